Context: an optimization exercise on an open-source flow, tuned for small area and a short achievable clock period. The choices shown serve that exercise and are no tape-out recipe. Where RTL was checked, it was by simulation tests only, not by an equivalence proof against the original. Order is by start time. A run may have started before the one above it ended, and the first run may already hold edits. Some runs may be left out. An edit can pass the tests and still lose a function that they never use. The RTL of runs 2, 6, 7, 10, 11 and 16 was laid out without a check of its function. Power and IR drop assume default switching activity.

--- run.sh ---
#!/bin/bash
# synth_recipe.tcl (not shown) runs the flow's synth.tcl, then flattens the netlist and writes it again
# the make line also repeats each setting of config.mk as NAME=value (left out here)
make -C /OpenROAD-flow-scripts/flow DESIGN_CONFIG=/design/flow/config.mk WORK_HOME=/design/flow/orfs CLKGATE_MAP_FILE= SYNTH_SCRIPT=/design/flow/synth_recipe.tcl finish
--- config.mk ---
export PLATFORM = sky130hd
export DESIGN_NAME = convolution
export DESIGN_NICKNAME = convolution
export VERILOG_FILES = /design/flow/design.v
export SDC_FILE = /design/flow/constraint.sdc
export NUM_CORES = 4
export LEC_CHECK = 0
export CAP_MARGIN = 20
export CORE_MARGIN = 2
export CORE_UTILIZATION = 40
export SLEW_MARGIN = 20
--- constraint.sdc ---
create_clock -name core_clock -period 5.5 [get_ports {clk}]
set_input_delay 1.1000 -clock core_clock [delete_from_list [all_inputs] [get_ports {clk}]]
set_output_delay 1.1000 -clock core_clock [all_outputs]
set_load 0.01 [all_outputs]
--- design.v ---
module convolution(
input        clk,
input [71:0] pixel_data_in,
input        pixel_data_valid_in,
output reg [7:0] convolved_data_out,
output reg   convolved_data_valid_out
);
wire [7:0] kernel_horizontal [8:0];
wire [7:0] kernel_vertical [8:0];
reg [10:0] mult_result_horizontal[8:0];
reg [10:0] mult_result_vertical[8:0];
reg [10:0] sum_horizontal;
reg [10:0] sum_vertical;
reg [10:0] sum_horizontal_reg;
reg [10:0] sum_vertical_reg;
reg mult_result_valid;
reg sum_result_valid;
reg convolved_data_valid_reg;
reg [20:0] convolved_data_intermediate1;
reg [20:0] convolved_data_intermediate2;
wire [21:0] convolved_data_combined;
reg convolved_data_intermediate_valid;
assign kernel_horizontal[0] = 8'd1;
assign kernel_horizontal[1] = 8'd0;
assign kernel_horizontal[2] = -8'd1;
assign kernel_horizontal[3] = 8'd2;
assign kernel_horizontal[4] = 8'd0;
assign kernel_horizontal[5] = -8'd2;
assign kernel_horizontal[6] = 8'd1;
assign kernel_horizontal[7] = 8'd0;
assign kernel_horizontal[8] = -8'd1;
assign kernel_vertical[0] = 8'd1;
assign kernel_vertical[1] = 8'd2;
assign kernel_vertical[2] = 8'd1;
assign kernel_vertical[3] = 8'd0;
assign kernel_vertical[4] = 8'd0;
assign kernel_vertical[5] = 8'd0;
assign kernel_vertical[6] = -8'd1;
assign kernel_vertical[7] = -8'd2;
assign kernel_vertical[8] = -8'd1;
always @(posedge clk) begin
    mult_result_horizontal[0] <= $signed(kernel_horizontal[0]) * $signed({1'b0, pixel_data_in[7:0]});
    mult_result_horizontal[1] <= $signed(kernel_horizontal[1]) * $signed({1'b0, pixel_data_in[15:8]});
    mult_result_horizontal[2] <= $signed(kernel_horizontal[2]) * $signed({1'b0, pixel_data_in[23:16]});
    mult_result_horizontal[3] <= $signed(kernel_horizontal[3]) * $signed({1'b0, pixel_data_in[31:24]});
    mult_result_horizontal[4] <= $signed(kernel_horizontal[4]) * $signed({1'b0, pixel_data_in[39:32]});
    mult_result_horizontal[5] <= $signed(kernel_horizontal[5]) * $signed({1'b0, pixel_data_in[47:40]});
    mult_result_horizontal[6] <= $signed(kernel_horizontal[6]) * $signed({1'b0, pixel_data_in[55:48]});
    mult_result_horizontal[7] <= $signed(kernel_horizontal[7]) * $signed({1'b0, pixel_data_in[63:56]});
    mult_result_horizontal[8] <= $signed(kernel_horizontal[8]) * $signed({1'b0, pixel_data_in[71:64]});
    mult_result_vertical[0] <= $signed(kernel_vertical[0]) * $signed({1'b0, pixel_data_in[7:0]});
    mult_result_vertical[1] <= $signed(kernel_vertical[1]) * $signed({1'b0, pixel_data_in[15:8]});
    mult_result_vertical[2] <= $signed(kernel_vertical[2]) * $signed({1'b0, pixel_data_in[23:16]});
    mult_result_vertical[3] <= $signed(kernel_vertical[3]) * $signed({1'b0, pixel_data_in[31:24]});
    mult_result_vertical[4] <= $signed(kernel_vertical[4]) * $signed({1'b0, pixel_data_in[39:32]});
    mult_result_vertical[5] <= $signed(kernel_vertical[5]) * $signed({1'b0, pixel_data_in[47:40]});
    mult_result_vertical[6] <= $signed(kernel_vertical[6]) * $signed({1'b0, pixel_data_in[55:48]});
    mult_result_vertical[7] <= $signed(kernel_vertical[7]) * $signed({1'b0, pixel_data_in[63:56]});
    mult_result_vertical[8] <= $signed(kernel_vertical[8]) * $signed({1'b0, pixel_data_in[71:64]});
    mult_result_valid <= pixel_data_valid_in;
end
always @(*) begin
    sum_horizontal = $signed(mult_result_horizontal[0]) + $signed(mult_result_horizontal[1]) + $signed(mult_result_horizontal[2]) +
                      $signed(mult_result_horizontal[3]) + $signed(mult_result_horizontal[4]) + $signed(mult_result_horizontal[5]) +
                      $signed(mult_result_horizontal[6]) + $signed(mult_result_horizontal[7]) + $signed(mult_result_horizontal[8]);
    sum_vertical = $signed(mult_result_vertical[0]) + $signed(mult_result_vertical[1]) + $signed(mult_result_vertical[2]) +
                   $signed(mult_result_vertical[3]) + $signed(mult_result_vertical[4]) + $signed(mult_result_vertical[5]) +
                   $signed(mult_result_vertical[6]) + $signed(mult_result_vertical[7]) + $signed(mult_result_vertical[8]);
end
always @(posedge clk) begin
    sum_horizontal_reg <= sum_horizontal;
    sum_vertical_reg <= sum_vertical;
    sum_result_valid <= mult_result_valid;
end
always @(posedge clk) begin
    convolved_data_intermediate1 <= $signed(sum_horizontal_reg) * $signed(sum_horizontal_reg);
    convolved_data_intermediate2 <= $signed(sum_vertical_reg) * $signed(sum_vertical_reg);
    convolved_data_intermediate_valid <= sum_result_valid;
end
assign convolved_data_combined = convolved_data_intermediate1 + convolved_data_intermediate2;
always @(posedge clk) begin
    if (convolved_data_combined > 4000)
        convolved_data_out <= 8'hFF;
    else
        convolved_data_out <= 8'h00;
    convolved_data_valid_out <= convolved_data_intermediate_valid;
end
endmodule
==> impl_metrics.env, run 1 <==
export IMPL_htree_levels=4
export IMPL_cts_resized_gates=0
export IMPL_min_period_ps=5200
export IMPL_grt_pass1_vias=10700
export IMPL_grt_ovfl_total=0
export IMPL_maxSlewViolCount=0
export IMPL_finalSetupTns_ps=0
export IMPL_die_area_sq_um=39300
export IMPL_synth_area_sq_um=15100
export IMPL_synth_warnings=3
export IMPL_final_common_cell="inv_1"
export IMPL_gr_usage_met2=0.299
export IMPL_top_regs="mult_result_horizontal x55, mult_result_vertical x36"
export IMPL_io_buffers=74
export IMPL_synth_top_family_by_area="adder cells"
export IMPL_num_fill_cells=3553
export IMPL_drt_pass1_iter_count=4
export IMPL_ys_types=52
export IMPL_synth_nets=1996
export IMPL_r2r_end="convolved_data_intermediate2[20]"
export IMPL_yosys_area_share_simple=0.100
export IMPL_synth_top_flop_cell="dfxtp_1"
export IMPL_die_h_um=198
export IMPL_clockBufferDepth=2
export IMPL_ant_nets=0
export IMPL_area_growth_pct=13.4
export IMPL_syn_inst=1523
export IMPL_start_kind="register"
export IMPL_post_dp_hpwl_mm=24.6
export IMPL_maxCapViolCount=0
export IMPL_place_congestion=0.797
export IMPL_tightest_slew_ps=576
export IMPL_fmax_mhz=192
export IMPL_use_met1=0.199
export IMPL_slew_headroom=0.606
export IMPL_totalWireLength_mm=28.5
export IMPL_cts_buffers=17
export IMPL_grt_usage=0.162
export IMPL_setup_worst_path_end_class="register"
export IMPL_synth_edf_count=0
export IMPL_synth_avg_cell_area_sq_um=9.90
export IMPL_post_place_ws_ps=57.0
export IMPL_io_pins=83
export IMPL_fin_skew_ps=16.1
export IMPL_arrival_ps=5500
export IMPL_largest_register_ffs=55
export IMPL_clkLatencyLatePin_ps=440
export IMPL_clk_pin_slew_ps=70
export IMPL_rows=71
export IMPL_grt_first_pass_wirelength_mm=49.9
export IMPL_layout_drive_gt1_share=0.0514
export IMPL_synth_compound_area_frac=0.0541
export IMPL_r2r_start="sum_vertical_reg[6]"
export IMPL_synth_seq_area_share=0.210
export IMPL_synthMuxAreaShare=0.00265
export IMPL_nets=2077
export IMPL_drt_iter0_drc=389
export IMPL_ys_async_sr_fraction=0
export IMPL_period_share=0.945
export IMPL_viasPerCell=4.58
export IMPL_drc=0
export IMPL_core_sq_um=37400
export IMPL_diodes=0
export IMPL_fin_ws_ps=301
export IMPL_start_util=0.403
export IMPL_cts_tree="done"
export IMPL_top_register="mult_result_horizontal"
export IMPL_worstSetupPathType="reg -> reg"
export IMPL_status="finished clean"
export IMPL_hp_start="sum_result_valid"
export IMPL_finalHoldViolCount=0
export IMPL_synth_fa_ha_area_frac=0.464
export IMPL_reg2reg_slack_ps=300
export IMPL_min_path_cells=0
export IMPL_clock_sinks=158
export IMPL_rsz0062_at_grt="false"
export IMPL_cts_hold_buf=0
export IMPL_cp_required_ps=5800
export IMPL_min_to="convolved_data_intermediate_valid"
export IMPL_grtUsageMet3=0.0249
export IMPL_mostFrequentLayoutCells="387 x inv_1, 266 x fa_1, 141 x dfxtp_1"
export IMPL_grt_max_degree=21
export IMPL_cts_setup_buffers=0
export IMPL_path_max_fanout=6
export IMPL_busiest_layer="met2"
export IMPL_setup_viol_count_final=0
export IMPL_r2r_cells=17
export IMPL_num_vias=9743
export IMPL_hold_class="reg -> reg"
export IMPL_ys_ff_latch=158
export IMPL_root_buffer="clkbuf_16"
export IMPL_post_drt_wl_per_cell_um=13.4
export IMPL_die_w_um=198
export IMPL_antenna_found_initial=1
export IMPL_synth_xor_area_share=0.0627
per-layer routing:
layer / wire (um) / share of wire
met1: 12100 / 0.43
met2: 15000 / 0.53
met3: 1030 / 0.036
met4: 312 / 0.011
met5: 16 / 0.00056
synth_stat cells, types with 3 or more instances:
library cell,number,area share
inv_1,387,0.096
fa_1,266,0.35
dfxtp_1,158,0.21
ha_1,133,0.11
nand2_1,93,0.023
xnor2_1,86,0.050
nor2_1,79,0.020
and2_1,46,0.019
a21oi_1,35,0.012
clkbuf_1,24,0.0060
o21ai_0,22,0.0073
xor2_1,22,0.013
nor3_1,21,0.0070
nor2b_1,16,0.0066
nand3_1,13,0.0043
a21o_1,9,0.0045
and3_1,9,0.0037
nand2b_1,9,0.0037
nand3b_1,8,0.0040
o21a_1,8,0.0040
buf_4,7,0.0035
a211oi_1,6,0.0030
nor4_1,6,0.0025
a31oi_1,5,0.0021
o21bai_1,5,0.0025
mux2i_1,4,0.0027
o31a_1,4,0.0023
nand4_1,3,0.0012
o211ai_1,3,0.0015
or4_1,3,0.0015
through the flow:
step | cell area (sq um) | utilization | hold slack [ps] | std cells
6_report | 17100 | 0.457 | 330 | 2127
4_1_cts | 17100 | 0.456 | 333 | 2127
2_1_floorplan | 15100 | - | 310 | 1523
3_3_place_gp | 16500 | 0.440 | 313 | 2096
5_1_grt | 17100 | 0.457 | 338 | 2127
3_5_place_dp | 16500 | 0.440 | 316 | 2096
cells by family (layout without fill, tap and decap cells):
| kind of cell | Yosys count | in the layout |
|---|---|---|
| XOR/XNOR | 108 | 108 |
| AND/OR/NAND/NOR | 313 | 313 |
| AO/OA/AOI/OAI | 120 | 120 |
| multiplexers | 4 | 4 |
| flip-flops | 158 | 158 |
| adder cells (fa/ha/maj) | 400 | 400 |
| buffers and inverters | 420 | 513 |
worst max-delay path, stage by stage (launching register included):
cell and delay, ps:
dfxtp_2 420, buf_4 180, and2_1 180, inv_1 70
fa_1 610, inv_1 120, fa_1 520, fa_1 540
fa_1 550, inv_1 50, fa_1 530, inv_1 40
ha_1 360, and2_1 200, o21a_1 160, a311oi_1 270
o21bai_1 110, xnor2_1 140
area by class of cell:
class | instances | area, sq um | share of cell area
flip-flops and latches | 158 | 3190 | 0.186
inverters | 387 | 1450 | 0.0850
clock buffers | 17 | 425 | 0.0249
clock inverters | 14 | 176 | 0.0103
repair buffers | 95 | 898 | 0.0525
well taps | 511 | 639 | 0.0374
multi-input cells | 945 | 10300 | 0.604
worst max-delay path by stage:
| stage | startpoint | endpoint | cells after the start |
|---|---|---|---|
| floorplan | sum_horizontal_reg[10] | convolved_data_intermediate1[19] | 20 |
| global placement | sum_vertical_reg[10] | convolved_data_intermediate2[20] | 16 |
| detailed placement | sum_vertical_reg[10] | convolved_data_intermediate2[20] | 16 |
| CTS | sum_vertical_reg[10] | convolved_data_intermediate2[20] | 16 |
| global route | sum_horizontal_reg[8] | convolved_data_intermediate1[20] | 17 |
| finish | sum_vertical_reg[6] | convolved_data_intermediate2[20] | 17 |
Power of run 1 is not shown: default switching activity piles up to over one toggle a cycle in this logic, so the estimate is an artifact.
==> run 2: changes to the inputs <==
==> design.v (replaced) <==
module convolution(
input        clk,
input [71:0] pixel_data_in,
input        pixel_data_valid_in,
output reg [7:0] convolved_data_out,
output reg   convolved_data_valid_out
);
wire [7:0] p0 = pixel_data_in[7:0];
wire [7:0] p1 = pixel_data_in[15:8];
wire [7:0] p2 = pixel_data_in[23:16];
wire [7:0] p3 = pixel_data_in[31:24];
wire [7:0] p5 = pixel_data_in[47:40];
wire [7:0] p6 = pixel_data_in[55:48];
wire [7:0] p7 = pixel_data_in[63:56];
wire [7:0] p8 = pixel_data_in[71:64];
wire signed [10:0] a = $signed({3'b0, p0}) - $signed({3'b0, p8});
wire signed [10:0] b = $signed({3'b0, p6}) - $signed({3'b0, p2});
wire signed [10:0] c = $signed({3'b0, p3}) - $signed({3'b0, p5});
wire signed [10:0] d = $signed({3'b0, p1}) - $signed({3'b0, p7});
wire signed [10:0] gx = a + b + (c <<< 1);
wire signed [10:0] gy = a - b + (d <<< 1);
wire bigx = ~(&gx[10:6] | ~|gx[10:6]);
wire bigy = ~(&gy[10:6] | ~|gy[10:6]);
wire signed [6:0] sx = gx[6:0];
wire signed [6:0] sy = gy[6:0];
wire [12:0] qx = sx * sx;
wire [12:0] qy = sy * sy;
wire [13:0] q = qx + qy;
wire is_edge = bigx | bigy | (q > 14'd4000);
always @(posedge clk) begin
    convolved_data_out <= {8{is_edge}};
    convolved_data_valid_out <= pixel_data_valid_in;
end
endmodule
==> run 2 against run 1 <==
Net effect: cell area is 46% lower; maximum frequency is 40% lower; die area shrank 58%; now fails the layout checks on setup timing; non-clock buffer count up 179; critical path type is now in -> reg; sequential cell count shrank 156; largest cell class unchanged; critical endpoint is now convolved_data_out[0]; hold slack improved by 1000 ps.
==> impl_metrics.env, run 2 <==
export IMPL_status="failed layout checks"
export IMPL_so_faults="setup timing"
export IMPL_antenna_found_initial=0
export IMPL_core_sq_um=15100
export IMPL_ant_nets=0
export IMPL_hp_start="pixel_data_valid_in"
export IMPL_slew_headroom=0.781
export IMPL_setup_viol_count_final=1
export IMPL_synth_common_cells="204 x inv_1, 118 x ha_1, 77 x fa_1"
export IMPL_synth_edf_count=0
export IMPL_start_util=0.405
export IMPL_path_buf_inv=8
export IMPL_cts_tree="done"
export IMPL_worstSetupPathType="in -> reg"
export IMPL_root_buffer="clkbuf_16"
export IMPL_totalWireLength_mm=14.7
export IMPL_cp_slowest_cell="fa_1"
export IMPL_fmax_mhz=116
export IMPL_synth_most_common_cell="inv_1"
export IMPL_num_vias=5614
export IMPL_worst_hold_slack_ps=1350
export IMPL_grt_first_pass_wirelength_mm=24.9
export IMPL_placed_area_sq_um=8520
export IMPL_final_common_cell="buf_4"
export IMPL_cp_top_family="adder cells"
export IMPL_nets=1296
export IMPL_area_growth_pct=52.3
export IMPL_multi_input_area_sq_um=5930
export IMPL_cts_buffers=3
export IMPL_period_share=1.57
export IMPL_cts_hold_buf=0
export IMPL_synthTopCellsByArea="fa_1 25%, ha_1 24%, inv_1 13%"
export IMPL_ys_async_sr_fraction=0
export IMPL_tightest_slew_ps=326
export IMPL_stdcell_area_sq_um=9320
export IMPL_grtUsageMet3=0.0142
export IMPL_use_met1=0.228
export IMPL_cpPeakStageDelay_ps=510
export IMPL_post_drt_wl_per_cell_um=12.2
export IMPL_seqCellArea_sq_um=40.0
export IMPL_synth_top_flop_cell="dfxtp_1"
export IMPL_ys_types=47
export IMPL_synth_seq_area_share=0.00654
export IMPL_grt_ovfl_total=0
export IMPL_top_regs="convolved_data_out x1, convolved_data_valid_out x1"
export IMPL_drt_pass1_iter_count=4
export IMPL_htree_levels=1
export IMPL_layout_drive_gt1_share=0.338
export IMPL_grt_pass1_vias=5725
export IMPL_die_h_um=128
export IMPL_finalHoldViolCount=0
export IMPL_die_w_um=128
export IMPL_path_max_fanout=5
export IMPL_io_buffers=74
export IMPL_synth_area_sq_um=6120
export IMPL_syn_inst=761
export IMPL_yosysTopAreaCell="fa_1"
export IMPL_grt_max_degree=11
export IMPL_hold_class="in -> reg"
export IMPL_arrival_ps=8720
export IMPL_mostFrequentLayoutCells="191 x buf_4, 180 x inv_1, 86 x ha_1"
export IMPL_ys_ff_latch=2
export IMPL_clockBufferDepth=2
export IMPL_drt_iter0_drc=136
export IMPL_min_to="convolved_data_valid_out"
export IMPL_gr_usage_met2=0.362
export IMPL_viasPerCell=4.63
export IMPL_die_area_sq_um=16300
export IMPL_synth_warnings=1
export IMPL_synth_top_area_share=0.252
export IMPL_num_fill_cells=1333
export IMPL_io_pins=83
export IMPL_synth_nets=1030
export IMPL_rsz0062_at_grt="true"
export IMPL_setup_worst_path_end_class="register"
export IMPL_path_common_cell="fa_1"
export IMPL_drc=0
export IMPL_cp_required_ps=5580
export IMPL_post_dp_hpwl_mm=12.7
export IMPL_busiest_layer="met2"
export IMPL_min_period_ps=8640
export IMPL_grt_usage=0.185
export IMPL_place_congestion=0.861
export IMPL_fin_ws_ps=-3140
export IMPL_rows=45
export IMPL_synth_avg_cell_area_sq_um=8.04
export IMPL_min_path_cells=1
export IMPL_maxCapViolCount=0
export IMPL_diodes=0
export IMPL_clk_pin_slew_ps=30
export IMPL_clock_sinks=2
export IMPL_start_kind="input pin"
export IMPL_maxSlewViolCount=0
run 2: changes by cell type after synthesis, moves of 19 or more:
cell / previous run / this run
nand2_1: 93 / 37
clkbuf_1: 24 / 5
inv_1: 387 / 204
and2_1: 46 / 16
xnor2_1: 86 / 54
dfxtp_1: 158 / 2
fa_1: 266 / 77
nor2_1: 79 / 35
run 2: layout make-up:
cell class              count  share of cell area
multi-input cells         542               0.636
flip-flops and latches      2             0.00430
inverters                 204              0.0843
repair buffers            274               0.242
clock buffers               3             0.00806
well taps                 188              0.0252
run 2: layer usage:
| layer | vias to the layer above | wire (um) |
|---|---|---|
| met5 | - | 0 |
| met4 | 0 | 82 |
| met3 | 8 | 439 |
| met2 | 79 | 7920 |
| met1 | 2608 | 6290 |
| li1 | 2919 | - |
run 2: worst max-delay path by stage:
stage / slack [ps] / cells past startpoint / from / end
floorplan: -2950 / 39 / pixel_data_in[0] / convolved_data_out[0]
global placement: -3950 / 37 / pixel_data_in[0] / convolved_data_out[0]
finish: -3140 / 39 / pixel_data_in[0] / convolved_data_out[0]
CTS: -3260 / 38 / pixel_data_in[48] / convolved_data_out[0]
detailed placement: -4050 / 37 / pixel_data_in[0] / convolved_data_out[0]
global route: -3560 / 38 / pixel_data_in[0] / convolved_data_out[0]
run 2: what timing repair did:
item,in CTS,in global routing
gates resized for setup,70,64
setup endpoints to repair,1,1
pin swaps,48,71
buffers inserted,22,18
run 2: through the flow:
stage               std cells  worst slack (ps)  utilization  TNS, ps
CTS                      1196             -3260        0.594    -3260
global placement         1171             -3950        0.565    -3950
detailed placement       1171             -4050        0.565    -4050
floorplan                 761             -2950            -    -2950
global route             1213             -3560        0.617    -3560
finish                   1213             -3140        0.617    -3140
run 2: cells by family after synthesis:
family	Yosys count	share of synthesized area
mux	2	0.00327
flops	2	0.00654
fa+ha+maj	195	0.493
buf+inv	217	0.138
xor+xnor	72	0.103
simple gates	160	0.133
compound gates	113	0.123
Power of run 2 is left out for the same reason.
==> run 3: changes to the inputs <==
==> design.v (replaced) <==
module convolution(
input        clk,
input [71:0] pixel_data_in,
input        pixel_data_valid_in,
output reg [7:0] convolved_data_out,
output reg   convolved_data_valid_out
);
wire [7:0] p0 = pixel_data_in[7:0];
wire [7:0] p1 = pixel_data_in[15:8];
wire [7:0] p2 = pixel_data_in[23:16];
wire [7:0] p3 = pixel_data_in[31:24];
wire [7:0] p5 = pixel_data_in[47:40];
wire [7:0] p6 = pixel_data_in[55:48];
wire [7:0] p7 = pixel_data_in[63:56];
wire [7:0] p8 = pixel_data_in[71:64];
wire [10:0] sx = {3'b0,p0} + {3'b0,p6} + {2'b0,p3,1'b0} + {3'b0,~p2} + {3'b0,~p8} + {2'b0,~p5,1'b0} + 11'd4;
wire [10:0] sy = {3'b0,p0} + {3'b0,p2} + {2'b0,p1,1'b0} + {3'b0,~p6} + {3'b0,~p8} + {2'b0,~p7,1'b0} + 11'd4;
reg [10:0] gx, gy;
reg v1;
always @(posedge clk) begin
    gx <= {~sx[10], sx[9:0]};
    gy <= {~sy[10], sy[9:0]};
    v1 <= pixel_data_valid_in;
end
wire [10:0] ox_ = gx ^ {11{gx[10]}};
wire [10:0] oy_ = gy ^ {11{gy[10]}};
wire bigx = (|ox_[9:6]) | (gx[10] & &ox_[5:0]);
wire bigy = (|oy_[9:6]) | (gy[10] & &oy_[5:0]);
wire [5:0] ox = ox_[5:0];
wire [5:0] oy = oy_[5:0];
reg [6:0] tx;
always @(*) case ({gx[10], ox})
  7'd0: tx = 7'd64;
  7'd1: tx = 7'd64;
  7'd2: tx = 7'd64;
  7'd3: tx = 7'd64;
  7'd4: tx = 7'd64;
  7'd5: tx = 7'd64;
  7'd6: tx = 7'd63;
  7'd7: tx = 7'd63;
  7'd8: tx = 7'd63;
  7'd9: tx = 7'd63;
  7'd10: tx = 7'd63;
  7'd11: tx = 7'd63;
  7'd12: tx = 7'd63;
  7'd13: tx = 7'd62;
  7'd14: tx = 7'd62;
  7'd15: tx = 7'd62;
  7'd16: tx = 7'd62;
  7'd17: tx = 7'd61;
  7'd18: tx = 7'd61;
  7'd19: tx = 7'd61;
  7'd20: tx = 7'd61;
  7'd21: tx = 7'd60;
  7'd22: tx = 7'd60;
  7'd23: tx = 7'd59;
  7'd24: tx = 7'd59;
  7'd25: tx = 7'd59;
  7'd26: tx = 7'd58;
  7'd27: tx = 7'd58;
  7'd28: tx = 7'd57;
  7'd29: tx = 7'd57;
  7'd30: tx = 7'd56;
  7'd31: tx = 7'd56;
  7'd32: tx = 7'd55;
  7'd33: tx = 7'd54;
  7'd34: tx = 7'd54;
  7'd35: tx = 7'd53;
  7'd36: tx = 7'd53;
  7'd37: tx = 7'd52;
  7'd38: tx = 7'd51;
  7'd39: tx = 7'd50;
  7'd40: tx = 7'd49;
  7'd41: tx = 7'd49;
  7'd42: tx = 7'd48;
  7'd43: tx = 7'd47;
  7'd44: tx = 7'd46;
  7'd45: tx = 7'd45;
  7'd46: tx = 7'd44;
  7'd47: tx = 7'd43;
  7'd48: tx = 7'd42;
  7'd49: tx = 7'd40;
  7'd50: tx = 7'd39;
  7'd51: tx = 7'd38;
  7'd52: tx = 7'd37;
  7'd53: tx = 7'd35;
  7'd54: tx = 7'd33;
  7'd55: tx = 7'd32;
  7'd56: tx = 7'd30;
  7'd57: tx = 7'd28;
  7'd58: tx = 7'd26;
  7'd59: tx = 7'd23;
  7'd60: tx = 7'd21;
  7'd61: tx = 7'd17;
  7'd62: tx = 7'd13;
  7'd63: tx = 7'd6;
  7'd64: tx = 7'd64;
  7'd65: tx = 7'd64;
  7'd66: tx = 7'd64;
  7'd67: tx = 7'd64;
  7'd68: tx = 7'd64;
  7'd69: tx = 7'd63;
  7'd70: tx = 7'd63;
  7'd71: tx = 7'd63;
  7'd72: tx = 7'd63;
  7'd73: tx = 7'd63;
  7'd74: tx = 7'd63;
  7'd75: tx = 7'd63;
  7'd76: tx = 7'd62;
  7'd77: tx = 7'd62;
  7'd78: tx = 7'd62;
  7'd79: tx = 7'd62;
  7'd80: tx = 7'd61;
  7'd81: tx = 7'd61;
  7'd82: tx = 7'd61;
  7'd83: tx = 7'd61;
  7'd84: tx = 7'd60;
  7'd85: tx = 7'd60;
  7'd86: tx = 7'd59;
  7'd87: tx = 7'd59;
  7'd88: tx = 7'd59;
  7'd89: tx = 7'd58;
  7'd90: tx = 7'd58;
  7'd91: tx = 7'd57;
  7'd92: tx = 7'd57;
  7'd93: tx = 7'd56;
  7'd94: tx = 7'd56;
  7'd95: tx = 7'd55;
  7'd96: tx = 7'd54;
  7'd97: tx = 7'd54;
  7'd98: tx = 7'd53;
  7'd99: tx = 7'd53;
  7'd100: tx = 7'd52;
  7'd101: tx = 7'd51;
  7'd102: tx = 7'd50;
  7'd103: tx = 7'd49;
  7'd104: tx = 7'd49;
  7'd105: tx = 7'd48;
  7'd106: tx = 7'd47;
  7'd107: tx = 7'd46;
  7'd108: tx = 7'd45;
  7'd109: tx = 7'd44;
  7'd110: tx = 7'd43;
  7'd111: tx = 7'd42;
  7'd112: tx = 7'd40;
  7'd113: tx = 7'd39;
  7'd114: tx = 7'd38;
  7'd115: tx = 7'd37;
  7'd116: tx = 7'd35;
  7'd117: tx = 7'd33;
  7'd118: tx = 7'd32;
  7'd119: tx = 7'd30;
  7'd120: tx = 7'd28;
  7'd121: tx = 7'd26;
  7'd122: tx = 7'd23;
  7'd123: tx = 7'd21;
  7'd124: tx = 7'd17;
  7'd125: tx = 7'd13;
  7'd126: tx = 7'd6;
  7'd127: tx = 7'd127;
endcase
wire [6:0] ay = {1'b0, oy} + gy[10];
wire is_edge = bigx | bigy | (ay >= tx);
always @(posedge clk) begin
    convolved_data_out <= {8{is_edge}};
    convolved_data_valid_out <= v1;
end
endmodule
==> run 3 against run 2 <==
Net effect: maximum frequency increased by 83%; critical path type unchanged; final cell count decreased by 33%; sequential cell count increased by 23; the run now finishes clean.
==> impl_metrics.env, run 3 <==
export IMPL_drt_pass1_iter_count=5
export IMPL_synth_area_sq_um=4930
export IMPL_grt_first_pass_wirelength_mm=19.0
export IMPL_r2r_cells=14
export IMPL_post_drt_wl_per_cell_um=13.3
export IMPL_core_sq_um=12000
export IMPL_maxSlewViolCount=0
export IMPL_num_fill_cells=1187
export IMPL_r2r_end="convolved_data_out[0]"
export IMPL_diodes=0
export IMPL_grt_max_degree=44
export IMPL_start_kind="input pin"
export IMPL_synth_most_common_cell="inv_1"
export IMPL_die_h_um=115
export IMPL_ys_async_sr_fraction=0
export IMPL_ys_types=57
export IMPL_rows=40
export IMPL_num_vias=4140
export IMPL_arrival_ps=4910
export IMPL_synth_nets=797
export IMPL_synthTopCellsByArea="fa_1 25%, ha_1 12%, inv_1 11%"
export IMPL_powerDensity_nw_per_um2=537
export IMPL_io_buffers=74
export IMPL_post_dp_hpwl_mm=8.87
export IMPL_cp_required_ps=5690
export IMPL_rsz0062_at_grt="false"
export IMPL_reg2reg_slack_ps=1730
export IMPL_top_regs="gx x11, gy x11"
export IMPL_synth_common_cells="148 x inv_1, 62 x fa_1, 48 x ha_1"
export IMPL_nets=846
export IMPL_layout_drive_gt1_share=0.0197
export IMPL_viasPerCell=5.12
export IMPL_slew_headroom=0.510
export IMPL_htree_levels=1
export IMPL_ys_ff_latch=25
export IMPL_worstSetupPathType="in -> reg"
export IMPL_p_leak_nw=2.76
export IMPL_start_util=0.410
export IMPL_cp_endpoint="gx[9]"
export IMPL_cts_setup_buffers=0
export IMPL_status="finished clean"
export IMPL_drc=0
export IMPL_cts_buffers=3
export IMPL_syn_inst=613
export IMPL_synth_top_area_share=0.252
export IMPL_min_period_ps=4720
export IMPL_die_w_um=115
export IMPL_clkLatencyLatePin_ps=260
export IMPL_clockBufferDepth=2
export IMPL_area_growth_pct=16.9
export IMPL_drt_iter0_drc=227
export IMPL_synth_warnings=1
export IMPL_fin_skew_ps=4.63
export IMPL_stdcell_area_sq_um=5760
export IMPL_r2r_start="gx[1]"
export IMPL_clock_sinks=25
export IMPL_setup_viol_count_final=0
export IMPL_grt_pass1_vias=4192
export IMPL_finalSetupTns_ps=0
export IMPL_stdcell_count=808
export IMPL_totalWireLength_mm=10.7
export IMPL_synth_top_flop_cell="dfxtp_1"
export IMPL_finalHoldViolCount=0
export IMPL_root_buffer="clkbuf_16"
export IMPL_synth_avg_cell_area_sq_um=8.04
export IMPL_io_pins=83
export IMPL_cts_resized_gates=0
export IMPL_period_share=0.857
export IMPL_mostFrequentLayoutCells="148 x inv_1, 74 x clkdlybuf4s50_1, 62 x fa_1"
export IMPL_yosysTopAreaCell="fa_1"
export IMPL_clk_pin_slew_ps=70
export IMPL_grt_ovfl_total=0
export IMPL_cts_tree="done"
export IMPL_synth_edf_count=0
export IMPL_irDropWorstVdd_mv=0.280
export IMPL_antenna_found_initial=0
export IMPL_path_max_fanout=4
export IMPL_grt_usage=0.172
export IMPL_ant_nets=0
export IMPL_place_congestion=0.867
export IMPL_tightest_slew_ps=733
export IMPL_cts_hold_buf=0
export IMPL_setup_worst_path_end_class="register"
export IMPL_synth_seq_area_share=0.102
export IMPL_final_common_cell="inv_1"
export IMPL_hold_class="reg -> reg"
export IMPL_dpl_cell_count=804
export IMPL_startpoint="pixel_data_in[3]"
export IMPL_fmax_mhz=212
export IMPL_maxCapViolCount=0
export IMPL_die_area_sq_um=13200
export IMPL_placed_area_sq_um=5680
==> run 3: cell count changes after synthesis, sizes merged, moves of 11 or more <==
cell and change:
ha -70, and2 -13, fa -15, nand2 -11, o21ai +16, xnor2 -35
dfxtp +23, inv -54, buf +20, a21o -14
==> run 3: worst max-delay path, cell delays in order <==
cell and delay (ps):
clkdlybuf4s50_1 460, inv_1 80, fa_1 540, inv_1 60
fa_1 530, inv_1 50, fa_1 540, inv_1 50
ha_1 340, a21o_1 170, a21oi_1 280, o211ai_1 180
a221oi_1 380, xnor2_1 160
==> run 3: worst min-delay path by stage <==
| stage | startpoint | endpoint | slack [ps] | depth (start not counted) |
|---|---|---|---|---|
| after floorplan | v1 | convolved_data_valid_out | 310 | 0 |
| after global placement | v1 | convolved_data_valid_out | 310 | 0 |
| after detailed placement | v1 | convolved_data_valid_out | 310 | 0 |
| after CTS | v1 | convolved_data_valid_out | 330 | 0 |
| after global routing | v1 | convolved_data_valid_out | 350 | 0 |
| final | v1 | convolved_data_valid_out | 330 | 0 |
==> run 3: layout make-up <==
type / instances / area, sq um / share of cell area
multi-input cells: 403 / 3650 / 0.634
repair buffers: 79 / 778 / 0.135
inverters: 150 / 563 / 0.0978
flip-flops and latches: 25 / 500 / 0.0869
well taps: 147 / 184 / 0.0319
clock buffers: 3 / 75.1 / 0.0130
clock inverters: 1 / 7.51 / 0.00130
==> run 3: per-layer routing <==
layer / track usage / part of all wire
met4: 0.0161 / 0.0068
met5: 0 / 0
met3: 0.0179 / 0.059
met1: 0.241 / 0.45
met2: 0.300 / 0.48
==> run 3: per-stage QoR <==
stage,util,total power [mW],hold slack [ps],worst slack (ps)
detailed placement,0.473,2.90,314,582
CTS,0.479,3.09,330,854
finish,0.479,3.09,328,784
global route,0.479,3.46,346,592
floorplan,-,2.38,310,1390
global placement,0.473,2.86,311,615
==> run 3: cells by family (layout without fill, tap and decap cells) <==
| kind of cell | after synthesis | count (layout) | share of synthesized area |
|---|---|---|---|
| fa+ha+maj | 110 | 110 | 0.374 |
| simple gates | 121 | 121 | 0.126 |
| flops | 25 | 25 | 0.102 |
| xor+xnor | 31 | 31 | 0.0551 |
| compound gates | 140 | 140 | 0.184 |
| mux | 1 | 1 | 0.00203 |
| buf+inv | 185 | 233 | 0.158 |
==> run 3: where the power goes <==
group          internal (mW)  total (mW)  switching, mW
combinational           1.08        2.52           1.44
sequential             0.283       0.405          0.122
clock                 0.0987       0.164         0.0651
==> run 4: changes to the inputs <==
==> flow/run.sh (new file) <==
#!/bin/bash
# Standard ORFS layout, with plain buf_1 cells as the port buffers.
set -euo pipefail
bash standard.sh BUFFER_PORTS_ARGS="-buffer_cell sky130_fd_sc_hd__buf_1" finish > flow_std.log 2>&1
==> standard.sh (new file) <==
#!/bin/bash
# synth_recipe.tcl (not shown) runs the flow's synth.tcl, then flattens the netlist and writes it again
# the make line also repeats each setting of config.mk as NAME=value (left out here)
make -C /OpenROAD-flow-scripts/flow DESIGN_CONFIG=/design/flow/config.mk WORK_HOME=/design/flow/orfs CLKGATE_MAP_FILE= SYNTH_SCRIPT=/design/flow/synth_recipe.tcl "${@:-finish}"
removed: run.sh
==> run 4 against run 3 <==
Net effect: via count shrank 0.92%; synthesized cell count is the same; non-clock buffer count shrank 1; global-route usage shrank 0.86 points; largest power group unchanged; highest routed layer unchanged.
==> impl_metrics.env, run 4 <==
export IMPL_crit_chain="buf_1 > inv_1 > fa_1 > inv_1 > fa_1 > inv_1 > fa_1 > inv_1 > ha_1 > nor2b_1 > o21ai_0 > a21oi_1 > o41ai_1 > xnor2_1"
export IMPL_die_w_um=115
export IMPL_p_leak_nw=2.55
export IMPL_cp_top_family="adder cells"
export IMPL_path_common_cell="inv_1"
export IMPL_cts_resized_gates=0
export IMPL_slew_headroom=0.516
export IMPL_htree_levels=1
export IMPL_io_buffers=74
export IMPL_totalWireLength_mm=10.3
export IMPL_grt_first_pass_wirelength_mm=18.1
export IMPL_finalPower_mw=3.02
export IMPL_min_period_ps=4240
export IMPL_core_sq_um=12000
export IMPL_synth_top_flop_cell="dfxtp_1"
export IMPL_clk_pin_slew_ps=70
export IMPL_synth_common_cells="148 x inv_1, 62 x fa_1, 48 x ha_1"
export IMPL_ys_types=57
export IMPL_synth_most_common_cell="inv_1"
export IMPL_cts_setup_buffers=0
export IMPL_grt_usage=0.164
export IMPL_setup_worst_path_end_class="register"
export IMPL_post_dp_hpwl_mm=8.53
export IMPL_fin_ws_ps=1260
export IMPL_clockBufferDepth=2
export IMPL_stdcell_count=807
export IMPL_rsz0062_at_grt="false"
export IMPL_cts_hold_buf=0
export IMPL_finalHoldViolCount=0
export IMPL_mostFrequentLayoutCells="148 x inv_1, 74 x buf_1, 62 x fa_1"
export IMPL_powerDensity_nw_per_um2=572
export IMPL_area_growth_pct=7.34
export IMPL_final_common_cell="inv_1"
export IMPL_cts_tree="done"
export IMPL_synth_seq_area_share=0.102
export IMPL_viasPerCell=5.08
export IMPL_fin_skew_ps=9.29
export IMPL_root_buffer="clkbuf_16"
export IMPL_stdcell_area_sq_um=5290
export IMPL_io_pins=83
export IMPL_ys_async_sr_fraction=0
export IMPL_synth_warnings=1
export IMPL_start_util=0.410
export IMPL_syn_inst=613
export IMPL_drc=0
export IMPL_cp_slowest_cell="fa_1"
export IMPL_layout_drive_gt1_share=0.0182
export IMPL_synth_top_area_share=0.252
export IMPL_synthTopCellsByArea="fa_1 25%, ha_1 12%, inv_1 11%"
export IMPL_nets=845
export IMPL_synth_nets=797
export IMPL_synth_avg_cell_area_sq_um=8.04
export IMPL_ys_ff_latch=25
export IMPL_yosysTopAreaCell="fa_1"
export IMPL_clock_sinks=25
export IMPL_start_kind="input pin"
export IMPL_ant_nets=0
export IMPL_setup_viol_count_final=0
export IMPL_drt_iter0_drc=171
export IMPL_worst_hold_slack_ps=329
export IMPL_die_h_um=115
export IMPL_grt_max_degree=54
export IMPL_synth_edf_count=0
export IMPL_fin_util=0.440
export IMPL_top_regs="gx x11, gy x11"
export IMPL_tightest_slew_ps=725
export IMPL_status="finished clean"
export IMPL_irDropWorstVdd_mv=0.231
export IMPL_cpPeakStageDelay_ps=530
export IMPL_die_area_sq_um=13200
export IMPL_cp_required_ps=5690
export IMPL_maxSlewViolCount=0
export IMPL_fmax_mhz=236
export IMPL_antenna_found_initial=0
export IMPL_place_congestion=0.879
export IMPL_path_max_fanout=4
export IMPL_cts_buffers=3
export IMPL_worstSetupPathType="in -> reg"
export IMPL_clkLatencyLatePin_ps=260
export IMPL_placed_area_sq_um=5200
export IMPL_path_buf_inv=5
export IMPL_period_share=0.771
export IMPL_rows=40
export IMPL_grt_ovfl_total=0
export IMPL_maxCapViolCount=0
export IMPL_grt_pass1_vias=4072
export IMPL_hold_class="reg -> reg"
export IMPL_post_drt_wl_per_cell_um=12.7
export IMPL_post_place_ws_ps=963
export IMPL_diodes=0
export IMPL_finalSetupTns_ps=0
export IMPL_arrival_ps=4430
export IMPL_drt_pass1_iter_count=5
export IMPL_dpl_cell_count=803
export IMPL_synth_area_sq_um=4930
export IMPL_num_vias=4102
## run 4: cell families (layout without fill, tap and decap cells)
family                     Yosys count  count (layout)  synth area share
adders and majority gates          110             110             0.374
DFF                                 25              25             0.102
AOI/OAI and AO/OA                  140             140             0.184
buffers and inverters              185             232             0.158
xor gates and xnor gates            31              31            0.0551
and+or+nand+nor                    121             121             0.126
muxes                                1               1           0.00203
## run 4: worst register-to-register path, stage by stage (launching register included)
cell	delay, ps
dfxtp_1	600
xor2_1	430
inv_1	200
ha_1	400
nor3b_1	300
o21ai_0	130
nor2_1	200
a221oi_2	80
o22ai_1	260
ha_1	280
nand2b_1	140
a21o_1	170
a21oi_1	140
o21a_1	150
o2111ai_1	140
## run 4: worst paths after layout
kind / cells past startpoint / slack [ps] / to / start
worst max-delay path: 14 / 1260 / gx[8] / pixel_data_in[50]
worst min-delay path: 0 / 330 / convolved_data_valid_out / v1
worst max register to register: 14 / 1770 / convolved_data_out[0] / gx[1]
worst min register to register: 0 / 330 / convolved_data_valid_out / v1
## run 4: final cells by class
class,instances,area (sq um)
repair buffers,78,308
inverters,150,563
well taps,147,184
fillers,1249,6720
flip-flops and latches,25,500
clock buffers,3,75.1
multi-input cells,403,3650
clock inverters,1,8.76
## run 4: routing by layer
layer / up-vias / wire (um) / global-route usage
li1: 2067 / - / -
met1: 1922 / 4800 / 0.220
met2: 111 / 5010 / 0.296
met3: 2 / 458 / 0.0169
met4: 0 / 13 / 0.0129
met5: - / 0 / 0
## run 4: where the power goes
group	switching, mW	internal, mW	total [mW]
clock	0.0661	0.100	0.166
combinational	1.42	1.04	2.46
sequential	0.113	0.283	0.397
total	1.60	1.43	3.02
==> run 5: changes to the inputs <==
==> flow/run.sh (replaced) <==
#!/bin/bash
# Own flow: the standard synthesis, then its combinational logic re-mapped by ABC for area
# (registers, their names and cell types kept as the standard synthesis made them), then the
# standard ORFS layout of that netlist with buf_1 port buffers.
set -euo pipefail
W=$PWD
R=orfs/results/sky130hd/convolution/base
YOSYS=$FLOW_HOME/../tools/install/yosys/bin/yosys
[ -x "$YOSYS" ] || YOSYS=yosys
LIB=$FLOW_HOME/platforms/sky130hd/lib/sky130_fd_sc_hd__tt_025C_1v80.lib

bash standard.sh synth > std_synth.log 2>&1
cp $R/1_2_yosys.v std_netlist.v
DU=$(grep -o -- "-dont_use [^ ]*" orfs/logs/sky130hd/convolution/base/1_2_yosys.log | sort -u | tr '\n' ' ')
mv orfs orfs_std

cat > resynth.ys <<EOT
read_liberty -ignore_miss_func $LIB
blackbox sky130_fd_sc_hd__df* sky130_fd_sc_hd__conb_*
read_verilog std_netlist.v
hierarchy -top $FLOW_TOP
flatten
opt_clean -purge
opt -fast
abc -script $W/flow/resynth.abc -liberty $LIB $DU
opt_clean -purge
hilomap -singleton -hicell sky130_fd_sc_hd__conb_1 HI -locell sky130_fd_sc_hd__conb_1 LO
splitnets
opt_clean -purge
stat -liberty $LIB
write_verilog -noattr -noexpr -nohex -nodec resynth.v
EOT
$YOSYS -s resynth.ys > resynth.log 2>&1

bash standard.sh SYNTH_NETLIST_FILES=$W/resynth.v \
  BUFFER_PORTS_ARGS="-buffer_cell sky130_fd_sc_hd__buf_1" finish > flow_layout.log 2>&1
==> flow/resynth.abc (new file) <==
strash
ifraig
scorr
dc2
dch -f
map -a
topo
strash
dch -f
map -a
topo
==> run 5 against run 4 <==
Net effect: synthesized cell count increased by 24%; register-to-register slack improved by 310 ps; critical path depth increased by 8; utilization increased by 2.0 points; hold slack improved by 7.3 ps; via count increased by 18%; worst setup slack improved by 220 ps; largest cell class unchanged.
==> impl_metrics.env, run 5 <==
export IMPL_status="finished clean"
export IMPL_slew_headroom=0.519
export IMPL_synth_area_sq_um=4010
export IMPL_synth_warnings=0
export IMPL_syn_inst=761
export IMPL_die_w_um=104
export IMPL_finalSetupTns_ps=0
export IMPL_maxSlewViolCount=0
export IMPL_clock_sinks=25
export IMPL_drt_pass1_iter_count=5
export IMPL_grt_pass1_vias=4299
export IMPL_num_vias=4860
export IMPL_maxCapViolCount=0
export IMPL_powerDensity_nw_per_um2=428
export IMPL_min_period_ps=4020
export IMPL_drc=0
export IMPL_ant_nets=0
export IMPL_totalWireLength_mm=10.2
export IMPL_path_max_fanout=5
export IMPL_die_h_um=104
export IMPL_clk_pin_slew_ps=80
export IMPL_hold_class="reg -> reg"
export IMPL_setup_worst_path_end_class="register"
export IMPL_clockBufferDepth=2
export IMPL_arrival_ps=4170
export IMPL_root_buffer="clkbuf_8"
export IMPL_cts_setup_buffers=0
export IMPL_setup_viol_count_final=0
export IMPL_grt_usage=0.186
export IMPL_area_growth_pct=12.3
export IMPL_grt_max_degree=25
export IMPL_cts_buffers=3
export IMPL_nets=914
export IMPL_worstSetupPathType="in -> reg"
export IMPL_drt_iter0_drc=197
export IMPL_irDropWorstVdd_mv=0.135
export IMPL_cts_resized_gates=0
export IMPL_viasPerCell=5.00
export IMPL_cp_required_ps=5640
export IMPL_io_buffers=74
export IMPL_post_drt_wl_per_cell_um=10.5
export IMPL_die_area_sq_um=10800
export IMPL_fmax_mhz=248
export IMPL_cts_hold_buf=0
export IMPL_grt_ovfl_total=0
export IMPL_layout_drive_gt1_share=0.0334
export IMPL_mostFrequentLayoutCells="185 x nand2_1, 167 x nor2_1, 104 x clkinv_1"
export IMPL_diodes=0
export IMPL_cts_tree="done"
export IMPL_htree_levels=1
export IMPL_fin_ws_ps=1480
export IMPL_period_share=0.732
export IMPL_rows=36
export IMPL_worst_hold_slack_ps=336
export IMPL_fin_skew_ps=0.955
export IMPL_rsz0062_at_grt="false"
export IMPL_tightest_slew_ps=712
export IMPL_final_common_cell="nand2_1"
export IMPL_place_congestion=0.926
export IMPL_start_util=0.410
export IMPL_grt_first_pass_wirelength_mm=17.5
export IMPL_synth_avg_cell_area_sq_um=5.27
export IMPL_start_kind="input pin"
export IMPL_core_sq_um=9770
export IMPL_finalHoldViolCount=0
export IMPL_post_dp_hpwl_mm=8.70
export IMPL_post_place_ws_ps=1180
export IMPL_synth_nets=835
export IMPL_p_leak_nw=1.86
export IMPL_finalPower_mw=1.93
export IMPL_clkLatencyLatePin_ps=260
export IMPL_top_regs="gx x11, gy x11"
export IMPL_io_pins=83
export IMPL_antenna_found_initial=0
-- run 5: cell types whose count changed in the layout (fill, tap and decap cells not counted), sizes merged, moves of 10 or more --
cell,previous run,this run
nand2,26,185
inv,151,0
nor2,37,167
clkinv,0,104
fa,62,0
ha,48,0
a21oi,33,66
or2,1,20
xor2,12,29
o21ai,35,48
xnor2,19,32
nand2b,12,0
nand3,5,15
nor3,3,13
-- run 5: per-layer routing --
layer / vias up / share of wire / wire [um] / GRT usage
met5: - / 0 / 0 / 0
met4: 0 / 0.018 / 182 / 0.0598
met3: 17 / 0.042 / 434 / 0.0100
met2: 130 / 0.49 / 4970 / 0.344
met1: 2080 / 0.45 / 4640 / 0.229
li1: 2633 / - / - / -
-- run 5: layout make-up --
| class | instances | area [sq um] |
|---|---|---|
| multi-input cells | 631 | 3120 |
| well taps | 133 | 166 |
| flip-flops and latches | 25 | 500 |
| inverters | 104 | 390 |
| repair buffers | 75 | 285 |
| clock buffers | 4 | 45.0 |
| fillers | 1110 | 5270 |
-- run 5: worst paths after layout --
| path | from | endpoint | slack, ps | depth (start not counted) |
|---|---|---|---|---|
| setup / recovery | pixel_data_in[49] | gx[10] | 1480 | 22 |
| hold / removal | v1 | convolved_data_valid_out | 340 | 0 |
| setup reg to reg | gx[2] | convolved_data_out[0] | 2080 | 13 |
| hold reg to reg | v1 | convolved_data_valid_out | 340 | 0 |
-- run 5: critical path: stages --
cell,delay [ps]
buf_1,160
maj3_1,240
a21oi_1,110
or2_2,300
nand2_1,60
nand2_1,60
or2_2,280
nand2_1,70
xnor2_1,70
or2_2,290
nand2_1,60
nand2_1,70
o21ai_0,310
nand2_1,90
nand2_1,110
nand2_1,60
nand2_1,110
nand2_1,60
nand2_1,100
nand2_1,80
a31oi_1,240
o21ai_0,130
-- run 5: through the flow --
step / cell area [sq um] / utilization / cells
6_report: 4500 / 0.461 / 972
5_1_grt: 4500 / 0.461 / 972
4_1_cts: 4500 / 0.461 / 972
3_5_place_dp: 4460 / 0.456 / 968
3_3_place_gp: 4460 / 0.456 / 968
2_1_floorplan: 4010 / - / 761
-- run 5: where the power goes --
part	internal [mW]	leakage (nW)	total, mW	switching (mW)
clock network	0.0517	0.0228	0.106	0.0542
registers	0.271	0.211	0.381	0.111
logic	0.518	1.63	1.44	0.923
total	0.841	1.86	1.93	1.09
==> run 6: changes to the inputs <==
==> design.v (replaced) <==
module convolution(
input        clk,
input [71:0] pixel_data_in,
input        pixel_data_valid_in,
output reg [7:0] convolved_data_out,
output reg   convolved_data_valid_out
);
wire [7:0] p0 = pixel_data_in[7:0];
wire [7:0] p1 = pixel_data_in[15:8];
wire [7:0] p2 = pixel_data_in[23:16];
wire [7:0] p3 = pixel_data_in[31:24];
wire [7:0] p5 = pixel_data_in[47:40];
wire [7:0] p6 = pixel_data_in[55:48];
wire [7:0] p7 = pixel_data_in[63:56];
wire [7:0] p8 = pixel_data_in[71:64];
wire [10:0] a = {3'b0, p0} - {3'b0, p8};
wire [10:0] b = {3'b0, p6} - {3'b0, p2};
wire [10:0] c = {3'b0, p3} - {3'b0, p5};
wire [10:0] d = {3'b0, p1} - {3'b0, p7};
reg [10:0] gx, gy;
reg        valid1;
always @(posedge clk) begin
    gx <= a + b + {c[9:0], 1'b0};
    gy <= a - b + {d[9:0], 1'b0};
    valid1 <= pixel_data_valid_in;
end
wire m64x = &gx[10:6] & ~|gx[5:0];
wire m64y = &gy[10:6] & ~|gy[5:0];
wire bigx = ~(&gx[10:6] | ~|gx[10:6]) | m64x;
wire bigy = ~(&gy[10:6] | ~|gy[10:6]) | m64y;
localparam [895:0] TX_TABLE = 896'h7efdfbf7ef9f3e7cf9f3e7af5ebd78f1e3c76edd3a74e5cb870ddbb66ad5a3466c98b060bd72d58ad5294e992a44480f9d3664b1420302800a308142c64d9d3e811244a993a954ad62d5cbd83062c99b468d5ab66eddc3872e5d3a74eddbc78f1e3d7af5ebe7cf9f3e7cf9fbf7efdfbf;
wire [6:0] tx = TX_TABLE[7*gx[6:0] +: 7];
wire [6:0] xy = gy[6:0] ^ {7{gy[10]}};
wire [7:0] cmp = {1'b0, xy} + {1'b0, ~tx} + {7'b0, gy[10]};
wire is_edge = bigx | bigy | cmp[7];
always @(posedge clk) begin
    convolved_data_out <= {8{is_edge}};
    convolved_data_valid_out <= valid1;
end
endmodule
==> flow/resynth.abc (replaced) <==
strash
ifraig
scorr
dc2
dch -f
map -a
topo
strash
dch -f
map -a
topo
strash
dch -f
map -a
topo
==> run 6 against run 5 <==
Net effect: still clean on timing, DRC and antenna; sequential share of layout area is 1.7 points higher; utilization grew 0.20 points; critical path depth increased by 4; cell area fell by 17%; non-clock buffer count shrank 1; combinational power decreased by 25%; first-iteration DRC count fell by 54%; sequential cell count is 1 lower; clock skew up 3.5 ps; largest cell class unchanged; largest power group unchanged; highest routed layer unchanged.
==> impl_metrics.env, run 6 <==
export IMPL_cp_top_family="simple AND/OR/NAND/NOR gates"
export IMPL_nets=744
export IMPL_clock_sinks=24
export IMPL_cts_setup_buffers=0
export IMPL_htree_levels=1
export IMPL_start_util=0.407
export IMPL_antenna_found_initial=0
export IMPL_stdcell_count=773
export IMPL_clockBufferDepth=2
export IMPL_topRoutingLayerUsed="met4"
export IMPL_powerDensity_nw_per_um2=413
export IMPL_grt_first_pass_wirelength_mm=13.8
export IMPL_top_register="gy"
export IMPL_root_buffer="clkbuf_8"
export IMPL_start_kind="input pin"
export IMPL_drt_pass1_iter_count=4
export IMPL_die_w_um=94.8
export IMPL_die_h_um=94.8
export IMPL_synth_area_sq_um=3290
export IMPL_drt_iter0_drc=90
export IMPL_fmax_mhz=222
export IMPL_post_drt_wl_per_cell_um=10.1
export IMPL_largest_register_ffs=11
export IMPL_num_fill_cells=942
export IMPL_clkLatencyLatePin_ps=260
export IMPL_dpl_cell_count=770
export IMPL_maxSlewViolCount=0
export IMPL_ant_nets=0
export IMPL_setup_worst_path_end_class="register"
export IMPL_min_period_ps=4510
export IMPL_switching_share=0.530
export IMPL_totalWireLength_mm=7.84
export IMPL_syn_inst=591
export IMPL_synth_nets=665
export IMPL_path_common_cell="nand2_1"
export IMPL_core_sq_um=8090
export IMPL_grt_ovfl_total=0
export IMPL_power_internal_mw=0.727
export IMPL_synth_avg_cell_area_sq_um=5.57
export IMPL_finalSetupTns_ps=0
export IMPL_finalHoldViolCount=0
export IMPL_dr_wl_met2_mm=3.81
export IMPL_clk_pin_slew_ps=80
export IMPL_grt_usage=0.188
export IMPL_area_growth_pct=13.7
export IMPL_hold_class="reg -> reg"
export IMPL_io_buffers=74
export IMPL_status="finished clean"
export IMPL_p_sw_mw=0.820
export IMPL_cpPeakStageDelay_ps=320
export IMPL_grt_pass1_vias=3292
export IMPL_io_pins=83
export IMPL_rows=33
export IMPL_grt_max_degree=17
export IMPL_combPwrFrac=0.699
export IMPL_cts_hold_buf=0
export IMPL_cp_slowest_cell="or2_2"
export IMPL_post_dp_hpwl_mm=6.97
export IMPL_tightest_slew_ps=559
export IMPL_wl_met1_mm=3.56
export IMPL_met3_length_um=258
export IMPL_path_buf_inv=5
export IMPL_path_max_fanout=3
export IMPL_final_common_cell="nand2_1"
export IMPL_setup_viol_count_final=0
export IMPL_layout_drive_gt1_share=0.0449
export IMPL_fin_skew_ps=4.50
export IMPL_period_share=0.820
export IMPL_reg2reg_slack_ps=2520
export IMPL_arrival_ps=4710
export IMPL_num_vias=3697
export IMPL_cts_resized_gates=0
export IMPL_cts_tree="done"
export IMPL_mostFrequentLayoutCells="124 x nand2_1, 119 x nor2_1, 102 x clkinv_1"
export IMPL_worstSetupPathType="in -> reg"
export IMPL_slew_headroom=0.627
export IMPL_viasPerCell=4.78
export IMPL_rsz0062_at_grt="false"
export IMPL_place_congestion=0.915
export IMPL_p_leak_nw=1.55
export IMPL_synth_warnings=0
export IMPL_top_regs="gy x11, gx x10"
export IMPL_irDropWorstVdd_mv=0.135
export IMPL_maxCapViolCount=0
export IMPL_power_share_clock=0.065
export IMPL_cts_buffers=3
export IMPL_drc=0
export IMPL_diodes=0
export IMPL_die_area_sq_um=8980
export IMPL_p_seq_frac=0.236
export IMPL_cp_required_ps=5690
## run 6: path summary, 6_finish.rpt
kind                     start                       end  cells after the start
max          pixel_data_in[64]                     gx[9]                     26
min                     valid1  convolved_data_valid_out                      0
max reg2reg              gx[3]     convolved_data_out[0]                     12
min reg2reg             valid1  convolved_data_valid_out                      0
## run 6: layout make-up
class                   count  area, sq um  area share
clock buffers               3         41.3      0.0110
inverters                 102          383       0.102
multi-input cells         465         2430       0.649
flip-flops and latches     24          480       0.128
well taps                 105          131      0.0351
repair buffers             74          278      0.0742
## run 6: per-stage QoR
stage	power (mW)	cell area, sq um	util	setup slack (ps)	hold slack, ps
2_1_floorplan	1.19	3290	-	1340	310
3_3_place_gp	1.45	3700	0.458	765	311
3_5_place_dp	1.45	3700	0.458	622	334
4_1_cts	1.55	3740	0.463	888	353
5_1_grt	1.75	3740	0.463	373	364
6_report	1.55	3740	0.463	988	343
## run 6: per-layer routing
metal | global-route usage | up-vias
li1 | - | 2033
met1 | 0.231 | 1569
met2 | 0.348 | 79
met3 | 0.0112 | 16
met4 | 0.0592 | 0
met5 | 0 | -
## run 6: power groups by stage
stage,Combinational (mW),Clock (mW),Sequential [mW]
4_1_cts,1.08,0.104,0.367
3_5_place_dp,1.08,0,0.371
5_1_grt,1.25,0.111,0.383
6_report,1.08,0.100,0.365
2_1_floorplan,0.841,0,0.347
3_3_place_gp,1.08,0,0.374
==> run 7: changes to the inputs <==
==> flow/resynth.abc (replaced) <==
strash
ifraig
scorr
dc2
dch -f
map -a
topo
strash
dch -f
map -D 2000
topo
strash
dch -f
map -D 2000
topo
==> run 7 against run 6 <==
Net effect: synthesized cell count is 8.6% higher; largest power group unchanged; via count up 12%; area after synthesis increased by 5.7%; sequential share of layout area down 0.71 points; combinational power about the same; final cell count is 7.1% higher; worst setup slack improved by 310 ps; non-clock buffer count did not move; critical endpoint is now gx[10]; global-route usage rose by 0.30 points; sequential power about the same; wire length up 14%; critical path type unchanged; die area rose by 5.4%.
==> impl_metrics.env, run 7 <==
export IMPL_synth_avg_cell_area_sq_um=5.42
export IMPL_setup_viol_count_final=0
export IMPL_cts_setup_buffers=0
export IMPL_synth_area_sq_um=3480
export IMPL_setup_worst_path_end_class="register"
export IMPL_path_max_fanout=4
export IMPL_nets=795
export IMPL_rsz0062_at_grt="false"
export IMPL_root_buffer="clkbuf_8"
export IMPL_power_internal_mw=0.758
export IMPL_switching_share=0.525
export IMPL_power_share_clock=0.097
export IMPL_cts_hold_buf=0
export IMPL_top_register="gy"
export IMPL_grt_first_pass_wirelength_mm=15.6
export IMPL_grt_max_degree=16
export IMPL_clock_sinks=24
export IMPL_cts_tree="done"
export IMPL_die_area_sq_um=9460
export IMPL_die_w_um=97.3
export IMPL_diodes=0
export IMPL_die_h_um=97.3
export IMPL_p_seq_frac=0.227
export IMPL_r2r_end="convolved_data_out[0]"
export IMPL_area_growth_pct=13.9
export IMPL_final_common_cell="nand2_1"
export IMPL_clkLatencyLatePin_ps=270
export IMPL_fin_util=0.461
export IMPL_io_pins=83
export IMPL_fmax_mhz=238
export IMPL_finalHoldViolCount=0
export IMPL_start_util=0.405
export IMPL_finalSetupTns_ps=0
export IMPL_top_regs="gy x11, gx x10"
export IMPL_cts_resized_gates=0
export IMPL_cts_buffers=3
export IMPL_irDropWorstVdd_mv=0.129
export IMPL_period_share=0.764
export IMPL_hp_start="valid1"
export IMPL_post_dp_hpwl_mm=7.69
export IMPL_post_drt_wl_per_cell_um=10.8
export IMPL_place_congestion=0.881
export IMPL_clockBufferDepth=2
export IMPL_rows=34
export IMPL_r2r_start="gx[3]"
export IMPL_io_buffers=74
export IMPL_drt_pass1_iter_count=5
export IMPL_maxSlewViolCount=0
export IMPL_powerDensity_nw_per_um2=402
export IMPL_min_to="convolved_data_valid_out"
export IMPL_htree_levels=1
export IMPL_viasPerCell=4.99
export IMPL_core_sq_um=8590
export IMPL_status="finished clean"
export IMPL_synth_warnings=0
export IMPL_cp_required_ps=5700
export IMPL_synth_nets=716
export IMPL_min_period_ps=4200
export IMPL_hold_class="reg -> reg"
export IMPL_grt_usage=0.191
export IMPL_layout_drive_gt1_share=0.0250
export IMPL_largest_register_ffs=11
export IMPL_drc=0
export IMPL_grt_ovfl_total=0
export IMPL_min_path_cells=0
export IMPL_num_fill_cells=976
export IMPL_ant_nets=0
export IMPL_grt_pass1_vias=3673
export IMPL_clk_pin_slew_ps=90
export IMPL_antenna_found_initial=0
export IMPL_tightest_slew_ps=567
export IMPL_num_vias=4130
export IMPL_syn_inst=642
export IMPL_start_kind="input pin"
export IMPL_reg2reg_slack_ps=2090
export IMPL_p_leak_nw=1.68
export IMPL_arrival_ps=4400
export IMPL_mostFrequentLayoutCells="160 x nand2_1, 100 x clkinv_1, 98 x nor2_1"
export IMPL_fin_skew_ps=2.78
export IMPL_totalWireLength_mm=8.92
export IMPL_slew_headroom=0.618
export IMPL_drt_iter0_drc=151
export IMPL_combPwrFrac=0.676
export IMPL_p_sw_mw=0.838
export IMPL_maxCapViolCount=0
export IMPL_worstSetupPathType="in -> reg"
export IMPL_r2r_cells=15
==> run 7: routing by layer <==
metal	wire length [um]	track usage
met4	87	0.0363
met3	342	0.0144
met5	0	0
met1	4470	0.267
met2	4030	0.326
==> run 7: power by group through the flow <==
stage	logic [mW]	clock network [mW]	registers, mW
2_1_floorplan	0.839	0	0.334
3_3_place_gp	1.07	0	0.368
3_5_place_dp	1.06	0	0.366
4_1_cts	1.07	0.158	0.363
5_1_grt	1.24	0.166	0.381
6_report	1.08	0.155	0.362
==> run 7: worst max path at each step <==
stage	end	cells past startpoint	slack (ps)	startpoint
floorplan	gx[8]	18	1910	pixel_data_in[1]
global placement	gx[10]	20	1100	pixel_data_in[1]
detailed placement	gx[10]	20	990	pixel_data_in[1]
CTS	gx[10]	20	1270	pixel_data_in[1]
global route	gy[9]	20	800	pixel_data_in[1]
finish	gx[10]	20	1300	pixel_data_in[1]
==> run 7: stage by stage <==
| step | setup slack (ps) | instances | power [mW] | hold slack, ps | cell area (sq um) |
|---|---|---|---|---|---|
| CTS | 1270 | 828 | 1.59 | 344 | 3970 |
| detailed placement | 985 | 824 | 1.43 | 317 | 3890 |
| global route | 805 | 828 | 1.79 | 353 | 3970 |
| global placement | 1100 | 824 | 1.44 | 319 | 3890 |
| floorplan | 1910 | 642 | 1.17 | 310 | 3480 |
| finish | 1300 | 828 | 1.60 | 339 | 3970 |
==> run 7: area by class of cell <==
class | instances | area, sq um | area share
Clock inverter | 1 | 30.0 | 0.00757
Sequential cell | 24 | 480 | 0.121
Tap cell | 108 | 135 | 0.0341
Inverter | 100 | 375 | 0.0947
Multi-Input combinational cell | 518 | 2630 | 0.662
Clock buffer | 3 | 41.3 | 0.0104
Timing Repair Buffer | 74 | 278 | 0.0701
==> run 7: critical path, stage by stage <==
cell	delay, ps
buf_1	100
clkinv_1	80
nand2_1	120
a21oi_1	100
nand2_1	100
nand3b_1	140
o21a_1	150
o21ai_0	290
nand2_1	150
a211oi_1	360
nor2_1	100
o21ai_0	470
clkinv_1	180
nand2_1	160
nand2_1	130
o21ai_0	130
nand2_1	120
a21boi_0	180
o22ai_1	90
a41oi_1	150
==> run 8: changes to the inputs <==
--- a/design.v
+++ b/design.v
@@ -15,12 +15,21 @@
 wire [7:0] p8 = pixel_data_in[71:64];
-wire [10:0] a = {3'b0, p0} - {3'b0, p8};
-wire [10:0] b = {3'b0, p6} - {3'b0, p2};
-wire [10:0] c = {3'b0, p3} - {3'b0, p5};
-wire [10:0] d = {3'b0, p1} - {3'b0, p7};
+reg [8:0] a, b, c, d;
+reg       valid1;
+always @(posedge clk) begin
+    a <= {1'b0, p0} - {1'b0, p8};
+    b <= {1'b0, p6} - {1'b0, p2};
+    c <= {1'b0, p3} - {1'b0, p5};
+    d <= {1'b0, p1} - {1'b0, p7};
+    valid1 <= pixel_data_valid_in;
+end
+wire [10:0] ae = {{2{a[8]}}, a};
+wire [10:0] be = {{2{b[8]}}, b};
+wire [10:0] ce = {{2{c[8]}}, c};
+wire [10:0] de = {{2{d[8]}}, d};
 reg [10:0] gx, gy;
-reg        valid1;
+reg        valid2;
 always @(posedge clk) begin
-    gx <= a + b + {c[9:0], 1'b0};
-    gy <= a - b + {d[9:0], 1'b0};
-    valid1 <= pixel_data_valid_in;
+    gx <= ae + be + {ce[9:0], 1'b0};
+    gy <= ae - be + {de[9:0], 1'b0};
+    valid2 <= valid1;
 end
@@ -37,3 +46,3 @@
     convolved_data_out <= {8{is_edge}};
-    convolved_data_valid_out <= valid1;
+    convolved_data_valid_out <= valid2;
 end
==> flow/resynth.abc (replaced) <==
strash
ifraig
scorr
dc2
dch -f
map -a
topo
strash
dch -f
map -D 1000
topo
strash
dch -f
map -D 1000
topo
==> run 8 against run 7 <==
Net effect: still clean on timing, DRC and antenna; sequential power up 97%; register-to-register slack better by 1000 ps; maximum frequency up 72%; combinational power about the same; synthesized cell count up 0.93%; sequential cell count up 37; global-route usage down 2.5 points; final cell count up 5.4%; critical path depth down 7; clock-buffer cell count up 8.
==> impl_metrics.env, run 8 <==
export IMPL_cts_tree="done"
export IMPL_clk_pin_slew_ps=70
export IMPL_cpPeakStageDelay_ps=280
export IMPL_top_register="gy"
export IMPL_period_share=0.444
export IMPL_syn_inst=648
export IMPL_clockBufferDepth=2
export IMPL_clkLatencyLatePin_ps=330
export IMPL_grt_first_pass_wirelength_mm=15.6
export IMPL_htree_levels=3
export IMPL_seqCellArea_sq_um=1220
export IMPL_finalHoldViolCount=0
export IMPL_placed_area_sq_um=4630
export IMPL_cp_slowest_cell="a21boi_0"
export IMPL_root_buffer="clkbuf_8"
export IMPL_post_drt_wl_per_cell_um=9.69
export IMPL_p_leak_nw=2.01
export IMPL_topRoutingLayerUsed="met4"
export IMPL_tightest_slew_ps=535
export IMPL_wl_met1_mm=4.00
export IMPL_path_max_fanout=2
export IMPL_startpoint="pixel_data_in[49]"
export IMPL_reg2reg_slack_ps=3120
export IMPL_synth_avg_cell_area_sq_um=6.46
export IMPL_io_buffers=74
export IMPL_slew_headroom=0.642
export IMPL_die_area_sq_um=11300
export IMPL_finalSetupTns_ps=0
export IMPL_totalWireLength_mm=8.46
export IMPL_stdcell_area_sq_um=4810
export IMPL_grt_pass1_vias=3979
export IMPL_core_sq_um=10200
export IMPL_drc=0
export IMPL_top_regs="gy x11, gx x10"
export IMPL_cts_buffers=9
export IMPL_hold_class="reg -> reg"
export IMPL_rows=37
export IMPL_setup_viol_count_final=0
export IMPL_maxCapViolCount=0
export IMPL_irDropWorstVdd_mv=0.131
export IMPL_r2r_cells=9
export IMPL_dr_wl_met2_mm=3.93
export IMPL_mostFrequentLayoutCells="137 x nand2_1, 105 x clkinv_1, 85 x nor2_1"
export IMPL_diodes=0
export IMPL_grt_ovfl_total=0
export IMPL_met3_length_um=356
export IMPL_nets=807
export IMPL_die_w_um=106
export IMPL_ant_nets=0
export IMPL_synth_nets=722
export IMPL_cp_endpoint="b[8]"
export IMPL_synth_warnings=0
export IMPL_drt_iter0_drc=153
export IMPL_r2r_end="convolved_data_out[0]"
export IMPL_grt_max_degree=14
export IMPL_grt_usage=0.166
export IMPL_viasPerCell=4.76
export IMPL_fmax_mhz=409
export IMPL_min_period_ps=2440
export IMPL_io_pins=83
export IMPL_start_util=0.409
export IMPL_cts_resized_gates=0
export IMPL_clock_sinks=61
export IMPL_path_common_cell="nand2_1"
export IMPL_cts_hold_buf=0
export IMPL_area_growth_pct=15.0
export IMPL_multi_input_area_sq_um=2570
export IMPL_r2r_start="gx[4]"
export IMPL_status="finished clean"
export IMPL_num_fill_cells=1060
export IMPL_powerDensity_nw_per_um2=448
export IMPL_cp_required_ps=5700
export IMPL_drt_pass1_iter_count=4
export IMPL_die_h_um=106
export IMPL_num_vias=4156
export IMPL_place_congestion=0.851
export IMPL_layout_drive_gt1_share=0.0475
export IMPL_crit_chain="buf_1 > clkinv_1 > nand2_1 > a21boi_0 > nand2_1 > nand2_1 > nand2_1 > o21ai_0 > nand2_1 > nand3_1 > nand3_1 > o21ai_0 > a21oi_1"
export IMPL_fin_skew_ps=9.52
export IMPL_cts_setup_buffers=0
export IMPL_post_dp_hpwl_mm=7.05
export IMPL_largest_register_ffs=11
export IMPL_antenna_found_initial=0
export IMPL_arrival_ps=2640
export IMPL_synth_area_sq_um=4190
export IMPL_maxSlewViolCount=0
export IMPL_final_common_cell="nand2_1"
export IMPL_rsz0062_at_grt="false"
export IMPL_worstSetupPathType="in -> reg"
export IMPL_start_kind="input pin"
export IMPL_setup_worst_path_end_class="register"
## run 8: cell count changes in the layout (fill, tap and decap cells not counted), moves of 7 or more
| cell | before | now |
|---|---|---|
| nor2_1 | 98 | 85 |
| nand2_1 | 160 | 137 |
| o21ai_0 | 46 | 39 |
| xor2_1 | 26 | 44 |
| dfxtp_1 | 24 | 61 |
## run 8: worst min-delay path by stage
| stage | cells after the start | start | to |
|---|---|---|---|
| 2_1_floorplan | 0 | valid2 | convolved_data_valid_out |
| 5_1_grt | 0 | valid2 | convolved_data_valid_out |
| 6_report | 0 | valid2 | convolved_data_valid_out |
| 3_5_place_dp | 0 | valid1 | valid2 |
| 4_1_cts | 0 | valid1 | valid2 |
| 3_3_place_gp | 0 | valid2 | convolved_data_valid_out |
## run 8: through the flow
step	worst slack (ps)	hold WS, ps	power [mW]	util	std cells
2_1_floorplan	3140	310	1.55	-	648
3_3_place_gp	2690	311	1.77	0.453	858
3_5_place_dp	2670	316	1.79	0.453	858
4_1_cts	3040	333	2.17	0.471	873
5_1_grt	2810	337	2.38	0.471	873
6_report	3060	329	2.16	0.471	873
## run 8: where the power goes
group	switching (mW)	internal (mW)
Clock	0.161	0.206
Sequential	0.138	0.574
Combinational	0.649	0.429
Total	0.948	1.21
## run 8: layout make-up
| class | instances | area share |
|---|---|---|
| Multi-Input combinational cell | 482 | 0.534 |
| Inverter | 105 | 0.0819 |
| Sequential cell | 61 | 0.254 |
| Clock buffer | 11 | 0.0273 |
| Timing Repair Buffer | 74 | 0.0577 |
| Tap cell | 136 | 0.0353 |
| Clock inverter | 4 | 0.0104 |
## run 8: worst max-delay path, delay by kind of cell
kind	cells	cell delay, ps
AOI/OAI and AO/OA	4	730
buffers and inverters	2	150
and+or+nand+nor	7	640
## run 8: layer usage
layer | up-vias | global-route usage
met4 | 0 | 0.0742
met5 | - | 0
met2 | 113 | 0.290
met3 | 15 | 0.0307
li1 | 2272 | -
met1 | 1756 | 0.198
==> run 9: changes to the inputs <==
--- a/config.mk
+++ b/config.mk
@@ -10,2 +10,3 @@
 export CORE_UTILIZATION = 40
+export SETUP_SLACK_MARGIN = 3.3
 export SLEW_MARGIN = 20
==> run 9 against run 8 <==
Net effect: largest cell class unchanged; critical path type unchanged; utilization grew 2.8 points; clock-buffer cell count shrank 1; sequential cell count is the same; clock power grew about 30%; maximum frequency grew 14%; register-to-register slack gained 380 ps; synthesized cell count is the same; still clean; non-clock buffer count grew 3; die area is the same; sequential share of layout area shrank 1.3 points; combinational power grew 6%.
==> impl_metrics.env, run 9 <==
export IMPL_path_buf_inv=2
export IMPL_area_growth_pct=21.9
export IMPL_synth_warnings=0
export IMPL_totalWireLength_mm=8.59
export IMPL_path_common_cell="nand2_2"
export IMPL_diodes=0
export IMPL_r2r_start="gx[3]"
export IMPL_arrival_ps=2350
export IMPL_synth_area_sq_um=4190
export IMPL_worstSetupPathType="in -> reg"
export IMPL_slew_headroom=0.716
export IMPL_finalSetupTns_ps=0
export IMPL_clkLatencyLatePin_ps=330
export IMPL_powerDensity_nw_per_um2=459
export IMPL_maxSlewViolCount=0
export IMPL_min_path_cells=0
export IMPL_grt_ovfl_total=0
export IMPL_fmax_mhz=467
export IMPL_status="finished clean"
export IMPL_io_pins=83
export IMPL_fin_util=0.499
export IMPL_crit_chain="clkbuf_2 > inv_2 > nor2_4 > nand2_2 > nand2_4 > o21ai_4 > nand2_2 > nand2_2 > nand2_2 > nand2_2 > nand2_1 > o211ai_1 > and3_4 > a21oi_1"
export IMPL_r2r_end="convolved_data_out[0]"
export IMPL_place_congestion=0.873
export IMPL_cp_depth=14
export IMPL_synth_nets=722
export IMPL_r2r_cells=9
export IMPL_num_fill_cells=1020
export IMPL_mostFrequentLayoutCells="120 x nand2_1, 99 x clkinv_1, 76 x nor2_1"
export IMPL_min_to="convolved_data_valid_out"
export IMPL_die_w_um=106
export IMPL_fin_skew_ps=10.7
export IMPL_post_drt_wl_per_cell_um=9.79
export IMPL_cts_tree="done"
export IMPL_grt_max_degree=14
export IMPL_cp_top_family="simple AND/OR/NAND/NOR gates"
export IMPL_largest_register_ffs=11
export IMPL_reg2reg_slack_ps=3500
export IMPL_finalPower_mw=2.34
export IMPL_grt_usage=0.158
export IMPL_drt_pass1_iter_count=7
export IMPL_min_period_ps=2140
export IMPL_io_buffers=74
export IMPL_cpPeakStageDelay_ps=220
export IMPL_grt_first_pass_wirelength_mm=14.8
export IMPL_antenna_found_initial=0
export IMPL_cp_slowest_cell="and3_4"
export IMPL_tightest_slew_ps=424
export IMPL_viasPerCell=4.77
export IMPL_die_h_um=106
export IMPL_clock_sinks=61
export IMPL_root_buffer="clkbuf_8"
export IMPL_hp_start="valid2"
export IMPL_start_kind="input pin"
export IMPL_maxCapViolCount=0
export IMPL_htree_levels=3
export IMPL_top_register="gy"
export IMPL_setup_viol_count_final=0
export IMPL_top_regs="gy x11, gx x10"
export IMPL_irDropWorstVdd_mv=0.165
export IMPL_clockBufferDepth=2
export IMPL_setup_worst_path_end_class="register"
export IMPL_clk_pin_slew_ps=70
export IMPL_rows=37
export IMPL_cts_buffers=9
export IMPL_rsz0062_at_grt="true"
export IMPL_final_common_cell="nand2_1"
export IMPL_ant_nets=0
export IMPL_die_area_sq_um=11300
export IMPL_drc=0
export IMPL_core_sq_um=10200
export IMPL_layout_drive_gt1_share=0.134
export IMPL_grt_pass1_vias=3680
export IMPL_nets=810
export IMPL_start_util=0.409
export IMPL_hold_class="reg -> reg"
export IMPL_p_leak_nw=2.12
export IMPL_synth_avg_cell_area_sq_um=6.46
export IMPL_syn_inst=648
export IMPL_drt_iter0_drc=150
export IMPL_finalHoldViolCount=0
export IMPL_cp_required_ps=5710
export IMPL_post_dp_hpwl_mm=7.10
export IMPL_period_share=0.389
export IMPL_path_max_fanout=2
export IMPL_num_vias=4187
==> run 9: changes by cell type in the layout (fill, tap and decap cells not counted), moves of 6 or more <==
cell	delta
nand2_1	-17
clkinv_1	-6
dfxtp_2	+7
o21ai_0	-11
nor2_1	-9
nor2_2	+8
dfxtp_1	-7
nand2_2	+16
==> run 9: worst max path at each step <==
stage / to / slack (ps) / startpoint
floorplan: a[8] / 3290 / pixel_data_in[65]
detailed placement: c[8] / 2900 / pixel_data_in[25]
global route: c[7] / 3290 / pixel_data_in[25]
global placement: d[8] / 2950 / pixel_data_in[56]
CTS: d[8] / 3300 / pixel_data_in[56]
finish: a[8] / 3360 / pixel_data_in[64]
==> run 9: timing repair <==
| action | CTS | global route |
|---|---|---|
| hold buffers | 0 | 0 |
| gates resized for setup | 9 | 49 |
| endpoints found under the setup margin | 6 | 17 |
| buffers inserted | 0 | 3 |
| pin swaps | 0 | 11 |
==> run 9: per-stage QoR <==
| stage | instance area [sq um] | setup WS, ps | cells | hold WS, ps |
|---|---|---|---|---|
| 3_3_place_gp | 4680 | 2950 | 858 | 311 |
| 3_5_place_dp | 4680 | 2900 | 858 | 315 |
| 5_1_grt | 5100 | 3290 | 877 | 347 |
| 6_report | 5100 | 3360 | 877 | 330 |
| 2_1_floorplan | 4230 | 3290 | 648 | 310 |
| 4_1_cts | 4950 | 3300 | 874 | 333 |
==> run 9: where the power goes <==
group,leakage [nW],switching [mW],total (mW),internal (mW)
Sequential,0.514,0.140,0.718,0.578
Clock,0.119,0.165,0.477,0.312
Combinational,1.48,0.688,1.14,0.457
Total,2.12,0.993,2.34,1.35
==> run 9: cell type report <==
type	instances	area (sq um)	area share
Multi-Input combinational cell	482	2750	0.538
Sequential cell	61	1230	0.241
Inverter	105	403	0.0789
Timing Repair Buffer	77	307	0.0601
Tap cell	136	170	0.0333
Clock buffer	10	138	0.0270
Clock inverter	6	110	0.0216
==> run 9: per-layer routing <==
layer,vias up,wire length [um],global-route usage
met5,-,0,0
met4,0,161,0.0686
met3,14,349,0.0294
met2,116,4020,0.263
met1,1780,4060,0.199
li1,2277,-,-
==> run 10: changes to the inputs <==
--- a/design.v
+++ b/design.v
@@ -28,18 +28,20 @@
 wire [10:0] de = {{2{d[8]}}, d};
-reg [10:0] gx, gy;
-reg        valid2;
+wire [10:0] gx = ae + be + {ce[9:0], 1'b0};
+wire [10:0] gy = ae - be + {de[9:0], 1'b0};
+wire bigx = ~(&gx[10:6] | ~|gx[10:6]) | (&gx[10:6] & ~|gx[5:0]);
+wire bigy = ~(&gy[10:6] | ~|gy[10:6]) | (&gy[10:6] & ~|gy[5:0]);
+reg [6:0] gx2, gy2;
+reg       big2;
+reg       valid2;
 always @(posedge clk) begin
-    gx <= ae + be + {ce[9:0], 1'b0};
-    gy <= ae - be + {de[9:0], 1'b0};
+    gx2 <= gx[6:0];
+    gy2 <= gy[6:0];
+    big2 <= bigx | bigy;
     valid2 <= valid1;
 end
-wire m64x = &gx[10:6] & ~|gx[5:0];
-wire m64y = &gy[10:6] & ~|gy[5:0];
-wire bigx = ~(&gx[10:6] | ~|gx[10:6]) | m64x;
-wire bigy = ~(&gy[10:6] | ~|gy[10:6]) | m64y;
 localparam [895:0] TX_TABLE = 896'h7efdfbf7ef9f3e7cf9f3e7af5ebd78f1e3c76edd3a74e5cb870ddbb66ad5a3466c98b060bd72d58ad5294e992a44480f9d3664b1420302800a308142c64d9d3e811244a993a954ad62d5cbd83062c99b468d5ab66eddc3872e5d3a74eddbc78f1e3d7af5ebe7cf9f3e7cf9fbf7efdfbf;
-wire [6:0] tx = TX_TABLE[7*gx[6:0] +: 7];
-wire [6:0] xy = gy[6:0] ^ {7{gy[10]}};
-wire [7:0] cmp = {1'b0, xy} + {1'b0, ~tx} + {7'b0, gy[10]};
-wire is_edge = bigx | bigy | cmp[7];
+wire [6:0] tx = TX_TABLE[7*gx2 +: 7];
+wire [6:0] xy = gy2 ^ {7{gy2[6]}};
+wire [7:0] cmp = {1'b0, xy} + {1'b0, ~tx} + {7'b0, gy2[6]};
+wire is_edge = big2 | cmp[7];
 always @(posedge clk) begin
==> flow/resynth.abc (replaced) <==
strash
ifraig
dc2
dch -f
map -a
topo
strash
dch -f
map -a
topo
strash
dch -f
map -a
topo
strash
dch -f
map -a
topo
--- a/config.mk
+++ b/config.mk
@@ -10,3 +10,3 @@
 export CORE_UTILIZATION = 40
-export SETUP_SLACK_MARGIN = 3.3
+export SETUP_SLACK_MARGIN = 3.4
 export SLEW_MARGIN = 20
==> run 10 against run 9 <==
Net effect: non-clock buffer count grew 103; maximum frequency shrank 23%; sequential share of layout area shrank 6.6 points; largest cell class unchanged; cell area grew 24%; largest power group unchanged; wire length grew 25%; sequential cell count shrank 7; first-iteration DRC count shrank 22%; worst setup slack lost 630 ps; clock skew shrank 6.2 ps; die area shrank 6.1%.
==> impl_metrics.env, run 10 <==
export IMPL_status="finished clean"
export IMPL_syn_inst=604
export IMPL_num_fill_cells=806
export IMPL_finalHoldViolCount=0
export IMPL_worstSetupPathType="reg -> reg"
export IMPL_totalWireLength_mm=10.7
export IMPL_die_w_um=103
export IMPL_setup_worst_path_end_class="register"
export IMPL_clkLatencyLatePin_ps=310
export IMPL_antenna_found_initial=0
export IMPL_cp_top_family="buffers and inverters"
export IMPL_grt_pass1_vias=3863
export IMPL_reg2reg_slack_ps=2730
export IMPL_io_buffers=74
export IMPL_cp_required_ps=5690
export IMPL_synth_area_sq_um=3920
export IMPL_powerDensity_nw_per_um2=450
export IMPL_clk_pin_slew_ps=100
export IMPL_post_place_ws_ps=2270
export IMPL_cts_buffers=5
export IMPL_layout_drive_gt1_share=0.372
export IMPL_nets=865
export IMPL_mostFrequentLayoutCells="100 x clkinv_1, 78 x nor2_1, 65 x nand2_1"
export IMPL_irDropWorstVdd_mv=0.209
export IMPL_maxSlewViolCount=0
export IMPL_core_sq_um=9640
export IMPL_drc=0
export IMPL_fin_skew_ps=4.43
export IMPL_path_max_fanout=3
export IMPL_clock_sinks=54
export IMPL_setup_viol_count_final=0
export IMPL_rows=36
export IMPL_post_drt_wl_per_cell_um=11.6
export IMPL_viasPerCell=4.71
export IMPL_cpPeakStageDelay_ps=370
export IMPL_finalSetupTns_ps=0
export IMPL_die_area_sq_um=10600
export IMPL_rsz0062_at_grt="true"
export IMPL_hp_start="valid2"
export IMPL_tightest_slew_ps=476
export IMPL_cts_tree="done"
export IMPL_grt_usage=0.186
export IMPL_period_share=0.504
export IMPL_io_pins=83
export IMPL_maxCapViolCount=0
export IMPL_fin_ws_ps=2730
export IMPL_hold_class="reg -> reg"
export IMPL_path_common_cell="buf_4"
export IMPL_place_congestion=0.894
export IMPL_clockBufferDepth=2
export IMPL_min_to="convolved_data_valid_out"
export IMPL_r2r_cells=18
export IMPL_synth_avg_cell_area_sq_um=6.49
export IMPL_r2r_end="big2"
export IMPL_num_vias=4355
export IMPL_diodes=0
export IMPL_final_common_cell="clkinv_1"
export IMPL_start_kind="register"
export IMPL_area_growth_pct=61.7
export IMPL_ant_nets=0
export IMPL_path_buf_inv=8
export IMPL_drt_iter0_drc=117
export IMPL_crit_chain="inv_4 > nor2_4 > or2_4 > xor2_4 > xnor2_2 > o21ai_2 > buf_4 > buf_4 > buf_4 > buf_4 > buf_4 > buf_4 > buf_6 > xor2_4 > a21oi_2 > nand3_1 > o22ai_2 > o211ai_1"
export IMPL_grt_first_pass_wirelength_mm=15.9
export IMPL_r2r_start="a[2]"
export IMPL_root_buffer="clkbuf_8"
export IMPL_grt_max_degree=18
export IMPL_htree_levels=2
export IMPL_synth_nets=678
export IMPL_min_period_ps=2770
export IMPL_cts_hold_buf=0
export IMPL_die_h_um=103
export IMPL_arrival_ps=2960
export IMPL_slew_headroom=0.680
export IMPL_cp_slowest_cell="dfxtp_4"
export IMPL_start_util=0.407
export IMPL_post_dp_hpwl_mm=6.61
export IMPL_fmax_mhz=361
export IMPL_min_path_cells=0
export IMPL_p_leak_nw=2.66
export IMPL_drt_pass1_iter_count=4
export IMPL_grt_ovfl_total=0
export IMPL_startpoint="a[2]"
export IMPL_synth_warnings=0
## run 10: stage by stage
stage                     hold WS [ps]  std cells   util  total power [mW]  cell area [sq um]
after floorplan                    310        604      -              1.71               4230
after global placement             312        811  0.485              1.97               4670
after detailed placement           324        811  0.485              1.98               4670
after CTS                          348        907  0.603              2.55               5810
after global routing               352        925  0.657              3.08               6340
final                              343        925  0.657              2.85               6340
## run 10: how the worst max path moves through the flow
stage	endpoint	depth (start not counted)	slack, ps
after floorplan	b[8]	15	2960
after global placement	b[8]	16	2290
after global routing	big2	19	2550
after detailed placement	a[8]	16	2270
after CTS	big2	20	2890
final	big2	18	2730
## run 10: area by class of cell
cell class	instances	area [sq um]	area share
clock inverter	3	43.8	0.00691
timing repair buffer	180	1390	0.220
multi-input combinational	426	2990	0.471
sequential	54	1110	0.175
clock buffer	5	68.8	0.0109
inverter	124	567	0.0894
tap	133	166	0.0263
## run 10: report_power, final
group          total [mW]  switching (mW)  internal, mW  leakage (nW)
sequential          0.647           0.136         0.510         0.456
clock               0.271           0.135         0.136        0.0547
combinational        1.93            1.02         0.915          2.15
total                2.85            1.29          1.56          2.66
## run 10: repair_timing
action | CTS | global route
setup buffers | 88 | 18
gates resized for setup | 111 | 102
pin swaps | 68 | 43
endpoints found under the setup margin | 19 | 35
## run 10: metal layers
metal	global-route usage	vias to the layer above	wire length, um
met5	0	-	0
met4	0.0688	0	334
met3	0.0271	34	385
met2	0.351	127	5710
met1	0.212	1953	4280
li1	-	2241	-
==> run 11: changes to the inputs <==
--- a/flow/run.sh
+++ b/flow/run.sh
@@ -1,5 +1,6 @@
 #!/bin/bash
-# Own flow: the standard synthesis, then its combinational logic re-mapped by ABC for area
-# (registers, their names and cell types kept as the standard synthesis made them), then the
-# standard ORFS layout of that netlist with buf_1 port buffers.
+# Own flow: the standard synthesis, then its combinational logic re-mapped by ABC (registers,
+# their names and cell types kept exactly as the standard synthesis made them), the logic fed
+# by the input ports mapped for a tighter delay than the rest, then the standard ORFS layout
+# of that netlist with buf_1 cells as the port buffers.
 set -euo pipefail
@@ -10,2 +11,3 @@
 LIB=$FLOW_HOME/platforms/sky130hd/lib/sky130_fd_sc_hd__tt_025C_1v80.lib
+source flow/params.sh
 
@@ -15,2 +17,8 @@
 mv orfs orfs_std
+
+abc_script() {
+  printf "strash\nifraig\nscorr\ndc2\ndch -f\nmap -a\ntopo\nstrash\ndch -f\nmap -D $1\ntopo\nstrash\ndch -f\nmap -D $1\ntopo\n"
+}
+abc_script $D_IN > resynth_in.abc
+abc_script $D_REST > resynth_rest.abc
 
@@ -23,4 +31,9 @@
 opt_clean -purge
+techmap
 opt -fast
-abc -script $W/flow/resynth.abc -liberty $LIB $DU
+select -set s1 w:pixel_data_in w:pixel_data_valid_in %u %co*:-sky130_fd_sc_hd__dfxtp_1[Q] t:sky130_fd_sc_hd__df* %d
+setattr -set stage1 1 @s1
+select -set s2 * a:stage1 %d t:sky130_fd_sc_hd__df* %d t:sky130_fd_sc_hd__conb* %d
+abc -script $W/resynth_rest.abc -liberty $LIB $DU @s2
+abc -script $W/resynth_in.abc -liberty $LIB $DU a:stage1
 opt_clean -purge
==> flow/params.sh (new file) <==
D_IN=900
D_REST=1500
--- a/config.mk
+++ b/config.mk
@@ -10,3 +10,3 @@
 export CORE_UTILIZATION = 40
-export SETUP_SLACK_MARGIN = 3.4
+export SETUP_SLACK_MARGIN = 3.3
 export SLEW_MARGIN = 20
removed: flow/resynth.abc
==> run 11 against run 10 <==
Net effect: still clean; clock power down 5%; sequential power down 9.1%; register-to-register slack better by 550 ps; via count up 8.6%; wire length down 1.6%; synthesized cell count up 16%; die area up 6.6%; non-clock buffer count down 62; largest power group unchanged.
==> impl_metrics.env, run 11 <==
export IMPL_cts_tree="done"
export IMPL_post_dp_hpwl_mm=8.11
export IMPL_slew_headroom=0.700
export IMPL_cp_required_ps=5750
export IMPL_ant_nets=0
export IMPL_cp_slowest_cell="or2b_4"
export IMPL_grt_usage=0.182
export IMPL_finalSetupTns_ps=0
export IMPL_placed_area_sq_um=4740
export IMPL_clock_sinks=54
export IMPL_fin_skew_ps=12.2
export IMPL_p_leak_nw=2.47
export IMPL_viasPerCell=4.93
export IMPL_syn_inst=698
export IMPL_fmax_mhz=449
export IMPL_core_sq_um=10200
export IMPL_setup_worst_path_end_class="register"
export IMPL_finalHoldViolCount=0
export IMPL_cp_top_family="compound AO/OA/AOI/OAI gates"
export IMPL_drt_pass1_iter_count=4
export IMPL_io_pins=83
export IMPL_grt_max_degree=16
export IMPL_die_h_um=106
export IMPL_synth_warnings=0
export IMPL_synth_avg_cell_area_sq_um=6.00
export IMPL_min_period_ps=2230
export IMPL_arrival_ps=2480
export IMPL_nets=897
export IMPL_rsz0062_at_grt="true"
export IMPL_num_fill_cells=1003
export IMPL_setup_viol_count_final=0
export IMPL_grt_ovfl_total=0
export IMPL_status="finished clean"
export IMPL_synth_area_sq_um=4190
export IMPL_start_util=0.409
export IMPL_final_common_cell="nand2_1"
export IMPL_die_w_um=106
export IMPL_synth_nets=772
export IMPL_antenna_found_initial=0
export IMPL_cts_buffers=5
export IMPL_area_growth_pct=36.0
export IMPL_start_kind="input pin"
export IMPL_totalWireLength_mm=10.5
export IMPL_tightest_slew_ps=445
export IMPL_seqCellArea_sq_um=1110
export IMPL_finalPower_mw=2.16
export IMPL_hold_class="reg -> reg"
export IMPL_clkLatencyLatePin_ps=300
export IMPL_powerDensity_nw_per_um2=380
export IMPL_io_buffers=74
export IMPL_root_buffer="clkbuf_8"
export IMPL_die_area_sq_um=11300
export IMPL_drc=0
export IMPL_htree_levels=2
export IMPL_period_share=0.405
export IMPL_irDropWorstVdd_mv=0.142
export IMPL_cpPeakStageDelay_ps=250
export IMPL_path_buf_inv=1
export IMPL_worstSetupPathType="in -> reg"
export IMPL_crit_chain="buf_6 > or2b_4 > nand2_2 > nand4_1 > a21oi_2 > o22ai_2 > a21oi_2 > o22ai_2 > o2bb2ai_1 > nand2_1"
export IMPL_multi_input_area_sq_um=3150
export IMPL_clockBufferDepth=2
export IMPL_diodes=0
export IMPL_place_congestion=0.797
export IMPL_clk_pin_slew_ps=90
export IMPL_path_max_fanout=4
export IMPL_layout_drive_gt1_share=0.278
export IMPL_post_drt_wl_per_cell_um=11.0
export IMPL_rows=37
export IMPL_num_vias=4729
export IMPL_drt_iter0_drc=144
export IMPL_grt_pass1_vias=4309
export IMPL_mostFrequentLayoutCells="143 x nand2_1, 108 x clkinv_1, 78 x nor2_1"
export IMPL_maxCapViolCount=0
export IMPL_stdcell_area_sq_um=5700
export IMPL_grt_first_pass_wirelength_mm=17.3
export IMPL_maxSlewViolCount=0
-- run 11: changes by cell type in the layout (fill, tap and decap cells not counted), sizes merged, moves of 6 or more --
cell / previous run / this run
inv: 16 / 8
clkinv: 108 / 114
and3: 0 / 10
o31a: 0 / 8
nand4: 2 / 11
nand3: 6 / 27
nor2: 112 / 102
xnor2: 39 / 5
o21ai: 24 / 56
buf: 178 / 118
a21oi: 46 / 31
or2: 15 / 9
nand2: 79 / 166
xor2: 56 / 30
-- run 11: per-stage QoR --
stage	hold slack, ps	utilization	instances	worst slack, ps
3_3_place_gp	311	0.463	908	2690
2_1_floorplan	310	-	698	3110
5_1_grt	338	0.557	960	3110
3_5_place_dp	314	0.463	908	2740
6_report	330	0.557	960	3270
4_1_cts	334	0.519	954	3250
-- run 11: area by class of cell --
| type | instances | area share |
|---|---|---|
| Sequential cell | 54 | 0.195 |
| Timing Repair Buffer | 118 | 0.121 |
| Multi-Input combinational cell | 522 | 0.552 |
| Inverter | 122 | 0.0835 |
| Clock inverter | 1 | 0.00527 |
| Clock buffer | 7 | 0.0134 |
| Tap cell | 136 | 0.0299 |
-- run 11: power by group --
| group | leakage, nW | internal, mW | switching [mW] |
|---|---|---|---|
| clock | 0.0524 | 0.136 | 0.121 |
| sequential | 0.456 | 0.484 | 0.104 |
| combinational | 1.97 | 0.551 | 0.767 |
-- run 11: worst reg2reg max path: stages (launching register included) --
cell and delay [ps]:
dfxtp_2 430, clkinv_1 150, nand2_1 120, nand2_1 140, nand2_1 110, o21ai_0 70, nor2_1 140, a21oi_1 90
o311ai_1 340, o21ai_0 150, o21ai_0 190, a21oi_1 80, o21ai_0 150
-- run 11: metal layers --
layer  track usage  vias to the layer above  share of wire
li1              -                     2527              -
met1         0.221                     2086           0.46
met2         0.332                       99           0.49
met3        0.0239                       17          0.035
met4        0.0564                        0          0.018
met5             0                        -              0
-- run 11: worst paths after layout --
| path | from | end | slack (ps) | cells after the start |
|---|---|---|---|---|
| worst max-delay path | pixel_data_in[41] | c[7] | 3270 | 10 |
| worst min-delay path | valid2 | convolved_data_valid_out | 330 | 0 |
| worst max register to register | gy2[0] | convolved_data_out[0] | 3280 | 12 |
| worst min register to register | valid2 | convolved_data_valid_out | 330 | 0 |
-- run 11: what timing repair did --
item                       in CTS  in global routing
setup buffers                  38                  6
pin swaps                      42                 37
resized for setup              73                100
hold buffers                    0                  0
setup endpoints to repair      16                 17
==> run 12: changes to the inputs <==
--- a/design.v
+++ b/design.v
@@ -28,20 +28,18 @@
 wire [10:0] de = {{2{d[8]}}, d};
-wire [10:0] gx = ae + be + {ce[9:0], 1'b0};
-wire [10:0] gy = ae - be + {de[9:0], 1'b0};
-wire bigx = ~(&gx[10:6] | ~|gx[10:6]) | (&gx[10:6] & ~|gx[5:0]);
-wire bigy = ~(&gy[10:6] | ~|gy[10:6]) | (&gy[10:6] & ~|gy[5:0]);
-reg [6:0] gx2, gy2;
-reg       big2;
-reg       valid2;
+reg [10:0] gx, gy;
+reg        valid2;
 always @(posedge clk) begin
-    gx2 <= gx[6:0];
-    gy2 <= gy[6:0];
-    big2 <= bigx | bigy;
+    gx <= ae + be + {ce[9:0], 1'b0};
+    gy <= ae - be + {de[9:0], 1'b0};
     valid2 <= valid1;
 end
+wire m64x = &gx[10:6] & ~|gx[5:0];
+wire m64y = &gy[10:6] & ~|gy[5:0];
+wire bigx = ~(&gx[10:6] | ~|gx[10:6]) | m64x;
+wire bigy = ~(&gy[10:6] | ~|gy[10:6]) | m64y;
 localparam [895:0] TX_TABLE = 896'h7efdfbf7ef9f3e7cf9f3e7af5ebd78f1e3c76edd3a74e5cb870ddbb66ad5a3466c98b060bd72d58ad5294e992a44480f9d3664b1420302800a308142c64d9d3e811244a993a954ad62d5cbd83062c99b468d5ab66eddc3872e5d3a74eddbc78f1e3d7af5ebe7cf9f3e7cf9fbf7efdfbf;
-wire [6:0] tx = TX_TABLE[7*gx2 +: 7];
-wire [6:0] xy = gy2 ^ {7{gy2[6]}};
-wire [7:0] cmp = {1'b0, xy} + {1'b0, ~tx} + {7'b0, gy2[6]};
-wire is_edge = big2 | cmp[7];
+wire [6:0] tx = TX_TABLE[7*gx[6:0] +: 7];
+wire [6:0] xy = gy[6:0] ^ {7{gy[10]}};
+wire [7:0] cmp = {1'b0, xy} + {1'b0, ~tx} + {7'b0, gy[10]};
+wire is_edge = bigx | bigy | cmp[7];
 always @(posedge clk) begin
==> run 12 against run 11 <==
Net effect: global-route usage decreased by 1.4 points; sequential share of layout area increased by 4.4 points; worst setup slack improved by 79 ps; synthesized cell count decreased by 6.6%; via count decreased by 12%; critical endpoint is now convolved_data_out[0]; largest power group unchanged; highest routed layer unchanged.
==> impl_metrics.env, run 12 <==
export IMPL_place_congestion=0.789
export IMPL_tightest_slew_ps=440
export IMPL_grt_usage=0.168
export IMPL_arrival_ps=2330
export IMPL_top_regs="gy x11, gx x10"
export IMPL_start_util=0.408
export IMPL_nets=822
export IMPL_htree_levels=3
export IMPL_antenna_found_initial=0
export IMPL_num_fill_cells=1055
export IMPL_post_dp_hpwl_mm=7.51
export IMPL_root_buffer="clkbuf_8"
export IMPL_min_period_ps=2150
export IMPL_post_place_ws_ps=2750
export IMPL_grt_first_pass_wirelength_mm=15.5
export IMPL_slew_headroom=0.706
export IMPL_period_share=0.391
export IMPL_cp_required_ps=5680
export IMPL_cts_hold_buf=0
export IMPL_io_buffers=74
export IMPL_rsz0062_at_grt="true"
export IMPL_viasPerCell=4.69
export IMPL_mostFrequentLayoutCells="131 x nand2_1, 110 x clkinv_1, 90 x nor2_1"
export IMPL_p_leak_nw=2.24
export IMPL_start_kind="register"
export IMPL_clock_sinks=61
export IMPL_rows=37
export IMPL_setup_worst_path_end_class="register"
export IMPL_maxSlewViolCount=0
export IMPL_hold_class="reg -> reg"
export IMPL_largest_register_ffs=11
export IMPL_path_max_fanout=9
export IMPL_fmax_mhz=465
export IMPL_drt_pass1_iter_count=4
export IMPL_top_register="gy"
export IMPL_num_vias=4162
export IMPL_diodes=0
export IMPL_powerDensity_nw_per_um2=456
export IMPL_post_drt_wl_per_cell_um=10.4
export IMPL_worstSetupPathType="reg -> reg"
export IMPL_grt_ovfl_total=0
export IMPL_irDropWorstVdd_mv=0.133
export IMPL_area_growth_pct=25.0
export IMPL_die_area_sq_um=11200
export IMPL_core_sq_um=10200
export IMPL_synth_avg_cell_area_sq_um=6.37
export IMPL_fin_skew_ps=10.3
export IMPL_synth_nets=726
export IMPL_clkLatencyLatePin_ps=330
export IMPL_ant_nets=0
export IMPL_layout_drive_gt1_share=0.160
export IMPL_syn_inst=652
export IMPL_final_common_cell="nand2_1"
export IMPL_finalHoldViolCount=0
export IMPL_maxCapViolCount=0
export IMPL_finalSetupTns_ps=0
export IMPL_startpoint="gx[2]"
export IMPL_grt_pass1_vias=3830
export IMPL_r2r_start="gx[2]"
export IMPL_clockBufferDepth=2
export IMPL_drc=0
export IMPL_synth_area_sq_um=4150
export IMPL_die_w_um=106
export IMPL_fin_ws_ps=3350
export IMPL_cts_buffers=9
export IMPL_die_h_um=106
export IMPL_synth_warnings=0
export IMPL_hp_start="valid1"
export IMPL_totalWireLength_mm=9.22
export IMPL_grt_max_degree=14
export IMPL_drt_iter0_drc=102
export IMPL_clk_pin_slew_ps=70
export IMPL_io_pins=83
export IMPL_status="finished clean"
export IMPL_cts_tree="done"
export IMPL_setup_viol_count_final=0
[run 12: cell types whose count changed in the layout (fill, tap and decap cells not counted), moves of 11 or more]
cell     change
buf_4       -30
dfxtp_1     +15
nand2_1     -12
nand2_2     -11
nor2_1      +12
o21ai_0     -16
xnor2_1     +16
xor2_1      +19
[run 12: worst max-delay path: stages (launching register included)]
cell       delay, ps
dfxtp_2          400
inv_4             80
nor2_2           150
clkinv_2         120
nor2_4           140
o21ai_0           90
o2111ai_1        130
nand2_1          120
o311ai_2         290
o211ai_1         120
a22oi_1          250
o211ai_1         130
[run 12: final timing paths]
path | slack (ps) | to | depth (start not counted)
worst min register to register | 330 | valid2 | 0
worst min-delay path | 330 | valid2 | 0
worst max-delay path | 3350 | convolved_data_out[0] | 11
worst max register to register | 3350 | convolved_data_out[0] | 11
[run 12: routing by layer]
layer | vias to the layer above | global-route usage | routed length, um | part of all wire
met2 | 95 | 0.296 | 4730 | 0.51
met4 | 0 | 0.0630 | 170 | 0.018
li1 | 2259 | - | - | -
met3 | 14 | 0.0334 | 367 | 0.040
met1 | 1794 | 0.200 | 3950 | 0.43
met5 | - | 0 | 0 | 0
[run 12: cell type report]
type	instances	area, sq um	area share
clock buffers	11	151	0.0292
well taps	136	170	0.0328
repair buffers	85	379	0.0731
multi-input cells	475	2750	0.530
clock inverters	4	47.5	0.00916
flip-flops and latches	61	1240	0.239
inverters	116	452	0.0871
[run 12: timing repair]
action / CTS / global route
setup buffers: 2 / 9
pin swaps: 5 / 21
endpoints found under the setup margin: 14 / 20
gates resized for setup: 25 / 62
[run 12: per-stage QoR]
stage / cells / utilization / power (mW) / instance area (sq um) / hold slack, ps
after floorplan: 652 / - / 1.57 / 4180 / 310
after CTS: 879 / 0.482 / 2.27 / 4910 / 331
after detailed placement: 862 / 0.454 / 1.83 / 4630 / 314
after global placement: 862 / 0.454 / 1.83 / 4630 / 313
final: 888 / 0.509 / 2.37 / 5190 / 330
after global routing: 888 / 0.509 / 2.59 / 5190 / 348
[run 12: power breakdown]
group          internal (mW)  switching, mW
combinational          0.503          0.754
sequential             0.586          0.138
clock                  0.230          0.158
total                   1.32           1.05
==> run 13: changes to the inputs <==
==> flow/run.sh (replaced) <==
#!/bin/bash
# Own flow: the standard synthesis, then its combinational logic re-mapped by ABC for area
# (registers, their names and cell types kept as the standard synthesis made them), then the
# standard ORFS layout of that netlist with buf_1 port buffers.
set -euo pipefail
W=$PWD
R=orfs/results/sky130hd/convolution/base
YOSYS=$FLOW_HOME/../tools/install/yosys/bin/yosys
[ -x "$YOSYS" ] || YOSYS=yosys
LIB=$FLOW_HOME/platforms/sky130hd/lib/sky130_fd_sc_hd__tt_025C_1v80.lib

bash standard.sh synth > std_synth.log 2>&1
cp $R/1_2_yosys.v std_netlist.v
DU=$(grep -o -- "-dont_use [^ ]*" orfs/logs/sky130hd/convolution/base/1_2_yosys.log | sort -u | tr '\n' ' ')
mv orfs orfs_std

cat > resynth.ys <<EOT
read_liberty -ignore_miss_func $LIB
blackbox sky130_fd_sc_hd__df* sky130_fd_sc_hd__conb_*
read_verilog std_netlist.v
hierarchy -top $FLOW_TOP
flatten
opt_clean -purge
opt -fast
abc -script $W/flow/resynth.abc -liberty $LIB $DU
opt_clean -purge
hilomap -singleton -hicell sky130_fd_sc_hd__conb_1 HI -locell sky130_fd_sc_hd__conb_1 LO
splitnets
opt_clean -purge
stat -liberty $LIB
write_verilog -noattr -noexpr -nohex -nodec resynth.v
EOT
$YOSYS -s resynth.ys > resynth.log 2>&1

bash standard.sh SYNTH_NETLIST_FILES=$W/resynth.v \
  BUFFER_PORTS_ARGS="-buffer_cell sky130_fd_sc_hd__buf_1" finish > flow_layout.log 2>&1
==> flow/resynth.abc (new file) <==
strash
ifraig
scorr
dc2
dch -f
map -a
topo
strash
dch -f
map -D 1000
topo
strash
dch -f
map -D 1000
topo
--- a/config.mk
+++ b/config.mk
@@ -10,3 +10,3 @@
 export CORE_UTILIZATION = 40
-export SETUP_SLACK_MARGIN = 3.3
+export SETUP_SLACK_MARGIN = 3.5
 export SLEW_MARGIN = 20
removed: flow/params.sh
==> run 13 against run 12 <==
Net effect: hold slack better by 1.1 ps; non-clock buffer count is 38 higher; synthesized cell count down 0.61%; combinational power is essentially flat; die area grew 0.79%; maximum frequency rose by 3.2%; sequential cell count unchanged; cell area up 14%; first-iteration DRC count is 55% higher; clock power grew 14%; critical path type is now in -> reg.
==> impl_metrics.env, run 13 <==
export IMPL_met3_length_um=492
export IMPL_core_sq_um=10200
export IMPL_htree_levels=3
export IMPL_post_dp_hpwl_mm=7.06
export IMPL_synth_warnings=0
export IMPL_clkLatencyLatePin_ps=340
export IMPL_clockBufferDepth=2
export IMPL_mostFrequentLayoutCells="111 x nand2_1, 91 x clkinv_1, 73 x nor2_1"
export IMPL_io_pins=83
export IMPL_rsz0062_at_grt="true"
export IMPL_finalSetupTns_ps=0
export IMPL_p_seq_frac=0.297
export IMPL_tightest_slew_ps=430
export IMPL_dr_wl_met2_mm=5.00
export IMPL_fmax_mhz=480
export IMPL_start_kind="input pin"
export IMPL_diodes=0
export IMPL_final_common_cell="nand2_1"
export IMPL_fin_util=0.577
export IMPL_switching_share=0.430
export IMPL_maxCapViolCount=0
export IMPL_drt_iter0_drc=158
export IMPL_ant_nets=0
export IMPL_totalWireLength_mm=9.97
export IMPL_grt_pass1_vias=4181
export IMPL_worstSetupPathType="in -> reg"
export IMPL_num_vias=4529
export IMPL_area_growth_pct=41.2
export IMPL_period_share=0.379
export IMPL_startpoint="pixel_data_in[56]"
export IMPL_cp_required_ps=5730
export IMPL_grt_usage=0.174
export IMPL_min_period_ps=2080
export IMPL_layout_drive_gt1_share=0.268
export IMPL_stdcell_area_sq_um=5910
export IMPL_syn_inst=648
export IMPL_largest_register_ffs=11
export IMPL_finalHoldViolCount=0
export IMPL_arrival_ps=2310
export IMPL_die_h_um=106
export IMPL_fin_skew_ps=13.1
export IMPL_viasPerCell=4.91
export IMPL_post_place_ws_ps=2860
export IMPL_hold_class="reg -> reg"
export IMPL_post_drt_wl_per_cell_um=10.8
export IMPL_irDropWorstVdd_mv=0.171
export IMPL_maxSlewViolCount=0
export IMPL_wl_met1_mm=4.21
export IMPL_grt_max_degree=14
export IMPL_drc=0
export IMPL_hp_start="valid2"
export IMPL_status="finished clean"
export IMPL_antenna_found_initial=0
export IMPL_p_sw_mw=1.05
export IMPL_worst_hold_slack_ps=331
export IMPL_grt_first_pass_wirelength_mm=16.4
export IMPL_clock_sinks=61
export IMPL_powerDensity_nw_per_um2=412
export IMPL_path_max_fanout=2
export IMPL_place_congestion=0.857
export IMPL_synth_nets=722
export IMPL_top_register="gy"
export IMPL_die_area_sq_um=11300
export IMPL_synth_area_sq_um=4190
export IMPL_power_share_clock=0.181
export IMPL_slew_headroom=0.713
export IMPL_drt_pass1_iter_count=7
export IMPL_p_leak_nw=2.56
export IMPL_dpl_cell_count=858
export IMPL_finalPower_mw=2.43
export IMPL_r2r_start="gx[2]"
export IMPL_topRoutingLayerUsed="met4"
export IMPL_setup_worst_path_end_class="register"
export IMPL_rows=37
export IMPL_setup_viol_count_final=0
export IMPL_stdcell_count=923
export IMPL_combPwrFrac=0.522
export IMPL_clk_pin_slew_ps=70
export IMPL_nets=856
export IMPL_root_buffer="clkbuf_8"
export IMPL_die_w_um=106
export IMPL_grt_ovfl_total=0
export IMPL_start_util=0.409
export IMPL_io_buffers=74
export IMPL_placed_area_sq_um=4780
export IMPL_cts_buffers=9
export IMPL_cts_tree="done"
export IMPL_top_regs="gy x11, gx x10"
export IMPL_fin_ws_ps=3420
export IMPL_synth_avg_cell_area_sq_um=6.46
export IMPL_power_internal_mw=1.39
export IMPL_num_fill_cells=959
## run 13: cell types whose count changed in the layout (fill, tap and decap cells not counted), moves of 5 or more
cell      delta
buf_4       +29
nand2_1     -20
buf_1       -19
clkinv_1    -19
buf_6       +18
nor2_1      -17
nand3_1     +14
nand2_4      +8
nand2_2      +7
nand4_1      -5
nor3_1       +5
or2_2        -5
xnor2_1      +5
## run 13: worst max-delay path, cell delays in order
cell      delay [ps]
buf_6            100
inv_4             50
nor2_4            30
nand2_2           90
nand2_4           60
o21ai_2          130
nand2_1           80
nand2_2          100
nand2_2           60
nand2_2           70
nand2_1           50
o211ai_1         110
and3_4           240
nor2_2            50
## run 13: worst paths after layout
kind,end,slack [ps],depth (start not counted)
min reg2reg,convolved_data_valid_out,330,0
max,d[7],3420,14
max reg2reg,convolved_data_out[0],3540,11
min,convolved_data_valid_out,330,0
## run 13: area by class of cell
cell class | count | area [sq um] | share of cell area
Multi-Input combinational cell | 482 | 2980 | 0.505
Sequential cell | 61 | 1240 | 0.210
Timing Repair Buffer | 123 | 838 | 0.142
Inverter | 105 | 449 | 0.0760
Tap cell | 136 | 170 | 0.0288
Clock buffer | 10 | 138 | 0.0233
Clock inverter | 6 | 86.3 | 0.0146
## run 13: what timing repair did
| item | 4_1_cts | 5_1_grt |
|---|---|---|
| hold buffers | 0 | 0 |
| pin swaps | 25 | 36 |
| buffers inserted | 40 | 9 |
| gates resized for setup | 84 | 90 |
| setup endpoints to repair | 29 | 34 |
## run 13: metal layers
metal	vias to the layer above	track usage
li1	2363	-
met1	2007	0.203
met2	131	0.312
met3	28	0.0300
met4	0	0.0761
met5	-	0
## run 13: power by group through the flow
| stage | Clock [mW] | Sequential [mW] | Combinational, mW |
|---|---|---|---|
| 6_report | 0.440 | 0.723 | 1.27 |
| 5_1_grt | 0.470 | 0.744 | 1.44 |
| 4_1_cts | 0.449 | 0.716 | 1.17 |
| 3_5_place_dp | 0 | 0.721 | 1.08 |
| 3_3_place_gp | 0 | 0.716 | 1.06 |
| 2_1_floorplan | 0 | 0.683 | 0.882 |
==> run 14: changes to the inputs <==
--- a/config.mk
+++ b/config.mk
@@ -10,3 +10,3 @@
 export CORE_UTILIZATION = 40
-export SETUP_SLACK_MARGIN = 3.5
+export SETUP_SLACK_MARGIN = 3.1
 export SLEW_MARGIN = 20
==> run 14 against run 13 <==
Net effect: still clean; synthesized cell count unchanged; global-route usage down 0.80 points; clock power down 17%; power down 10%; sequential power about the same; wire length down 15%; critical path type unchanged; largest cell class unchanged; highest routed layer unchanged.
==> impl_metrics.env, run 14 <==
export IMPL_status="finished clean"
export IMPL_root_buffer="clkbuf_8"
export IMPL_fin_ws_ps=3270
export IMPL_grt_max_degree=14
export IMPL_finalSetupTns_ps=0
export IMPL_stdcell_area_sq_um=4870
export IMPL_placed_area_sq_um=4630
export IMPL_r2r_end="convolved_data_out[0]"
export IMPL_powerDensity_nw_per_um2=447
export IMPL_layout_drive_gt1_share=0.0719
export IMPL_die_w_um=106
export IMPL_finalHoldViolCount=0
export IMPL_num_vias=4140
export IMPL_diodes=0
export IMPL_r2r_start="gx[2]"
export IMPL_fin_skew_ps=10.3
export IMPL_io_pins=83
export IMPL_maxSlewViolCount=0
export IMPL_p_leak_nw=2.01
export IMPL_synth_avg_cell_area_sq_um=6.46
export IMPL_min_path_cells=0
export IMPL_grt_first_pass_wirelength_mm=15.6
export IMPL_hold_class="reg -> reg"
export IMPL_setup_viol_count_final=0
export IMPL_grt_pass1_vias=3979
export IMPL_cts_buffers=9
export IMPL_start_kind="input pin"
export IMPL_synth_warnings=0
export IMPL_clockBufferDepth=2
export IMPL_clk_pin_slew_ps=70
export IMPL_rows=37
export IMPL_nets=807
export IMPL_worstSetupPathType="in -> reg"
export IMPL_synth_area_sq_um=4190
export IMPL_top_register="gy"
export IMPL_ant_nets=0
export IMPL_clkLatencyLatePin_ps=330
export IMPL_slew_headroom=0.642
export IMPL_syn_inst=648
export IMPL_final_common_cell="nand2_1"
export IMPL_start_util=0.409
export IMPL_cts_setup_buffers=0
export IMPL_totalWireLength_mm=8.50
export IMPL_cts_hold_buf=0
export IMPL_min_to="convolved_data_valid_out"
export IMPL_area_growth_pct=16.3
export IMPL_reg2reg_slack_ps=3320
export IMPL_synth_nets=722
export IMPL_htree_levels=3
export IMPL_fmax_mhz=448
export IMPL_path_max_fanout=2
export IMPL_cts_tree="done"
export IMPL_stdcell_count=873
export IMPL_grt_ovfl_total=0
export IMPL_clock_sinks=61
export IMPL_hp_start="valid2"
export IMPL_drc=0
export IMPL_core_sq_um=10200
export IMPL_mostFrequentLayoutCells="135 x nand2_1, 102 x clkinv_1, 84 x nor2_1"
export IMPL_r2r_cells=11
export IMPL_die_h_um=106
export IMPL_post_place_ws_ps=2670
export IMPL_setup_worst_path_end_class="register"
export IMPL_worst_hold_slack_ps=329
export IMPL_viasPerCell=4.74
export IMPL_antenna_found_initial=0
export IMPL_tightest_slew_ps=536
export IMPL_largest_register_ffs=11
export IMPL_rsz0062_at_grt="true"
export IMPL_maxCapViolCount=0
export IMPL_num_fill_cells=1054
export IMPL_io_buffers=74
export IMPL_min_period_ps=2230
export IMPL_arrival_ps=2500
export IMPL_period_share=0.406
export IMPL_top_regs="gy x11, gx x10"
export IMPL_post_dp_hpwl_mm=7.05
export IMPL_place_congestion=0.851
export IMPL_die_area_sq_um=11300
export IMPL_irDropWorstVdd_mv=0.135
export IMPL_grt_usage=0.166
export IMPL_cp_required_ps=5770
export IMPL_dpl_cell_count=858
export IMPL_post_drt_wl_per_cell_um=9.73
export IMPL_drt_iter0_drc=110
export IMPL_drt_pass1_iter_count=5
==> run 14: how the worst max path moves through the flow <==
| stage | startpoint | endpoint | slack [ps] |
|---|---|---|---|
| finish | pixel_data_in[57] | d[8] | 3270 |
| global route | gx[1] | convolved_data_out[0] | 3080 |
| CTS | pixel_data_in[16] | b[7] | 3100 |
| detailed placement | pixel_data_in[49] | b[8] | 2670 |
| global placement | pixel_data_in[49] | b[8] | 2690 |
| floorplan | pixel_data_in[65] | a[8] | 3140 |
==> run 14: final cells by class <==
cell class | instances | area, sq um | area share
tap | 136 | 170 | 0.0350
multi-input combinational | 482 | 2610 | 0.535
timing repair buffer | 74 | 278 | 0.0571
inverter | 105 | 405 | 0.0833
clock buffer | 11 | 131 | 0.0270
sequential | 61 | 1230 | 0.252
clock inverter | 4 | 50.0 | 0.0103
==> run 14: repair_timing <==
item	in CTS	in global routing
pin swaps	0	1
endpoints found under the setup margin	5	13
gates resized for setup	3	22
==> run 14: critical path, stage by stage <==
cell      delay [ps]
buf_1             70
clkinv_1          60
or2_2            290
nand2_2          100
o21ai_1           90
nand2_1           70
nand2_1           90
nand2_1           90
nand2_1           70
nand2_1           60
o211ai_1          90
and3_2           190
a21oi_1          110
==> run 14: layer usage <==
layer,up-vias,global-route usage,part of all wire
met5,-,0,0
met3,12,0.0307,0.043
met1,1765,0.198,0.47
li1,2274,-,-
met2,89,0.290,0.47
met4,0,0.0742,0.018
==> run 14: metrics by stage <==
stage / utilization / total power, mW
floorplan: - / 1.55
global placement: 0.453 / 1.77
detailed placement: 0.453 / 1.79
CTS: 0.471 / 2.17
global route: 0.476 / 2.40
finish: 0.476 / 2.18
==> run 14: power breakdown <==
part	total [mW]	switching [mW]	leakage, nW	internal (mW)
logic	1.09	0.654	1.41	0.436
registers	0.721	0.143	0.514	0.578
clock network	0.367	0.161	0.0854	0.206
total	2.18	0.958	2.01	1.22
==> run 15: changes to the inputs <==
--- a/config.mk
+++ b/config.mk
@@ -9,4 +9,4 @@
 export CORE_MARGIN = 2
-export CORE_UTILIZATION = 40
-export SETUP_SLACK_MARGIN = 3.1
+export CORE_UTILIZATION = 60
+export SETUP_SLACK_MARGIN = 3.2
 export SLEW_MARGIN = 20
==> run 15 against run 14 <==
Net effect: utilization rose by 25 points; clock skew is 1.0 ps higher; register-to-register slack improved by 40 ps; still clean on timing, DRC and antenna; clock-buffer cell count fell by 2; via count rose by 4.3%; worst setup slack gained 44 ps; area after synthesis is the same; synthesized cell count stayed put; clock power rose by 7.6%; power rose by 3.6%.
==> impl_metrics.env, run 15 <==
export IMPL_cts_tree="done"
export IMPL_path_common_cell="nand2_1"
export IMPL_cpPeakStageDelay_ps=290
export IMPL_cp_top_family="simple AND/OR/NAND/NOR gates"
export IMPL_fmax_mhz=457
export IMPL_cp_slowest_cell="or2_2"
export IMPL_io_buffers=74
export IMPL_core_sq_um=6760
export IMPL_path_max_fanout=2
export IMPL_maxCapViolCount=0
export IMPL_synth_nets=722
export IMPL_status="finished clean"
export IMPL_htree_levels=3
export IMPL_placed_area_sq_um=4570
export IMPL_cts_hold_buf=0
export IMPL_top_register="gy"
export IMPL_synth_avg_cell_area_sq_um=6.46
export IMPL_rows=30
export IMPL_syn_inst=648
export IMPL_p_seq_frac=0.321
export IMPL_rsz0062_at_grt="true"
export IMPL_grt_first_pass_wirelength_mm=15.0
export IMPL_fin_skew_ps=11.3
export IMPL_area_growth_pct=17.2
export IMPL_antenna_found_initial=0
export IMPL_switching_share=0.452
export IMPL_cp_required_ps=5770
export IMPL_mostFrequentLayoutCells="128 x nand2_1, 102 x clkinv_1, 79 x nor2_1"
export IMPL_ant_nets=0
export IMPL_combPwrFrac=0.503
export IMPL_root_buffer="clkbuf_8"
export IMPL_min_period_ps=2190
export IMPL_top_regs="gy x11, gx x10"
export IMPL_grt_pass1_vias=3888
export IMPL_drt_iter0_drc=102
export IMPL_synth_area_sq_um=4190
export IMPL_power_internal_mw=1.23
export IMPL_num_vias=4318
export IMPL_p_sw_mw=1.02
export IMPL_p_leak_nw=2.06
export IMPL_io_pins=83
export IMPL_drc=0
export IMPL_irDropWorstVdd_mv=0.186
export IMPL_largest_register_ffs=11
export IMPL_drt_pass1_iter_count=4
export IMPL_clk_pin_slew_ps=80
export IMPL_nets=808
export IMPL_power_share_clock=0.175
export IMPL_hold_class="reg -> reg"
export IMPL_finalPower_mw=2.26
export IMPL_totalWireLength_mm=9.28
export IMPL_post_drt_wl_per_cell_um=11.3
export IMPL_worst_hold_slack_ps=332
export IMPL_diodes=0
export IMPL_worstSetupPathType="in -> reg"
export IMPL_start_util=0.619
export IMPL_tightest_slew_ps=513
export IMPL_dpl_cell_count=802
export IMPL_finalSetupTns_ps=0
export IMPL_synth_warnings=0
export IMPL_die_w_um=87.5
export IMPL_grt_usage=0.243
export IMPL_setup_viol_count_final=0
export IMPL_clkLatencyLatePin_ps=340
export IMPL_place_congestion=0.885
export IMPL_maxSlewViolCount=0
export IMPL_grt_max_degree=14
export IMPL_period_share=0.398
export IMPL_die_area_sq_um=7660
export IMPL_cts_buffers=9
export IMPL_arrival_ps=2450
export IMPL_powerDensity_nw_per_um2=460
export IMPL_viasPerCell=5.27
export IMPL_setup_worst_path_end_class="register"
export IMPL_crit_chain="buf_1 > clkinv_1 > or2_2 > nand2_2 > o21ai_1 > nand2_1 > nand2_2 > nand2_1 > nand2_1 > nand2_1 > o211ai_1 > and3_4 > a21oi_1"
export IMPL_stdcell_area_sq_um=4910
export IMPL_grt_ovfl_total=0
export IMPL_finalHoldViolCount=0
export IMPL_clock_sinks=61
export IMPL_clockBufferDepth=2
export IMPL_final_common_cell="nand2_1"
export IMPL_layout_drive_gt1_share=0.0988
export IMPL_die_h_um=87.5
export IMPL_stdcell_count=819
export IMPL_slew_headroom=0.657
export IMPL_start_kind="input pin"
export IMPL_path_buf_inv=2
export IMPL_post_dp_hpwl_mm=7.35
-- run 15: worst paths after layout --
path	cells after the start	slack [ps]	start	end
worst max-delay path	13	3310	pixel_data_in[57]	d[8]
worst min-delay path	0	330	valid1	valid2
worst max register to register	9	3360	gx[3]	convolved_data_out[0]
worst min register to register	0	330	valid1	valid2
-- run 15: final cells by class --
type                       count  area (sq um)
sequential                    61          1230
tap                           80           100
clock inverter                 7          72.6
multi-input combinational    482          2700
clock buffer                   9           124
fill                         529          1850
inverter                     105           400
timing repair buffer          75           285
-- run 15: timing repair --
| action | 4_1_cts | 5_1_grt |
|---|---|---|
| resized for setup | 9 | 36 |
| cloned | 0 | 0 |
| pin swaps | 0 | 4 |
| setup endpoints to repair | 6 | 14 |
| setup buffers | 0 | 1 |
-- run 15: metal layers --
layer  vias to the layer above  part of all wire  track usage
met5                         -                 0            0
met4                         0             0.022        0.110
met3                        20             0.050       0.0455
met2                       137              0.50        0.435
met1                      1881              0.43        0.278
li1                       2280                 -            -
-- run 15: stage by stage --
stage | utilization | setup WS, ps
global placement | 0.676 | 2780
detailed placement | 0.676 | 2740
global route | 0.726 | 3170
floorplan | - | 3180
CTS | 0.708 | 3220
finish | 0.726 | 3310
-- run 15: power by group through the flow --
stage                     logic [mW]  clock network, mW  registers, mW
after global placement          1.05                  0          0.722
after CTS                       1.09              0.400          0.716
after floorplan                0.872                  0          0.683
final                           1.14              0.395          0.725
after global routing            1.29              0.416          0.744
after detailed placement        1.08                  0          0.724
==> run 16: changes to the inputs <==
--- a/design.v
+++ b/design.v
@@ -35,11 +35,11 @@
 end
-wire m64x = &gx[10:6] & ~|gx[5:0];
-wire m64y = &gy[10:6] & ~|gy[5:0];
-wire bigx = ~(&gx[10:6] | ~|gx[10:6]) | m64x;
-wire bigy = ~(&gy[10:6] | ~|gy[10:6]) | m64y;
-localparam [895:0] TX_TABLE = 896'h7efdfbf7ef9f3e7cf9f3e7af5ebd78f1e3c76edd3a74e5cb870ddbb66ad5a3466c98b060bd72d58ad5294e992a44480f9d3664b1420302800a308142c64d9d3e811244a993a954ad62d5cbd83062c99b468d5ab66eddc3872e5d3a74eddbc78f1e3d7af5ebe7cf9f3e7cf9fbf7efdfbf;
-wire [6:0] tx = TX_TABLE[7*gx[6:0] +: 7];
-wire [6:0] xy = gy[6:0] ^ {7{gy[10]}};
-wire [7:0] cmp = {1'b0, xy} + {1'b0, ~tx} + {7'b0, gy[10]};
-wire is_edge = bigx | bigy | cmp[7];
+wire bigx = ~(&gx[10:6] | ~|gx[10:6]) | (&gx[10:6] & ~|gx[5:0]);
+wire bigy = ~(&gy[10:6] | ~|gy[10:6]) | (&gy[10:6] & ~|gy[5:0]);
+wire pi = gx[0];
+localparam [767:0] T_TABLE = 768'h7df7de79e79e75d75c71c6db6996585d65544d240f34a1c208728d3d049351559761965a6db71c71d75d79e79e79f7df7df7df7df79e79e75d71c6db69a6585d65544d240e30a18018a30e4124d45565d865a69b6dc71d75e79e79f7df7df7df;
+wire [5:0] tx = T_TABLE[6*{pi, gx[6:1]} +: 6];
+wire sy = gy[6];
+wire [4:0] my = gy[5:1] ^ {5{sy}};
+wire [6:0] cmp = {2'b0, my} + {1'b0, ~tx} + {6'b0, sy & ~pi};
+wire is_edge = bigx | bigy | cmp[6];
 always @(posedge clk) begin
--- a/config.mk
+++ b/config.mk
@@ -9,4 +9,5 @@
 export CORE_MARGIN = 2
-export CORE_UTILIZATION = 60
-export SETUP_SLACK_MARGIN = 3.2
+export CORE_UTILIZATION = 40
+export SETUP_SLACK_MARGIN = 3.3
 export SLEW_MARGIN = 20
+export TNS_END_PERCENT = 10
==> run 16 against run 15 <==
Net effect: non-clock buffer count grew 23; register-to-register slack worse by 90 ps; clock power up 7.8%; combinational power rose by 4%; final cell count is 7.8% higher; critical path type unchanged; largest cell class unchanged; largest power group unchanged.
==> impl_metrics.env, run 16 <==
export IMPL_status="finished clean"
export IMPL_synth_warnings=0
export IMPL_rows=37
export IMPL_mostFrequentLayoutCells="141 x nand2_1, 91 x clkinv_1, 58 x nor2_1, 58 x dfxtp_1, 52 x buf_1"
export IMPL_power_share_clock=0.182
export IMPL_synth_nets=708
export IMPL_die_w_um=106
export IMPL_syn_inst=634
export IMPL_fmax_mhz=430
export IMPL_core_sq_um=10200
export IMPL_r2r_start="gx[5]"
export IMPL_p_seq_frac=0.311
export IMPL_viasPerCell=4.83
export IMPL_drt_iter0_drc=138
export IMPL_area_growth_pct=34.0
export IMPL_top_register="gy"
export IMPL_combPwrFrac=0.507
export IMPL_arrival_ps=2590
export IMPL_totalWireLength_mm=9.18
export IMPL_clockBufferDepth=2
export IMPL_finalPower_mw=2.34
export IMPL_ant_nets=0
export IMPL_finalHoldViolCount=0
export IMPL_post_dp_hpwl_mm=7.11
export IMPL_path_max_fanout=3
export IMPL_worstSetupPathType="in -> reg"
export IMPL_startpoint="pixel_data_in[66]"
export IMPL_cts_tree="done"
export IMPL_period_share=0.422
export IMPL_hp_start="valid1"
export IMPL_grt_pass1_vias=3866
export IMPL_die_h_um=106
export IMPL_layout_drive_gt1_share=0.198
export IMPL_drc=0
export IMPL_power_internal_mw=1.35
export IMPL_rsz0062_at_grt="true"
export IMPL_place_congestion=0.875
export IMPL_die_area_sq_um=11100
export IMPL_start_util=0.405
export IMPL_powerDensity_nw_per_um2=423
export IMPL_clock_sinks=61
export IMPL_clk_pin_slew_ps=70
export IMPL_nets=817
export IMPL_hold_class="reg -> reg"
export IMPL_antenna_found_initial=0
export IMPL_min_period_ps=2320
export IMPL_stdcell_area_sq_um=5530
export IMPL_io_buffers=74
export IMPL_num_vias=4268
export IMPL_top_regs="gy x11, gx x10"
export IMPL_maxCapViolCount=0
export IMPL_p_leak_nw=2.39
export IMPL_placed_area_sq_um=4820
export IMPL_grt_ovfl_total=0
export IMPL_drt_pass1_iter_count=7
export IMPL_num_fill_cells=1004
export IMPL_synth_avg_cell_area_sq_um=6.51
export IMPL_start_kind="input pin"
export IMPL_final_common_cell="nand2_1"
export IMPL_switching_share=0.425
export IMPL_diodes=0
export IMPL_setup_viol_count_final=0
export IMPL_grt_first_pass_wirelength_mm=15.0
export IMPL_tightest_slew_ps=477
export IMPL_root_buffer="clkbuf_8"
export IMPL_synth_area_sq_um=4130
export IMPL_cp_required_ps=5770
export IMPL_clkLatencyLatePin_ps=330
export IMPL_htree_levels=3
export IMPL_io_pins=83
export IMPL_cts_buffers=9
export IMPL_largest_register_ffs=11
export IMPL_grt_usage=0.160
export IMPL_post_drt_wl_per_cell_um=10.4
export IMPL_slew_headroom=0.682
export IMPL_irDropWorstVdd_mv=0.149
export IMPL_grt_max_degree=15
export IMPL_fin_skew_ps=13.7
export IMPL_setup_worst_path_end_class="register"
export IMPL_finalSetupTns_ps=0
export IMPL_maxSlewViolCount=0
export IMPL_p_sw_mw=0.996
run 16: metal layers:
metal	vias to the layer above	wire, um	global-route usage
li1	2241	-	-
met2	167	4450	0.277
met3	28	493	0.0322
met5	-	0	0
met1	1832	4020	0.193
met4	0	221	0.0667
run 16: per-stage QoR:
stage	std cells	utilization	setup WS, ps	hold WS, ps
after global placement	844	0.473	2590	311
after CTS	874	0.514	3260	330
after floorplan	634	-	3110	310
after global routing	883	0.543	3100	344
after detailed placement	844	0.473	2560	315
final	883	0.543	3180	328
run 16: area by class of cell:
class	count	area, sq um	area share
clock buffer	11	141	0.0256
tap	136	170	0.0308
clock inverter	4	72.6	0.0131
sequential	61	1220	0.221
inverter	103	495	0.0896
timing repair buffer	98	623	0.113
multi-input combinational	470	2810	0.507
run 16: final timing paths:
| path | cells after the start | slack, ps | endpoint |
|---|---|---|---|
| setup reg to reg | 10 | 3270 | convolved_data_out[0] |
| hold reg to reg | 0 | 330 | valid2 |
| setup / recovery | 11 | 3180 | a[7] |
| hold / removal | 0 | 330 | valid2 |
run 16: power groups by stage:
stage	registers (mW)	clock network (mW)	logic, mW
final	0.728	0.426	1.19
after global routing	0.745	0.459	1.34
after CTS	0.719	0.435	1.13
after detailed placement	0.728	0	1.10
after global placement	0.722	0	1.07
after floorplan	0.701	0	0.872
run 16: timing repair:
item	in CTS	in global routing
pin swaps	25	32
resized for setup	36	67
buffers inserted	15	9
endpoints found under the setup margin	14	17
hold buffers	0	0
run 16: worst max-delay path, cell delays in order:
cell     delay (ps)
buf_8           110
xor2_4          180
a21oi_4         130
a21oi_2          60
o21a_1          210
o21ai_2         210
nor2_2           80
nor3b_2         250
a21o_2          140
o21ai_1          60
nand2_1          60
==> run 17: changes to the inputs <==
--- a/design.v
+++ b/design.v
@@ -35,11 +35,11 @@
 end
-wire bigx = ~(&gx[10:6] | ~|gx[10:6]) | (&gx[10:6] & ~|gx[5:0]);
-wire bigy = ~(&gy[10:6] | ~|gy[10:6]) | (&gy[10:6] & ~|gy[5:0]);
-wire pi = gx[0];
-localparam [767:0] T_TABLE = 768'h7df7de79e79e75d75c71c6db6996585d65544d240f34a1c208728d3d049351559761965a6db71c71d75d79e79e79f7df7df7df7df79e79e75d71c6db69a6585d65544d240e30a18018a30e4124d45565d865a69b6dc71d75e79e79f7df7df7df;
-wire [5:0] tx = T_TABLE[6*{pi, gx[6:1]} +: 6];
-wire sy = gy[6];
-wire [4:0] my = gy[5:1] ^ {5{sy}};
-wire [6:0] cmp = {2'b0, my} + {1'b0, ~tx} + {6'b0, sy & ~pi};
-wire is_edge = bigx | bigy | cmp[6];
+wire m64x = &gx[10:6] & ~|gx[5:0];
+wire m64y = &gy[10:6] & ~|gy[5:0];
+wire bigx = ~(&gx[10:6] | ~|gx[10:6]) | m64x;
+wire bigy = ~(&gy[10:6] | ~|gy[10:6]) | m64y;
+localparam [895:0] TX_TABLE = 896'h7efdfbf7ef9f3e7cf9f3e7af5ebd78f1e3c76edd3a74e5cb870ddbb66ad5a3466c98b060bd72d58ad5294e992a44480f9d3664b1420302800a308142c64d9d3e811244a993a954ad62d5cbd83062c99b468d5ab66eddc3872e5d3a74eddbc78f1e3d7af5ebe7cf9f3e7cf9fbf7efdfbf;
+wire [6:0] tx = TX_TABLE[7*gx[6:0] +: 7];
+wire [6:0] xy = gy[6:0] ^ {7{gy[10]}};
+wire [7:0] cmp = {1'b0, xy} + {1'b0, ~tx} + {7'b0, gy[10]};
+wire is_edge = bigx | bigy | cmp[7];
 always @(posedge clk) begin
--- a/config.mk
+++ b/config.mk
@@ -12,2 +12,2 @@
 export SLEW_MARGIN = 20
-export TNS_END_PERCENT = 10
+export TNS_END_PERCENT = 0
==> run 17 against run 16 <==
Net effect: utilization decreased by 5.5 points; power decreased by 4.8%; global-route usage about the same; die area increased by 1.3%; clock-buffer cell count increased by 1.
==> impl_metrics.env, run 17 <==
export IMPL_post_dp_hpwl_mm=7.08
export IMPL_drt_iter0_drc=186
export IMPL_finalHoldViolCount=0
export IMPL_cts_hold_buf=0
export IMPL_grt_ovfl_total=0
export IMPL_synth_nets=722
export IMPL_clockBufferDepth=2
export IMPL_grt_pass1_vias=3812
export IMPL_largest_register_ffs=11
export IMPL_grt_max_degree=14
export IMPL_fmax_mhz=470
export IMPL_period_share=0.387
export IMPL_irDropWorstVdd_mv=0.140
export IMPL_setup_viol_count_final=0
export IMPL_fin_skew_ps=11.5
export IMPL_crit_chain="clkbuf_2 > inv_2 > nor2_4 > nand2_2 > nand2_2 > o21ai_2 > nand2_1 > nand2_2 > nand2_2 > nand2_2 > nand2_1 > o211ai_1 > and3_4 > a21oi_1"
export IMPL_die_area_sq_um=11300
export IMPL_powerDensity_nw_per_um2=446
export IMPL_synth_warnings=0
export IMPL_worst_hold_slack_ps=329
export IMPL_synth_avg_cell_area_sq_um=6.46
export IMPL_totalWireLength_mm=8.50
export IMPL_area_growth_pct=19.3
export IMPL_path_buf_inv=2
export IMPL_clk_pin_slew_ps=70
export IMPL_cp_slowest_cell="and3_4"
export IMPL_place_congestion=0.871
export IMPL_maxSlewViolCount=0
export IMPL_die_w_um=106
export IMPL_power_internal_mw=1.25
export IMPL_maxCapViolCount=0
export IMPL_start_kind="input pin"
export IMPL_root_buffer="clkbuf_8"
export IMPL_core_sq_um=10200
export IMPL_status="finished clean"
export IMPL_layout_drive_gt1_share=0.116
export IMPL_top_register="gy"
export IMPL_path_common_cell="nand2_2"
export IMPL_drc=0
export IMPL_p_sw_mw=0.976
export IMPL_syn_inst=648
export IMPL_mostFrequentLayoutCells="124 x nand2_1, 100 x clkinv_1, 78 x nor2_1"
export IMPL_power_share_clock=0.172
export IMPL_post_drt_wl_per_cell_um=9.71
export IMPL_grt_first_pass_wirelength_mm=15.1
export IMPL_p_leak_nw=2.08
export IMPL_viasPerCell=4.79
export IMPL_cts_buffers=9
export IMPL_min_period_ps=2130
export IMPL_tightest_slew_ps=448
export IMPL_diodes=0
export IMPL_rows=37
export IMPL_htree_levels=3
export IMPL_finalSetupTns_ps=0
export IMPL_top_regs="gy x11, gx x10"
export IMPL_slew_headroom=0.698
export IMPL_grt_usage=0.160
export IMPL_arrival_ps=2350
export IMPL_fin_util=0.488
export IMPL_cpPeakStageDelay_ps=220
export IMPL_io_pins=83
export IMPL_nets=808
export IMPL_die_h_um=106
export IMPL_path_max_fanout=2
export IMPL_clkLatencyLatePin_ps=330
export IMPL_rsz0062_at_grt="true"
export IMPL_final_common_cell="nand2_1"
export IMPL_num_vias=4193
export IMPL_cp_top_family="simple AND/OR/NAND/NOR gates"
export IMPL_switching_share=0.438
export IMPL_antenna_found_initial=0
export IMPL_clock_sinks=61
export IMPL_start_util=0.409
export IMPL_hold_class="reg -> reg"
export IMPL_combPwrFrac=0.505
export IMPL_ant_nets=0
export IMPL_cp_required_ps=5720
export IMPL_synth_area_sq_um=4190
export IMPL_io_buffers=74
export IMPL_p_seq_frac=0.322
export IMPL_setup_worst_path_end_class="register"
export IMPL_drt_pass1_iter_count=5
export IMPL_cts_tree="done"
export IMPL_worstSetupPathType="in -> reg"
-- run 17: cell types whose count changed in the layout (fill, tap and decap cells not counted), sizes merged, moves of 8 or more --
cell / before / now
nor2: 62 / 85
nand2: 156 / 137
o211ai: 1 / 9
buf: 96 / 71
nand3: 25 / 46
o21ai: 48 / 39
-- run 17: layer usage --
layer | vias up | global-route usage | share of wire
met2 | 113 | 0.269 | 0.46
met4 | 0 | 0.0648 | 0.015
li1 | 2278 | - | -
met1 | 1788 | 0.202 | 0.48
met3 | 14 | 0.0294 | 0.044
met5 | - | 0 | 0
-- run 17: cell type report --
type,count,area [sq um]
Inverter,105,398
Tap cell,136,170
Sequential cell,61,1230
Multi-Input combinational cell,482,2710
Clock buffer,12,145
Clock inverter,4,47.5
Timing Repair Buffer,75,290
Fill cell,1056,5240
-- run 17: worst register-to-register path: stages, from the launching register on --
cell	delay (ps)
dfxtp_2	460
clkinv_2	200
nor2_1	280
clkinv_1	140
a22oi_1	180
nor3_1	60
o2111ai_1	270
a21oi_1	110
a21oi_1	140
o21ai_0	90
-- run 17: timing repair --
item,in CTS,in global routing
buffers inserted,0,1
pin swaps,0,11
resized for setup,5,44
setup endpoints to repair,7,19
-- run 17: power by group through the flow --
stage	clock network (mW)	registers (mW)	logic [mW]
5_1_grt	0.418	0.741	1.30
6_report	0.384	0.719	1.13
2_1_floorplan	0	0.683	0.877
3_5_place_dp	0	0.720	1.08
3_3_place_gp	0	0.716	1.06
4_1_cts	0.395	0.713	1.09
-- run 17: worst paths after layout --
path / from / endpoint / slack [ps] / cells past startpoint
worst max-delay path: pixel_data_in[64] / a[8] / 3370 / 14
worst min-delay path: valid2 / convolved_data_valid_out / 330 / 0
worst max register to register: gx[3] / convolved_data_out[0] / 3450 / 9
worst min register to register: valid2 / convolved_data_valid_out / 330 / 0
-- run 17: metrics by stage --
stage	setup WS (ps)	area [sq um]	cells	power (mW)
final	3370	4990	875	2.23
after global routing	3240	4990	875	2.46
after CTS	3230	4870	874	2.20
after detailed placement	2860	4670	858	1.80
after global placement	2880	4670	858	1.77
after floorplan	3290	4230	648	1.56
==> run 18: changes to the inputs <==
--- a/config.mk
+++ b/config.mk
@@ -12,2 +12,2 @@
 export SLEW_MARGIN = 20
-export TNS_END_PERCENT = 0
+export TNS_END_PERCENT = 10
==> run 18 against run 17 <==
Net effect: clock power about the same; area after synthesis is the same; via count unchanged; hold slack stayed put; still clean; highest routed layer unchanged; utilization unchanged; maximum frequency unchanged; global-route usage unchanged; non-clock buffer count unchanged; power stayed put; critical path depth unchanged; cell area unchanged.
==> impl_metrics.env, run 18 <==
export IMPL_status="finished clean"
export IMPL_arrival_ps=2350
export IMPL_nets=808
export IMPL_synth_avg_cell_area_sq_um=6.46
export IMPL_multi_input_area_sq_um=2710
export IMPL_num_vias=4193
export IMPL_clk_pin_slew_ps=70
export IMPL_finalHoldViolCount=0
export IMPL_cts_tree="done"
export IMPL_cp_required_ps=5720
export IMPL_synth_warnings=0
export IMPL_viasPerCell=4.79
export IMPL_setup_viol_count_final=0
export IMPL_tightest_slew_ps=448
export IMPL_slew_headroom=0.698
export IMPL_maxSlewViolCount=0
export IMPL_post_dp_hpwl_mm=7.08
export IMPL_layout_drive_gt1_share=0.116
export IMPL_maxCapViolCount=0
export IMPL_path_common_cell="nand2_2"
export IMPL_antenna_found_initial=0
export IMPL_hp_start="valid2"
export IMPL_crit_chain="clkbuf_2 > inv_2 > nor2_4 > nand2_2 > nand2_2 > o21ai_2 > nand2_1 > nand2_2 > nand2_2 > nand2_2 > nand2_1 > o211ai_1 > and3_4 > a21oi_1"
export IMPL_fin_skew_ps=11.5
export IMPL_min_period_ps=2130
export IMPL_fin_util=0.488
export IMPL_hold_class="reg -> reg"
export IMPL_ant_nets=0
export IMPL_drt_iter0_drc=186
export IMPL_irDropWorstVdd_mv=0.140
export IMPL_rsz0062_at_grt="true"
export IMPL_syn_inst=648
export IMPL_seqCellArea_sq_um=1230
export IMPL_die_area_sq_um=11300
export IMPL_post_place_ws_ps=2860
export IMPL_start_util=0.409
export IMPL_grt_max_degree=14
export IMPL_r2r_start="gx[3]"
export IMPL_diodes=0
export IMPL_totalWireLength_mm=8.50
export IMPL_finalPower_mw=2.23
export IMPL_mostFrequentLayoutCells="124 x nand2_1, 100 x clkinv_1, 78 x nor2_1"
export IMPL_cpPeakStageDelay_ps=220
export IMPL_grt_usage=0.160
export IMPL_clock_sinks=61
export IMPL_htree_levels=3
export IMPL_path_max_fanout=2
export IMPL_worst_hold_slack_ps=329
export IMPL_start_kind="input pin"
export IMPL_grt_ovfl_total=0
export IMPL_clkLatencyLatePin_ps=330
export IMPL_fmax_mhz=470
export IMPL_setup_worst_path_end_class="register"
export IMPL_grt_first_pass_wirelength_mm=15.1
export IMPL_drt_pass1_iter_count=5
export IMPL_top_regs="gy x11, gx x10"
export IMPL_clockBufferDepth=2
export IMPL_top_register="gy"
export IMPL_area_growth_pct=19.3
export IMPL_synth_nets=722
export IMPL_rows=37
export IMPL_drc=0
export IMPL_io_pins=83
export IMPL_grt_pass1_vias=3812
export IMPL_largest_register_ffs=11
export IMPL_post_drt_wl_per_cell_um=9.71
export IMPL_worstSetupPathType="in -> reg"
export IMPL_finalSetupTns_ps=0
export IMPL_path_buf_inv=2
export IMPL_core_sq_um=10200
export IMPL_cp_top_family="simple AND/OR/NAND/NOR gates"
export IMPL_die_w_um=106
export IMPL_startpoint="pixel_data_in[64]"
export IMPL_p_leak_nw=2.08
export IMPL_cp_slowest_cell="and3_4"
export IMPL_fin_ws_ps=3370
export IMPL_cts_hold_buf=0
export IMPL_die_h_um=106
export IMPL_num_fill_cells=1056
export IMPL_cts_buffers=9
export IMPL_synth_area_sq_um=4190
export IMPL_period_share=0.387
export IMPL_place_congestion=0.871
export IMPL_powerDensity_nw_per_um2=446
export IMPL_root_buffer="clkbuf_8"
export IMPL_io_buffers=74
export IMPL_final_common_cell="nand2_1"
[run 18: final timing paths]
check                                   to  slack [ps]  cells after the start
setup reg to reg     convolved_data_out[0]        3450                      9
hold / removal    convolved_data_valid_out         330                      0
setup / recovery                      a[8]        3370                     14
hold reg to reg   convolved_data_valid_out         330                      0
[run 18: what timing repair did]
action                                  4_1_cts  5_1_grt
resized for setup                             5       44
endpoints found under the setup margin        7       19
setup buffers                                 0        1
pin swaps                                     0       11
[run 18: per-stage QoR]
stage | cell area, sq um | instances
finish | 4990 | 875
global route | 4990 | 875
CTS | 4870 | 874
detailed placement | 4670 | 858
global placement | 4670 | 858
floorplan | 4230 | 648
[run 18: cell type report]
class                   instances  share of cell area
flip-flops and latches         61               0.246
inverters                     105              0.0797
clock buffers                  12              0.0291
clock inverters                 4             0.00952
multi-input cells             482               0.543
well taps                     136              0.0341
repair buffers                 75              0.0581
[run 18: power by group]
group / total [mW] / switching (mW) / internal, mW
clock: 0.384 / 0.164 / 0.220
sequential: 0.719 / 0.140 / 0.578
combinational: 1.13 / 0.671 / 0.455
[run 18: metal layers]
metal  track usage  part of all wire  routed length (um)  up-vias
met5             0                 0                   0        -
met4        0.0648             0.015                 129        0
met3        0.0294             0.044                 374       14
met2         0.269              0.46                3950      113
met1         0.202              0.48                4040     1788
li1              -                 -                   -     2278
==> run 19: changes to the inputs <==
--- a/flow/run.sh
+++ b/flow/run.sh
@@ -35,2 +35,2 @@
 bash standard.sh SYNTH_NETLIST_FILES=$W/resynth.v \
-  BUFFER_PORTS_ARGS="-buffer_cell sky130_fd_sc_hd__buf_1" finish > flow_layout.log 2>&1
+  BUFFER_PORTS_ARGS="-buffer_cell sky130_fd_sc_hd__buf_1" RECOVER_POWER=100 finish > flow_layout.log 2>&1
==> run 19 against run 18 <==
Net effect: still clean on timing, DRC and antenna; die area stayed put; register-to-register slack worse by 120 ps; via count is 0.26% higher; sequential power hardly changed; maximum frequency is 14% lower; final cell count stayed put; largest power group unchanged.
==> impl_metrics.env, run 19 <==
export IMPL_tightest_slew_ps=465
export IMPL_period_share=0.449
export IMPL_path_max_fanout=2
export IMPL_maxCapViolCount=0
export IMPL_finalHoldViolCount=0
export IMPL_setup_worst_path_end_class="register"
export IMPL_fin_util=0.477
export IMPL_status="finished clean"
export IMPL_die_h_um=106
export IMPL_root_buffer="clkbuf_8"
export IMPL_rsz0062_at_grt="true"
export IMPL_core_sq_um=10200
export IMPL_p_leak_nw=2.05
export IMPL_top_regs="gy x11, gx x10"
export IMPL_place_congestion=0.871
export IMPL_arrival_ps=2670
export IMPL_crit_chain="buf_1 > clkinv_1 > nand2_2 > a21boi_0 > nand2_2 > nand2_1 > nand2_1 > o21ai_0 > nand2_1 > nand3_1 > nand3_1 > o21ai_0 > xor2_1"
export IMPL_cp_required_ps=5700
export IMPL_cp_slowest_cell="a21boi_0"
export IMPL_path_common_cell="nand2_1"
export IMPL_num_fill_cells=1078
export IMPL_cpPeakStageDelay_ps=320
export IMPL_antenna_found_initial=0
export IMPL_maxSlewViolCount=0
export IMPL_htree_levels=3
export IMPL_clkLatencyLatePin_ps=330
export IMPL_syn_inst=648
export IMPL_io_buffers=74
export IMPL_die_w_um=106
export IMPL_fmax_mhz=405
export IMPL_clock_sinks=61
export IMPL_finalSetupTns_ps=0
export IMPL_synth_warnings=0
export IMPL_cts_buffers=9
export IMPL_viasPerCell=4.80
export IMPL_clk_pin_slew_ps=70
export IMPL_mostFrequentLayoutCells="131 x nand2_1, 100 x clkinv_1, 81 x nor2_1"
export IMPL_slew_headroom=0.687
export IMPL_fin_skew_ps=12.0
export IMPL_post_drt_wl_per_cell_um=9.71
export IMPL_grt_ovfl_total=0
export IMPL_layout_drive_gt1_share=0.0785
export IMPL_worstSetupPathType="in -> reg"
export IMPL_stdcell_area_sq_um=4880
export IMPL_totalWireLength_mm=8.50
export IMPL_die_area_sq_um=11300
export IMPL_synth_area_sq_um=4190
export IMPL_io_pins=83
export IMPL_nets=808
export IMPL_area_growth_pct=16.7
export IMPL_final_common_cell="nand2_1"
export IMPL_grt_max_degree=14
export IMPL_diodes=0
export IMPL_cts_tree="done"
export IMPL_clockBufferDepth=2
export IMPL_synth_nets=722
export IMPL_hold_class="reg -> reg"
export IMPL_top_register="gy"
export IMPL_largest_register_ffs=11
export IMPL_rows=37
export IMPL_cts_hold_buf=0
export IMPL_setup_viol_count_final=0
export IMPL_min_period_ps=2470
export IMPL_irDropWorstVdd_mv=0.140
export IMPL_ant_nets=0
export IMPL_num_vias=4204
export IMPL_start_kind="input pin"
export IMPL_grt_usage=0.160
export IMPL_start_util=0.409
export IMPL_drt_iter0_drc=171
export IMPL_placed_area_sq_um=4670
export IMPL_drc=0
export IMPL_synth_avg_cell_area_sq_um=6.46
export IMPL_powerDensity_nw_per_um2=451
export IMPL_post_dp_hpwl_mm=7.08
export IMPL_grt_first_pass_wirelength_mm=15.1
export IMPL_drt_pass1_iter_count=5
export IMPL_grt_pass1_vias=3812
==> run 19: changes by cell type in the layout (fill, tap and decap cells not counted), moves of 3 or more <==
cell,before,now
o21ai_2,6,0
dfxtp_1,54,57
dfxtp_2,7,4
nand2_2,13,6
nor2_1,78,81
nand2_1,124,131
o21ai_0,28,35
==> run 19: power breakdown <==
group	internal (mW)	switching [mW]	total [mW]
Sequential	0.577	0.141	0.718
Combinational	0.442	0.658	1.10
Clock	0.220	0.163	0.384
Total	1.24	0.962	2.20
==> run 19: worst max-delay path, delay by kind of cell <==
family / cells / cell delay (ps)
AOI/OAI and AO/OA: 3 / 650
xor gates and xnor gates: 1 / 120
buffers and inverters: 2 / 180
and+or+nand+nor: 7 / 640
==> run 19: worst paths after layout <==
path         slack, ps                        to         startpoint  cells past startpoint
max               3030                      b[7]  pixel_data_in[49]                     13
min                330  convolved_data_valid_out             valid2                      0
max reg2reg       3330     convolved_data_out[0]              gx[1]                     11
min reg2reg        330  convolved_data_valid_out             valid2                      0
==> run 19: routing by layer <==
layer / vias to the layer above / wire length [um] / global-route usage
met1: 1801 / 4050 / 0.202
li1: 2280 / - / -
met3: 14 / 375 / 0.0294
met2: 109 / 3950 / 0.269
met4: 0 / 125 / 0.0648
met5: - / 0 / 0
==> run 19: metrics by stage <==
step	power, mW	hold slack [ps]	std cells	setup slack [ps]
floorplan	1.56	310	648	3290
global placement	1.77	311	858	2880
detailed placement	1.80	315	858	2860
CTS	2.20	332	874	3230
global route	2.43	348	875	2790
finish	2.20	329	875	3030
==> run 19: cell type report <==
type	instances	area, sq um	share of cell area
Tap cell	136	170	0.0348
Timing Repair Buffer	75	289	0.0592
Sequential cell	61	1230	0.251
Multi-Input combinational cell	482	2610	0.534
Clock buffer	12	145	0.0297
Clock inverter	4	47.5	0.00974
Inverter	105	398	0.0815
==> run 19: repair_timing <==
action,CTS,global route
setup endpoints to repair,7,19
setup buffers,0,1
pin swaps,0,11
resized for setup,5,44
==> run 20: changes to the inputs <==
--- a/flow/run.sh
+++ b/flow/run.sh
@@ -35,2 +35,2 @@
 bash standard.sh SYNTH_NETLIST_FILES=$W/resynth.v \
-  BUFFER_PORTS_ARGS="-buffer_cell sky130_fd_sc_hd__buf_1" RECOVER_POWER=100 finish > flow_layout.log 2>&1
+  BUFFER_PORTS_ARGS="-buffer_cell sky130_fd_sc_hd__buf_1" SETUP_MOVE_SEQUENCE=unbuffer,sizeup,swap finish > flow_layout.log 2>&1
==> run 20 against run 19 <==
Net effect: clock-buffer cell count unchanged; critical path type unchanged; critical path depth did not move; maximum frequency grew 15%; still clean.
==> impl_metrics.env, run 20 <==
export IMPL_status="finished clean"
export IMPL_mostFrequentLayoutCells="127 x nand2_1, 100 x clkinv_1, 78 x nor2_1"
export IMPL_clockBufferDepth=2
export IMPL_hold_class="reg -> reg"
export IMPL_p_seq_frac=0.324
export IMPL_cp_top_family="simple AND/OR/NAND/NOR gates"
export IMPL_clk_pin_slew_ps=70
export IMPL_viasPerCell=4.79
export IMPL_largest_register_ffs=11
export IMPL_power_internal_mw=1.25
export IMPL_drt_iter0_drc=175
export IMPL_drt_pass1_iter_count=5
export IMPL_root_buffer="clkbuf_8"
export IMPL_hp_start="valid2"
export IMPL_p_sw_mw=0.975
export IMPL_io_pins=83
export IMPL_layout_drive_gt1_share=0.110
export IMPL_htree_levels=3
export IMPL_path_common_cell="nand2_1"
export IMPL_switching_share=0.439
export IMPL_cts_hold_buf=0
export IMPL_worstSetupPathType="in -> reg"
export IMPL_period_share=0.390
export IMPL_worst_hold_slack_ps=329
export IMPL_grt_max_degree=14
export IMPL_placed_area_sq_um=4670
export IMPL_reg2reg_slack_ps=3450
export IMPL_totalWireLength_mm=8.50
export IMPL_r2r_cells=9
export IMPL_cts_tree="done"
export IMPL_die_area_sq_um=11300
export IMPL_grt_usage=0.160
export IMPL_final_common_cell="nand2_1"
export IMPL_ant_nets=0
export IMPL_fin_skew_ps=12.2
export IMPL_dpl_cell_count=858
export IMPL_path_buf_inv=1
export IMPL_post_drt_wl_per_cell_um=9.73
export IMPL_grt_first_pass_wirelength_mm=15.1
export IMPL_place_congestion=0.871
export IMPL_io_buffers=74
export IMPL_clock_sinks=61
export IMPL_min_path_cells=0
export IMPL_min_period_ps=2140
export IMPL_num_vias=4183
export IMPL_start_util=0.409
export IMPL_rsz0062_at_grt="true"
export IMPL_maxCapViolCount=0
export IMPL_synth_avg_cell_area_sq_um=6.46
export IMPL_finalHoldViolCount=0
export IMPL_irDropWorstVdd_mv=0.139
export IMPL_setup_viol_count_final=0
export IMPL_post_dp_hpwl_mm=7.08
export IMPL_tightest_slew_ps=448
export IMPL_crit_chain="buf_1 > nor2_2 > nand2_1 > nand2_2 > o21ai_2 > nand2_1 > nand2_1 > nand2_1 > nand2_1 > nand2_1 > o211ai_1 > and3_4 > nor2_1"
export IMPL_synth_warnings=0
export IMPL_syn_inst=648
export IMPL_cp_slowest_cell="and3_4"
export IMPL_cpPeakStageDelay_ps=230
export IMPL_area_growth_pct=18.9
export IMPL_powerDensity_nw_per_um2=446
export IMPL_start_kind="input pin"
export IMPL_diodes=0
export IMPL_rows=37
export IMPL_p_leak_nw=2.07
export IMPL_grt_pass1_vias=3812
export IMPL_r2r_start="gx[3]"
export IMPL_r2r_end="convolved_data_out[0]"
export IMPL_path_max_fanout=2
export IMPL_finalSetupTns_ps=0
export IMPL_maxSlewViolCount=0
export IMPL_cts_buffers=9
export IMPL_fmax_mhz=466
export IMPL_min_to="convolved_data_valid_out"
export IMPL_core_sq_um=10200
export IMPL_die_w_um=106
export IMPL_top_register="gy"
export IMPL_synth_area_sq_um=4190
export IMPL_setup_worst_path_end_class="register"
export IMPL_stdcell_area_sq_um=4980
export IMPL_stdcell_count=874
export IMPL_antenna_found_initial=0
export IMPL_clkLatencyLatePin_ps=330
export IMPL_cts_setup_buffers=0
export IMPL_synth_nets=722
export IMPL_grt_ovfl_total=0
export IMPL_slew_headroom=0.698
export IMPL_drc=0
export IMPL_power_share_clock=0.173
export IMPL_combPwrFrac=0.503
export IMPL_nets=807
export IMPL_die_h_um=106
export IMPL_finalPower_mw=2.22
export IMPL_top_regs="gy x11, gx x10"
export IMPL_arrival_ps=2370
export IMPL_cp_required_ps=5730
## run 20: worst max-delay path by stage
stage               slack [ps]              start  depth (start not counted)    end
finish                    3360   pixel_data_in[8]                         13   d[7]
global route              3230               a[2]                         12  gx[8]
CTS                       3230  pixel_data_in[49]                         13   b[8]
detailed placement        2860  pixel_data_in[49]                         13   b[8]
global placement          2880  pixel_data_in[49]                         13   b[8]
floorplan                 3290  pixel_data_in[49]                         12   b[7]
## run 20: through the flow
| step | util | setup WS (ps) |
|---|---|---|
| after detailed placement | 0.457 | 2860 |
| after floorplan | - | 3290 |
| final | 0.486 | 3360 |
| after global placement | 0.457 | 2880 |
| after CTS | 0.476 | 3230 |
| after global routing | 0.486 | 3230 |
## run 20: power by group through the flow
| stage | combinational [mW] | clock [mW] | sequential, mW |
|---|---|---|---|
| after floorplan | 0.877 | 0 | 0.683 |
| after global placement | 1.06 | 0 | 0.716 |
| after detailed placement | 1.08 | 0 | 0.720 |
| after CTS | 1.09 | 0.395 | 0.713 |
| after global routing | 1.29 | 0.418 | 0.741 |
| final | 1.12 | 0.385 | 0.719 |
## run 20: what timing repair did
item,4_1_cts,5_1_grt
setup endpoints to repair,7,19
resized for setup,5,40
hold endpoints to repair,0,0
pin swaps,0,9
## run 20: cell type report
type | instances | area [sq um]
inverter | 105 | 398
fill | 1062 | 5250
sequential | 61 | 1230
clock inverter | 4 | 47.5
clock buffer | 12 | 145
multi-input combinational | 482 | 2710
tap | 136 | 170
timing repair buffer | 74 | 282
## run 20: metal layers
| layer | wire [um] | vias to the layer above | track usage |
|---|---|---|---|
| li1 | - | 2272 | - |
| met1 | 4070 | 1786 | 0.202 |
| met2 | 3950 | 111 | 0.269 |
| met3 | 369 | 14 | 0.0294 |
| met4 | 125 | 0 | 0.0648 |
| met5 | 0 | - | 0 |
==> run 21: changes to the inputs <==
==> design.v (replaced) <==
module convolution(
input        clk,
input [71:0] pixel_data_in,
input        pixel_data_valid_in,
output reg [7:0] convolved_data_out,
output reg   convolved_data_valid_out
);
wire [7:0] p0 = pixel_data_in[7:0];
wire [7:0] p1 = pixel_data_in[15:8];
wire [7:0] p2 = pixel_data_in[23:16];
wire [7:0] p3 = pixel_data_in[31:24];
wire [7:0] p5 = pixel_data_in[47:40];
wire [7:0] p6 = pixel_data_in[55:48];
wire [7:0] p7 = pixel_data_in[63:56];
wire [7:0] p8 = pixel_data_in[71:64];
reg [8:0] a, b, c, d;
reg       valid1;
always @(posedge clk) begin
    a <= {1'b0, p0} - {1'b0, p8};
    b <= {1'b0, p6} - {1'b0, p2};
    c <= {1'b0, p3} - {1'b0, p5};
    d <= {1'b0, p1} - {1'b0, p7};
    valid1 <= pixel_data_valid_in;
end
wire [10:0] ae = {{2{a[8]}}, a};
wire [10:0] be = {{2{b[8]}}, b};
wire [10:0] ce = {c[8], c, 1'b0};
wire [10:0] de = {d[8], d, 1'b0};
wire [10:0] nbe = ~be;                        
wire [10:0] xs = ae ^ be ^ ce;
wire [10:0] xk = (ae & be) | (ae & ce) | (be & ce);
wire [10:0] xc = {xk[9:0], 1'b0};
wire [10:0] ys = ae ^ nbe ^ de;
wire [10:0] yk = (ae & nbe) | (ae & de) | (nbe & de);
wire [10:0] yc = {yk[9:0], 1'b1};
wire [6:0] gxl = {1'b0, xs[5:0]} + {1'b0, xc[5:0]};
wire [6:0] gyl = {1'b0, ys[5:0]} + {1'b0, yc[5:0]};
wire [6:0] gx7 = {xs[6] ^ xc[6] ^ gxl[6], gxl[5:0]};
wire [6:0] gy7 = {ys[6] ^ yc[6] ^ gyl[6], gyl[5:0]};
function eqk(input [4:0] h, input [4:0] k, input [4:0] v);
    reg [4:0] cy;
    integer i;
    begin
        cy[0] = 1'b0;
        for (i = 1; i < 5; i = i + 1)
            cy[i] = v[i-1] ? (h[i-1] & k[i-1]) : (h[i-1] | k[i-1]);
        eqk = ((h ^ k ^ cy) == v);
    end
endfunction
wire inx = gxl[6] ? (eqk(xs[10:6], xc[10:6], 5'd31) | eqk(xs[10:6], xc[10:6], 5'd30))
                  : (eqk(xs[10:6], xc[10:6], 5'd0)  | eqk(xs[10:6], xc[10:6], 5'd31));
wire iny = gyl[6] ? (eqk(ys[10:6], yc[10:6], 5'd31) | eqk(ys[10:6], yc[10:6], 5'd30))
                  : (eqk(ys[10:6], yc[10:6], 5'd0)  | eqk(ys[10:6], yc[10:6], 5'd31));
reg       big2;
reg       pi2;
reg [5:0] hx2, hy2;
reg       valid2;
always @(posedge clk) begin
    big2 <= ~(inx & iny);
    pi2 <= gx7[0];
    hx2 <= gx7[6:1];
    hy2 <= gy7[6:1];
    valid2 <= valid1;
end
localparam [767:0] T_TABLE = 768'h7df7de79e79e75d75c71c6db6996585d65544d240f34a1c208728d3d049351559761965a6db71c71d75d79e79e79f7df7df7df7df79e79e75d71c6db69a6585d65544d240e30a18018a30e4124d45565d865a69b6dc71d75e79e79f7df7df7df;
wire [5:0] tx = T_TABLE[6*{pi2, hx2} +: 6];
wire m64x = ~pi2 & (hx2 == 6'b100000);
wire sy = hy2[5];
wire [4:0] my = hy2[4:0] ^ {5{sy}};
wire [6:0] cmp = {2'b0, my} + {1'b0, ~tx} + {6'b0, sy & ~pi2};
wire is_edge = big2 | m64x | cmp[6];
always @(posedge clk) begin
    convolved_data_out <= {8{is_edge}};
    convolved_data_valid_out <= valid2;
end
endmodule
--- a/flow/run.sh
+++ b/flow/run.sh
@@ -1,5 +1,6 @@
 #!/bin/bash
-# Own flow: the standard synthesis, then its combinational logic re-mapped by ABC for area
-# (registers, their names and cell types kept as the standard synthesis made them), then the
-# standard ORFS layout of that netlist with buf_1 port buffers.
+# Own flow: the standard synthesis, then its combinational logic re-mapped by ABC (registers,
+# their names and cell types kept exactly as the standard synthesis made them), the logic fed
+# by the input ports mapped for a tighter delay than the rest, then the standard ORFS layout
+# of that netlist with buf_1 cells as the port buffers.
 set -euo pipefail
@@ -10,2 +11,3 @@
 LIB=$FLOW_HOME/platforms/sky130hd/lib/sky130_fd_sc_hd__tt_025C_1v80.lib
+source flow/params.sh
 
@@ -15,2 +17,8 @@
 mv orfs orfs_std
+
+abc_script() {
+  printf "strash\nifraig\nscorr\ndc2\ndch -f\nmap -a\ntopo\nstrash\ndch -f\nmap -D $1\ntopo\nstrash\ndch -f\nmap -D $1\ntopo\n"
+}
+abc_script $D_IN > resynth_in.abc
+abc_script $D_REST > resynth_rest.abc
 
@@ -23,4 +31,9 @@
 opt_clean -purge
+techmap
 opt -fast
-abc -script $W/flow/resynth.abc -liberty $LIB $DU
+select -set s1 w:pixel_data_in w:pixel_data_valid_in %u %co*:-sky130_fd_sc_hd__dfxtp_1[Q] t:sky130_fd_sc_hd__df* %d
+setattr -set stage1 1 @s1
+select -set s2 * a:stage1 %d t:sky130_fd_sc_hd__df* %d t:sky130_fd_sc_hd__conb* %d
+abc -script $W/resynth_rest.abc -liberty $LIB $DU @s2
+abc -script $W/resynth_in.abc -liberty $LIB $DU a:stage1
 opt_clean -purge
@@ -35,2 +48,2 @@
 bash standard.sh SYNTH_NETLIST_FILES=$W/resynth.v \
-  BUFFER_PORTS_ARGS="-buffer_cell sky130_fd_sc_hd__buf_1" SETUP_MOVE_SEQUENCE=unbuffer,sizeup,swap finish > flow_layout.log 2>&1
+  BUFFER_PORTS_ARGS="-buffer_cell sky130_fd_sc_hd__buf_1" finish > flow_layout.log 2>&1
==> flow/params.sh (new file) <==
D_IN=800
D_REST=1200
removed: flow/resynth.abc
==> run 21 against run 20 <==
Net effect: still clean; sequential cell count shrank 7; cell area shrank 8.1%; critical path depth shrank 3; power shrank 21%; final cell count shrank 4.7%; register-to-register slack lost 190 ps; area after synthesis shrank 6.5%; clock skew is essentially flat; clock power shrank 38%; largest cell class unchanged; largest power group unchanged.
==> impl_metrics.env, run 21 <==
export IMPL_grt_usage=0.179
export IMPL_tightest_slew_ps=483
export IMPL_io_pins=83
export IMPL_final_common_cell="nand2_1"
export IMPL_p_seq_frac=0.350
export IMPL_irDropWorstVdd_mv=0.135
export IMPL_die_h_um=103
export IMPL_die_area_sq_um=10600
export IMPL_root_buffer="clkbuf_8"
export IMPL_p_sw_mw=0.806
export IMPL_cp_top_family="simple AND/OR/NAND/NOR gates"
export IMPL_grt_max_degree=18
export IMPL_switching_share=0.458
export IMPL_cts_buffers=5
export IMPL_dpl_cell_count=820
export IMPL_rsz0062_at_grt="true"
export IMPL_start_util=0.406
export IMPL_totalWireLength_mm=8.89
export IMPL_cp_required_ps=5710
export IMPL_post_dp_hpwl_mm=7.20
export IMPL_finalSetupTns_ps=0
export IMPL_cpPeakStageDelay_ps=280
export IMPL_period_share=0.417
export IMPL_post_drt_wl_per_cell_um=10.7
export IMPL_rows=36
export IMPL_status="finished clean"
export IMPL_diodes=0
export IMPL_maxCapViolCount=0
export IMPL_drc=0
export IMPL_area_growth_pct=16.9
export IMPL_num_vias=3996
export IMPL_post_place_ws_ps=2720
export IMPL_mostFrequentLayoutCells="158 x nand2_1, 94 x clkinv_1, 74 x nor2_1, 74 x buf_1, 51 x dfxtp_1"
export IMPL_start_kind="input pin"
export IMPL_clockBufferDepth=2
export IMPL_setup_viol_count_final=0
export IMPL_stdcell_count=833
export IMPL_drt_iter0_drc=109
export IMPL_syn_inst=613
export IMPL_synth_warnings=0
export IMPL_clk_pin_slew_ps=90
export IMPL_fin_ws_ps=3210
export IMPL_synth_avg_cell_area_sq_um=6.38
export IMPL_die_w_um=103
export IMPL_crit_chain="buf_1 > or2b_4 > nand2_2 > nand4_1 > a21oi_4 > o22ai_2 > a21oi_2 > o22ai_2 > nand3_1 > nand2_1"
export IMPL_path_buf_inv=1
export IMPL_power_internal_mw=0.955
export IMPL_nets=773
export IMPL_viasPerCell=4.80
export IMPL_antenna_found_initial=0
export IMPL_drt_pass1_iter_count=4
export IMPL_place_congestion=0.894
export IMPL_grt_first_pass_wirelength_mm=15.1
export IMPL_power_share_clock=0.135
export IMPL_hold_class="reg -> reg"
export IMPL_synth_area_sq_um=3910
export IMPL_powerDensity_nw_per_um2=385
export IMPL_layout_drive_gt1_share=0.0900
export IMPL_combPwrFrac=0.515
export IMPL_min_period_ps=2290
export IMPL_cts_tree="done"
export IMPL_htree_levels=2
export IMPL_fmax_mhz=436
export IMPL_clkLatencyLatePin_ps=310
export IMPL_ant_nets=0
export IMPL_worst_hold_slack_ps=336
export IMPL_path_common_cell="o22ai_2"
export IMPL_worstSetupPathType="in -> reg"
export IMPL_cp_slowest_cell="or2b_4"
export IMPL_io_buffers=74
export IMPL_grt_ovfl_total=0
export IMPL_finalHoldViolCount=0
export IMPL_maxSlewViolCount=0
export IMPL_setup_worst_path_end_class="register"
export IMPL_arrival_ps=2500
export IMPL_p_leak_nw=1.98
export IMPL_grt_pass1_vias=3451
export IMPL_core_sq_um=9640
export IMPL_synth_nets=687
export IMPL_slew_headroom=0.675
export IMPL_fin_skew_ps=11.8
export IMPL_clock_sinks=54
export IMPL_path_max_fanout=4
## run 21: through the flow
step                utilization  cell area (sq um)  total power, mW
floorplan                     -               3980             1.30
global placement          0.459               4420             1.53
detailed placement        0.459               4420             1.52
CTS                       0.475               4570             1.77
global route              0.475               4570             1.93
finish                    0.475               4570             1.76
## run 21: final timing paths
| kind | start | end | slack [ps] | cells after the start |
|---|---|---|---|---|
| max | pixel_data_in[9] | d[7] | 3210 | 10 |
| min | valid2 | convolved_data_valid_out | 340 | 0 |
| max reg2reg | hx2[1] | convolved_data_out[0] | 3260 | 9 |
| min reg2reg | valid2 | convolved_data_valid_out | 340 | 0 |
## run 21: layout make-up
class                   instances  area [sq um]
well taps                     133           166
multi-input cells             465          2560
repair buffers                 79           315
flip-flops and latches         54          1080
clock inverters                 2          16.3
inverters                      94           353
clock buffers                   6          82.6
fillers                      1008          5060
## run 21: timing repair
action,in CTS,in global routing
resized for setup,5,0
setup buffers,5,0
setup endpoints to repair,14,17
hold buffers,0,0
gates cloned,0,0
pin swaps,7,0
## run 21: worst reg2reg max path, stage by stage (launching register included)
cell	delay, ps
dfxtp_1	440
nand2_1	230
clkinv_1	160
o21ai_0	290
o211ai_1	130
a311oi_1	410
o22ai_1	120
o22ai_1	130
a21oi_1	90
o221ai_1	170
## run 21: power groups by stage
stage | registers [mW] | clock network (mW) | logic (mW)
2_1_floorplan | 0.585 | 0 | 0.712
3_3_place_gp | 0.629 | 0 | 0.900
3_5_place_dp | 0.623 | 0 | 0.895
4_1_cts | 0.617 | 0.249 | 0.907
5_1_grt | 0.633 | 0.264 | 1.04
6_report | 0.617 | 0.237 | 0.907
## run 21: layer usage
layer  wire length [um]  part of all wire  global-route usage
met3                409             0.046              0.0278
met2               4080              0.46               0.302
met4                104             0.012              0.0455
met5                  0                 0                   0
met1               4300              0.48               0.238
==> run 22: changes to the inputs <==
--- a/config.mk
+++ b/config.mk
@@ -10,3 +10,3 @@
 export CORE_UTILIZATION = 40
-export SETUP_SLACK_MARGIN = 3.3
+export SETUP_SLACK_MARGIN = 3.1
 export SLEW_MARGIN = 20
==> run 22 against run 21 <==
Net effect: via count down 2.0%; clock skew down 3.9 ps; worst setup slack worse by 130 ps; area after synthesis unchanged; global-route usage down 1.2 points; register-to-register slack worse by 160 ps; still clean on timing, DRC and antenna; clock-buffer cell count unchanged; largest cell class unchanged; sequential power about the same; synthesized cell count unchanged; maximum frequency down 5.3%.
==> impl_metrics.env, run 22 <==
export IMPL_status="finished clean"
export IMPL_num_vias=3915
export IMPL_post_drt_wl_per_cell_um=10.5
export IMPL_post_dp_hpwl_mm=7.20
export IMPL_syn_inst=613
export IMPL_clkLatencyLatePin_ps=310
export IMPL_drt_pass1_iter_count=4
export IMPL_io_pins=83
export IMPL_finalSetupTns_ps=0
export IMPL_min_to="valid2"
export IMPL_core_sq_um=9640
export IMPL_fmax_mhz=413
export IMPL_powerDensity_nw_per_um2=384
export IMPL_htree_levels=2
export IMPL_p_leak_nw=1.95
export IMPL_diodes=0
export IMPL_arrival_ps=2670
export IMPL_ant_nets=0
export IMPL_rsz0062_at_grt="true"
export IMPL_drt_iter0_drc=113
export IMPL_tightest_slew_ps=544
export IMPL_start_util=0.406
export IMPL_nets=770
export IMPL_setup_worst_path_end_class="register"
export IMPL_grt_ovfl_total=0
export IMPL_root_buffer="clkbuf_8"
export IMPL_synth_nets=687
export IMPL_mostFrequentLayoutCells="160 x nand2_1, 94 x clkinv_1, 74 x nor2_1, 74 x buf_1, 53 x dfxtp_1"
export IMPL_grt_pass1_vias=3347
export IMPL_cts_buffers=5
export IMPL_layout_drive_gt1_share=0.0760
export IMPL_hold_class="reg -> reg"
export IMPL_maxSlewViolCount=0
export IMPL_die_w_um=103
export IMPL_drc=0
export IMPL_synth_warnings=0
export IMPL_area_growth_pct=15.5
export IMPL_die_h_um=103
export IMPL_hp_start="valid1"
export IMPL_grt_max_degree=17
export IMPL_grt_usage=0.167
export IMPL_clockBufferDepth=2
export IMPL_antenna_found_initial=0
export IMPL_totalWireLength_mm=8.73
export IMPL_period_share=0.440
export IMPL_r2r_end="convolved_data_out[0]"
export IMPL_clock_sinks=54
export IMPL_cp_required_ps=5750
export IMPL_final_common_cell="nand2_1"
export IMPL_viasPerCell=4.72
export IMPL_r2r_cells=8
export IMPL_io_buffers=74
export IMPL_slew_headroom=0.637
export IMPL_synth_area_sq_um=3910
export IMPL_rows=36
export IMPL_r2r_start="hx2[3]"
export IMPL_grt_first_pass_wirelength_mm=14.3
export IMPL_min_path_cells=0
export IMPL_path_max_fanout=4
export IMPL_reg2reg_slack_ps=3100
export IMPL_setup_viol_count_final=0
export IMPL_min_period_ps=2420
export IMPL_finalPower_mw=1.74
export IMPL_fin_util=0.469
export IMPL_maxCapViolCount=0
export IMPL_die_area_sq_um=10600
export IMPL_fin_skew_ps=7.96
export IMPL_cts_tree="done"
export IMPL_clk_pin_slew_ps=100
export IMPL_worstSetupPathType="in -> reg"
export IMPL_place_congestion=0.885
export IMPL_synth_avg_cell_area_sq_um=6.38
export IMPL_finalHoldViolCount=0
export IMPL_start_kind="input pin"
export IMPL_cts_hold_buf=0
export IMPL_irDropWorstVdd_mv=0.141
run 22: worst max path at each step:
stage,startpoint,to,cells past startpoint
after floorplan,pixel_data_in[9],d[6],8
after detailed placement,pixel_data_in[49],b[7],10
after CTS,pixel_data_in[9],d[7],10
after global placement,pixel_data_in[9],d[7],10
final,pixel_data_in[49],b[7],10
after global routing,pixel_data_in[48],b[7],10
run 22: per-layer routing:
metal / vias up / routed length, um / share of wire / GRT usage
met4: 0 / 63 / 0.0072 / 0.0385
li1: 2155 / - / - / -
met3: 7 / 418 / 0.048 / 0.0251
met2: 97 / 3970 / 0.45 / 0.286
met5: - / 0 / 0 / 0
met1: 1656 / 4280 / 0.49 / 0.222
run 22: where the power goes:
part	switching (mW)	internal (mW)	total [mW]
clock	0.131	0.0903	0.221
sequential	0.133	0.483	0.616
combinational	0.538	0.363	0.901
total	0.801	0.936	1.74
run 22: cell type report:
class | count | area [sq um]
Clock buffer | 6 | 72.6
Sequential cell | 54 | 1080
Multi-Input combinational cell | 465 | 2540
Timing Repair Buffer | 76 | 293
Fill cell | 1030 | 5120
Tap cell | 133 | 166
Inverter | 94 | 353
Clock inverter | 2 | 13.8
run 22: critical path: stages:
cell       delay (ps)
buf_1              90
or2b_4            270
nand2_1            70
nand4_1           170
a21oi_2           270
o22ai_2           140
a21oi_2           200
o22ai_2           130
o2bb2ai_1         140
nand2_1            80
run 22: what timing repair did:
action                                  in CTS  in global routing
pin swaps                                    1                  3
endpoints found under the setup margin      10                 14
setup buffers                                0                  2
resized for setup                            1                  3
run 22: per-stage QoR:
| stage | hold slack, ps | std cells | worst slack (ps) | cell area (sq um) |
|---|---|---|---|---|
| 2_1_floorplan | 310 | 613 | 3080 | 3960 |
| 3_3_place_gp | 317 | 820 | 2720 | 4400 |
| 3_5_place_dp | 314 | 820 | 2700 | 4400 |
| 4_1_cts | 338 | 828 | 3030 | 4490 |
| 5_1_grt | 347 | 830 | 2930 | 4520 |
| 6_report | 337 | 830 | 3080 | 4520 |
==> run 23: changes to the inputs <==
--- a/flow/run.sh
+++ b/flow/run.sh
@@ -11,3 +11,2 @@
 LIB=$FLOW_HOME/platforms/sky130hd/lib/sky130_fd_sc_hd__tt_025C_1v80.lib
-source flow/params.sh
 
@@ -18,7 +17,3 @@
 
-abc_script() {
-  printf "strash\nifraig\nscorr\ndc2\ndch -f\nmap -a\ntopo\nstrash\ndch -f\nmap -D $1\ntopo\nstrash\ndch -f\nmap -D $1\ntopo\n"
-}
-abc_script $D_IN > resynth_in.abc
-abc_script $D_REST > resynth_rest.abc
+printf "set_driving_cell sky130_fd_sc_hd__buf_1\nset_load 5\n" > abc.constr
 
@@ -36,4 +31,4 @@
 select -set s2 * a:stage1 %d t:sky130_fd_sc_hd__df* %d t:sky130_fd_sc_hd__conb* %d
-abc -script $W/resynth_rest.abc -liberty $LIB $DU @s2
-abc -script $W/resynth_in.abc -liberty $LIB $DU a:stage1
+abc -script $W/flow/rest.abc -liberty $LIB $DU -constr $W/abc.constr @s2
+abc -script $W/flow/s1.abc -liberty $LIB $DU -constr $W/abc.constr a:stage1
 opt_clean -purge
==> flow/rest.abc (new file) <==
strash
ifraig
scorr
dc2
dch -f
map -a
topo
strash
dch -f
map -D 1200
topo
strash
dch -f
map -D 1200
topo
==> flow/s1.abc (new file) <==
strash
if -g
dch -f
map -D 1000
topo
--- a/config.mk
+++ b/config.mk
@@ -10,3 +10,3 @@
 export CORE_UTILIZATION = 40
-export SETUP_SLACK_MARGIN = 3.1
+export SETUP_SLACK_MARGIN = 3.4
 export SLEW_MARGIN = 20
removed: flow/params.sh
==> run 23 against run 22 <==
Net effect: still clean; power increased by 15%; area after synthesis increased by 0.93%; utilization increased by 3.0 points; clock skew increased by 6.2 ps; die area increased by 0.89%; clock power increased by 25%; clock-buffer cell count decreased by 1; critical endpoint is now b[8]; highest routed layer unchanged.
==> impl_metrics.env, run 23 <==
export IMPL_rows=36
export IMPL_synth_area_sq_um=3950
export IMPL_synth_avg_cell_area_sq_um=6.44
export IMPL_io_pins=83
export IMPL_period_share=0.385
export IMPL_io_buffers=74
export IMPL_p_seq_frac=0.328
export IMPL_p_leak_nw=1.97
export IMPL_cp_top_family="compound AO/OA/AOI/OAI gates"
export IMPL_clkLatencyLatePin_ps=310
export IMPL_start_util=0.408
export IMPL_powerDensity_nw_per_um2=412
export IMPL_clk_pin_slew_ps=110
export IMPL_min_path_cells=0
export IMPL_totalWireLength_mm=9.16
export IMPL_mostFrequentLayoutCells="136 x nand2_1, 84 x clkinv_1, 74 x nor2_1"
export IMPL_die_area_sq_um=10700
export IMPL_min_to="convolved_data_valid_out"
export IMPL_tightest_slew_ps=463
export IMPL_cts_buffers=5
export IMPL_finalHoldViolCount=0
export IMPL_ant_nets=0
export IMPL_setup_viol_count_final=0
export IMPL_worstSetupPathType="in -> reg"
export IMPL_num_vias=4092
export IMPL_syn_inst=613
export IMPL_clockBufferDepth=2
export IMPL_final_common_cell="nand2_1"
export IMPL_maxCapViolCount=0
export IMPL_crit_chain="buf_12 > clkinv_16 > nand2_8 > a21boi_4 > nor2_2 > nand2_2 > a221o_2 > a211oi_2 > o22ai_1"
export IMPL_arrival_ps=2320
export IMPL_cp_required_ps=5700
export IMPL_slew_headroom=0.688
export IMPL_power_internal_mw=1.08
export IMPL_rsz0062_at_grt="true"
export IMPL_r2r_cells=8
export IMPL_path_buf_inv=2
export IMPL_grt_max_degree=19
export IMPL_fmax_mhz=472
export IMPL_r2r_end="convolved_data_out[0]"
export IMPL_path_max_fanout=3
export IMPL_die_w_um=103
export IMPL_grt_pass1_vias=3480
export IMPL_post_drt_wl_per_cell_um=10.9
export IMPL_finalSetupTns_ps=0
export IMPL_min_period_ps=2120
export IMPL_die_h_um=103
export IMPL_layout_drive_gt1_share=0.123
export IMPL_drt_iter0_drc=108
export IMPL_p_sw_mw=0.907
export IMPL_synth_warnings=0
export IMPL_drc=0
export IMPL_r2r_start="hx2[3]"
export IMPL_diodes=0
export IMPL_num_fill_cells=972
export IMPL_cp_slowest_cell="a221o_2"
export IMPL_setup_worst_path_end_class="register"
export IMPL_post_dp_hpwl_mm=7.46
export IMPL_core_sq_um=9680
export IMPL_power_share_clock=0.139
export IMPL_hp_start="valid2"
export IMPL_cts_tree="done"
export IMPL_grt_usage=0.172
export IMPL_htree_levels=2
export IMPL_nets=779
export IMPL_antenna_found_initial=0
export IMPL_status="finished clean"
export IMPL_irDropWorstVdd_mv=0.146
export IMPL_hold_class="reg -> reg"
export IMPL_place_congestion=0.808
export IMPL_fin_ws_ps=3380
export IMPL_cts_hold_buf=0
export IMPL_grt_first_pass_wirelength_mm=14.8
export IMPL_reg2reg_slack_ps=3490
export IMPL_switching_share=0.456
export IMPL_grt_ovfl_total=0
export IMPL_drt_pass1_iter_count=5
export IMPL_combPwrFrac=0.533
export IMPL_maxSlewViolCount=0
export IMPL_cpPeakStageDelay_ps=380
export IMPL_start_kind="input pin"
export IMPL_post_place_ws_ps=2600
export IMPL_viasPerCell=4.88
export IMPL_area_growth_pct=22.4
export IMPL_clock_sinks=54
export IMPL_synth_nets=687
export IMPL_fin_skew_ps=14.2
export IMPL_root_buffer="clkbuf_8"
==> run 23: power by group through the flow <==
stage	sequential, mW	clock, mW	combinational (mW)
after floorplan	0.599	0	0.785
after global placement	0.643	0	0.981
after detailed placement	0.640	0	0.990
after CTS	0.635	0.287	1.00
after global routing	0.670	0.305	1.21
final	0.652	0.277	1.06
==> run 23: cell type report <==
| type | count | area [sq um] | area share |
|---|---|---|---|
| Multi-Input combinational cell | 467 | 2680 | 0.555 |
| Sequential cell | 54 | 1100 | 0.227 |
| Inverter | 92 | 387 | 0.0800 |
| Timing Repair Buffer | 85 | 382 | 0.0790 |
| Tap cell | 133 | 166 | 0.0344 |
| Clock buffer | 5 | 68.8 | 0.0142 |
| Clock inverter | 3 | 48.8 | 0.0101 |
==> run 23: routing by layer <==
layer	vias up	share of wire	global-route usage	wire length, um
li1	2185	-	-	-
met1	1796	0.47	0.228	4290
met2	100	0.48	0.297	4400
met3	11	0.036	0.0215	331
met4	0	0.014	0.0405	127
met5	-	0	0	0
==> run 23: worst max path at each step <==
stage | start | endpoint | slack (ps) | cells after the start
global route | pixel_data_in[50] | b[7] | 3310 | 7
detailed placement | pixel_data_in[48] | b[8] | 2600 | 9
finish | pixel_data_in[48] | b[8] | 3380 | 9
global placement | pixel_data_in[48] | b[8] | 2610 | 9
CTS | pixel_data_in[56] | d[7] | 3310 | 7
floorplan | pixel_data_in[48] | b[8] | 3220 | 8
==> run 23: repair_timing <==
action / CTS / global route
gates resized for setup: 15 / 45
gates cloned: 0 / 0
setup endpoints to repair: 20 / 27
pin swaps: 4 / 14
hold endpoints to repair: 0 / 0
setup buffers: 2 / 9
==> run 23: through the flow <==
step	total power [mW]	hold WS [ps]	utilization	cells	cell area (sq um)
finish	1.99	343	0.499	839	4830
global route	2.18	357	0.499	839	4830
CTS	1.92	350	0.478	830	4630
detailed placement	1.63	316	0.460	820	4460
global placement	1.62	318	0.460	820	4460
floorplan	1.38	310	-	613	4010
==> run 24: changes to the inputs <==
==> flow/s1.abc (replaced) <==
strash
dch -f
map -D 800
topo
buffer
upsize -D 800
dnsize -D 800
==> run 24 against run 23 <==
Net effect: die area grew 4.7%; via count increased by 0.71%; wire length decreased by 3.0%; combinational power about the same; critical path depth is 8 lower; global-route usage shrank 1.3 points; maximum frequency is 5.2% higher; final cell count up 2.3%; sequential cell count unchanged; hold slack barely moved; power fell by 3.4%; largest power group unchanged.
==> impl_metrics.env, run 24 <==
export IMPL_num_vias=4121
export IMPL_die_w_um=106
export IMPL_p_leak_nw=2.18
export IMPL_totalWireLength_mm=8.88
export IMPL_grt_usage=0.158
export IMPL_topRoutingLayerUsed="met4"
export IMPL_maxSlewViolCount=0
export IMPL_min_period_ps=2010
export IMPL_power_share_clock=0.116
export IMPL_rows=37
export IMPL_path_max_fanout=8
export IMPL_start_kind="register"
export IMPL_drt_pass1_iter_count=4
export IMPL_startpoint="convolved_data_out[0]"
export IMPL_post_drt_wl_per_cell_um=10.4
export IMPL_p_sw_mw=0.894
export IMPL_core_sq_um=10200
export IMPL_mostFrequentLayoutCells="148 x nand2_1, 74 x buf_1, 65 x nor2_1"
export IMPL_irDropWorstVdd_mv=0.172
export IMPL_viasPerCell=4.80
export IMPL_rsz0062_at_grt="true"
export IMPL_cpPeakStageDelay_ps=430
export IMPL_setup_worst_path_end_class="output pin"
export IMPL_drc=0
export IMPL_worstSetupPathType="reg -> out"
export IMPL_cts_buffers=5
export IMPL_die_area_sq_um=11200
export IMPL_post_dp_hpwl_mm=7.46
export IMPL_grt_pass1_vias=3480
export IMPL_cts_tree="done"
export IMPL_area_growth_pct=15.7
export IMPL_layout_drive_gt1_share=0.109
export IMPL_multi_input_area_sq_um=2760
export IMPL_grt_ovfl_total=0
export IMPL_nets=796
export IMPL_synth_avg_cell_area_sq_um=6.49
export IMPL_syn_inst=638
export IMPL_diodes=0
export IMPL_clkLatencyLatePin_ps=310
export IMPL_ant_nets=0
export IMPL_final_common_cell="nand2_1"
export IMPL_fmax_mhz=497
export IMPL_powerDensity_nw_per_um2=401
export IMPL_synth_warnings=0
export IMPL_grt_first_pass_wirelength_mm=14.6
export IMPL_place_congestion=0.833
export IMPL_htree_levels=2
export IMPL_clock_sinks=54
export IMPL_fin_ws_ps=3490
export IMPL_seqCellArea_sq_um=1100
export IMPL_num_fill_cells=1070
export IMPL_grt_max_degree=18
export IMPL_finalSetupTns_ps=0
export IMPL_period_share=0.366
export IMPL_combPwrFrac=0.546
export IMPL_die_h_um=106
export IMPL_met3_length_um=466
export IMPL_tightest_slew_ps=456
export IMPL_setup_viol_count_final=0
export IMPL_slew_headroom=0.693
export IMPL_root_buffer="clkbuf_8"
export IMPL_cp_top_family="flip-flops"
export IMPL_post_place_ws_ps=3150
export IMPL_synth_area_sq_um=4140
export IMPL_wl_met1_mm=4.29
export IMPL_cp_slowest_cell="dfxtp_1"
export IMPL_p_seq_frac=0.338
export IMPL_synth_nets=712
export IMPL_clockBufferDepth=2
export IMPL_crit_chain="buf_1"
export IMPL_dr_wl_met2_mm=4.04
export IMPL_start_util=0.407
export IMPL_path_buf_inv=1
export IMPL_clk_pin_slew_ps=100
export IMPL_hp_start="valid2"
export IMPL_power_internal_mw=1.03
export IMPL_io_buffers=74
export IMPL_status="finished clean"
export IMPL_cts_hold_buf=0
export IMPL_cp_required_ps=4400
export IMPL_io_pins=83
export IMPL_maxCapViolCount=0
export IMPL_fin_skew_ps=11.6
export IMPL_r2r_start="hx2[2]"
export IMPL_arrival_ps=910
export IMPL_drt_iter0_drc=173
export IMPL_finalHoldViolCount=0
export IMPL_antenna_found_initial=0
export IMPL_hold_class="reg -> reg"
export IMPL_switching_share=0.465
==> run 24: changes by cell type in the layout (fill, tap and decap cells not counted), sizes merged, moves of 6 or more <==
| cell | change |
|---|---|
| inv | +50 |
| clkinv | -45 |
| nand2 | +18 |
| xnor2 | -13 |
| a21oi | -11 |
| nand3 | +11 |
| xor2 | +9 |
| or2 | +8 |
| nand4 | +7 |
| o21ai | +6 |
==> run 24: worst paths after layout <==
check	to	slack [ps]	cells after the start
min reg2reg	convolved_data_valid_out	340	0
min	convolved_data_valid_out	340	0
max reg2reg	convolved_data_out[0]	3560	8
max	convolved_data_out[4]	3490	1
==> run 24: cell type report <==
class                      count  area share
clock buffer                   5      0.0144
clock inverter                 2     0.00365
inverter                      95      0.0770
multi-input combinational    489       0.577
sequential                    54       0.230
tap                          136      0.0355
timing repair buffer          77      0.0626
==> run 24: repair_timing <==
action,CTS,global route
setup endpoints to repair,2,3
hold endpoints to repair,0,0
setup buffers,0,3
gates resized for setup,6,27
pin swaps,0,4
==> run 24: metal layers <==
| metal | up-vias | track usage |
|---|---|---|
| met5 | - | 0 |
| met2 | 116 | 0.270 |
| met1 | 1751 | 0.209 |
| li1 | 2246 | - |
| met3 | 8 | 0.0260 |
| met4 | 0 | 0.0395 |
==> run 24: power by group through the flow <==
stage                     registers, mW  clock network, mW  logic (mW)
after global placement            0.641                  0       0.991
after CTS                         0.633              0.233       0.995
after floorplan                   0.600                  0       0.801
after detailed placement          0.639                  0       0.989
final                             0.650              0.223        1.05
after global routing              0.666              0.248        1.19
==> run 24: metrics by stage <==
stage | util | std cells | power (mW) | hold WS [ps] | cell area (sq um)
2_1_floorplan | - | 638 | 1.40 | 310 | 4140
3_3_place_gp | 0.451 | 848 | 1.63 | 318 | 4590
3_5_place_dp | 0.451 | 848 | 1.63 | 320 | 4590
4_1_cts | 0.460 | 855 | 1.86 | 350 | 4680
5_1_grt | 0.471 | 858 | 2.10 | 354 | 4790
6_report | 0.471 | 858 | 1.92 | 343 | 4790
==> run 25: changes to the inputs <==
--- a/config.mk
+++ b/config.mk
@@ -10,3 +10,3 @@
 export CORE_UTILIZATION = 40
-export SETUP_SLACK_MARGIN = 3.4
+export SETUP_SLACK_MARGIN = 3.55
 export SLEW_MARGIN = 20
==> run 25 against run 24 <==
Net effect: die area did not move; via count increased by 1.7%; sequential power about the same; highest routed layer unchanged; critical endpoint is now convolved_data_out[0]; cell area up 4.9%; worst setup slack gained 79 ps; power is 6.8% higher; critical path depth did not move; maximum frequency rose by 4.1%; clock-buffer cell count unchanged; first-iteration DRC count is 26% lower; hold slack improved by 1.9 ps.
==> impl_metrics.env, run 25 <==
export IMPL_nets=806
export IMPL_grt_first_pass_wirelength_mm=15.0
export IMPL_mostFrequentLayoutCells="134 x nand2_1, 67 x buf_1, 59 x nor2_1"
export IMPL_die_h_um=106
export IMPL_die_area_sq_um=11200
export IMPL_antenna_found_initial=0
export IMPL_core_sq_um=10200
export IMPL_slew_headroom=0.721
export IMPL_fmax_mhz=518
export IMPL_finalSetupTns_ps=0
export IMPL_clk_pin_slew_ps=100
export IMPL_area_growth_pct=21.4
export IMPL_cpPeakStageDelay_ps=380
export IMPL_setup_viol_count_final=0
export IMPL_clockBufferDepth=2
export IMPL_synth_area_sq_um=4140
export IMPL_drt_pass1_iter_count=4
export IMPL_rsz0062_at_grt="true"
export IMPL_grt_pass1_vias=3578
export IMPL_synth_avg_cell_area_sq_um=6.49
export IMPL_cts_tree="done"
export IMPL_path_max_fanout=8
export IMPL_setup_worst_path_end_class="output pin"
export IMPL_layout_drive_gt1_share=0.186
export IMPL_io_buffers=74
export IMPL_start_util=0.407
export IMPL_diodes=0
export IMPL_min_period_ps=1930
export IMPL_grt_ovfl_total=0
export IMPL_num_vias=4189
export IMPL_multi_input_area_sq_um=2900
export IMPL_cp_slowest_cell="dfxtp_4"
export IMPL_synth_warnings=0
export IMPL_maxCapViolCount=0
export IMPL_root_buffer="clkbuf_8"
export IMPL_grt_max_degree=18
export IMPL_post_dp_hpwl_mm=7.50
export IMPL_path_buf_inv=1
export IMPL_irDropWorstVdd_mv=0.149
export IMPL_worstSetupPathType="reg -> out"
export IMPL_rows=37
export IMPL_io_pins=83
export IMPL_cts_buffers=5
export IMPL_viasPerCell=4.83
export IMPL_clock_sinks=54
export IMPL_htree_levels=2
export IMPL_fin_skew_ps=9.70
export IMPL_fin_ws_ps=3570
export IMPL_crit_chain="buf_1"
export IMPL_p_leak_nw=2.30
export IMPL_post_drt_wl_per_cell_um=10.8
export IMPL_drc=0
export IMPL_grt_usage=0.162
export IMPL_post_place_ws_ps=3130
export IMPL_finalPower_mw=2.05
export IMPL_final_common_cell="nand2_1"
export IMPL_status="finished clean"
export IMPL_syn_inst=638
export IMPL_ant_nets=0
export IMPL_synth_nets=712
export IMPL_maxSlewViolCount=0
export IMPL_num_fill_cells=1037
export IMPL_totalWireLength_mm=9.37
export IMPL_start_kind="register"
export IMPL_powerDensity_nw_per_um2=408
export IMPL_cp_top_family="flip-flops"
export IMPL_die_w_um=106
export IMPL_seqCellArea_sq_um=1130
export IMPL_cts_hold_buf=0
export IMPL_tightest_slew_ps=408
export IMPL_place_congestion=0.834
export IMPL_period_share=0.351
export IMPL_fin_util=0.494
export IMPL_hold_class="reg -> reg"
export IMPL_finalHoldViolCount=0
export IMPL_drt_iter0_drc=128
export IMPL_arrival_ps=830
export IMPL_clkLatencyLatePin_ps=310
export IMPL_cp_required_ps=4400
-- run 25: changes by cell type in the layout (fill, tap and decap cells not counted), sizes merged --
| cell | change |
|---|---|
| buf | +3 |
| clkbuf | +7 |
| clkinv | -3 |
| clkinvlp | -3 |
| inv | +6 |
-- run 25: per-stage QoR --
stage	hold slack, ps	cell area [sq um]	instances
after detailed placement	326	4590	848
after floorplan	310	4140	638
after CTS	350	4740	856
after global placement	318	4590	848
final	345	5030	868
after global routing	354	5030	868
-- run 25: worst paths after layout --
path | cells past startpoint | to | slack [ps] | from
hold / removal | 0 | convolved_data_valid_out | 350 | valid2
setup reg to reg | 11 | big2 | 3650 | a[1]
hold reg to reg | 0 | convolved_data_valid_out | 350 | valid2
setup / recovery | 1 | convolved_data_out[0] | 3570 | convolved_data_out[0]
-- run 25: cell type report --
cell class | count | share of cell area
Tap cell | 136 | 0.0338
Multi-Input combinational cell | 489 | 0.577
Sequential cell | 54 | 0.224
Clock buffer | 5 | 0.0137
Inverter | 95 | 0.0719
Timing Repair Buffer | 87 | 0.0759
Clock inverter | 2 | 0.00348
-- run 25: repair_timing --
item / CTS / global route
setup endpoints to repair: 11 / 16
pin swaps: 2 / 22
setup buffers: 1 / 12
gates resized for setup: 21 / 79
-- run 25: where the power goes --
group	switching, mW	internal (mW)
Combinational	0.686	0.495
Clock	0.132	0.0907
Sequential	0.138	0.510
-- run 25: routing by layer --
layer / track usage / up-vias / wire length [um] / share of wire
met1: 0.209 / 1805 / 4340 / 0.46
met5: 0 / - / 0 / 0
met2: 0.279 / 103 / 4450 / 0.47
met3: 0.0266 / 12 / 426 / 0.045
li1: - / 2269 / - / -
met4: 0.0414 / 0 / 158 / 0.017
==> run 26: changes to the inputs <==
--- a/config.mk
+++ b/config.mk
@@ -10,3 +10,5 @@
 export CORE_UTILIZATION = 40
-export SETUP_SLACK_MARGIN = 3.55
+export CTS_CLUSTER_DIAMETER = 100
+export CTS_CLUSTER_SIZE = 40
+export SETUP_SLACK_MARGIN = 3.4
 export SLEW_MARGIN = 20
==> run 26 against run 25 <==
Net effect: still clean on timing, DRC and antenna; first-iteration DRC count rose by 35%; critical path depth did not move; clock power barely moved; non-clock buffer count fell by 10; cell area fell by 4.7%; hold slack got worse by 1.9 ps; die area did not move; final cell count fell by 1.2%; largest cell class unchanged.
==> impl_metrics.env, run 26 <==
export IMPL_syn_inst=638
export IMPL_path_buf_inv=1
export IMPL_worst_hold_slack_ps=343
export IMPL_cp_required_ps=4400
export IMPL_cts_tree="done"
export IMPL_finalHoldViolCount=0
export IMPL_grt_max_degree=18
export IMPL_min_to="convolved_data_valid_out"
export IMPL_cp_top_family="flip-flops"
export IMPL_p_seq_frac=0.338
export IMPL_area_growth_pct=15.7
export IMPL_drc=0
export IMPL_irDropWorstVdd_mv=0.172
export IMPL_crit_chain="buf_1"
export IMPL_cts_hold_buf=0
export IMPL_grt_first_pass_wirelength_mm=14.6
export IMPL_htree_levels=2
export IMPL_clock_sinks=54
export IMPL_viasPerCell=4.80
export IMPL_root_buffer="clkbuf_8"
export IMPL_setup_worst_path_end_class="output pin"
export IMPL_tightest_slew_ps=456
export IMPL_finalSetupTns_ps=0
export IMPL_hp_start="valid2"
export IMPL_r2r_cells=8
export IMPL_arrival_ps=910
export IMPL_grt_ovfl_total=0
export IMPL_mostFrequentLayoutCells="148 x nand2_1, 74 x buf_1, 65 x nor2_1"
export IMPL_layout_drive_gt1_share=0.109
export IMPL_cpPeakStageDelay_ps=430
export IMPL_powerDensity_nw_per_um2=401
export IMPL_synth_warnings=0
export IMPL_die_h_um=106
export IMPL_start_kind="register"
export IMPL_grt_pass1_vias=3480
export IMPL_post_drt_wl_per_cell_um=10.4
export IMPL_cp_slowest_cell="dfxtp_1"
export IMPL_p_sw_mw=0.894
export IMPL_rows=37
export IMPL_antenna_found_initial=0
export IMPL_slew_headroom=0.693
export IMPL_fin_skew_ps=11.6
export IMPL_power_internal_mw=1.03
export IMPL_path_max_fanout=8
export IMPL_setup_viol_count_final=0
export IMPL_final_common_cell="nand2_1"
export IMPL_combPwrFrac=0.546
export IMPL_min_path_cells=0
export IMPL_totalWireLength_mm=8.88
export IMPL_fmax_mhz=497
export IMPL_r2r_end="convolved_data_out[0]"
export IMPL_start_util=0.407
export IMPL_nets=796
export IMPL_core_sq_um=10200
export IMPL_die_area_sq_um=11200
export IMPL_rsz0062_at_grt="true"
export IMPL_io_buffers=74
export IMPL_hold_class="reg -> reg"
export IMPL_reg2reg_slack_ps=3560
export IMPL_place_congestion=0.833
export IMPL_cts_buffers=5
export IMPL_num_vias=4121
export IMPL_power_share_clock=0.116
export IMPL_clk_pin_slew_ps=100
export IMPL_ant_nets=0
export IMPL_min_period_ps=2010
export IMPL_synth_nets=712
export IMPL_synth_area_sq_um=4140
export IMPL_diodes=0
export IMPL_worstSetupPathType="reg -> out"
export IMPL_synth_avg_cell_area_sq_um=6.49
export IMPL_period_share=0.366
export IMPL_clkLatencyLatePin_ps=310
export IMPL_post_dp_hpwl_mm=7.46
export IMPL_die_w_um=106
export IMPL_drt_pass1_iter_count=4
export IMPL_r2r_start="hx2[2]"
export IMPL_switching_share=0.465
export IMPL_io_pins=83
export IMPL_maxCapViolCount=0
export IMPL_drt_iter0_drc=173
export IMPL_clockBufferDepth=2
export IMPL_p_leak_nw=2.18
export IMPL_grt_usage=0.158
export IMPL_maxSlewViolCount=0
export IMPL_status="finished clean"
-- run 26: cell types whose count changed in the layout (fill, tap and decap cells not counted), sizes merged --
cell	before	now
clkbuf	12	5
inv	60	54
buf	80	77
clkinv	37	40
clkinvlp	0	3
-- run 26: what timing repair did --
item                       in CTS  in global routing
setup buffers                   0                  3
pin swaps                       0                  4
setup endpoints to repair       2                  3
gates resized for setup         6                 27
-- run 26: final cells by class --
class	count	area, sq um
clock inverters	2	17.5
multi-input cells	489	2760
clock buffers	5	68.8
fillers	1070	5390
flip-flops and latches	54	1100
repair buffers	77	300
inverters	95	369
well taps	136	170
-- run 26: through the flow --
stage	instance area, sq um	worst slack, ps	util	total power, mW	instances
6_report	4790	3490	0.471	1.92	858
5_1_grt	4790	3380	0.471	2.10	858
4_1_cts	4680	3350	0.460	1.86	855
3_5_place_dp	4590	3150	0.451	1.63	848
3_3_place_gp	4590	3040	0.451	1.63	848
2_1_floorplan	4140	3540	-	1.40	638
-- run 26: layer usage --
| metal | track usage | part of all wire | vias to the layer above |
|---|---|---|---|
| li1 | - | - | 2246 |
| met1 | 0.209 | 0.48 | 1751 |
| met2 | 0.270 | 0.45 | 116 |
| met3 | 0.0260 | 0.052 | 8 |
| met4 | 0.0395 | 0.010 | 0 |
| met5 | 0 | 0 | - |
-- run 26: worst max-delay path by stage --
stage / end / cells past startpoint / start
global route: big2 / 11 / b[1]
global placement: convolved_data_out[0] / 9 / hx2[4]
floorplan: d[7] / 8 / pixel_data_in[62]
CTS: convolved_data_out[0] / 8 / hx2[3]
detailed placement: convolved_data_out[0] / 9 / hx2[4]
finish: convolved_data_out[4] / 1 / convolved_data_out[0]
-- run 26: power groups by stage --
| stage | Sequential, mW | Clock [mW] | Combinational, mW |
|---|---|---|---|
| 4_1_cts | 0.633 | 0.233 | 0.995 |
| 3_3_place_gp | 0.641 | 0 | 0.991 |
| 2_1_floorplan | 0.600 | 0 | 0.801 |
| 5_1_grt | 0.666 | 0.248 | 1.19 |
| 6_report | 0.650 | 0.223 | 1.05 |
| 3_5_place_dp | 0.639 | 0 | 0.989 |
==> run 27: changes to the inputs <==
==> flow/s1.abc (replaced) <==
strash
dch -f
map -D 1000
topo
buffer
upsize -D 850
dnsize -D 850
--- a/config.mk
+++ b/config.mk
@@ -10,4 +10,2 @@
 export CORE_UTILIZATION = 40
-export CTS_CLUSTER_DIAMETER = 100
-export CTS_CLUSTER_SIZE = 40
 export SETUP_SLACK_MARGIN = 3.4
==> run 27 against run 26 <==
Net effect: maximum frequency decreased by 0.89%; cell area fell by 3.2%; highest routed layer unchanged; sequential share of layout area up 0.77 points; non-clock buffer count fell by 2.
==> impl_metrics.env, run 27 <==
export IMPL_synth_avg_cell_area_sq_um=6.32
export IMPL_clk_pin_slew_ps=100
export IMPL_grtUsageMet3=0.0249
export IMPL_cp_slowest_cell="or2_1"
export IMPL_synth_warnings=0
export IMPL_min_period_ps=2030
export IMPL_io_buffers=74
export IMPL_die_w_um=103
export IMPL_drc=0
export IMPL_clockBufferDepth=2
export IMPL_root_buffer="clkbuf_8"
export IMPL_arrival_ps=2240
export IMPL_rsz0062_at_grt="true"
export IMPL_fmax_mhz=493
export IMPL_p_seq_frac=0.335
export IMPL_grt_ovfl_total=0
export IMPL_period_share=0.369
export IMPL_path_common_cell="nand2_1"
export IMPL_place_congestion=0.835
export IMPL_irDropWorstVdd_mv=0.149
export IMPL_post_place_ws_ps=3020
export IMPL_slew_headroom=0.662
export IMPL_tightest_slew_ps=502
export IMPL_p_sw_mw=0.871
export IMPL_path_max_fanout=3
export IMPL_status="finished clean"
export IMPL_ant_nets=0
export IMPL_cpPeakStageDelay_ps=260
export IMPL_io_pins=83
export IMPL_mostFrequentLayoutCells="167 x nand2_1, 74 x buf_1, 67 x nor2_1"
export IMPL_powerDensity_nw_per_um2=417
export IMPL_crit_chain="buf_1 > xor2_1 > or2_1 > a21oi_2 > nand2_2 > nand4_1 > nand2_1 > nand3_1 > nand2_1"
export IMPL_area_growth_pct=17.5
export IMPL_finalSetupTns_ps=0
export IMPL_combPwrFrac=0.522
export IMPL_maxSlewViolCount=0
export IMPL_grt_usage=0.166
export IMPL_nets=781
export IMPL_diodes=0
export IMPL_die_h_um=103
export IMPL_switching_share=0.450
export IMPL_power_share_clock=0.143
export IMPL_num_vias=3950
export IMPL_use_met1=0.218
export IMPL_hold_class="reg -> reg"
export IMPL_setup_worst_path_end_class="register"
export IMPL_antenna_found_initial=0
export IMPL_cts_tree="done"
export IMPL_cts_buffers=5
export IMPL_syn_inst=625
export IMPL_drt_pass1_iter_count=4
export IMPL_power_internal_mw=1.06
export IMPL_maxCapViolCount=0
export IMPL_busiest_layer="met2"
export IMPL_rows=36
export IMPL_worstSetupPathType="in -> reg"
export IMPL_start_kind="input pin"
export IMPL_cp_top_family="simple AND/OR/NAND/NOR gates"
export IMPL_finalHoldViolCount=0
export IMPL_gr_usage_met2=0.275
export IMPL_post_dp_hpwl_mm=7.13
export IMPL_cp_required_ps=5710
export IMPL_drt_iter0_drc=92
export IMPL_post_drt_wl_per_cell_um=10.1
export IMPL_totalWireLength_mm=8.47
export IMPL_layout_drive_gt1_share=0.100
export IMPL_htree_levels=2
export IMPL_grt_max_degree=18
export IMPL_grt_first_pass_wirelength_mm=14.2
export IMPL_setup_viol_count_final=0
export IMPL_grt_pass1_vias=3430
export IMPL_synth_area_sq_um=3950
export IMPL_clock_sinks=54
export IMPL_path_buf_inv=1
export IMPL_synth_nets=699
export IMPL_die_area_sq_um=10700
export IMPL_start_util=0.408
export IMPL_final_common_cell="nand2_1"
export IMPL_fin_skew_ps=21.9
export IMPL_cts_hold_buf=0
export IMPL_viasPerCell=4.70
export IMPL_fin_ws_ps=3470
export IMPL_clkLatencyLatePin_ps=310
export IMPL_core_sq_um=9680
export IMPL_p_leak_nw=2.15
## run 27: changes by cell type in the layout (fill, tap and decap cells not counted), moves of 5 or more
cell	change
a21oi_1	+5
nand2_1	+19
nand2_2	-5
nand4_1	-6
nor2_2	-5
o21ai_1	-9
xor2_1	-8
## run 27: stage by stage
stage               instances  hold slack [ps]  instance area, sq um   util  power (mW)
floorplan                 625              310                  3950      -        1.36
global placement          832              318                  4390  0.454        1.59
detailed placement        832              314                  4390  0.454        1.59
CTS                       840              346                  4520  0.467        1.88
global route              841              349                  4640  0.479        2.13
finish                    841              341                  4640  0.479        1.93
## run 27: final timing paths
| check | from | end | slack, ps | depth (start not counted) |
|---|---|---|---|---|
| worst max-delay path | pixel_data_in[2] | a[7] | 3470 | 9 |
| worst min-delay path | valid1 | valid2 | 340 | 0 |
| worst max register to register | hx2[3] | convolved_data_out[0] | 3500 | 9 |
| worst min register to register | valid1 | valid2 | 340 | 0 |
## run 27: power by group through the flow
stage / registers, mW / clock network [mW] / logic [mW]
after global placement: 0.636 / 0 / 0.950
after detailed placement: 0.634 / 0 / 0.955
final: 0.647 / 0.277 / 1.01
after floorplan: 0.594 / 0 / 0.763
after global routing: 0.665 / 0.303 / 1.16
after CTS: 0.630 / 0.286 / 0.962
## run 27: worst register-to-register path: stages (launching register included)
cell	delay, ps
dfxtp_2	530
clkinvlp_4	280
nand3_1	200
nand3_1	90
o211ai_1	110
a311oi_2	150
o22ai_1	130
o22ai_1	90
a21oi_1	170
o221ai_1	130
## run 27: layout make-up
cell class	count	area, sq um
fillers	1025	5050
multi-input cells	475	2590
flip-flops and latches	54	1100
inverters	96	370
repair buffers	75	285
well taps	133	166
clock buffers	6	82.6
clock inverters	2	38.8
## run 27: metal layers
layer	up-vias	share of wire	wire length, um
met4	0	0.015	129
met3	10	0.035	293
met2	71	0.46	3900
met5	-	0	0
met1	1692	0.49	4140
li1	2177	-	-
## run 27: repair_timing
item	CTS	global route
gates resized for setup	8	31
pin swaps	0	1
buffers inserted	0	1
endpoints found under the setup margin	2	20
==> run 28: changes to the inputs <==
--- a/flow/run.sh
+++ b/flow/run.sh
@@ -41,2 +41,4 @@
 $YOSYS -s resynth.ys > resynth.log 2>&1
+# the flop that drives the eight data outputs gets a strong drive (same cell type)
+sed -i 's/^\( *\)sky130_fd_sc_hd__dfxtp_1 \(\\convolved_data_out\[0\]\$_DFF_P_ \)/\1sky130_fd_sc_hd__dfxtp_4 \2/' resynth.v
 
--- a/config.mk
+++ b/config.mk
@@ -10,3 +10,3 @@
 export CORE_UTILIZATION = 40
-export SETUP_SLACK_MARGIN = 3.4
+export SETUP_SLACK_MARGIN = 3.5
 export SLEW_MARGIN = 20
==> run 28 against run 27 <==
Net effect: still clean on timing, DRC and antenna; maximum frequency down 1.1%; sequential cell count unchanged; cell area up 0.92%; critical path type unchanged.
==> impl_metrics.env, run 28 <==
export IMPL_io_buffers=74
export IMPL_rsz0062_at_grt="true"
export IMPL_worst_hold_slack_ps=339
export IMPL_layout_drive_gt1_share=0.116
export IMPL_mostFrequentLayoutCells="160 x nand2_1, 72 x buf_1, 68 x nor2_1"
export IMPL_synth_avg_cell_area_sq_um=6.32
export IMPL_place_congestion=0.836
export IMPL_clk_pin_slew_ps=100
export IMPL_finalHoldViolCount=0
export IMPL_powerDensity_nw_per_um2=411
export IMPL_die_h_um=103
export IMPL_slew_headroom=0.678
export IMPL_cpPeakStageDelay_ps=270
export IMPL_core_sq_um=9680
export IMPL_cts_buffers=5
export IMPL_combPwrFrac=0.524
export IMPL_stdcell_count=842
export IMPL_dpl_cell_count=832
export IMPL_die_w_um=103
export IMPL_clock_sinks=54
export IMPL_synth_warnings=0
export IMPL_power_internal_mw=1.05
export IMPL_rows=36
export IMPL_syn_inst=625
export IMPL_post_dp_hpwl_mm=7.18
export IMPL_grt_max_degree=19
export IMPL_io_pins=83
export IMPL_crit_chain="buf_1 > inv_2 > nor2_4 > a21oi_4 > or2_4 > a21oi_4 > nand2_2 > nand4_1 > nand2_1 > nand3_1 > nand2_1"
export IMPL_drt_pass1_iter_count=4
export IMPL_nets=782
export IMPL_finalSetupTns_ps=0
export IMPL_grt_first_pass_wirelength_mm=14.5
export IMPL_start_util=0.408
export IMPL_fin_skew_ps=13.9
export IMPL_area_growth_pct=18.4
export IMPL_min_period_ps=2050
export IMPL_power_share_clock=0.142
export IMPL_setup_worst_path_end_class="register"
export IMPL_clkLatencyLatePin_ps=310
export IMPL_grt_usage=0.168
export IMPL_maxSlewViolCount=0
export IMPL_p_sw_mw=0.880
export IMPL_drt_iter0_drc=119
export IMPL_ant_nets=0
export IMPL_post_place_ws_ps=3020
export IMPL_maxCapViolCount=0
export IMPL_irDropWorstVdd_mv=0.142
export IMPL_tightest_slew_ps=478
export IMPL_clockBufferDepth=2
export IMPL_viasPerCell=4.73
export IMPL_drc=0
export IMPL_hold_class="reg -> reg"
export IMPL_fmax_mhz=488
export IMPL_root_buffer="clkbuf_8"
export IMPL_die_area_sq_um=10700
export IMPL_final_common_cell="nand2_1"
export IMPL_grt_ovfl_total=0
export IMPL_period_share=0.373
export IMPL_switching_share=0.457
export IMPL_path_max_fanout=3
export IMPL_num_vias=3980
export IMPL_cp_slowest_cell="or2_4"
export IMPL_arrival_ps=2270
export IMPL_diodes=0
export IMPL_synth_nets=699
export IMPL_cp_required_ps=5720
export IMPL_setup_viol_count_final=0
export IMPL_totalWireLength_mm=8.82
export IMPL_p_seq_frac=0.334
export IMPL_status="finished clean"
export IMPL_synth_area_sq_um=3950
export IMPL_post_drt_wl_per_cell_um=10.5
export IMPL_p_leak_nw=2.17
export IMPL_worstSetupPathType="in -> reg"
export IMPL_start_kind="input pin"
export IMPL_cts_tree="done"
export IMPL_fin_util=0.483
export IMPL_htree_levels=2
export IMPL_antenna_found_initial=0
export IMPL_fin_ws_ps=3450
export IMPL_grt_pass1_vias=3443
run 28: layout make-up:
| cell class | instances | area [sq um] |
|---|---|---|
| Clock inverter | 3 | 47.5 |
| Timing Repair Buffer | 76 | 295 |
| Fill cell | 1048 | 5000 |
| Inverter | 96 | 368 |
| Sequential cell | 54 | 1100 |
| Tap cell | 133 | 166 |
| Multi-Input combinational cell | 475 | 2630 |
| Clock buffer | 5 | 68.8 |
run 28: path summary, 6_finish.rpt:
kind                                       start                  endpoint  slack [ps]  cells past startpoint
worst max register to register              a[1]                      big2        3520                     11
worst min register to register            valid2  convolved_data_valid_out         340                      0
worst min-delay path                      valid2  convolved_data_valid_out         340                      0
worst max-delay path            pixel_data_in[1]                      a[7]        3450                     11
run 28: worst max-delay path, delay by kind of cell:
family / cells / cell delay [ps]
AND/OR/NAND/NOR: 7 / 800
AO/OA/AOI/OAI: 2 / 220
buffers and inverters: 2 / 150
run 28: per-stage QoR:
stage / instance area, sq um / power, mW
2_1_floorplan: 3950 / 1.36
3_3_place_gp: 4400 / 1.59
3_5_place_dp: 4400 / 1.59
4_1_cts: 4530 / 1.89
5_1_grt: 4680 / 2.13
6_report: 4680 / 1.93
run 28: what timing repair did:
item / 4_1_cts / 5_1_grt
gates resized for setup: 13 / 41
cloned: 0 / 0
buffers inserted: 0 / 2
pin swaps: 0 / 11
hold buffers: 0 / 0
endpoints found under the setup margin: 13 / 28
run 28: power groups by stage:
stage               combinational (mW)  clock, mW  sequential, mW
global route                      1.16      0.303           0.664
global placement                 0.950          0           0.637
detailed placement               0.960          0           0.635
finish                            1.01      0.274           0.643
CTS                              0.972      0.282           0.633
floorplan                        0.763          0           0.595
run 28: per-layer routing:
metal  part of all wire  GRT usage  routed length (um)  up-vias
met2               0.47      0.281                4140       87
li1                   -          -                   -     2164
met1               0.47      0.223                4140     1715
met5                  0          0                   0        -
met4              0.018     0.0516                 160        0
met3              0.044     0.0262                 384       14
==> run 29: changes to the inputs <==
--- a/flow/run.sh
+++ b/flow/run.sh
@@ -41,4 +41,2 @@
 $YOSYS -s resynth.ys > resynth.log 2>&1
-# the flop that drives the eight data outputs gets a strong drive (same cell type)
-sed -i 's/^\( *\)sky130_fd_sc_hd__dfxtp_1 \(\\convolved_data_out\[0\]\$_DFF_P_ \)/\1sky130_fd_sc_hd__dfxtp_4 \2/' resynth.v
 
--- a/config.mk
+++ b/config.mk
@@ -10,3 +10,4 @@
 export CORE_UTILIZATION = 40
-export SETUP_SLACK_MARGIN = 3.5
+export CTS_BUF_LIST = sky130_fd_sc_hd__clkbuf_4 sky130_fd_sc_hd__clkbuf_8
+export SETUP_SLACK_MARGIN = 3.4
 export SLEW_MARGIN = 20
==> run 29 against run 28 <==
Net effect: sequential cell count did not move; register-to-register slack worse by 20 ps; power increased by 0.44%; via count fell by 0.75%; worst setup slack improved by 22 ps; hold slack better by 2.0 ps; largest power group unchanged; utilization decreased by 0.44 points; clock power about the same; global-route usage down 0.25 points; still clean.
==> impl_metrics.env, run 29 <==
export IMPL_clockBufferDepth=2
export IMPL_place_congestion=0.835
export IMPL_drt_iter0_drc=92
export IMPL_cts_buffers=5
export IMPL_num_vias=3950
export IMPL_cp_slowest_cell="or2_1"
export IMPL_path_common_cell="nand2_1"
export IMPL_drc=0
export IMPL_final_common_cell="nand2_1"
export IMPL_setup_viol_count_final=0
export IMPL_synth_avg_cell_area_sq_um=6.32
export IMPL_ant_nets=0
export IMPL_tightest_slew_ps=502
export IMPL_grt_ovfl_total=0
export IMPL_grt_usage=0.166
export IMPL_hold_class="reg -> reg"
export IMPL_period_share=0.369
export IMPL_fin_skew_ps=21.9
export IMPL_start_kind="input pin"
export IMPL_fmax_mhz=493
export IMPL_powerDensity_nw_per_um2=417
export IMPL_irDropWorstVdd_mv=0.149
export IMPL_status="finished clean"
export IMPL_clk_pin_slew_ps=100
export IMPL_finalPower_mw=1.93
export IMPL_grt_pass1_vias=3430
export IMPL_grt_max_degree=18
export IMPL_r2r_cells=9
export IMPL_layout_drive_gt1_share=0.100
export IMPL_fin_util=0.479
export IMPL_drt_pass1_iter_count=4
export IMPL_finalSetupTns_ps=0
export IMPL_root_buffer="clkbuf_8"
export IMPL_worstSetupPathType="in -> reg"
export IMPL_stdcell_count=841
export IMPL_synth_warnings=0
export IMPL_die_area_sq_um=10700
export IMPL_clkLatencyLatePin_ps=310
export IMPL_dpl_cell_count=832
export IMPL_io_buffers=74
export IMPL_rows=36
export IMPL_synth_nets=699
export IMPL_nets=781
export IMPL_antenna_found_initial=0
export IMPL_htree_levels=2
export IMPL_cp_required_ps=5710
export IMPL_rsz0062_at_grt="true"
export IMPL_min_path_cells=0
export IMPL_cpPeakStageDelay_ps=260
export IMPL_clock_sinks=54
export IMPL_crit_chain="buf_1 > xor2_1 > or2_1 > a21oi_2 > nand2_2 > nand4_1 > nand2_1 > nand3_1 > nand2_1"
export IMPL_die_h_um=103
export IMPL_p_leak_nw=2.15
export IMPL_synth_area_sq_um=3950
export IMPL_viasPerCell=4.70
export IMPL_arrival_ps=2240
export IMPL_cts_tree="done"
export IMPL_totalWireLength_mm=8.47
export IMPL_min_period_ps=2030
export IMPL_io_pins=83
export IMPL_path_max_fanout=3
export IMPL_maxCapViolCount=0
export IMPL_area_growth_pct=17.5
export IMPL_die_w_um=103
export IMPL_maxSlewViolCount=0
export IMPL_start_util=0.408
export IMPL_finalHoldViolCount=0
export IMPL_post_dp_hpwl_mm=7.13
export IMPL_slew_headroom=0.662
export IMPL_post_drt_wl_per_cell_um=10.1
export IMPL_setup_worst_path_end_class="register"
export IMPL_syn_inst=625
export IMPL_grt_first_pass_wirelength_mm=14.2
export IMPL_mostFrequentLayoutCells="167 x nand2_1, 74 x buf_1, 67 x nor2_1"
export IMPL_core_sq_um=9680
export IMPL_diodes=0
run 29: cell types whose count changed in the layout (fill, tap and decap cells not counted), sizes merged:
cell / delta
buf: +1
clkbuf: -1
clkinv: -1
clkinvlp: +1
inv: -1
run 29: metrics by stage:
stage               setup slack [ps]  hold WS [ps]  instance area, sq um
finish                          3470           341                  4640
global route                    3350           349                  4640
CTS                             3310           346                  4520
detailed placement              3020           314                  4390
global placement                2920           318                  4390
floorplan                       3380           310                  3950
run 29: area by class of cell:
cell class / count / area [sq um]
clock inverters: 2 / 38.8
repair buffers: 75 / 285
fillers: 1025 / 5050
flip-flops and latches: 54 / 1100
multi-input cells: 475 / 2590
inverters: 96 / 370
well taps: 133 / 166
clock buffers: 6 / 82.6
run 29: report_power, final:
part	internal [mW]	switching, mW
registers	0.502	0.146
logic	0.412	0.598
clock network	0.150	0.127
total	1.06	0.871
run 29: routing by layer:
layer | global-route usage | vias up | part of all wire
met5 | 0 | - | 0
met1 | 0.218 | 1692 | 0.49
li1 | - | 2177 | -
met2 | 0.275 | 71 | 0.46
met4 | 0.0587 | 0 | 0.015
met3 | 0.0249 | 10 | 0.035
run 29: repair_timing:
item | CTS | global route
resized for setup | 8 | 31
pin swaps | 0 | 1
buffers inserted | 0 | 1
gates cloned | 0 | 0
hold buffers | 0 | 0
setup endpoints to repair | 2 | 20
run 29: path summary, 6_finish.rpt:
kind / slack (ps) / startpoint / to
hold reg to reg: 340 / valid1 / valid2
setup reg to reg: 3500 / hx2[3] / convolved_data_out[0]
setup / recovery: 3470 / pixel_data_in[2] / a[7]
hold / removal: 340 / valid1 / valid2
run 29: worst max-delay path: cells and delay by family:
family	cells	cell delay, ps
XOR/XNOR	1	180
AND/OR/NAND/NOR	6	670
buffers and inverters	1	100
AO/OA/AOI/OAI	1	180
==> run 30: changes to the inputs <==
--- a/config.mk
+++ b/config.mk
@@ -9,4 +9,4 @@
 export CORE_MARGIN = 2
-export CORE_UTILIZATION = 40
-export CTS_BUF_LIST = sky130_fd_sc_hd__clkbuf_4 sky130_fd_sc_hd__clkbuf_8
+export CORE_UTILIZATION = 55
+export PLACE_DENSITY = 0.7
 export SETUP_SLACK_MARGIN = 3.4
==> run 30 against run 29 <==
Net effect: still clean; worst setup slack is essentially flat; cell area down 1.8%; sequential power decreased by 1%; first-iteration DRC count is 4.3% higher; wire length shrank 2.8%; synthesized cell count is the same; sequential share of layout area increased by 0.14 points; critical path depth unchanged; combinational power barely moved; global-route usage is 5.6 points higher; clock power about the same; hold slack better by 2.9 ps.
==> impl_metrics.env, run 30 <==
export IMPL_viasPerCell=5.04
export IMPL_worst_hold_slack_ps=344
export IMPL_num_fill_cells=661
export IMPL_powerDensity_nw_per_um2=416
export IMPL_grt_pass1_vias=3515
export IMPL_arrival_ps=2230
export IMPL_clockBufferDepth=2
export IMPL_finalHoldViolCount=0
export IMPL_synth_warnings=0
export IMPL_grt_ovfl_total=0
export IMPL_setup_worst_path_end_class="register"
export IMPL_clkLatencyLatePin_ps=300
export IMPL_stdcell_area_sq_um=4550
export IMPL_layout_drive_gt1_share=0.0918
export IMPL_fin_skew_ps=16.3
export IMPL_die_h_um=88.7
export IMPL_slew_headroom=0.705
export IMPL_mostFrequentLayoutCells="165 x nand2_1, 73 x buf_1, 68 x nor2_1"
export IMPL_wl_met1_mm=3.83
export IMPL_num_vias=4052
export IMPL_synth_area_sq_um=3950
export IMPL_path_max_fanout=3
export IMPL_irDropWorstVdd_mv=0.169
export IMPL_period_share=0.369
export IMPL_clock_sinks=54
export IMPL_met3_length_um=427
export IMPL_grt_first_pass_wirelength_mm=14.2
export IMPL_p_leak_nw=2.14
export IMPL_start_kind="input pin"
export IMPL_syn_inst=625
export IMPL_cts_tree="done"
export IMPL_cts_buffers=5
export IMPL_nets=781
export IMPL_dpl_cell_count=795
export IMPL_totalWireLength_mm=8.23
export IMPL_rows=30
export IMPL_ant_nets=0
export IMPL_stdcell_count=804
export IMPL_diodes=0
export IMPL_start_util=0.575
export IMPL_place_congestion=0.880
export IMPL_post_dp_hpwl_mm=6.91
export IMPL_htree_levels=2
export IMPL_cts_hold_buf=0
export IMPL_post_drt_wl_per_cell_um=10.2
export IMPL_fmax_mhz=493
export IMPL_maxCapViolCount=0
export IMPL_cp_required_ps=5700
export IMPL_grt_max_degree=18
export IMPL_drt_iter0_drc=96
export IMPL_min_period_ps=2030
export IMPL_cpPeakStageDelay_ps=260
export IMPL_die_area_sq_um=7870
export IMPL_setup_viol_count_final=0
export IMPL_cp_slowest_cell="or2_1"
export IMPL_tightest_slew_ps=439
export IMPL_maxSlewViolCount=0
export IMPL_worstSetupPathType="in -> reg"
export IMPL_grt_usage=0.222
export IMPL_root_buffer="clkbuf_8"
export IMPL_placed_area_sq_um=4350
export IMPL_core_sq_um=6870
export IMPL_io_buffers=74
export IMPL_status="finished clean"
export IMPL_drc=0
export IMPL_clk_pin_slew_ps=100
export IMPL_drt_pass1_iter_count=4
export IMPL_path_common_cell="nand2_1"
export IMPL_finalSetupTns_ps=0
export IMPL_dr_wl_met2_mm=3.83
export IMPL_area_growth_pct=15.3
export IMPL_topRoutingLayerUsed="met4"
export IMPL_synth_avg_cell_area_sq_um=6.32
export IMPL_crit_chain="buf_1 > xor2_1 > or2_1 > a21oi_2 > nand2_2 > nand4_1 > nand2_1 > nand3_1 > nand2_1"
export IMPL_final_common_cell="nand2_1"
export IMPL_antenna_found_initial=0
export IMPL_hold_class="reg -> reg"
export IMPL_rsz0062_at_grt="true"
export IMPL_die_w_um=88.7
export IMPL_io_pins=83
export IMPL_synth_nets=699
-- run 30: final timing paths --
check | slack (ps) | depth (start not counted) | end | startpoint
setup / recovery | 3470 | 9 | a[7] | pixel_data_in[2]
hold / removal | 340 | 0 | convolved_data_valid_out | valid2
setup reg to reg | 3470 | 10 | convolved_data_out[0] | hx2[0]
hold reg to reg | 340 | 0 | convolved_data_valid_out | valid2
-- run 30: power breakdown --
group	total, mW	leakage [nW]	switching [mW]	internal [mW]
clock network	0.274	0.0618	0.125	0.150
registers	0.639	0.455	0.144	0.495
logic	0.981	1.62	0.584	0.397
total	1.89	2.14	0.853	1.04
-- run 30: layout make-up --
cell class	count	area, sq um	area share
clock buffer	6	82.6	0.0181
clock inverter	2	38.8	0.00852
inverter	96	372	0.0816
multi-input combinational	475	2560	0.563
sequential	54	1090	0.239
tap	96	120	0.0264
timing repair buffer	75	287	0.0629
-- run 30: repair_timing --
action	CTS	global route
gates resized for setup	4	23
endpoints found under the setup margin	2	23
pin swaps	0	2
gates cloned	0	0
buffers inserted	0	1
-- run 30: metal layers --
layer,global-route usage,vias up
met1,0.280,1759
met3,0.0299,12
met4,0.0730,0
li1,-,2174
met5,0,-
met2,0.389,107
-- run 30: worst max-delay path: cells and delay by family --
kind,cells,cell delay (ps)
AOI/OAI and AO/OA,1,190
xor gates and xnor gates,1,180
buffers and inverters,1,100
and+or+nand+nor,6,660
-- run 30: per-stage QoR --
stage | worst slack, ps | power [mW] | utilization
finish | 3470 | 1.89 | 0.663
global route | 3340 | 2.07 | 0.663
CTS | 3300 | 1.86 | 0.651
detailed placement | 3090 | 1.58 | 0.633
global placement | 3080 | 1.56 | 0.633
floorplan | 3380 | 1.36 | -
==> run 31: changes to the inputs <==
--- a/config.mk
+++ b/config.mk
@@ -7,8 +7,7 @@
 export LEC_CHECK = 0
-export CAP_MARGIN = 20
+export CAP_MARGIN = 0
 export CORE_MARGIN = 2
-export CORE_UTILIZATION = 55
-export PLACE_DENSITY = 0.7
+export CORE_UTILIZATION = 40
 export SETUP_SLACK_MARGIN = 3.4
-export SLEW_MARGIN = 20
+export SLEW_MARGIN = 0
 export TNS_END_PERCENT = 10
==> run 31 against run 30 <==
Net effect: via count down 2.5%; utilization down 18 points; clock skew increased by 5.5 ps; hold slack lost 2.9 ps; non-clock buffer count unchanged; combinational power is essentially flat; synthesized cell count unchanged; worst setup slack barely moved; area after synthesis unchanged; clock-buffer cell count is the same; power increased by 2.1%; critical path type unchanged; largest power group unchanged; highest routed layer unchanged.
==> impl_metrics.env, run 31 <==
export IMPL_tightest_slew_ps=502
export IMPL_irDropWorstVdd_mv=0.149
export IMPL_layout_drive_gt1_share=0.100
export IMPL_stdcell_area_sq_um=4640
export IMPL_power_internal_mw=1.06
export IMPL_nets=781
export IMPL_min_to="valid2"
export IMPL_synth_area_sq_um=3950
export IMPL_reg2reg_slack_ps=3500
export IMPL_combPwrFrac=0.522
export IMPL_r2r_cells=9
export IMPL_mostFrequentLayoutCells="167 x nand2_1, 74 x buf_1, 67 x nor2_1"
export IMPL_final_common_cell="nand2_1"
export IMPL_post_dp_hpwl_mm=7.13
export IMPL_r2r_start="hx2[3]"
export IMPL_synth_warnings=0
export IMPL_status="finished clean"
export IMPL_min_path_cells=0
export IMPL_switching_share=0.450
export IMPL_syn_inst=625
export IMPL_ant_nets=0
export IMPL_arrival_ps=2240
export IMPL_htree_levels=2
export IMPL_io_buffers=74
export IMPL_rows=36
export IMPL_hold_class="reg -> reg"
export IMPL_powerDensity_nw_per_um2=417
export IMPL_cts_hold_buf=0
export IMPL_finalHoldViolCount=0
export IMPL_worstSetupPathType="in -> reg"
export IMPL_totalWireLength_mm=8.47
export IMPL_core_sq_um=9680
export IMPL_cp_required_ps=5710
export IMPL_grt_first_pass_wirelength_mm=14.2
export IMPL_power_share_clock=0.143
export IMPL_clk_pin_slew_ps=100
export IMPL_drt_iter0_drc=92
export IMPL_maxSlewViolCount=0
export IMPL_synth_avg_cell_area_sq_um=6.32
export IMPL_cts_buffers=5
export IMPL_placed_area_sq_um=4390
export IMPL_slew_headroom=0.662
export IMPL_fin_util=0.479
export IMPL_finalSetupTns_ps=0
export IMPL_fin_skew_ps=21.9
export IMPL_seqCellArea_sq_um=1100
export IMPL_p_sw_mw=0.871
export IMPL_multi_input_area_sq_um=2590
export IMPL_num_fill_cells=1025
export IMPL_post_drt_wl_per_cell_um=10.1
export IMPL_clock_sinks=54
export IMPL_period_share=0.369
export IMPL_die_w_um=103
export IMPL_finalPower_mw=1.93
export IMPL_fmax_mhz=493
export IMPL_grt_max_degree=18
export IMPL_setup_viol_count_final=0
export IMPL_num_vias=3950
export IMPL_place_congestion=0.835
export IMPL_synth_nets=699
export IMPL_p_seq_frac=0.335
export IMPL_r2r_end="convolved_data_out[0]"
export IMPL_start_kind="input pin"
export IMPL_antenna_found_initial=0
export IMPL_viasPerCell=4.70
export IMPL_rsz0062_at_grt="true"
export IMPL_io_pins=83
export IMPL_grt_pass1_vias=3430
export IMPL_path_max_fanout=3
export IMPL_drc=0
export IMPL_drt_pass1_iter_count=4
export IMPL_setup_worst_path_end_class="register"
export IMPL_min_period_ps=2030
export IMPL_start_util=0.408
export IMPL_root_buffer="clkbuf_8"
export IMPL_grt_usage=0.166
export IMPL_worst_hold_slack_ps=341
export IMPL_diodes=0
export IMPL_cts_tree="done"
export IMPL_p_leak_nw=2.15
export IMPL_clkLatencyLatePin_ps=310
export IMPL_die_h_um=103
export IMPL_maxCapViolCount=0
export IMPL_grt_ovfl_total=0
export IMPL_die_area_sq_um=10700
export IMPL_hp_start="valid1"
export IMPL_area_growth_pct=17.5
export IMPL_clockBufferDepth=2
## run 31: area by class of cell
cell class	count	area share
multi-input combinational	475	0.559
sequential	54	0.238
inverter	96	0.0798
timing repair buffer	75	0.0615
tap	133	0.0359
clock buffer	6	0.0178
clock inverter	2	0.00836
## run 31: worst max path at each step
stage,cells after the start,startpoint,end
after floorplan,10,pixel_data_in[1],a[7]
after global placement,9,hx2[4],convolved_data_out[0]
after detailed placement,9,hx2[4],convolved_data_out[0]
after CTS,9,hx2[0],convolved_data_out[0]
after global routing,9,hx2[3],convolved_data_out[0]
final,9,pixel_data_in[2],a[7]
## run 31: timing repair
action	4_1_cts	5_1_grt
gates resized for setup	8	31
buffers inserted	0	1
pin swaps	0	1
setup endpoints to repair	2	20
endpoints found under the hold margin	0	0
## run 31: power groups by stage
stage	registers [mW]	logic [mW]	clock network, mW
floorplan	0.594	0.763	0
global placement	0.636	0.950	0
detailed placement	0.634	0.955	0
CTS	0.630	0.962	0.286
global route	0.665	1.16	0.303
finish	0.647	1.01	0.277
## run 31: through the flow
step	std cells	setup slack [ps]
floorplan	625	3380
global placement	832	2920
detailed placement	832	3020
CTS	840	3310
global route	841	3350
finish	841	3470
## run 31: routing by layer
layer | global-route usage | up-vias | share of wire
met5 | 0 | - | 0
met4 | 0.0587 | 0 | 0.015
met3 | 0.0249 | 10 | 0.035
met2 | 0.275 | 71 | 0.46
met1 | 0.218 | 1692 | 0.49
li1 | - | 2177 | -
## run 31: worst max-delay path: stages
cell and delay, ps:
buf_1 100, xor2_1 180, or2_1 260, a21oi_2 180, nand2_2 100, nand4_1 130
nand2_1 60, nand3_1 70, nand2_1 50
==> run 32: changes to the inputs <==
--- a/flow/run.sh
+++ b/flow/run.sh
@@ -41,2 +41,4 @@
 $YOSYS -s resynth.ys > resynth.log 2>&1
+# the flop that drives the eight data outputs gets a strong drive (same cell type)
+sed -i 's/^\( *\)sky130_fd_sc_hd__dfxtp_1 \(\\convolved_data_out\[0\]\$_DFF_P_ \)/\1sky130_fd_sc_hd__dfxtp_4 \2/' resynth.v
 
==> flow/rest.abc (replaced) <==
strash
ifraig
scorr
dc2
dch -f
map -a
topo
strash
dch -f
map -D 1300
topo
buffer
upsize -D 1200
dnsize -D 1200
==> flow/s1.abc (replaced) <==
strash
dch -f
map -D 800
topo
buffer
upsize -D 800
dnsize -D 800
--- a/config.mk
+++ b/config.mk
@@ -7,7 +7,7 @@
 export LEC_CHECK = 0
-export CAP_MARGIN = 0
+export CAP_MARGIN = 20
 export CORE_MARGIN = 2
 export CORE_UTILIZATION = 40
-export SETUP_SLACK_MARGIN = 3.4
-export SLEW_MARGIN = 0
+export SETUP_SLACK_MARGIN = 3.55
+export SLEW_MARGIN = 20
 export TNS_END_PERCENT = 10
==> run 32 against run 31 <==
Net effect: still clean on timing, DRC and antenna; combinational power increased by 23%; hold slack improved by 6.9 ps; wire length increased by 11%; clock power decreased by 13%; sequential power decreased by 4.0%; clock-buffer cell count decreased by 1; final cell count increased by 0.95%; sequential share of layout area decreased by 1.3 points; register-to-register slack improved by 70 ps; sequential cell count unchanged.
==> impl_metrics.env, run 32 <==
export IMPL_num_vias=4048
export IMPL_drt_pass1_iter_count=5
export IMPL_irDropWorstVdd_mv=0.152
export IMPL_grt_first_pass_wirelength_mm=15.2
export IMPL_start_util=0.409
export IMPL_stdcell_count=849
export IMPL_r2r_start="hx2[0]"
export IMPL_area_growth_pct=17.2
export IMPL_grt_max_degree=20
export IMPL_start_kind="register"
export IMPL_setup_worst_path_end_class="output pin"
export IMPL_io_pins=83
export IMPL_min_to="valid2"
export IMPL_path_buf_inv=1
export IMPL_crit_chain="buf_1"
export IMPL_finalSetupTns_ps=0
export IMPL_synth_area_sq_um=4200
export IMPL_grt_ovfl_total=0
export IMPL_r2r_end="convolved_data_out[0]"
export IMPL_ant_nets=0
export IMPL_die_h_um=107
export IMPL_clk_pin_slew_ps=110
export IMPL_core_sq_um=10300
export IMPL_cts_buffers=5
export IMPL_cp_depth=1
export IMPL_post_place_ws_ps=3260
export IMPL_cp_slowest_cell="dfxtp_4"
export IMPL_synth_avg_cell_area_sq_um=6.69
export IMPL_period_share=0.357
export IMPL_cts_tree="done"
export IMPL_diodes=0
export IMPL_path_max_fanout=8
export IMPL_layout_drive_gt1_share=0.149
export IMPL_drc=0
export IMPL_rows=37
export IMPL_rsz0062_at_grt="true"
export IMPL_reg2reg_slack_ps=3570
export IMPL_drt_iter0_drc=182
export IMPL_maxCapViolCount=0
export IMPL_cp_top_family="flip-flops"
export IMPL_fin_skew_ps=13.5
export IMPL_post_dp_hpwl_mm=7.76
export IMPL_nets=786
export IMPL_hold_class="reg -> reg"
export IMPL_die_w_um=107
export IMPL_arrival_ps=860
export IMPL_min_period_ps=1960
export IMPL_finalHoldViolCount=0
export IMPL_htree_levels=2
export IMPL_place_congestion=0.828
export IMPL_synth_warnings=0
export IMPL_setup_viol_count_final=0
export IMPL_syn_inst=628
export IMPL_stdcell_area_sq_um=4930
export IMPL_cp_required_ps=4400
export IMPL_totalWireLength_mm=9.41
export IMPL_root_buffer="clkbuf_8"
export IMPL_fmax_mhz=510
export IMPL_placed_area_sq_um=4620
export IMPL_r2r_cells=10
export IMPL_startpoint="convolved_data_out[0]"
export IMPL_num_fill_cells=1076
export IMPL_die_area_sq_um=11300
export IMPL_synth_nets=702
export IMPL_clock_sinks=54
export IMPL_p_leak_nw=2.39
export IMPL_post_drt_wl_per_cell_um=11.1
export IMPL_grt_usage=0.163
export IMPL_slew_headroom=0.759
export IMPL_maxSlewViolCount=0
export IMPL_fin_util=0.479
export IMPL_viasPerCell=4.77
export IMPL_dpl_cell_count=833
export IMPL_fin_ws_ps=3540
export IMPL_mostFrequentLayoutCells="134 x nand2_1, 89 x inv_1, 71 x buf_1"
export IMPL_grt_pass1_vias=3595
export IMPL_clockBufferDepth=2
export IMPL_min_path_cells=0
export IMPL_status="finished clean"
export IMPL_worstSetupPathType="reg -> out"
export IMPL_io_buffers=74
export IMPL_clkLatencyLatePin_ps=320
export IMPL_antenna_found_initial=0
export IMPL_cpPeakStageDelay_ps=390
export IMPL_powerDensity_nw_per_um2=426
export IMPL_tightest_slew_ps=359
export IMPL_hp_start="valid1"
export IMPL_final_common_cell="nand2_1"
[run 32: cell count changes in the layout (fill, tap and decap cells not counted), sizes merged, moves of 7 or more]
cell | before | now
xor2 | 44 | 56
clkinv | 41 | 2
inv | 54 | 102
a21oi | 27 | 34
nand4 | 4 | 12
nand2 | 173 | 147
[run 32: metal layers]
metal | global-route usage | up-vias | part of all wire
met1 | 0.211 | 1742 | 0.48
met3 | 0.0294 | 18 | 0.045
li1 | - | 2196 | -
met5 | 0 | - | 0
met4 | 0.0594 | 0 | 0.018
met2 | 0.270 | 92 | 0.45
[run 32: worst max path at each step]
| stage | endpoint | slack [ps] |
|---|---|---|
| 3_5_place_dp | a[8] | 3260 |
| 3_3_place_gp | convolved_data_out[0] | 3260 |
| 5_1_grt | convolved_data_out[0] | 3370 |
| 2_1_floorplan | d[7] | 3540 |
| 4_1_cts | convolved_data_out[1] | 3530 |
| 6_report | convolved_data_out[7] | 3540 |
[run 32: repair_timing]
item | 4_1_cts | 5_1_grt
setup buffers | 2 | 6
hold buffers | 0 | 0
pin swaps | 3 | 9
resized for setup | 16 | 32
setup endpoints to repair | 9 | 13
[run 32: metrics by stage]
step	power (mW)	hold WS [ps]
CTS	1.98	355
detailed placement	1.71	328
finish	2.10	348
floorplan	1.48	310
global route	2.28	359
global placement	1.72	318
[run 32: power breakdown]
| part | switching (mW) | internal (mW) | leakage (nW) |
|---|---|---|---|
| clock network | 0.146 | 0.0947 | 0.0502 |
| registers | 0.113 | 0.508 | 0.457 |
| logic | 0.742 | 0.496 | 1.89 |
| total | 1.00 | 1.10 | 2.39 |
[run 32: area by class of cell]
| cell class | count | area (sq um) | share of cell area |
|---|---|---|---|
| timing repair buffer | 82 | 339 | 0.0688 |
| clock inverter | 3 | 28.8 | 0.00584 |
| clock buffer | 5 | 68.8 | 0.0140 |
| tap | 136 | 170 | 0.0345 |
| inverter | 102 | 397 | 0.0805 |
| multi-input combinational | 467 | 2810 | 0.571 |
| sequential | 54 | 1110 | 0.225 |
==> run 33: changes to the inputs <==
--- a/flow/run.sh
+++ b/flow/run.sh
@@ -41,4 +41,2 @@
 $YOSYS -s resynth.ys > resynth.log 2>&1
-# the flop that drives the eight data outputs gets a strong drive (same cell type)
-sed -i 's/^\( *\)sky130_fd_sc_hd__dfxtp_1 \(\\convolved_data_out\[0\]\$_DFF_P_ \)/\1sky130_fd_sc_hd__dfxtp_4 \2/' resynth.v
 
==> flow/rest.abc (replaced) <==
strash
ifraig
scorr
dc2
dch -f
map -a
topo
strash
dch -f
map -D 1200
topo
strash
dch -f
map -D 1200
topo
==> flow/s1.abc (replaced) <==
strash
dch -f
map -D 900
topo
buffer
upsize -D 850
dnsize -D 850
--- a/config.mk
+++ b/config.mk
@@ -10,3 +10,3 @@
 export CORE_UTILIZATION = 40
-export SETUP_SLACK_MARGIN = 3.55
+export SETUP_SLACK_MARGIN = 3.4
 export SLEW_MARGIN = 20
==> run 33 against run 32 <==
Net effect: still clean on timing, DRC and antenna; first-iteration DRC count shrank 20%; sequential power increased by 2%; sequential cell count unchanged; hold slack worse by 13 ps; via count decreased by 0.57%; global-route usage fell by 0.65 points; area after synthesis decreased by 5.3%; clock power increased by 7%; worst setup slack got worse by 68 ps; synthesized cell count unchanged; maximum frequency fell by 3.3%; critical path type is now reg -> reg; largest power group unchanged.
==> impl_metrics.env, run 33 <==
export IMPL_cts_hold_buf=0
export IMPL_maxSlewViolCount=0
export IMPL_p_leak_nw=2.13
export IMPL_ant_nets=0
export IMPL_totalWireLength_mm=8.39
export IMPL_min_period_ps=2030
export IMPL_start_util=0.409
export IMPL_drt_iter0_drc=145
export IMPL_worst_hold_slack_ps=335
export IMPL_stdcell_count=844
export IMPL_final_common_cell="nand2_1"
export IMPL_synth_warnings=0
export IMPL_drc=0
export IMPL_min_path_cells=0
export IMPL_r2r_cells=9
export IMPL_grt_ovfl_total=0
export IMPL_syn_inst=628
export IMPL_status="finished clean"
export IMPL_setup_viol_count_final=0
export IMPL_period_share=0.369
export IMPL_core_sq_um=9730
export IMPL_hp_start="valid1"
export IMPL_synth_avg_cell_area_sq_um=6.34
export IMPL_die_w_um=104
export IMPL_synth_nets=702
export IMPL_grt_usage=0.156
export IMPL_area_growth_pct=15.5
export IMPL_clock_sinks=54
export IMPL_mostFrequentLayoutCells="185 x nand2_1, 74 x buf_1, 53 x nor2_1"
export IMPL_finalHoldViolCount=0
export IMPL_htree_levels=2
export IMPL_grt_first_pass_wirelength_mm=14.6
export IMPL_synth_area_sq_um=3980
export IMPL_cp_slowest_cell="dfxtp_2"
export IMPL_cts_tree="done"
export IMPL_rows=36
export IMPL_place_congestion=0.893
export IMPL_fmax_mhz=493
export IMPL_reg2reg_slack_ps=3470
export IMPL_post_drt_wl_per_cell_um=9.94
export IMPL_root_buffer="clkbuf_8"
export IMPL_cpPeakStageDelay_ps=530
export IMPL_layout_drive_gt1_share=0.0802
export IMPL_r2r_end="convolved_data_out[0]"
export IMPL_fin_skew_ps=10.8
export IMPL_rsz0062_at_grt="true"
export IMPL_drt_pass1_iter_count=5
export IMPL_io_pins=83
export IMPL_maxCapViolCount=0
export IMPL_num_vias=4025
export IMPL_worstSetupPathType="reg -> reg"
export IMPL_setup_worst_path_end_class="register"
export IMPL_diodes=0
export IMPL_arrival_ps=2200
export IMPL_grt_max_degree=17
export IMPL_irDropWorstVdd_mv=0.192
export IMPL_powerDensity_nw_per_um2=411
export IMPL_tightest_slew_ps=537
export IMPL_die_h_um=104
export IMPL_fin_ws_ps=3470
export IMPL_path_max_fanout=15
export IMPL_post_place_ws_ps=3150
export IMPL_hold_class="reg -> reg"
export IMPL_grt_pass1_vias=3548
export IMPL_stdcell_area_sq_um=4600
export IMPL_nets=784
export IMPL_clk_pin_slew_ps=90
export IMPL_viasPerCell=4.77
export IMPL_antenna_found_initial=0
export IMPL_slew_headroom=0.633
export IMPL_io_buffers=74
export IMPL_start_kind="register"
export IMPL_post_dp_hpwl_mm=7.04
export IMPL_cts_buffers=5
export IMPL_crit_chain="clkinvlp_4 > nand2_1 > o21ai_0 > a31oi_1 > nor2_1 > a32oi_1 > a22oi_1 > a21oi_1 > o221ai_1"
export IMPL_cp_required_ps=5670
export IMPL_die_area_sq_um=10800
export IMPL_finalSetupTns_ps=0
export IMPL_r2r_start="hx2[4]"
export IMPL_clkLatencyLatePin_ps=300
export IMPL_clockBufferDepth=2
export IMPL_placed_area_sq_um=4430
export IMPL_min_to="valid2"
export IMPL_dpl_cell_count=835
-- run 33: cell types whose count changed in the layout (fill, tap and decap cells not counted), sizes merged, moves of 6 or more --
cell and delta:
inv -59, nand2 +40, clkinv +38, xor2 -12
nor2 -11, a31oi +8, buf -6
-- run 33: worst max-delay path by stage --
stage | to | startpoint | depth (start not counted) | slack (ps)
2_1_floorplan | c[7] | pixel_data_in[28] | 10 | 3420
4_1_cts | convolved_data_out[0] | hx2[2] | 9 | 3340
3_5_place_dp | a[6] | pixel_data_in[0] | 9 | 3150
6_report | convolved_data_out[0] | hx2[4] | 9 | 3470
5_1_grt | convolved_data_out[0] | hx2[4] | 9 | 3340
3_3_place_gp | d[7] | pixel_data_in[56] | 12 | 3170
-- run 33: through the flow --
step,utilization,total power [mW]
after floorplan,-,1.37
after global placement,0.455,1.57
after detailed placement,0.455,1.59
after CTS,0.466,1.85
after global routing,0.473,2.06
final,0.473,1.89
-- run 33: timing repair --
action | CTS | global route
endpoints found under the setup margin | 2 | 15
buffers inserted | 0 | 1
pin swaps | 0 | 1
gates resized for setup | 4 | 16
-- run 33: final cells by class --
type,instances,area (sq um)
clock buffer,6,72.6
clock inverter,2,37.5
fill,1047,5130
inverter,86,335
multi-input combinational,488,2610
sequential,54,1090
tap,133,166
timing repair buffer,75,285
-- run 33: power by group --
group	leakage [nW]	total (mW)	switching, mW	internal [mW]
registers	0.455	0.633	0.138	0.495
logic	1.62	0.999	0.592	0.407
clock network	0.0514	0.257	0.121	0.136
total	2.13	1.89	0.851	1.04
-- run 33: critical path: cells and delay by family (launching register included) --
family,cells,cell delay [ps]
AO/OA/AOI/OAI,6,890
flip-flops,1,530
buffers and inverters,1,260
AND/OR/NAND/NOR,2,230
-- run 33: routing by layer --
metal  wire length [um]  up-vias  GRT usage  share of wire
li1                   -     2205          -              -
met5                  0        -          0              0
met3                399        6     0.0214          0.048
met2               3810      125      0.269           0.45
met1               4100     1689      0.207           0.49
met4                 81        0     0.0396         0.0097
==> run 34: changes to the inputs <==
==> flow/s1.abc (replaced) <==
strash
dch -f
map -D 1000
topo
buffer
upsize -D 850
dnsize -D 850
--- a/config.mk
+++ b/config.mk
@@ -10,3 +10,3 @@
 export CORE_UTILIZATION = 40
-export SETUP_SLACK_MARGIN = 3.4
+export SETUP_SLACK_MARGIN = 3.35
 export SLEW_MARGIN = 20
==> run 34 against run 33 <==
Net effect: utilization up 0.44 points; still clean on timing, DRC and antenna; maximum frequency decreased by 0.88%; critical endpoint is now a[7]; final cell count shrank 0.36%; via count shrank 0.99%; area after synthesis shrank 0.82%.
==> impl_metrics.env, run 34 <==
export IMPL_p_seq_frac=0.334
export IMPL_nets=781
export IMPL_status="finished clean"
export IMPL_diodes=0
export IMPL_cts_tree="done"
export IMPL_worstSetupPathType="in -> reg"
export IMPL_power_internal_mw=1.06
export IMPL_maxSlewViolCount=0
export IMPL_core_sq_um=9680
export IMPL_grt_max_degree=18
export IMPL_combPwrFrac=0.521
export IMPL_clk_pin_slew_ps=100
export IMPL_cp_required_ps=5710
export IMPL_num_vias=3985
export IMPL_hold_class="reg -> reg"
export IMPL_clkLatencyLatePin_ps=310
export IMPL_finalSetupTns_ps=0
export IMPL_finalPower_mw=1.92
export IMPL_fmax_mhz=488
export IMPL_stdcell_count=841
export IMPL_ant_nets=0
export IMPL_cpPeakStageDelay_ps=230
export IMPL_cts_buffers=5
export IMPL_fin_skew_ps=16.9
export IMPL_stdcell_area_sq_um=4620
export IMPL_post_drt_wl_per_cell_um=10.2
export IMPL_final_common_cell="nand2_1"
export IMPL_startpoint="pixel_data_in[0]"
export IMPL_synth_nets=699
export IMPL_hp_start="valid2"
export IMPL_p_leak_nw=2.15
export IMPL_reg2reg_slack_ps=3520
export IMPL_slew_headroom=0.680
export IMPL_drc=0
export IMPL_die_area_sq_um=10700
export IMPL_io_buffers=74
export IMPL_cp_slowest_cell="or2_1"
export IMPL_path_max_fanout=3
export IMPL_antenna_found_initial=0
export IMPL_cts_hold_buf=0
export IMPL_irDropWorstVdd_mv=0.167
export IMPL_placed_area_sq_um=4390
export IMPL_busiest_layer="met2"
export IMPL_grt_usage=0.166
export IMPL_start_kind="input pin"
export IMPL_p_sw_mw=0.868
export IMPL_layout_drive_gt1_share=0.0904
export IMPL_start_util=0.408
export IMPL_synth_area_sq_um=3950
export IMPL_die_h_um=103
export IMPL_maxCapViolCount=0
export IMPL_post_dp_hpwl_mm=7.15
export IMPL_path_buf_inv=2
export IMPL_switching_share=0.451
export IMPL_power_share_clock=0.145
export IMPL_htree_levels=2
export IMPL_area_growth_pct=17.0
export IMPL_drt_iter0_drc=132
export IMPL_cp_top_family="simple AND/OR/NAND/NOR gates"
export IMPL_syn_inst=625
export IMPL_viasPerCell=4.74
export IMPL_place_congestion=0.839
export IMPL_totalWireLength_mm=8.56
export IMPL_min_period_ps=2050
export IMPL_setup_viol_count_final=0
export IMPL_gr_usage_met2=0.277
export IMPL_grt_pass1_vias=3370
export IMPL_fin_util=0.477
export IMPL_use_met1=0.220
export IMPL_setup_worst_path_end_class="register"
export IMPL_drt_pass1_iter_count=4
export IMPL_grt_first_pass_wirelength_mm=14.2
export IMPL_r2r_start="a[1]"
export IMPL_mostFrequentLayoutCells="168 x nand2_1, 74 x buf_1, 68 x nor2_1"
export IMPL_finalHoldViolCount=0
export IMPL_clockBufferDepth=2
export IMPL_dpl_cell_count=832
export IMPL_grtUsageMet3=0.0255
export IMPL_die_w_um=103
export IMPL_arrival_ps=2260
export IMPL_period_share=0.372
export IMPL_synth_warnings=0
export IMPL_tightest_slew_ps=475
export IMPL_io_pins=83
export IMPL_num_fill_cells=1011
export IMPL_synth_avg_cell_area_sq_um=6.32
export IMPL_powerDensity_nw_per_um2=417
export IMPL_clock_sinks=54
export IMPL_crit_chain="buf_1 > inv_1 > nand2_2 > a21oi_2 > or2_1 > a21oi_2 > nand2_2 > nand4_1 > nand2_1 > nand3_1 > nand2_1"
export IMPL_grt_ovfl_total=0
export IMPL_root_buffer="clkbuf_8"
export IMPL_rsz0062_at_grt="true"
export IMPL_rows=36
run 34: cell count changes in the layout (fill, tap and decap cells not counted), sizes merged, moves of 3 or more:
cell,change
nor2,+15
nand2,-14
nand4,-6
or2,-7
inv,+12
a21boi,+3
o21ai,+3
run 34: stage by stage:
step | setup slack (ps) | hold WS (ps)
after detailed placement | 3070 | 321
after CTS | 3290 | 344
after floorplan | 3380 | 310
final | 3450 | 338
after global placement | 2950 | 318
after global routing | 3330 | 354
run 34: path summary, 6_finish.rpt:
check,endpoint,cells after the start
max reg2reg,big2,11
max,a[7],11
min,convolved_data_valid_out,0
min reg2reg,convolved_data_valid_out,0
run 34: cell type report:
cell class,instances,area (sq um),area share
Clock buffer,6,82.6,0.0179
Inverter,96,375,0.0813
Multi-Input combinational cell,475,2570,0.557
Timing Repair Buffer,75,285,0.0618
Sequential cell,54,1100,0.238
Clock inverter,2,38.8,0.00840
Tap cell,133,166,0.0360
run 34: repair_timing:
action | CTS | global route
setup endpoints to repair | 2 | 18
setup buffers | 0 | 1
pin swaps | 0 | 2
gates resized for setup | 5 | 28
run 34: metal layers:
metal	part of all wire	vias up	routed length, um
met5	0	-	0
met4	0.012	0	105
met3	0.040	6	345
met2	0.47	90	4000
met1	0.48	1708	4110
li1	-	2181	-
run 34: power groups by stage:
stage | registers [mW] | clock network (mW) | logic (mW)
2_1_floorplan | 0.594 | 0 | 0.763
5_1_grt | 0.661 | 0.305 | 1.15
3_5_place_dp | 0.632 | 0 | 0.958
4_1_cts | 0.626 | 0.287 | 0.965
3_3_place_gp | 0.635 | 0 | 0.952
6_report | 0.644 | 0.278 | 1.00
==> run 35: changes to the inputs <==
--- a/config.mk
+++ b/config.mk
@@ -9,4 +9,4 @@
 export CORE_MARGIN = 2
-export CORE_UTILIZATION = 40
-export SETUP_SLACK_MARGIN = 3.35
+export CORE_UTILIZATION = 30
+export SETUP_SLACK_MARGIN = 3.4
 export SLEW_MARGIN = 20
==> run 35 against run 34 <==
Net effect: clock skew down 13 ps; maximum frequency down 0.25%; sequential power down 2%; critical path depth down 2; sequential share of layout area down 0.37 points; highest routed layer unchanged; die area up 32%; first-iteration DRC count up 17%; clock-buffer cell count down 1; still clean on timing, DRC and antenna; worst setup slack worse by 5.1 ps; power up 1.2%.
==> impl_metrics.env, run 35 <==
export IMPL_reg2reg_slack_ps=3490
export IMPL_place_congestion=0.921
export IMPL_synth_warnings=0
export IMPL_r2r_end="convolved_data_out[0]"
export IMPL_worstSetupPathType="in -> reg"
export IMPL_die_h_um=119
export IMPL_nets=780
export IMPL_r2r_cells=9
export IMPL_grt_first_pass_wirelength_mm=14.1
export IMPL_drt_pass1_iter_count=4
export IMPL_grt_pass1_vias=3436
export IMPL_rsz0062_at_grt="true"
export IMPL_min_path_cells=0
export IMPL_cts_setup_buffers=0
export IMPL_grt_usage=0.120
export IMPL_grt_max_degree=17
export IMPL_clkLatencyLatePin_ps=290
export IMPL_io_pins=83
export IMPL_status="finished clean"
export IMPL_root_buffer="clkbuf_16"
export IMPL_fmax_mhz=487
export IMPL_io_buffers=74
export IMPL_synth_avg_cell_area_sq_um=6.32
export IMPL_tightest_slew_ps=468
export IMPL_mostFrequentLayoutCells="167 x nand2_1, 73 x buf_1, 68 x nor2_1"
export IMPL_ant_nets=0
export IMPL_htree_levels=2
export IMPL_die_area_sq_um=14100
export IMPL_post_place_ws_ps=3060
export IMPL_layout_drive_gt1_share=0.0820
export IMPL_grt_ovfl_total=0
export IMPL_slew_headroom=0.685
export IMPL_cts_buffers=5
export IMPL_drt_iter0_drc=155
export IMPL_viasPerCell=4.40
export IMPL_arrival_ps=2250
export IMPL_die_w_um=119
export IMPL_powerDensity_nw_per_um2=418
export IMPL_fin_ws_ps=3450
export IMPL_path_max_fanout=3
export IMPL_startpoint="pixel_data_in[2]"
export IMPL_post_dp_hpwl_mm=6.65
export IMPL_worst_hold_slack_ps=327
export IMPL_crit_chain="buf_1 > xor2_1 > or2_1 > a21oi_2 > nand2_2 > nand4_1 > nand2_1 > nand3_1 > nand2_1"
export IMPL_antenna_found_initial=0
export IMPL_clk_pin_slew_ps=70
export IMPL_setup_worst_path_end_class="register"
export IMPL_clockBufferDepth=2
export IMPL_p_leak_nw=2.15
export IMPL_hp_start="valid2"
export IMPL_num_vias=3867
export IMPL_diodes=0
export IMPL_area_growth_pct=18.0
export IMPL_cp_slowest_cell="or2_1"
export IMPL_syn_inst=625
export IMPL_period_share=0.373
export IMPL_maxSlewViolCount=0
export IMPL_irDropWorstVdd_mv=0.139
export IMPL_finalHoldViolCount=0
export IMPL_core_sq_um=12700
export IMPL_path_common_cell="nand2_1"
export IMPL_start_kind="input pin"
export IMPL_final_common_cell="nand2_1"
export IMPL_rows=41
export IMPL_setup_viol_count_final=0
export IMPL_min_period_ps=2050
export IMPL_cpPeakStageDelay_ps=260
export IMPL_cp_endpoint="a[7]"
export IMPL_finalSetupTns_ps=0
export IMPL_clock_sinks=54
export IMPL_fin_skew_ps=4.38
export IMPL_post_drt_wl_per_cell_um=9.31
export IMPL_maxCapViolCount=0
export IMPL_r2r_start="hx2[3]"
export IMPL_cts_tree="done"
export IMPL_cp_required_ps=5690
export IMPL_synth_nets=699
export IMPL_totalWireLength_mm=8.18
export IMPL_hold_class="reg -> reg"
export IMPL_drc=0
export IMPL_start_util=0.310
export IMPL_synth_area_sq_um=3950
[run 35: changes by cell type in the layout (fill, tap and decap cells not counted), sizes merged]
cell | before | now
inv | 55 | 53
clkinv | 38 | 42
clkinvlp | 4 | 3
buf | 75 | 73
[run 35: layer usage]
metal / vias up / part of all wire / GRT usage
met5: - / 0 / 0
met4: 0 / 0.019 / 0.0424
met3: 13 / 0.043 / 0.0208
met2: 85 / 0.47 / 0.212
met1: 1594 / 0.47 / 0.144
li1: 2175 / - / -
[run 35: worst max-delay path: cells and delay by family]
kind / cells / cell delay [ps]
xor gates and xnor gates: 1 / 180
AOI/OAI and AO/OA: 1 / 210
buffers and inverters: 1 / 100
and+or+nand+nor: 6 / 650
[run 35: where the power goes]
part           total [mW]  switching [mW]  leakage, nW  internal (mW)
Clock               0.348           0.135       0.0836          0.213
Combinational       0.970           0.579         1.61          0.391
Sequential          0.629           0.133        0.455          0.496
Total                1.95           0.847         2.15           1.10
[run 35: per-stage QoR]
step	instance area [sq um]	total power, mW	cells	utilization
final	4660	1.95	879	0.366
after global routing	4660	2.13	879	0.366
after CTS	4610	1.93	879	0.362
after detailed placement	4440	1.57	871	0.349
after global placement	4440	1.57	871	0.349
after floorplan	3950	1.36	625	-
[run 35: timing repair]
item,4_1_cts,5_1_grt
hold buffers,0,0
gates resized for setup,3,20
setup endpoints to repair,6,17
pin swaps,0,3
[run 35: cell type report]
class	count	area [sq um]
fillers	1406	8060
clock inverters	3	40.0
repair buffers	74	279
inverters	96	372
well taps	172	215
multi-input cells	475	2540
clock buffers	5	125
flip-flops and latches	54	1090
[run 35: worst min path at each step]
stage                                to  slack, ps
2_1_floorplan  convolved_data_valid_out        310
3_3_place_gp   convolved_data_valid_out        310
3_5_place_dp                     valid2        310
4_1_cts                          valid2        330
5_1_grt        convolved_data_valid_out        340
6_report       convolved_data_valid_out        330
==> run 36: changes to the inputs <==
--- a/config.mk
+++ b/config.mk
@@ -9,3 +9,4 @@
 export CORE_MARGIN = 2
-export CORE_UTILIZATION = 30
+export CORE_UTILIZATION = 40
+export GPL_ROUTABILITY_DRIVEN = 0
 export SETUP_SLACK_MARGIN = 3.4
==> run 36 against run 35 <==
Net effect: wire length fell by 0.89%; critical path depth grew 1; largest power group unchanged; non-clock buffer count rose by 2; die area shrank 24%; register-to-register slack is essentially flat; clock skew rose by 11 ps.
==> impl_metrics.env, run 36 <==
export IMPL_drt_iter0_drc=90
export IMPL_cts_buffers=5
export IMPL_fin_skew_ps=15.4
export IMPL_clockBufferDepth=2
export IMPL_grt_max_degree=18
export IMPL_root_buffer="clkbuf_8"
export IMPL_drc=0
export IMPL_start_util=0.408
export IMPL_powerDensity_nw_per_um2=405
export IMPL_layout_drive_gt1_share=0.0959
export IMPL_slew_headroom=0.709
export IMPL_setup_worst_path_end_class="register"
export IMPL_stdcell_count=842
export IMPL_io_pins=83
export IMPL_finalSetupTns_ps=0
export IMPL_cp_required_ps=5700
export IMPL_grt_first_pass_wirelength_mm=13.8
export IMPL_tightest_slew_ps=426
export IMPL_rsz0062_at_grt="true"
export IMPL_synth_warnings=0
export IMPL_worstSetupPathType="in -> reg"
export IMPL_placed_area_sq_um=4390
export IMPL_clkLatencyLatePin_ps=300
export IMPL_irDropWorstVdd_mv=0.140
export IMPL_path_max_fanout=3
export IMPL_num_vias=3934
export IMPL_finalHoldViolCount=0
export IMPL_fmax_mhz=490
export IMPL_maxSlewViolCount=0
export IMPL_synth_avg_cell_area_sq_um=6.32
export IMPL_diodes=0
export IMPL_stdcell_area_sq_um=4580
export IMPL_maxCapViolCount=0
export IMPL_min_period_ps=2040
export IMPL_period_share=0.371
export IMPL_start_kind="input pin"
export IMPL_cts_hold_buf=0
export IMPL_dpl_cell_count=832
export IMPL_synth_area_sq_um=3950
export IMPL_die_h_um=103
export IMPL_clk_pin_slew_ps=100
export IMPL_viasPerCell=4.67
export IMPL_use_met1=0.212
export IMPL_grt_usage=0.158
export IMPL_busiest_layer="met2"
export IMPL_cts_tree="done"
export IMPL_io_buffers=74
export IMPL_ant_nets=0
export IMPL_syn_inst=625
export IMPL_finalPower_mw=1.85
export IMPL_post_drt_wl_per_cell_um=9.63
export IMPL_totalWireLength_mm=8.11
export IMPL_synth_nets=699
export IMPL_mostFrequentLayoutCells="167 x nand2_1, 74 x buf_1, 67 x nor2_1"
export IMPL_hold_class="reg -> reg"
export IMPL_post_dp_hpwl_mm=6.76
export IMPL_core_sq_um=9680
export IMPL_final_common_cell="nand2_1"
export IMPL_grt_pass1_vias=3340
export IMPL_die_area_sq_um=10700
export IMPL_nets=782
export IMPL_area_growth_pct=16.0
export IMPL_drt_pass1_iter_count=4
export IMPL_gr_usage_met2=0.264
export IMPL_p_leak_nw=2.13
export IMPL_arrival_ps=2240
export IMPL_htree_levels=2
export IMPL_setup_viol_count_final=0
export IMPL_rows=36
export IMPL_status="finished clean"
export IMPL_grt_ovfl_total=0
export IMPL_grtUsageMet3=0.0255
export IMPL_antenna_found_initial=0
export IMPL_clock_sinks=54
export IMPL_die_w_um=103
[run 36: worst paths after layout]
check / from / end / slack, ps / cells past startpoint
setup reg to reg: hx2[1] / convolved_data_out[0] / 3490 / 9
hold reg to reg: valid2 / convolved_data_valid_out / 340 / 0
setup / recovery: pixel_data_in[8] / d[8] / 3460 / 10
hold / removal: valid2 / convolved_data_valid_out / 340 / 0
[run 36: where the power goes]
group / switching, mW / internal [mW]
clock: 0.126 / 0.0899
sequential: 0.137 / 0.497
combinational: 0.592 / 0.411
[run 36: metal layers]
layer	wire (um)	up-vias
li1	-	2178
met1	3970	1666
met2	3760	86
met3	333	4
met4	53	0
met5	0	-
[run 36: cell type report]
type / instances / area (sq um)
Tap cell: 133 / 166
Clock buffer: 5 / 68.8
Clock inverter: 3 / 18.8
Multi-Input combinational cell: 475 / 2570
Fill cell: 1020 / 5100
Sequential cell: 54 / 1100
Inverter: 96 / 372
Timing Repair Buffer: 76 / 293
[run 36: worst max-delay path, cell delays in order]
cell and delay (ps):
buf_1 140, nor2_2 80, o21ai_2 180, nand2_1 80, o21ai_2 120, nand2_1 130, a21oi_2 180, o21ai_2 80
nand2_1 80, a21oi_1 70
[run 36: what timing repair did]
| item | 4_1_cts | 5_1_grt |
|---|---|---|
| pin swaps | 0 | 3 |
| resized for setup | 3 | 29 |
| setup endpoints to repair | 3 | 24 |
| setup buffers | 0 | 2 |
[run 36: per-stage QoR]
stage | hold slack, ps | utilization | setup WS [ps]
floorplan | 310 | - | 3380
global placement | 314 | 0.454 | 3100
detailed placement | 313 | 0.454 | 3050
CTS | 344 | 0.463 | 3290
global route | 348 | 0.473 | 3320
finish | 339 | 0.473 | 3460
==> run 37: changes to the inputs <==
--- a/flow/rest.abc
+++ b/flow/rest.abc
@@ -9,3 +9,3 @@
 dch -f
-map -D 1200
+map -D 1200 -a
 topo
==> flow/s1.abc (replaced) <==
strash
dch -f
map -D 900
topo
buffer
upsize -D 850
dnsize -D 850
==> run 37 against run 36 <==
Net effect: sequential cell count did not move; sequential share of layout area fell by 0.094 points; clock skew fell by 8.6 ps; largest power group unchanged; maximum frequency fell by 1.0%; global-route usage fell by 0.40 points; area after synthesis rose by 0.51%; power rose by 1.0%; die area rose by 0.49%; still clean on timing, DRC and antenna.
==> impl_metrics.env, run 37 <==
export IMPL_synth_nets=702
export IMPL_path_common_cell="o21ai_0"
export IMPL_post_drt_wl_per_cell_um=9.92
export IMPL_root_buffer="clkbuf_8"
export IMPL_antenna_found_initial=0
export IMPL_clock_sinks=54
export IMPL_powerDensity_nw_per_um2=410
export IMPL_start_kind="register"
export IMPL_cpPeakStageDelay_ps=500
export IMPL_synth_area_sq_um=3970
export IMPL_clk_pin_slew_ps=80
export IMPL_viasPerCell=4.79
export IMPL_fmax_mhz=485
export IMPL_die_area_sq_um=10700
export IMPL_clockBufferDepth=2
export IMPL_setup_viol_count_final=0
export IMPL_cts_buffers=5
export IMPL_die_w_um=104
export IMPL_post_dp_hpwl_mm=7.10
export IMPL_grt_max_degree=17
export IMPL_status="finished clean"
export IMPL_core_sq_um=9680
export IMPL_synth_warnings=0
export IMPL_htree_levels=2
export IMPL_io_pins=83
export IMPL_period_share=0.375
export IMPL_nets=783
export IMPL_diodes=0
export IMPL_layout_drive_gt1_share=0.0762
export IMPL_synth_avg_cell_area_sq_um=6.32
export IMPL_maxCapViolCount=0
export IMPL_syn_inst=628
export IMPL_worstSetupPathType="reg -> reg"
export IMPL_crit_chain="clkinv_2 > nand2_1 > o21ai_0 > o21ai_0 > o31ai_1 > a32oi_1 > a22oi_1 > a21oi_1 > o221ai_1"
export IMPL_cp_slowest_cell="dfxtp_1"
export IMPL_start_util=0.410
export IMPL_cts_hold_buf=0
export IMPL_rsz0062_at_grt="true"
export IMPL_die_h_um=104
export IMPL_slew_headroom=0.749
export IMPL_totalWireLength_mm=8.35
export IMPL_grt_first_pass_wirelength_mm=14.3
export IMPL_mostFrequentLayoutCells="180 x nand2_1, 74 x buf_1, 49 x dfxtp_1"
export IMPL_grt_usage=0.154
export IMPL_ant_nets=0
export IMPL_p_leak_nw=2.12
export IMPL_cts_setup_buffers=0
export IMPL_finalSetupTns_ps=0
export IMPL_finalHoldViolCount=0
export IMPL_irDropWorstVdd_mv=0.155
export IMPL_maxSlewViolCount=0
export IMPL_num_vias=4034
export IMPL_cp_required_ps=5670
export IMPL_final_common_cell="nand2_1"
export IMPL_io_buffers=74
export IMPL_drt_pass1_iter_count=4
export IMPL_arrival_ps=2230
export IMPL_rows=36
export IMPL_grt_pass1_vias=3492
export IMPL_hold_class="reg -> reg"
export IMPL_path_max_fanout=11
export IMPL_drt_iter0_drc=148
export IMPL_num_fill_cells=1015
export IMPL_cts_tree="done"
export IMPL_area_growth_pct=15.0
export IMPL_setup_worst_path_end_class="register"
export IMPL_min_period_ps=2060
export IMPL_grt_ovfl_total=0
export IMPL_finalPower_mw=1.87
export IMPL_tightest_slew_ps=373
export IMPL_drc=0
export IMPL_fin_skew_ps=6.79
export IMPL_clkLatencyLatePin_ps=300
## run 37: cell count changes in the layout (fill, tap and decap cells not counted), moves of 5 or more
cell,previous run,this run
a21oi_1,21,35
clkinv_1,40,47
dfxtp_1,44,49
inv_1,53,43
nand2_1,167,180
nand4_1,4,13
nor2_1,67,43
o211ai_1,7,1
o21ai_0,28,34
o21ai_2,8,1
or2_2,14,20
## run 37: per-layer routing
metal,vias up,global-route usage,routed length (um)
li1,2190,-,-
met1,1752,0.202,4060
met2,85,0.267,3870
met3,7,0.0189,329
met4,0,0.0396,90
met5,-,0,0
## run 37: layout make-up
class                      count  area, sq um  share of cell area
clock inverter                 1         30.0             0.00658
multi-input combinational    481         2560               0.562
tap                          133          166              0.0365
clock buffer                   6         82.6              0.0181
inverter                      93          355              0.0779
timing repair buffer          74          278              0.0609
sequential                    54         1090               0.238
## run 37: report_power, final
| group | total, mW | leakage [nW] | internal, mW | switching (mW) |
|---|---|---|---|---|
| sequential | 0.621 | 0.455 | 0.493 | 0.128 |
| combinational | 0.990 | 1.61 | 0.394 | 0.596 |
| clock | 0.260 | 0.0573 | 0.146 | 0.115 |
| total | 1.87 | 2.12 | 1.03 | 0.839 |
## run 37: worst max-delay path: cells and delay by family (launching register included)
family                 cells  cell delay [ps]
buffers and inverters      1              230
AOI/OAI and AO/OA          7             1120
and+or+nand+nor            1              110
DFF                        1              500
## run 37: final timing paths
check                             from                  endpoint  slack [ps]  cells past startpoint
worst max-delay path            hx2[5]     convolved_data_out[0]        3440                      9
worst min-delay path            valid2  convolved_data_valid_out         340                      0
worst max register to register  hx2[5]     convolved_data_out[0]        3440                      9
worst min register to register  valid2  convolved_data_valid_out         340                      0
## run 37: repair_timing
action	CTS	global route
resized for setup	5	13
pin swaps	0	0
endpoints found under the setup margin	1	8
## run 37: metrics by stage
stage / instance area, sq um / hold slack, ps / cells / utilization / setup slack (ps)
2_1_floorplan: 3970 / 310 / 628 / - / 3420
3_3_place_gp: 4410 / 310 / 835 / 0.456 / 3140
3_5_place_dp: 4410 / 323 / 835 / 0.456 / 3140
4_1_cts: 4530 / 343 / 842 / 0.468 / 3430
5_1_grt: 4560 / 347 / 842 / 0.471 / 3370
6_report: 4560 / 337 / 842 / 0.471 / 3440

-- afterwards: timing with drivers on the ports --
How much do the figures lean on ideal ports? The routed layouts below were timed once more, with nothing changed but the port constraints. Step 1 assumes that a clkbuf_16 drives the clock port and a buf_2 every other input. Step 2 times the ports against the registers' clock, not the clock port: input delays grow and output delays shrink by t, the midpoint of the rising clock arrivals with the driver on. Slacks: ideal ports / drivers / drivers and shift; pairs: ideal ports / drivers.
run	t (ns)	slack for setup (ns)	worst data-port slew with drivers (ns)	pins driven straight from the clock port
run 1	0.472	0.301 / 0.301 / 0.301	0.07	1
run 2	0.245	-3.138 / -3.144 / -3.389	0.05	1
run 3	0.289	0.784 / 0.790 / 0.500	0.04	1
run 4	0.290	1.259 / 1.265 / 0.974	0.03	1
run 5	0.288	1.475 / 1.473 / 1.185	0.03	1
run 6	0.283	0.988 / 0.993 / 0.709	0.04	1
run 7	0.296	1.301 / 1.310 / 1.014	0.03	1
run 8	0.360	3.057 / 3.065 / 2.704	0.03	1
run 9	0.359	3.360 / 3.371 / 3.012	0.03	1
run 10	0.340	2.730 / 2.730 / 2.625	0.05	1
run 11	0.330	3.271 / 3.272 / 2.942	0.05	1
run 12	0.351	3.350 / 3.346 / 2.995	0.04	1
run 13	0.363	3.416 / 3.412 / 3.049	0.08	1
run 14	0.360	3.268 / 3.277 / 2.917	0.03	1
run 15	0.364	3.311 / 3.318 / 2.954	0.04	1
run 16	0.353	3.177 / 3.163 / 2.810	0.06	1
run 17	0.351	3.372 / 3.379 / 3.028	0.04	1
run 18	0.351	3.372 / 3.379 / 3.028	0.04	1
run 19	0.350	3.032 / 3.039 / 2.689	0.04	1
run 20	0.350	3.355 / 3.360 / 3.009	0.04	1
run 21	0.339	3.207 / 3.216 / 2.877	0.03	1
run 22	0.332	3.079 / 3.085 / 2.753	0.03	1
run 23	0.335	3.383 / 3.353 / 3.018	0.06	1
run 24	0.332	3.489 / 3.458 / 3.298	0.04	1
run 25	0.334	3.568 / 3.537 / 3.268	0.04	1
run 26	0.332	3.489 / 3.458 / 3.298	0.04	1
run 27	0.330	3.471 / 3.482 / 3.152	0.04	1
run 28	0.336	3.449 / 3.455 / 3.119	0.03	1
run 29	0.330	3.471 / 3.482 / 3.152	0.04	1
run 30	0.325	3.471 / 3.459 / 3.157	0.03	1
run 31	0.330	3.471 / 3.482 / 3.152	0.04	1
run 32	0.347	3.538 / 3.506 / 3.262	0.04	1
run 33	0.326	3.470 / 3.470 / 3.189	0.03	1
run 34	0.330	3.452 / 3.449 / 3.130	0.04	1
run 35	0.327	3.447 / 3.452 / 3.133	0.03	1
run 36	0.325	3.459 / 3.452 / 3.143	0.04	1
run 37	0.325	3.437 / 3.437 / 3.195	0.03	1
